This is an optimization exercise on Yosys and OpenROAD, whose aim is a short achievable clock period and few clock cycles, not a production implementation. Function was checked by simulation only, so behaviour that the tests miss may differ from the original. Order is by start time. A run may have started before the one above it ended, and the first run may already hold edits. The series may have gaps, and a smaller design here may also do less where the tests do not look. Power is estimated from default activity; no workload was simulated.

## design/flow/config.mk

```make
export PLATFORM = sky130hd
export DESIGN_NAME = CPU
export DESIGN_NICKNAME = CPU
export VERILOG_FILES = /design/flow/design.v
export SDC_FILE = /design/flow/constraint.sdc
export NUM_CORES = 4
export LEC_CHECK = 0
export CAP_MARGIN = 20
export CORE_MARGIN = 2
export CORE_UTILIZATION = 40
export PLACE_DENSITY = 0.6
export SLEW_MARGIN = 20
```

## design/flow/constraint.sdc

```tcl
create_clock -name core_clock -period 6.0 [get_ports {in_clk}]
set_input_delay 1.2000 -clock core_clock [delete_from_list [all_inputs] [get_ports {in_clk}]]
set_output_delay 1.2000 -clock core_clock [all_outputs]
set_load 0.01 [all_outputs]
```

## design/flow/design.v

```verilog
module register_9bit (
    input wire [8:0] d,
    input wire clk,
    input wire en,  
    input wire re,  
    output reg [8:0] q
);
    always @(posedge clk) begin
        if (re)  
            q <= 9'b0;
        else if (en)  
            q <= d;
    end
endmodule
module register_1bit (
    input wire d,
    input wire clk,
    input wire re,  
    output reg q
);
    always @(posedge clk) begin
        if (re)  
            q <= 0;
        else     
            q <= d;
    end
endmodule
module counter_9bit (
    input wire clk,
    input wire re,          
    input wire en_write,    
    input wire incr_pc,     
    input wire [8:0] d,     
    output reg [8:0] q      
);
    always @(posedge clk) begin
        if (re)              
            q <= 9'b0;
        else if (en_write)   
            q <= d;
        else if (incr_pc)    
            q <= q + 1;
    end
endmodule
module mux_9to1 (
    input wire [8:0] in0, in1, in2, in3, in4, in5, in6, in7, in8, in9,
    input wire [3:0] sel,
    output reg [8:0] out
);
    always @(*) begin
        case (sel)
            4'd0: out = in0;
            4'd1: out = in1;
            4'd2: out = in2;
            4'd3: out = in3;
            4'd4: out = in4;
            4'd5: out = in5;
            4'd6: out = in6;
            4'd7: out = in7;
            4'd8: out = in8;
				4'd9: out = in9;
            default: out = 9'b0;
        endcase
    end
endmodule
module addsub_9bit (
    input wire [8:0] A,
    input wire [8:0] B,
    input wire sub_mode,  
    output wire [8:0] result
);
    assign result = sub_mode ? (A - B) : (A + B);
endmodule
module comparator (
    input  wire [8:0] A,        
    input  wire [8:0] B,        
    output wire       A_eq_B,   
    output wire       A_gt_B,   
    output wire       A_lt_B    
);
    assign A_eq_B = (A == B);
    assign A_gt_B = (A > B);
    assign A_lt_B = (A < B);
endmodule
module control_unit (
    input run,
    input clk,
    input reset,
    input [8:0] IR,
	 input [8:0] flag,	 
    output reg [3:0] mux_sel,
    output reg [15:0] en_reg,  
    output reg incr_pc,
    output reg addsub_sel,  
    output reg W,
	 output reg [2:0] step,
	 output [8:0] IR_process
);
    wire [2:0] opcode = IR[8:6];
    wire [2:0] Rx = IR[5:3];
    wire [2:0] Ry = IR[2:0];
	 assign IR_process = IR;
    reg [2:0] next_step;
    always @(posedge clk) begin   
        if (reset)
            step <= 0;
        else if(run)
            step <= next_step;
    end
    always @(*) begin
        next_step = step + 1;
        mux_sel = 4'b0000;
        en_reg  = 15'b0;
        incr_pc = 0;
        addsub_sel = 0;
        W = 0;
        if (step == 3'd0)
            en_reg[12] = 1;  
        case (opcode)
            3'b000: begin
                case (step)
                    3'd1: begin
                        mux_sel = {1'b0, Ry};   
                        en_reg[Rx] = 1;         
                    end
                    3'd2: begin
                        incr_pc = 1;           		 
                    end
                    3'd3: begin
                        mux_sel = {1'b0, 3'b111}; 	 
                        en_reg[11] = 1;           
                    end
                    3'd4: begin
                        next_step = 0;          
                    end
                endcase
            end
            3'b001: begin 
                case (step)
                    3'd1: begin
                        incr_pc = 1;            
                    end
                    3'd2: begin
                        mux_sel = {1'b0, 3'b111};  
                        en_reg[11] = 1;           
                    end
                    3'd3: begin
                        mux_sel = 9;          			 
                        en_reg[{1'b0,Rx}] = 1;         
                    end
                    3'd4: begin
                        incr_pc = 1;            
                    end
                    3'd5: begin
                        mux_sel = {1'b0, 3'b111};  
                        en_reg[11] = 1;           
                    end
                    3'd6: begin
                        next_step = 0;          
                    end
                endcase
            end
            3'b010: begin
                case (step)
                    3'd1: begin
                        mux_sel = {1'b0, Rx};   
                        en_reg[10] = 1;         
                    end
                    3'd2: begin
                        mux_sel = {1'b0, Ry};   
                        en_reg[8] = 1;          
                    end
                    3'd3: begin
                        mux_sel = 8;           	 
                        en_reg[Rx] = 1;  			 
                    end
                    3'd4: begin
                        incr_pc = 1;            
                    end
                    3'd5: begin
                        mux_sel = {1'b0, 3'b111};  
                        en_reg[11] = 1;           
                    end
                    3'd6: begin
                        next_step = 0;          
                    end
                endcase
            end
            3'b011: begin
                case (step)
                    3'd1: begin
                        mux_sel = {1'b0, Rx};   
                        en_reg[10] = 1;         
                    end
                    3'd2: begin
                        addsub_sel = 1;         
                        mux_sel = {1'b0, Ry};   
                        en_reg[8] = 1;          
                    end
                    3'd3: begin
                        mux_sel = 8;            
                        en_reg[Rx] = 1;         
                    end
                    3'd4: begin
                        incr_pc = 1;            
                    end
                    3'd5: begin
                        mux_sel = {1'b0, 3'b111};  
                        en_reg[11] = 1;           
                    end
                    3'd6: begin
                        next_step = 0;          
                    end
                endcase
            end
            3'b100: begin
                case (step)
                    3'd1: begin
                        mux_sel = {1'b0, Ry};   
                        en_reg[11] = 1;         
                    end
                    3'd2: begin
								mux_sel = 9;  			   
                        en_reg[Rx] = 1;         
                    end
						  3'd3: begin
                        incr_pc = 1;            
                    end
                    3'd4: begin
                        mux_sel = {1'b0, 3'b111};  
                        en_reg[11] = 1;           
                    end
                    3'd5: begin
                        next_step = 0;          
                    end
                endcase
            end
            3'b101: begin
                case (step)
                    3'd1: begin
                        mux_sel = {1'b0, Ry};   
                        en_reg[11] = 1;         
                    end
                    3'd2: begin
								mux_sel = {1'b0, Rx};   
                        en_reg[13] = 1;         
                    end
                    3'd3: begin
                        en_reg[14] = 1;         
                    end
						  3'd4: begin
                        incr_pc = 1;            
                    end
                    3'd5: begin
                        mux_sel = {1'b0, 3'b111};  
                        en_reg[11] = 1;           
                    end
                    3'd6: begin
                        next_step = 0;          
                    end
                endcase
            end
            3'b110: begin
                case (step)
						  3'd1: begin
                        en_reg[15] = 1;         
                    end
						  3'd2: begin
                        next_step = flag[0]? 4: next_step;  
                    end
                    3'd3: begin
                        mux_sel = {1'b0, Ry};   
                        en_reg[Rx] = 1;         
                    end
                    3'd4: begin
                        incr_pc = 1;           		 
                    end
                    3'd5: begin
                        mux_sel = {1'b0, 3'b111}; 	 
                        en_reg[11] = 1;           
                    end
                    3'd6: begin
                        next_step = 0;          
                    end
                endcase
            end
            default: begin
                next_step = 0;  
            end
        endcase
        if (!run) begin
            en_reg  = 16'b0;
            incr_pc = 0;
        end
    end
endmodule
module CPU(
	input wire [8:0] in_Din,
	input wire in_clk,
	input wire in_re,
	input wire in_run,
	output wire [8:0]out_Addr,
	output wire [8:0]out_Dout,
	output wire out_W
);
	wire [2:0] step;
	wire [8:0] IR_process;
	wire [15:0]en_reg_wire;
	wire [8:0] mux_output_wire;
	wire [8:0] IR_output;
	register_9bit IR_reg(
								 .d(in_Din),
								 .clk(in_clk),
								 .en(en_reg_wire[12]),
								 .q(IR_output),
								 .re(in_re)
								);
	wire [8:0] R0_output;
	register_9bit R0_reg(
								 .d(mux_output_wire),
								 .clk(in_clk),
								 .en(en_reg_wire[0]),
								 .q(R0_output),
								 .re(in_re)
								);
	wire [8:0] R1_output;
	register_9bit R1_reg(
								 .d(mux_output_wire),
								 .clk(in_clk),
								 .en(en_reg_wire[1]),
								 .q(R1_output),
								 .re(in_re)
								);
	wire [8:0] R2_output;
	register_9bit R2_reg(
								 .d(mux_output_wire),
								 .clk(in_clk),
								 .en(en_reg_wire[2]),
								 .q(R2_output),
								 .re(in_re)
								);
	wire [8:0] R3_output;
	register_9bit R3_reg(
								 .d(mux_output_wire),
								 .clk(in_clk),
								 .en(en_reg_wire[3]),
								 .q(R3_output),
								 .re(in_re)
								);
	wire [8:0] R4_output;
	register_9bit R4_reg(
								 .d(mux_output_wire),
								 .clk(in_clk),
								 .en(en_reg_wire[4]),
								 .q(R4_output),
								 .re(in_re)
								);
	wire [8:0] R5_output;
	register_9bit R5_reg(
								 .d(mux_output_wire),
								 .clk(in_clk),
								 .en(en_reg_wire[5]),
								 .q(R5_output),
								 .re(in_re)
								);
	wire [8:0] R6_output;
	register_9bit R6_reg(
								 .d(mux_output_wire),
								 .clk(in_clk),
								 .en(en_reg_wire[6]),
								 .q(R6_output),
								 .re(in_re)
								);
	wire [8:0] R7_output;
	wire incr_pc;
	counter_9bit R7_reg(
								 .d(mux_output_wire),
								 .clk(in_clk),
								 .incr_pc(incr_pc),
								 .en_write(en_reg_wire[7]),
								 .q(R7_output),
								 .re(in_re)
								);
	register_1bit W_reg(
								 .d(en_reg_wire[14]),
								 .clk(in_clk),
								 .q(out_W),
								 .re(in_re)
								);
	register_9bit ADDR_reg(
								 .d(mux_output_wire),
								 .clk(in_clk),
								 .en(en_reg_wire[11]),
								 .q(out_Addr),
								 .re(in_re)
								);
	register_9bit Dout_reg(
								 .d(mux_output_wire),
								 .clk(in_clk),
								 .en(en_reg_wire[13]),
								 .q(out_Dout),
								 .re(in_re)
								);
	wire [8:0] G_output;
	wire [8:0] addsub_out;
	wire addsub_sel;
	register_9bit G_reg(
								 .d(addsub_out),
								 .clk(in_clk),
								 .en(en_reg_wire[8]),
								 .q(G_output),
								 .re(in_re)
								);
	wire A_eq_B;
	wire A_gt_B;
	wire A_lt_B;
	comparator comparator_unit(
								.A(G_output),      
								.B(9'h000),			 
								.A_eq_B(A_eq_B),   
								.A_gt_B(A_gt_B),   
								.A_lt_B(A_lt_B)    
							);
	wire[8:0] flag_reg_input = {6'b000000,A_lt_B,A_gt_B,A_eq_B}; 
	wire[8:0] flag_reg_output;
	register_9bit flag_reg(
								 .d(flag_reg_input),
								 .clk(in_clk),
								 .en(en_reg_wire[15]),
								 .q(flag_reg_output),
								 .re(in_re)
								);
	wire [8:0] A_output;
	register_9bit A_reg(
								 .d(mux_output_wire),
								 .clk(in_clk),
								 .en(en_reg_wire[10]),
								 .q(A_output),
								 .re(in_re)
								);
	addsub_9bit addsub_unit(
							.A(A_output),
							.B(mux_output_wire),
							.sub_mode(addsub_sel),  
							.result(addsub_out)
							);
	wire [3:0]mux_sel_wire;
	mux_9to1 Mux_unit(
							.in0(R0_output), 
							.in1(R1_output), 
							.in2(R2_output), 
							.in3(R3_output), 
							.in4(R4_output), 
							.in5(R5_output), 
							.in6(R6_output), 
							.in7(R7_output), 
							.in8(G_output),
							.in9(in_Din),
							.sel(mux_sel_wire),
							.out(mux_output_wire)
							);
	control_unit uut (
		.clk(in_clk),
		.reset(in_re),
		.run(in_run),
		.IR(IR_output),
		.flag(flag_reg_output),
		.mux_sel(mux_sel_wire),
		.en_reg(en_reg_wire),
		.incr_pc(incr_pc),
		.addsub_sel(addsub_sel),
		.step(step),
		.IR_process(IR_process)
	);
endmodule
```

## design/flow/run.sh

```bash
#!/bin/bash
# synth_recipe.tcl (not shown) runs the flow's synth.tcl, then flattens the netlist and writes it again
# the make line also repeats each setting of config.mk as NAME=value (left out here)
make -C /OpenROAD-flow-scripts/flow DESIGN_CONFIG=/design/flow/config.mk WORK_HOME=/design/flow/orfs CLKGATE_MAP_FILE= SYNTH_SCRIPT=/design/flow/synth_recipe.tcl finish
```

==> results of run 1 <==
[worst paths after layout]
check              start          to  slack (ps)
max reg2reg  uut.step[0]  G_reg.q[8]         420
max          uut.step[0]  G_reg.q[8]         420
min reg2reg   G_reg.q[1]  G_reg.q[1]         500
min           G_reg.q[1]  G_reg.q[1]         500
[worst max-delay path, stage by stage (launching register included)]
cell and delay (ps):
dfxtp_1 430, inv_1 110, ha_2 300, mux2_2 310
a221o_1 350, a211o_1 360, nor2_1 290, buf_4 220
mux2i_1 260, o21ai_0 110, o2bb2ai_1 130, a21oi_1 170
buf_4 240, and3_1 230, nor2_1 70, xor2_1 160
ha_1 340, a21o_1 190, a21o_1 170, a21oi_1 210
o21ai_0 150, xor2_1 170, xnor2_1 150, xnor2_1 120
a211oi_1 210
[area by class of cell]
cell class	count	area share, %
clock buffer	18	5.52
timing repair buffer	75	7.99
tap	220	3.46
clock inverter	14	2.33
multi-input combinational	601	49.3
inverter	15	0.707
sequential	122	30.7
[sequential cells by signal, summed over array words and instances, names as in the netlist]
name,flops
Dout_reg.q,9
R5_reg.q,9
R1_reg.q,9
flag_reg.q,1
R3_reg.q,9
uut.step,3
R0_reg.q,9
A_reg.q,9
IR_reg.q,9
R2_reg.q,9
R6_reg.q,9
ADDR_reg.q,9
G_reg.q,9
R7_reg.q,9
W_reg.q,1
R4_reg.q,9
[cell families (layout without fill, tap and decap cells)]
family	count (synthesis)	after routing	synth area share, %
flops	122	122	36.8
xor+xnor	23	23	3.03
compound gates	235	235	26.1
simple gates	288	288	19.7
fa+ha+maj	20	20	3.88
buf+inv	81	122	5.14
mux	35	35	5.35
[routing by layer]
| layer | share of wire, % | GRT usage (%) |
|---|---|---|
| met3 | 6.1 | 5.10 |
| met4 | 2.6 | 9.56 |
| met5 | 0 | 0 |
| met1 | 46 | 34.1 |
| met2 | 46 | 38.8 |
[through the flow]
step           setup slack [ps]  instances  total power, mW
2_1_floorplan               469        804             1.25
3_3_place_gp                397       1033             1.41
3_5_place_dp                291       1033             1.42
4_1_cts                     254       1065             2.51
5_1_grt                    38.5       1065             2.61
6_report                    422       1065             2.50
[power breakdown]
part	switching, mW	total (mW)	internal, mW
Combinational	0.332	0.557	0.226
Clock	0.414	1.09	0.675
Sequential	0.0266	0.855	0.829
[timing repair]
item	4_1_cts	5_1_grt
setup endpoints to repair	0	2
hold buffers	0	0
resized for setup	0	5
[Yosys cell counts, types with 11 or more instances]
master / instances
nand2_1: 57
ha_1: 19
a211oi_1: 94
a21oi_1: 35
nor2_1: 142
mux2i_1: 31
inv_1: 15
nor3_1: 14
nand3_1: 16
xnor2_1: 12
clkbuf_1: 49
xor2_1: 11
o21ai_0: 18
dfxtp_1: 122
==> impl_metrics.env, run 1 <==
export IMPL_outcome="complete, no violations"
export IMPL_cap_violations=0
export IMPL_hold_ws_ps=498
export IMPL_pin_count=31
export IMPL_cts_root_buf="clkbuf_16"
export IMPL_grt_ovfl_total=0
export IMPL_finClkSkew_ps=7.08
export IMPL_place_area_mm2=0.00732
export IMPL_timing_final_crit_share_pct=93.0
export IMPL_multiInputGateArea_mm2=0.00393
export IMPL_worst_hold_path_num_cells=2
export IMPL_gp_congestion=0.929
export IMPL_hold_violations=0
export IMPL_yosys_warnings=5
export IMPL_dieHeight_um=133
export IMPL_cts_tree="yes"
export IMPL_ys_ff_latch=122
export IMPL_diodes=0
export IMPL_fin_crit_ps=5580
export IMPL_drt_pass1_iterations=5
export IMPL_avgViaCountPerCell=5.85
export IMPL_grt_max_degree=101
export IMPL_arrival_ps=5910
export IMPL_final_max_slew_viol_count=0
export IMPL_numCtsBuffers=17
export IMPL_register_area_mm2=0.00244
export IMPL_dieArea_mm2=0.0177
export IMPL_antenna_found_initial=0
export IMPL_synthFlopType="dfxtp_1"
export IMPL_grtUsageTotal_pct=25.0
export IMPL_ant_nets=0
export IMPL_fmax_ghz=0.179
export IMPL_area_delta_synth_final_pct=19.8
export IMPL_finalSetupViolCount=0
export IMPL_synth_top_cells_by_area="dfxtp_1 37%, a211oi_1 11%, nor2_1 8.0%"
export IMPL_rsz0062_at_grt="no"
export IMPL_die_w_um=133
export IMPL_port_buffers=30
export IMPL_worstSetupEndpointType="flop"
export IMPL_ff2ff_path_depth=24
export IMPL_critPathKind="reg -> reg"
export IMPL_drc_errors=0
export IMPL_cp_max_fo=14
export IMPL_synth_top_cell_by_area="dfxtp_1"
export IMPL_setup_tns_ps=0
export IMPL_path_clk_slew_ps=60
export IMPL_start_kind="flop"
export IMPL_async_flop_share_pct=0
export IMPL_rows=47
export IMPL_core_mm2=0.0164
export IMPL_dr_total_vias=6230
export IMPL_grt_pass1_wl_um=33900
export IMPL_post_cts_buffers=0
export IMPL_clock_latency_ps=420
export IMPL_synthesis_area_mm2=0.00664
export IMPL_initialDrtViolationCount=430
export IMPL_finalWirelength_um=21700
export IMPL_wl_per_cell_um=20.4
export IMPL_required_ps=6330
export IMPL_fill_cells=1609
export IMPL_drive_gt1_share_pct=13.1
export IMPL_nNetsFinal=864
export IMPL_htreeDepth=4
export IMPL_dp_hpwl_um=15100
export IMPL_synth_seq_area_share_pct=36.8
export IMPL_clock_path_buffers=2
export IMPL_start_util_pct=40.5
export IMPL_worstMarginPinSlew_ps=1100
export IMPL_syn_area_per_cell_um2=8.26
export IMPL_cts_sinks=122
export IMPL_stdcell_area_mm2=0.00796
export IMPL_layout_commonest_cell="nor2_1"
export IMPL_fin_util_pct=48.5
export IMPL_hp_class="reg -> reg"
export IMPL_synth_edff_count=0
export IMPL_slew_headroom_pct=26.6
export IMPL_grt_pass1_vias=5875
export IMPL_p_leak_nw=2.79
export IMPL_peakVddDrop_uv=210
export IMPL_cellPowerDensity_mw_per_mm2=314
export IMPL_yosysTopAreaCellShare_pct=36.8
export IMPL_layout_common_cells="142 x nor2_1, 122 x dfxtp_1, 93 x a211oi_1"
export IMPL_yosysUniqueCellTypes=72
export IMPL_netlist_instances=804
Testbench counts, summed over its fixed seeds: cycles 77,361.
==> run 2, diff against run 1 <==
==> design/flow/design.v (replaced) <==
module CPU(
	input wire [8:0] in_Din,
	input wire in_clk,
	input wire in_re,
	input wire in_run,
	output wire [8:0] out_Addr,
	output wire [8:0] out_Dout,
	output wire out_W
);
	localparam PH_NORM = 2'd0, PH_LD = 2'd1, PH_ST = 2'd2, PH_JG = 2'd3;
	reg [8:0] FA;         
	reg [8:0] IR;         
	reg       IRV;        
	reg [8:0] EPC;        
	reg [1:0] ph;         
	reg [2:0] LRX;        
	reg [8:0] R0, R1, R2, R3, R4, R5, R6, G;
	reg [8:0] DO;
	reg       W;
	assign out_Addr = FA;
	assign out_Dout = DO;
	assign out_W    = W;
	wire [2:0] op = IR[8:6];
	wire [2:0] rx = IR[5:3];
	wire [2:0] ry = IR[2:0];
	function [8:0] rd;
		input [2:0] i;
		begin
			case (i)
				3'd0: rd = R0;
				3'd1: rd = R1;
				3'd2: rd = R2;
				3'd3: rd = R3;
				3'd4: rd = R4;
				3'd5: rd = R5;
				3'd6: rd = R6;
				default: rd = EPC;
			endcase
		end
	endfunction
	wire [8:0] vx = rd(rx);
	wire [8:0] vy = rd(ry);
	wire [8:0] sum = (op[0]) ? (vx - vy) : (vx + vy);
	wire       gnz = |G;
	wire ex      = (ph == PH_NORM) && IRV;
	wire i_mv    = ex && op == 3'b000;
	wire i_mvi   = ex && op == 3'b001;
	wire i_as    = ex && (op == 3'b010 || op == 3'b011);
	wire i_ld    = ex && op == 3'b100;
	wire i_st    = ex && op == 3'b101;
	wire i_mvnz  = ex && op == 3'b110 && gnz;
	wire i_halt  = ex && op == 3'b111;
	reg        wen;
	reg  [2:0] wsel;
	reg  [8:0] wval;
	always @(*) begin
		wen = 1'b0; wsel = rx; wval = vy;
		if (ph == PH_LD) begin
			wen = 1'b1; wsel = LRX; wval = in_Din;
		end else if (i_mv || i_mvnz) begin
			wen = 1'b1; wval = vy;
		end else if (i_mvi) begin
			wen = 1'b1; wval = in_Din;
		end else if (i_as) begin
			wen = 1'b1; wval = sum;
		end
	end
	wire jump = wen && wsel == 3'd7;
	always @(posedge in_clk) begin
		if (in_re) begin
			FA <= 9'd0; IR <= 9'd0; IRV <= 1'b0; EPC <= 9'd0; ph <= PH_NORM; LRX <= 3'd0;
			R0 <= 9'd0; R1 <= 9'd0; R2 <= 9'd0; R3 <= 9'd0; R4 <= 9'd0; R5 <= 9'd0; R6 <= 9'd0;
			G <= 9'd0; DO <= 9'd0; W <= 1'b0;
		end else begin
			W <= 1'b0;
			if (ph == PH_ST) begin
				ph <= PH_NORM;
				FA <= EPC + 9'd1;
			end else if (in_run) begin
				if (wen && wsel != 3'd7) begin
					case (wsel)
						3'd0: R0 <= wval;
						3'd1: R1 <= wval;
						3'd2: R2 <= wval;
						3'd3: R3 <= wval;
						3'd4: R4 <= wval;
						3'd5: R5 <= wval;
						default: R6 <= wval;
					endcase
				end
				if (i_as) G <= sum;
				case (ph)
					PH_LD: begin
						ph <= PH_NORM;
						if (LRX == 3'd7) begin
							FA <= in_Din + 9'd1; IRV <= 1'b0;
						end else
							FA <= EPC + 9'd1;
					end
					PH_JG: begin
						ph <= PH_NORM;
						FA <= G + 9'd1;
					end
					default: begin
						if (i_halt) begin
						end else if (i_ld || i_st) begin
							FA <= vy;
							IR <= in_Din; EPC <= FA; IRV <= 1'b1;
							LRX <= rx;
							if (i_st) begin
								ph <= PH_ST; W <= 1'b1; DO <= vx;
							end else
								ph <= PH_LD;
						end else if (jump) begin
							IRV <= 1'b0;
							if (i_as) ph <= PH_JG;
							else FA <= wval + 9'd1;
						end else if (i_mvi) begin
							IRV <= 1'b0;
							FA <= FA + 9'd1;
						end else begin
							IR <= in_Din; EPC <= FA; IRV <= 1'b1;
							FA <= FA + 9'd1;
						end
					end
				endcase
			end
		end
	end
endmodule
==> impl_metrics.env, run 2 <==
export IMPL_outcome="complete, no violations"
export IMPL_grt_ovfl_total=0
export IMPL_clock_latency_ps=430
export IMPL_nNetsFinal=957
export IMPL_yosys_warnings=1
export IMPL_yosysTopAreaCellShare_pct=30.4
export IMPL_peakVddDrop_uv=196
export IMPL_cts_tree="yes"
export IMPL_finalWirelength_um=24300
export IMPL_grt_busiest_layer="met2"
export IMPL_use_met2_pct=40.2
export IMPL_path_clk_slew_ps=60
export IMPL_required_ps=6330
export IMPL_gr_usage_met3_pct=5.60
export IMPL_clock_path_buffers=2
export IMPL_wl_per_cell_um=20.7
export IMPL_numCtsBuffers=17
export IMPL_post_cts_buffers=0
export IMPL_ant_nets=0
export IMPL_grt_max_degree=62
export IMPL_stdcell_area_mm2=0.00859
export IMPL_start_util_pct=40.6
export IMPL_synthesis_area_mm2=0.00756
export IMPL_reg2reg_to="FA[8]"
export IMPL_avgViaCountPerCell=5.93
export IMPL_ys_ff_latch=115
export IMPL_netlist_instances=919
export IMPL_worstMarginPinSlew_ps=869
export IMPL_yosysMostFrequentCell="nor2_1"
export IMPL_ff2ff_path_depth=19
export IMPL_synthFlopType="dfxtp_1"
export IMPL_grt_pass1_vias=6783
export IMPL_dp_hpwl_um=17600
export IMPL_cellPowerDensity_mw_per_mm2=276
export IMPL_grtUsageTotal_pct=25.1
export IMPL_drt_pass1_iterations=5
export IMPL_place_area_mm2=0.00801
export IMPL_hold_ws_ps=484
export IMPL_crit_chain="inv_1 > a21oi_1 > a211oi_1 > or2_2 > ha_1 > o21a_1 > a21o_1 > xnor2_1 > ha_1 > inv_1 > a2111oi_0 > a211oi_1 > or2_1 > a31oi_4 > a21oi_1 > or4b_4 > xor2_1 > a311o_1 > o32ai_1"
export IMPL_dr_total_vias=6954
export IMPL_hp_class="reg -> reg"
export IMPL_setup_tns_ps=0
export IMPL_layout_common_cells="160 x nor2_1, 114 x dfxtp_1, 88 x mux2i_1"
export IMPL_hold_start="R2[7]"
export IMPL_start_kind="flop"
export IMPL_drive_gt1_share_pct=10.4
export IMPL_diodes=0
export IMPL_antenna_found_initial=0
export IMPL_finClkSkew_ps=9.27
export IMPL_p_total_mw=2.37
export IMPL_synth_top_cell_by_area="dfxtp_1"
export IMPL_cts_sinks=115
export IMPL_cts_root_buf="clkbuf_16"
export IMPL_critPathKind="reg -> reg"
export IMPL_dieArea_mm2=0.0200
export IMPL_layout_commonest_cell="nor2_1"
export IMPL_holdBufCountCts=0
export IMPL_timing_final_crit_share_pct=88.2
export IMPL_final_max_slew_viol_count=0
export IMPL_synth_top_cells_by_area="dfxtp_1 30%, mux2i_1 12%, nor2_1 8.0%"
export IMPL_area_delta_synth_final_pct=13.5
export IMPL_worstSetupEndpointType="flop"
export IMPL_dieHeight_um=142
export IMPL_initialDrtViolationCount=600
export IMPL_rows=50
export IMPL_die_w_um=142
export IMPL_core_mm2=0.0186
export IMPL_hold_violations=0
export IMPL_fin_crit_ps=5290
export IMPL_fin_util_pct=46.1
export IMPL_slew_headroom_pct=42.0
export IMPL_slowest_delay_ps=650
export IMPL_finalSetupViolCount=0
export IMPL_slowest_stage="dfxtp_1"
export IMPL_synth_common_cells="161 x nor2_1, 115 x dfxtp_1, 88 x mux2i_1"
export IMPL_drc_errors=0
export IMPL_hold_path_endpoint="R2[7]"
export IMPL_synth_edff_count=0
export IMPL_fmax_ghz=0.189
export IMPL_pin_count=31
export IMPL_gp_congestion=0.971
export IMPL_rsz0062_at_grt="no"
export IMPL_grt_pass1_wl_um=38700
export IMPL_cp_max_fo=16
export IMPL_r2r_slack_ps=710
export IMPL_yosysUniqueCellTypes=85
export IMPL_async_flop_share_pct=0
export IMPL_port_buffers=30
export IMPL_worst_hold_path_num_cells=2
export IMPL_arrival_ps=5630
export IMPL_cap_violations=0
export IMPL_rr_startpoint="IR[0]"
export IMPL_grt_use_met1_pct=33.0
export IMPL_htreeDepth=4
export IMPL_synth_seq_area_share_pct=30.4
export IMPL_p_leak_nw=3.11
export IMPL_syn_area_per_cell_um2=8.23
## run 2: how the worst max path moves through the flow
stage                     start     to  slack (ps)
after detailed placement  IR[2]  FA[8]         670
final                     IR[0]  FA[8]         710
after floorplan           IR[4]  FA[8]        1150
after CTS                 IR[2]  FA[8]         640
after global routing      IR[0]  FA[8]         130
after global placement    IR[2]  FA[8]         800
## run 2: cell families after synthesis
| group | share of synthesized area [%] |
|---|---|
| compound gates | 20.2 |
| xor+xnor | 5.09 |
| fa+ha+maj | 3.24 |
| buf+inv | 4.95 |
| flops | 30.4 |
| mux | 15.2 |
| simple gates | 20.8 |
## run 2: critical path, delay by kind of cell (launching register included)
| kind | cells | cell delay, ps |
|---|---|---|
| AOI/OAI and AO/OA | 10 | 2190 |
| xor gates and xnor gates | 2 | 300 |
| adders and majority gates | 2 | 560 |
| buffers and inverters | 2 | 370 |
| DFF | 1 | 650 |
| and+or+nand+nor | 3 | 1140 |
## run 2: final cells by class
| class | instances | area [um^2] |
|---|---|---|
| Clock buffer | 22 | 474 |
| Clock inverter | 9 | 105 |
| Fill cell | 1872 | 10100 |
| Inverter | 22 | 82.6 |
| Multi-Input combinational cell | 721 | 4890 |
| Sequential cell | 115 | 2300 |
| Tap cell | 234 | 293 |
| Timing Repair Buffer | 49 | 440 |
## run 2: per-stage QoR
stage | setup WS, ps | cells
after floorplan | 1150 | 919
after global placement | 803 | 1141
after detailed placement | 670 | 1141
after CTS | 643 | 1172
after global routing | 128 | 1172
final | 708 | 1172
## run 2: power by group
| part | internal (mW) | leakage (nW) | switching, mW | total (mW) |
|---|---|---|---|---|
| logic | 0.210 | 1.89 | 0.330 | 0.540 |
| clock network | 0.639 | 0.286 | 0.374 | 1.01 |
| registers | 0.784 | 0.930 | 0.0369 | 0.821 |
## run 2: timing repair
item | CTS | global route
hold endpoints to repair | 0 | 0
resized for setup | 0 | 1
setup endpoints to repair | 0 | 1
## run 2: layer usage
layer | share of wire [%] | wire length, um | vias to the layer above
met5 | 0 | 0 | -
met4 | 3.1 | 756 | 0
met3 | 6.2 | 1510 | 49
met2 | 46 | 11200 | 269
met1 | 45 | 10800 | 3310
li1 | - | - | 3326
Testbench counts for the RTL of run 2, summed over its fixed seeds: cycles 19,464.
==> run 3, diff against run 2 <==
--- a/design/flow/config.mk
+++ b/design/flow/config.mk
@@ -5,8 +5,11 @@
 export SDC_FILE = /design/flow/constraint.sdc
 export NUM_CORES = 4
 export LEC_CHECK = 0
+export ABC_CLOCK_PERIOD_IN_PS = 1500
 export CAP_MARGIN = 20
 export CORE_MARGIN = 2
 export CORE_UTILIZATION = 40
 export PLACE_DENSITY = 0.6
+export SETUP_SLACK_MARGIN = 4.0
 export SLEW_MARGIN = 20
+export TNS_END_PERCENT = 100
==> impl_metrics.env, run 3 <==
export IMPL_p_leak_nw=4.15
export IMPL_holdBufCountCts=0
export IMPL_synth_edff_count=0
export IMPL_cp_max_fo=6
export IMPL_syn_area_per_cell_um2=8.23
export IMPL_use_met2_pct=43.5
export IMPL_fin_ws_ps=1380
export IMPL_pin_count=31
export IMPL_synth_top_cells_by_area="dfxtp_1 30%, mux2i_1 12%, nor2_1 8.0%"
export IMPL_initialDrtViolationCount=906
export IMPL_yosys_warnings=1
export IMPL_start_kind="flop"
export IMPL_cap_violations=0
export IMPL_grt_ovfl_total=0
export IMPL_synth_top_cell_by_area="dfxtp_1"
export IMPL_yosysMostFrequentCell="nor2_1"
export IMPL_cellPowerDensity_mw_per_mm2=264
export IMPL_internal_power_mw=1.92
export IMPL_dr_total_vias=8033
export IMPL_slew_headroom_pct=27.5
export IMPL_drive_gt1_share_pct=41.2
export IMPL_nNetsFinal=1081
export IMPL_clkPwrFrac_pct=32.6
export IMPL_finClkSkew_ps=11.9
export IMPL_drc_errors=0
export IMPL_timing_final_crit_share_pct=76.9
export IMPL_worstSetupEndpointType="flop"
export IMPL_hold_violations=0
export IMPL_setup_tns_ps=0
export IMPL_grtUsageTotal_pct=27.6
export IMPL_numCtsBuffers=17
export IMPL_crit_chain="buf_4 > nand3b_1 > o21ai_1 > a211oi_2 > or2_4 > ha_4 > o21a_1 > a21o_4 > xnor2_4 > ha_4 > or3b_1 > nand3_2 > a211oi_2 > or2_1 > a31oi_4 > a21oi_2 > or4b_4 > buf_4 > mux2_2 > a21oi_2 > o32ai_2"
export IMPL_netlist_instances=919
export IMPL_arrival_ps=4890
export IMPL_layout_commonest_cell="nor2_1"
export IMPL_wl_per_cell_um=23.1
export IMPL_dp_hpwl_um=18000
export IMPL_synth_seq_area_share_pct=30.4
export IMPL_swShare_pct=34.4
export IMPL_worstMarginPinSlew_ps=1080
export IMPL_gp_congestion=0.932
export IMPL_grt_use_met1_pct=35.7
export IMPL_cts_tree="yes"
export IMPL_outcome="complete, no violations"
export IMPL_layout_common_cells="140 x nor2_1, 87 x dfxtp_1, 83 x mux2i_1"
export IMPL_core_mm2=0.0186
export IMPL_power_switching_mw=1.01
export IMPL_required_ps=6280
export IMPL_grt_pass1_vias=7391
export IMPL_pwr_share_seq_pct=28.1
export IMPL_grt_pass1_wl_um=42400
export IMPL_fin_crit_ps=4620
export IMPL_fmax_ghz=0.217
export IMPL_die_w_um=142
export IMPL_avgViaCountPerCell=6.19
export IMPL_slowest_stage="or4b_4"
export IMPL_async_flop_share_pct=0
export IMPL_rows=50
export IMPL_htreeDepth=4
export IMPL_peakVddDrop_uv=197
export IMPL_dieHeight_um=142
export IMPL_antenna_found_initial=1
export IMPL_synthFlopType="dfxtp_1"
export IMPL_gr_usage_met3_pct=7.36
export IMPL_slowest_delay_ps=570
export IMPL_pwr_share_comb_pct=39.2
export IMPL_yosysUniqueCellTypes=85
export IMPL_synth_common_cells="161 x nor2_1, 115 x dfxtp_1, 88 x mux2i_1"
export IMPL_grt_busiest_layer="met2"
export IMPL_area_delta_synth_final_pct=46.4
export IMPL_finalSetupViolCount=0
export IMPL_grt_max_degree=89
export IMPL_hp_class="reg -> reg"
export IMPL_cts_root_buf="clkbuf_16"
export IMPL_ys_ff_latch=115
export IMPL_path_clk_slew_ps=60
export IMPL_clock_path_buffers=2
export IMPL_finalWirelength_um=30000
export IMPL_ant_nets=0
export IMPL_dieArea_mm2=0.0200
export IMPL_synthesis_area_mm2=0.00756
export IMPL_critPathKind="reg -> reg"
export IMPL_cts_sinks=115
export IMPL_rsz0062_at_grt="yes"
export IMPL_yosysTopAreaCellShare_pct=30.4
export IMPL_clock_latency_ps=430
export IMPL_port_buffers=30
export IMPL_final_max_slew_viol_count=0
export IMPL_drt_pass1_iterations=5
export IMPL_start_util_pct=40.6
export IMPL_dp_slack_ps=667
-- run 3: cell counts after synthesis --
Identical to the previous run, type by type.
-- run 3: per-stage QoR --
stage / instances / util, % / total power, mW / hold slack [ps] / cell area, um^2
global placement: 1134 / 44.5 / 1.43 / 465 / 8300
finish: 1297 / 59.4 / 2.92 / 501 / 11100
detailed placement: 1134 / 44.5 / 1.43 / 471 / 8300
floorplan: 919 / - / 1.30 / 447 / 8070
global route: 1296 / 59.4 / 3.01 / 525 / 11100
CTS: 1250 / 54.7 / 2.66 / 479 / 10200
-- run 3: power groups by stage --
| stage | Combinational (mW) | Sequential, mW | Clock, mW |
|---|---|---|---|
| 3_3_place_gp | 0.594 | 0.838 | 0 |
| 6_report | 1.15 | 0.822 | 0.954 |
| 4_1_cts | 0.879 | 0.818 | 0.961 |
| 5_1_grt | 1.19 | 0.825 | 1.00 |
| 2_1_floorplan | 0.484 | 0.818 | 0 |
| 3_5_place_dp | 0.596 | 0.839 | 0 |
-- run 3: critical path: cells and delay by family (launching register included) --
family                     cells  cell delay (ps)
and+or+nand+nor                6             1720
muxes                          1              270
AOI/OAI and AO/OA              9             1200
DFF                            1              370
adders and majority gates      2              430
buffers and inverters          2              310
xor gates and xnor gates       1              170
-- run 3: path summary, 6_finish.rpt --
check | end | startpoint | depth (start not counted) | slack [ps]
max reg2reg | FA[8] | IR[2] | 21 | 1380
min reg2reg | DO[8] | DO[8] | 2 | 500
min | DO[8] | DO[8] | 2 | 500
max | FA[8] | IR[2] | 21 | 1380
-- run 3: cell families (layout without fill, tap and decap cells) --
kind of cell / count (synthesis) / after routing / synth area share, %
compound gates: 213 / 213 / 20.2
xor+xnor: 44 / 44 / 5.09
fa+ha+maj: 19 / 19 / 3.24
buf+inv: 83 / 225 / 4.95
flops: 115 / 115 / 30.4
mux: 106 / 106 / 15.2
other cells: 0 / 1 / 0
simple gates: 339 / 340 / 20.8
-- run 3: area by class of cell --
type / instances / area [um^2]
sequential: 115 / 2370
fill: 1496 / 7570
multi-input combinational: 722 / 6020
clock inverter: 13 / 114
antenna: 1 / 2.50
inverter: 22 / 114
clock buffer: 18 / 429
tap: 234 / 293
timing repair buffer: 172 / 1730
-- run 3: timing repair --
item	in CTS	in global routing
setup endpoints to repair	133	133
pin swaps	51	50
setup buffers	82	45
cloned	3	1
resized for setup	256	115
-- run 3: per-layer routing --
metal / vias up / wire (um)
met3: 139 / 2750
met1: 3858 / 11900
met4: 0 / 1720
li1: 3589 / -
met5: - / 0
met2: 447 / 13600
==> run 4, diff against run 3 <==
==> design/flow/design.v (replaced) <==
module CPU(
	input wire [8:0] in_Din,
	input wire in_clk,
	input wire in_re,
	input wire in_run,
	output wire [8:0] out_Addr,
	output wire [8:0] out_Dout,
	output wire out_W
);
	localparam PH_NORM = 2'd0, PH_LD = 2'd1, PH_ST = 2'd2, PH_JG = 2'd3;
	reg [8:0] FA;         
	reg [8:0] IR;         
	reg       IRV;        
	reg [8:0] EPC1;       
	reg [1:0] ph;         
	reg [2:0] LRX;        
	reg [8:0] R0, R1, R2, R3, R4, R5, R6, G;
	reg [8:0] OX, OY;     
	reg       FX, FY;     
	reg [8:0] RES;        
	reg [8:0] DO;
	reg       W;
	reg d_mv, d_mvi, d_as, d_sub, d_ld, d_st, d_mvnz, d_halt;
	assign out_Addr = FA;
	assign out_Dout = DO;
	assign out_W    = W;
	wire [8:0] FA1 = FA + 9'd1;
	wire [2:0] rx = IR[5:3];
	wire [2:0] dop = in_Din[8:6];
	wire [2:0] dx  = in_Din[5:3];
	wire [2:0] dy  = in_Din[2:0];
	function [8:0] rd;
		input [2:0] i;
		begin
			case (i)
				3'd0: rd = R0;
				3'd1: rd = R1;
				3'd2: rd = R2;
				3'd3: rd = R3;
				3'd4: rd = R4;
				3'd5: rd = R5;
				3'd6: rd = R6;
				default: rd = FA;
			endcase
		end
	endfunction
	function [8:0] rdp;
		input [2:0] i;
		begin
			case (i)
				3'd0: rdp = R0 + 9'd1;
				3'd1: rdp = R1 + 9'd1;
				3'd2: rdp = R2 + 9'd1;
				3'd3: rdp = R3 + 9'd1;
				3'd4: rdp = R4 + 9'd1;
				3'd5: rdp = R5 + 9'd1;
				3'd6: rdp = R6 + 9'd1;
				default: rdp = FA1;
			endcase
		end
	endfunction
	wire [8:0] vx  = FX ? RES : OX;
	wire [8:0] vy  = FY ? RES : OY;
	wire [8:0] sum = d_sub ? (vx - vy) : (vx + vy);
	wire       gnz = |G;
	wire ex   = (ph == PH_NORM) && IRV;
	wire e_wr = ex && (d_mv || d_mvi || d_as || (d_mvnz && gnz));    
	wire e_j  = e_wr && rx == 3'd7;                                 
	wire e_redirect = ex && (d_ld || d_st || d_mvi || d_halt || e_j);
	wire [8:0] e_val = d_mvi ? in_Din : d_as ? sum : vy;
	wire       w_en  = (ph == PH_LD) ? (LRX != 3'd7) : (e_wr && rx != 3'd7);
	wire [2:0] w_sel = (ph == PH_LD) ? LRX : rx;
	wire [8:0] w_val = (ph == PH_LD) ? in_Din : e_val;
	wire f_j = dx == 3'd7 && (dop == 3'b000 || (dop == 3'b110 && gnz && !(ex && d_as)))
	           && !(e_wr && rx == dy);
	always @(posedge in_clk) begin
		if (in_re) begin
			FA <= 9'd0; IR <= 9'd0; IRV <= 1'b0; EPC1 <= 9'd0; ph <= PH_NORM; LRX <= 3'd0;
			R0 <= 9'd0; R1 <= 9'd0; R2 <= 9'd0; R3 <= 9'd0; R4 <= 9'd0; R5 <= 9'd0; R6 <= 9'd0;
			G <= 9'd0; DO <= 9'd0; W <= 1'b0;
			OX <= 9'd0; OY <= 9'd0; FX <= 1'b0; FY <= 1'b0; RES <= 9'd0;
			d_mv <= 1'b0; d_mvi <= 1'b0; d_as <= 1'b0; d_sub <= 1'b0;
			d_ld <= 1'b0; d_st <= 1'b0; d_mvnz <= 1'b0; d_halt <= 1'b0;
		end else begin
			W <= 1'b0;
			if (ph == PH_ST) begin
				ph <= PH_NORM;
				FA <= EPC1;
			end else if (in_run) begin
				if (w_en) begin
					case (w_sel)
						3'd0: R0 <= w_val;
						3'd1: R1 <= w_val;
						3'd2: R2 <= w_val;
						3'd3: R3 <= w_val;
						3'd4: R4 <= w_val;
						3'd5: R5 <= w_val;
						default: R6 <= w_val;
					endcase
					RES <= w_val;
				end
				if (ex && d_as) G <= sum;
				if (ph == PH_LD) begin
					ph <= PH_NORM;
					FX <= IR[5:3] == LRX;
					FY <= IR[2:0] == LRX;
					if (LRX == 3'd7) begin
						FA <= in_Din + 9'd1; IRV <= 1'b0;
					end else
						FA <= EPC1;
				end else if (ph == PH_JG) begin
					ph <= PH_NORM;
					FA <= G + 9'd1;
				end else if (e_redirect) begin
					if (d_halt) begin
					end else if (d_ld || d_st) begin
						FA <= vy;
						LRX <= rx;
						if (d_st) begin
							ph <= PH_ST; W <= 1'b1; DO <= vx;
						end else
							ph <= PH_LD;
						IR <= in_Din; EPC1 <= FA1; IRV <= 1'b1;
						OX <= rd(dx); OY <= rd(dy); FX <= 1'b0; FY <= 1'b0;
						d_mv <= dop == 3'b000; d_mvi <= dop == 3'b001;
						d_as <= dop[2:1] == 2'b01; d_sub <= dop == 3'b011;
						d_ld <= dop == 3'b100; d_st <= dop == 3'b101;
						d_mvnz <= dop == 3'b110; d_halt <= dop == 3'b111;
					end else if (e_j) begin
						IRV <= 1'b0;
						if (d_as) ph <= PH_JG;
						else FA <= e_val + 9'd1;
					end else begin
						IRV <= 1'b0;
						FA <= FA1;
					end
				end else if (f_j) begin
					IRV <= 1'b0;
					FA <= rdp(dy);
				end else begin
					IR <= in_Din; EPC1 <= FA1; IRV <= 1'b1;
					FA <= FA1;
					OX <= rd(dx); OY <= rd(dy);
					FX <= w_en && w_sel == dx;
					FY <= w_en && w_sel == dy;
					d_mv <= dop == 3'b000; d_mvi <= dop == 3'b001;
					d_as <= dop[2:1] == 2'b01; d_sub <= dop == 3'b011;
					d_ld <= dop == 3'b100; d_st <= dop == 3'b101;
					d_mvnz <= dop == 3'b110; d_halt <= dop == 3'b111;
				end
			end
		end
	end
endmodule
==> impl_metrics.env, run 4 <==
export IMPL_cts_sinks=149
export IMPL_async_flop_share_pct=0
export IMPL_drc_errors=0
export IMPL_cellPowerDensity_mw_per_mm2=214
export IMPL_stdcell_area_mm2=0.0140
export IMPL_synthFlopType="dfxtp_1"
export IMPL_grt_pass1_vias=9964
export IMPL_hold_violations=0
export IMPL_drt_pass1_iterations=6
export IMPL_synthesis_area_mm2=0.00967
export IMPL_layout_commonest_cell="nor2_1"
export IMPL_fill_cells=1965
export IMPL_final_max_slew_viol_count=0
export IMPL_area_delta_synth_final_pct=44.5
export IMPL_timing_final_crit_share_pct=59.1
export IMPL_dp_slack_ps=1160
export IMPL_p_leak_nw=5.04
export IMPL_die_w_um=159
export IMPL_place_area_mm2=0.0104
export IMPL_fin_crit_ps=3550
export IMPL_diodes=0
export IMPL_pin_count=31
export IMPL_yosysUniqueCellTypes=83
export IMPL_multiInputGateArea_mm2=0.00767
export IMPL_worstMarginPinSlew_ps=968
export IMPL_yosysTopAreaCellShare_pct=30.8
export IMPL_dpl_cell_count=1466
export IMPL_start_kind="flop"
export IMPL_yosysMostFrequentCell="nor2_1"
export IMPL_critPathKind="reg -> reg"
export IMPL_clock_latency_ps=450
export IMPL_dp_hpwl_um=25100
export IMPL_hp_class="reg -> reg"
export IMPL_arrival_ps=3900
export IMPL_dieHeight_um=159
export IMPL_r2r_slack_ps=2450
export IMPL_ys_ff_latch=149
export IMPL_finalWirelength_um=40400
export IMPL_avgViaCountPerCell=6.35
export IMPL_synth_top_cells_by_area="dfxtp_1 31%, nor2_1 6.5%, mux2i_1 5.1%"
export IMPL_outcome="complete, no violations"
export IMPL_layout_common_cells="146 x nor2_1, 122 x dfxtp_1, 103 x buf_4"
export IMPL_htreeDepth=4
export IMPL_slew_headroom_pct=35.2
export IMPL_syn_area_per_cell_um2=8.05
export IMPL_cap_violations=0
export IMPL_synth_top_cell_by_area="dfxtp_1"
export IMPL_grt_ovfl_total=0
export IMPL_dieArea_mm2=0.0254
export IMPL_numCtsBuffers=17
export IMPL_wl_per_cell_um=24.3
export IMPL_dr_total_vias=10600
export IMPL_initialDrtViolationCount=1458
export IMPL_cts_root_buf="clkbuf_16"
export IMPL_peakVddDrop_uv=126
export IMPL_nNetsFinal=1369
export IMPL_grt_max_degree=70
export IMPL_grtUsageTotal_pct=30.5
export IMPL_finClkSkew_ps=15.7
export IMPL_setup_tns_ps=0
export IMPL_finalSetupViolCount=0
export IMPL_p_total_mw=3.00
export IMPL_drive_gt1_share_pct=39.5
export IMPL_start_util_pct=41.0
export IMPL_rsz0062_at_grt="yes"
export IMPL_synth_seq_area_share_pct=30.8
export IMPL_required_ps=6360
export IMPL_gp_congestion=1.04
export IMPL_cp_max_fo=6
export IMPL_cts_tree="yes"
export IMPL_clock_path_buffers=2
export IMPL_yosys_warnings=1
export IMPL_fmax_ghz=0.282
export IMPL_core_mm2=0.0236
export IMPL_path_clk_slew_ps=70
export IMPL_fin_util_pct=59.2
export IMPL_synth_edff_count=0
export IMPL_grt_pass1_wl_um=60400
export IMPL_final_cells=1665
export IMPL_port_buffers=30
export IMPL_worstSetupEndpointType="flop"
export IMPL_synth_common_cells="167 x nor2_1, 149 x dfxtp_1, 107 x nand2_1"
export IMPL_register_area_mm2=0.00305
export IMPL_fin_ws_ps=2450
export IMPL_rows=56
export IMPL_ant_nets=0
export IMPL_antenna_found_initial=0
export IMPL_netlist_instances=1201
export IMPL_hold_ws_ps=468
[run 4: changes by cell type in the layout (fill, tap and decap cells not counted), moves of 9 or more]
| cell | change |
|---|---|
| a211oi_1 | +22 |
| a21oi_1 | +35 |
| a221oi_1 | +9 |
| and2_4 | +10 |
| buf_12 | +15 |
| buf_4 | +23 |
| dfxtp_1 | +35 |
| mux2_2 | +16 |
| mux2i_1 | -49 |
| nand2_1 | +44 |
| o22ai_1 | +10 |
| xnor2_1 | +18 |
[run 4: power breakdown]
group          switching [mW]  internal [mW]  total, mW
registers              0.0348           1.01       1.04
clock network           0.550          0.566       1.12
logic                   0.451          0.387      0.838
total                    1.04           1.96       3.00
[run 4: cell families (layout without fill, tap and decap cells)]
family	Yosys count	after routing	synth area share, %
adders and majority gates	24	24	3.18
and+or+nand+nor	432	437	21.2
xor gates and xnor gates	60	60	5.43
AOI/OAI and AO/OA	336	338	24.6
muxes	82	82	9.52
DFF	149	149	30.8
buffers and inverters	118	256	5.25
[run 4: path summary, 6_finish.rpt]
check,end,start,depth (start not counted)
max,FA[8],FY,14
min,d_mvnz,d_mvnz,2
max reg2reg,FA[8],FY,14
min reg2reg,d_mvnz,d_mvnz,2
[run 4: layout make-up]
cell class | count | area share (%)
clock buffers | 17 | 3.04
clock inverters | 15 | 1.31
inverters | 22 | 0.868
multi-input cells | 941 | 54.9
flip-flops and latches | 149 | 21.8
well taps | 319 | 2.86
repair buffers | 202 | 15.2
[run 4: repair_timing]
item / CTS / global route
pin swaps: 89 / 56
hold buffers: 0 / 0
setup buffers: 119 / 38
gates resized for setup: 369 / 98
endpoints found under the setup margin: 168 / 168
gates cloned: 10 / 0
[run 4: metal layers]
| layer | routed length, um | global-route usage (%) | vias to the layer above |
|---|---|---|---|
| met3 | 3550 | 6.04 | 149 |
| met1 | 16300 | 39.5 | 5136 |
| met5 | 0 | 0 | - |
| li1 | - | - | 4682 |
| met2 | 18400 | 49.2 | 614 |
| met4 | 2110 | 13.5 | 0 |
[run 4: worst max-delay path, cell delays in order, from the launching register on]
cell,delay [ps]
dfxtp_4,440
mux2i_4,360
ha_4,180
o21a_1,150
nor2_1,80
xnor2_2,210
ha_4,250
a21o_1,210
and2_4,150
o311a_1,300
or3_4,350
mux2i_4,210
nor2_2,110
and3_1,190
o32ai_2,270
Testbench counts for the RTL of run 4, summed over its fixed seeds: cycles 18,339.
==> run 5, diff against run 4 <==
--- a/design/flow/design.v
+++ b/design/flow/design.v
@@ -20,6 +20,13 @@
 	reg [8:0] RES;        
 	reg [8:0] DO;
 	reg       W;
+	localparam CN = 16, CB = 4;
+	reg          CV [0:CN-1];
+	reg  [8-CB:0] CT [0:CN-1];
+	reg  [8:0]   CD [0:CN-1];
+	reg        IMMV;      
+	reg  [8:0] IMM;
+	reg  [8:0] EPC;       
 	reg d_mv, d_mvi, d_as, d_sub, d_ld, d_st, d_mvnz, d_halt;
 	assign out_Addr = FA;
 	assign out_Dout = DO;
@@ -66,15 +73,35 @@
 	wire ex   = (ph == PH_NORM) && IRV;
 	wire e_wr = ex && (d_mv || d_mvi || d_as || (d_mvnz && gnz));    
 	wire e_j  = e_wr && rx == 3'd7;                                 
-	wire e_redirect = ex && (d_ld || d_st || d_mvi || d_halt || e_j);
-	wire [8:0] e_val = d_mvi ? in_Din : d_as ? sum : vy;
+	wire e_redirect = ex && (d_ld || d_st || (d_mvi && !IMMV) || d_halt || e_j);
+	wire c_wr = ex && d_mvi && !IMMV;    
+	wire [CB-1:0] l_idx = FA[CB-1:0];
+	wire       l_hit = CV[l_idx] && CT[l_idx] == FA[8:CB];
+	wire       f_mvic = dop == 3'b001 && l_hit;   
+	wire [8:0] imm_val = IMMV ? IMM : in_Din;
+	wire [8:0] e_val = d_mvi ? imm_val : d_as ? sum : vy;
 	wire       w_en  = (ph == PH_LD) ? (LRX != 3'd7) : (e_wr && rx != 3'd7);
 	wire [2:0] w_sel = (ph == PH_LD) ? LRX : rx;
 	wire [8:0] w_val = (ph == PH_LD) ? in_Din : e_val;
 	wire f_j = dx == 3'd7 && (dop == 3'b000 || (dop == 3'b110 && gnz && !(ex && d_as)))
 	           && !(e_wr && rx == dy);
+	integer k;
 	always @(posedge in_clk) begin
 		if (in_re) begin
+			for (k = 0; k < CN; k = k + 1) CV[k] <= 1'b0;
+		end else if (in_run && c_wr) begin
+			CV[EPC[CB-1:0]] <= 1'b1;
+		end
+	end
+	always @(posedge in_clk) begin
+		if (!in_re && in_run && c_wr) begin
+			CT[EPC[CB-1:0]] <= EPC[8:CB];
+			CD[EPC[CB-1:0]] <= in_Din;
+		end
+	end
+	always @(posedge in_clk) begin
+		if (in_re) begin
+			IMMV <= 1'b0; IMM <= 9'd0; EPC <= 9'd0;
 			FA <= 9'd0; IR <= 9'd0; IRV <= 1'b0; EPC1 <= 9'd0; ph <= PH_NORM; LRX <= 3'd0;
 			R0 <= 9'd0; R1 <= 9'd0; R2 <= 9'd0; R3 <= 9'd0; R4 <= 9'd0; R5 <= 9'd0; R6 <= 9'd0;
 			G <= 9'd0; DO <= 9'd0; W <= 1'b0;
@@ -85,7 +112,7 @@
 			W <= 1'b0;
 			if (ph == PH_ST) begin
 				ph <= PH_NORM;
-				FA <= EPC1;
+				FA <= IMMV ? EPC1 + 9'd1 : EPC1;
 			end else if (in_run) begin
 				if (w_en) begin
 					case (w_sel)
@@ -107,7 +134,7 @@
 					if (LRX == 3'd7) begin
 						FA <= in_Din + 9'd1; IRV <= 1'b0;
 					end else
-						FA <= EPC1;
+						FA <= IMMV ? EPC1 + 9'd1 : EPC1;
 				end else if (ph == PH_JG) begin
 					ph <= PH_NORM;
 					FA <= G + 9'd1;
@@ -120,7 +147,8 @@
 							ph <= PH_ST; W <= 1'b1; DO <= vx;
 						end else
 							ph <= PH_LD;
-						IR <= in_Din; EPC1 <= FA1; IRV <= 1'b1;
+						IR <= in_Din; EPC1 <= FA1; IRV <= 1'b1; EPC <= FA;
+						IMMV <= f_mvic; IMM <= CD[l_idx];
 						OX <= rd(dx); OY <= rd(dy); FX <= 1'b0; FY <= 1'b0;
 						d_mv <= dop == 3'b000; d_mvi <= dop == 3'b001;
 						d_as <= dop[2:1] == 2'b01; d_sub <= dop == 3'b011;
@@ -138,8 +166,9 @@
 					IRV <= 1'b0;
 					FA <= rdp(dy);
 				end else begin
-					IR <= in_Din; EPC1 <= FA1; IRV <= 1'b1;
-					FA <= FA1;
+					IR <= in_Din; EPC1 <= FA1; IRV <= 1'b1; EPC <= FA;
+					IMMV <= f_mvic; IMM <= CD[l_idx];
+					FA <= f_mvic ? FA + 9'd2 : FA1;
 					OX <= rd(dx); OY <= rd(dy);
 					FX <= w_en && w_sel == dx;
 					FY <= w_en && w_sel == dy;
==> impl_metrics.env, run 5 <==
export IMPL_outcome="complete, no violations"
export IMPL_ant_nets=0
export IMPL_dieArea_mm2=0.0523
export IMPL_finalSetupViolCount=0
export IMPL_required_ps=6500
export IMPL_finalWirelength_um=73200
export IMPL_drc_errors=0
export IMPL_yosys_warnings=1
export IMPL_hold_violations=0
export IMPL_hold_ws_ps=447
export IMPL_avgViaCountPerCell=6.01
export IMPL_diodes=0
export IMPL_synth_seq_area_share_pct=52.0
export IMPL_worstSetupEndpointType="flop"
export IMPL_syn_area_per_cell_um2=11.3
export IMPL_fin_ws_ps=2310
export IMPL_dp_hpwl_um=41700
export IMPL_drt_pass1_iterations=6
export IMPL_cts_sinks=412
export IMPL_async_flop_share_pct=0
export IMPL_start_util_pct=40.4
export IMPL_antenna_found_initial=0
export IMPL_yosysUniqueCellTypes=91
export IMPL_finClkSkew_ps=44.9
export IMPL_gp_congestion=0.980
export IMPL_worstMarginPinSlew_ps=757
export IMPL_cts_tree="yes"
export IMPL_final_max_slew_viol_count=0
export IMPL_stdcell_area_mm2=0.0284
export IMPL_numCtsBuffers=44
export IMPL_timing_final_crit_share_pct=61.5
export IMPL_cts_root_buf="clkbuf_16"
export IMPL_dr_total_vias=16600
export IMPL_synthFlopType="edfxtp_1"
export IMPL_synth_top_cell_by_area="edfxtp_1"
export IMPL_grtUsageTotal_pct=26.8
export IMPL_pin_count=31
export IMPL_dp_slack_ps=1040
export IMPL_largest_reg_flops=144
export IMPL_cap_violations=0
export IMPL_slew_headroom_pct=48.1
export IMPL_layout_common_cells="224 x edfxtp_1, 173 x buf_4, 163 x nor2_1"
export IMPL_wl_per_cell_um=26.4
export IMPL_start_kind="flop"
export IMPL_fmax_ghz=0.271
export IMPL_dieHeight_um=229
export IMPL_peakVddDrop_uv=282
export IMPL_yosysTopAreaCellShare_pct=33.3
export IMPL_setup_tns_ps=0
export IMPL_arrival_ps=4190
export IMPL_critPathKind="reg -> reg"
export IMPL_synthesis_area_mm2=0.0202
export IMPL_htreeDepth=2
export IMPL_cp_max_fo=4
export IMPL_netlist_instances=1793
export IMPL_synth_top_cells_by_area="edfxtp_1 33%, dfxtp_1 19%, mux4_2 7.8%"
export IMPL_cellPowerDensity_mw_per_mm2=266
export IMPL_holdBufCountCts=0
export IMPL_grt_ovfl_total=0
export IMPL_synth_common_cells="224 x edfxtp_1, 211 x nor2_1, 188 x dfxtp_1"
export IMPL_synth_edff_count=224
export IMPL_yosysMostFrequentCell="edfxtp_1"
export IMPL_p_total_mw=7.55
export IMPL_clock_path_buffers=3
export IMPL_fin_crit_ps=3690
export IMPL_grt_pass1_wl_um=105000
export IMPL_ys_ff_latch=412
export IMPL_die_w_um=229
export IMPL_core_mm2=0.0500
export IMPL_grt_pass1_vias=16200
export IMPL_p_leak_nw=9.96
export IMPL_place_area_mm2=0.0216
export IMPL_hp_class="reg -> reg"
export IMPL_area_delta_synth_final_pct=40.8
export IMPL_initialDrtViolationCount=1651
export IMPL_drive_gt1_share_pct=42.5
export IMPL_grt_max_degree=88
export IMPL_rows=82
export IMPL_nNetsFinal=2101
export IMPL_layout_commonest_cell="edfxtp_1"
export IMPL_path_clk_slew_ps=60
export IMPL_rsz0062_at_grt="yes"
export IMPL_port_buffers=30
export IMPL_clock_latency_ps=610
## run 5: worst max-delay path: stages (launching register included)
cell and delay (ps):
dfxtp_4 420, mux2i_4 370, ha_4 210, nor2_4 40, xor2_1 160, ha_2 320, buf_6 150, o21a_1 170
o31a_1 150, buf_4 170, mux2i_4 180, o41ai_4 390, xnor2_1 240, a21oi_1 140, o221a_2 290, a211oi_2 210
## run 5: cells by family after synthesis
kind of cell / Yosys count / share of synthesized area (%)
simple gates: 579 / 13.3
fa+ha+maj: 26 / 1.65
xor+xnor: 70 / 3.04
mux: 199 / 14.5
flops: 412 / 52.0
compound gates: 357 / 12.2
buf+inv: 150 / 3.34
## run 5: cell type report
| type | instances | area, um^2 |
|---|---|---|
| Clock buffer | 58 | 1220 |
| Clock inverter | 22 | 375 |
| Tap cell | 672 | 841 |
| Fill cell | 4036 | 21500 |
| Multi-Input combinational cell | 1235 | 11300 |
| Timing Repair Buffer | 348 | 4070 |
| Inverter | 22 | 101 |
| Sequential cell | 412 | 10600 |
## run 5: metal layers
| layer | up-vias | GRT usage [%] | wire length, um |
|---|---|---|---|
| met3 | 181 | 4.18 | 5150 |
| met5 | - | 0 | 0 |
| li1 | 7271 | - | - |
| met4 | 0 | 10.1 | 3220 |
| met1 | 8443 | 36.4 | 30400 |
| met2 | 745 | 43.3 | 34400 |
## run 5: path summary, 6_finish.rpt
check             startpoint  endpoint  slack [ps]  depth (start not counted)
setup / recovery          FY     FA[5]        2310                         15
hold / removal         CV[2]     CV[2]         450                          1
setup reg to reg          FY     FA[5]        2310                         15
hold reg to reg        CV[2]     CV[2]         450                          1
## run 5: stage by stage
stage	std cells	utilization [%]
final	2769	56.9
after global routing	2769	56.9
after floorplan	1793	-
after detailed placement	2396	43.2
after global placement	2396	43.2
after CTS	2704	54.1
## run 5: what timing repair did
| item | 4_1_cts | 5_1_grt |
|---|---|---|
| endpoints found under the setup margin | 431 | 428 |
| setup buffers | 209 | 59 |
| gates cloned | 19 | 6 |
| gates resized for setup | 493 | 174 |
| pin swaps | 104 | 85 |
## run 5: power by group
part           switching (mW)  leakage (nW)  total, mW  internal (mW)
Sequential             0.0671          3.60       3.07           3.00
Combinational           0.774          5.58       1.45          0.680
Clock                    1.19         0.786       3.03           1.83
Testbench counts for the RTL of run 5, summed over its fixed seeds: cycles 16,833.
==> run 6, diff against run 5 <==
==> design/flow/design.v (replaced) <==
module CPU(
	input wire [8:0] in_Din,
	input wire in_clk,
	input wire in_re,
	input wire in_run,
	output wire [8:0] out_Addr,
	output wire [8:0] out_Dout,
	output wire out_W
);
	localparam CN = 16, CB = 4;
	reg [8:0] FA;                   
	reg       IRV;                  
	reg       pld, pst, pjr;        
	reg [8:0] R0, R1, R2, R3, R4, R5, R6, G;
	reg [6:0] WEN;                  
	reg [8:0] RES;
	reg       W;
	reg [8:0] DO;
	reg [2:0] rx;
	reg       d_x7, d_mv, d_mvi, d_add, d_sub, d_ld, d_st, d_mvnz, d_halt;
	reg [2:0] iy;                   
	reg [8:0] OX, OY;
	reg       FX, FY;
	reg [8:0] EPC;                  
	reg [8:0] AFT;                  
	reg       IMMV;                 
	reg [8:0] IMM;
	reg [2:0] LRX;                  
	reg          CV [0:CN-1];
	reg [8-CB:0] CT [0:CN-1];
	reg [8:0]    CD [0:CN-1];
	assign out_Addr = FA;
	assign out_Dout = DO;
	assign out_W    = W;
	wire [8:0] FA1 = FA + 9'd1;
	wire [8:0] FA2 = FA + 9'd2;
	wire norm = !(pld || pst || pjr);
	wire ex   = norm && IRV;
	wire [8:0] vx  = FX ? RES : OX;
	wire [8:0] vy  = FY ? RES : OY;
	wire [8:0] add = vx + vy;
	wire [8:0] dif = vx - vy;
	wire       gnz = |G;
	wire e_wr  = ex && (d_mv || d_mvi || d_add || d_sub || (d_mvnz && gnz));  
	wire e_wen = e_wr && !d_x7;
	wire e_j   = e_wr && d_x7;
	wire e_ldst  = ex && (d_ld || d_st);
	wire e_halt  = ex && d_halt;
	wire e_mviu  = ex && d_mvi && !IMMV;     
	wire e_mvic  = ex && d_mvi && IMMV;
	wire [8:0] e_val =
		({9{ex && d_add}} & add) |
		({9{ex && d_sub}} & dif) |
		({9{ex && (d_mv || d_mvnz)}} & vy) |
		({9{e_mvic}} & IMM) |
		({9{e_mviu || pld}} & in_Din);
	wire [2:0] dop = in_Din[8:6];
	wire [2:0] dx  = in_Din[5:3];
	wire [2:0] dy  = in_Din[2:0];
	wire [8:0] C0 = WEN[0] ? RES : R0;
	wire [8:0] C1 = WEN[1] ? RES : R1;
	wire [8:0] C2 = WEN[2] ? RES : R2;
	wire [8:0] C3 = WEN[3] ? RES : R3;
	wire [8:0] C4 = WEN[4] ? RES : R4;
	wire [8:0] C5 = WEN[5] ? RES : R5;
	wire [8:0] C6 = WEN[6] ? RES : R6;
	function [8:0] sel8;
		input [2:0] i;
		input [8:0] a0, a1, a2, a3, a4, a5, a6, a7;
		begin
			case (i)
				3'd0: sel8 = a0;
				3'd1: sel8 = a1;
				3'd2: sel8 = a2;
				3'd3: sel8 = a3;
				3'd4: sel8 = a4;
				3'd5: sel8 = a5;
				3'd6: sel8 = a6;
				default: sel8 = a7;
			endcase
		end
	endfunction
	wire [8:0] OXn = sel8(dx, C0, C1, C2, C3, C4, C5, C6, FA);
	wire [8:0] OYn = sel8(dy, C0, C1, C2, C3, C4, C5, C6, FA);
	wire [8:0] RESP1 = RES + 9'd1;
	wire [8:0] IMMP1 = IMM + 9'd1;
	wire [8:0] P0 = (e_mvic && rx == 3'd0) ? IMMP1 : WEN[0] ? RESP1 : R0 + 9'd1;
	wire [8:0] P1 = (e_mvic && rx == 3'd1) ? IMMP1 : WEN[1] ? RESP1 : R1 + 9'd1;
	wire [8:0] P2 = (e_mvic && rx == 3'd2) ? IMMP1 : WEN[2] ? RESP1 : R2 + 9'd1;
	wire [8:0] P3 = (e_mvic && rx == 3'd3) ? IMMP1 : WEN[3] ? RESP1 : R3 + 9'd1;
	wire [8:0] P4 = (e_mvic && rx == 3'd4) ? IMMP1 : WEN[4] ? RESP1 : R4 + 9'd1;
	wire [8:0] P5 = (e_mvic && rx == 3'd5) ? IMMP1 : WEN[5] ? RESP1 : R5 + 9'd1;
	wire [8:0] P6 = (e_mvic && rx == 3'd6) ? IMMP1 : WEN[6] ? RESP1 : R6 + 9'd1;
	wire [8:0] TJ = sel8(dy, P0, P1, P2, P3, P4, P5, P6, FA1);
	wire hz   = e_wen && !e_mvic && rx == dy;    
	wire f_j  = dx == 3'd7 && !hz &&
	            (dop == 3'b000 || (dop == 3'b110 && gnz && !(ex && (d_add || d_sub))));
	wire [CB-1:0] l_idx = FA[CB-1:0];
	wire          l_hit = CV[l_idx] && CT[l_idx] == FA[8:CB];
	wire f_mvic = dop == 3'b001 && l_hit;
	wire [8:0] FAS = f_mvic ? FA2 : FA1;      
	integer k;
	always @(posedge in_clk) begin
		if (in_re) begin
			for (k = 0; k < CN; k = k + 1) CV[k] <= 1'b0;
		end else if (in_run && !pst && e_mviu) begin
			CV[EPC[CB-1:0]] <= 1'b1;
		end
	end
	always @(posedge in_clk) begin
		if (!in_re && in_run && !pst && e_mviu) begin
			CT[EPC[CB-1:0]] <= EPC[8:CB];
			CD[EPC[CB-1:0]] <= in_Din;
		end
	end
	always @(posedge in_clk) begin
		if (in_re) begin
			R0 <= 9'd0; R1 <= 9'd0; R2 <= 9'd0; R3 <= 9'd0;
			R4 <= 9'd0; R5 <= 9'd0; R6 <= 9'd0;
		end else begin
			if (WEN[0]) R0 <= RES;
			if (WEN[1]) R1 <= RES;
			if (WEN[2]) R2 <= RES;
			if (WEN[3]) R3 <= RES;
			if (WEN[4]) R4 <= RES;
			if (WEN[5]) R5 <= RES;
			if (WEN[6]) R6 <= RES;
		end
	end
	always @(posedge in_clk) begin
		if (in_run && !pst) RES <= e_val;
	end
	always @(posedge in_clk) begin
		if (in_re) begin
			G <= 9'd0;
		end else if (in_run && ex && (d_add || d_sub)) begin
			G <= d_sub ? dif : add;
		end
	end
	always @(posedge in_clk) begin
		if (in_re || !in_run || pst) WEN <= 7'd0;
		else if (pld) WEN <= (7'd1 << LRX) & 7'h7f;
		else if (e_wen) WEN <= (7'd1 << rx) & 7'h7f;
		else WEN <= 7'd0;
	end
	task take;
		begin
			rx <= dx; iy <= dy; d_x7 <= dx == 3'd7;
			d_mv <= dop == 3'b000; d_mvi <= dop == 3'b001;
			d_add <= dop == 3'b010; d_sub <= dop == 3'b011;
			d_ld <= dop == 3'b100; d_st <= dop == 3'b101;
			d_mvnz <= dop == 3'b110; d_halt <= dop == 3'b111;
			OX <= OXn; OY <= OYn;
			EPC <= FA; AFT <= FAS;
			IMMV <= f_mvic; IMM <= CD[l_idx];
			IRV <= 1'b1;
		end
	endtask
	always @(posedge in_clk) begin
		if (in_re) begin
			FA <= 9'd0; IRV <= 1'b0; pld <= 1'b0; pst <= 1'b0; pjr <= 1'b0; W <= 1'b0;
		end else begin
			W <= 1'b0;
			if (pst) begin
				pst <= 1'b0;
				FA <= AFT;
			end else if (in_run) begin
				if (pld) begin
					pld <= 1'b0;
					if (LRX == 3'd7) begin
						pjr <= 1'b1; IRV <= 1'b0;
					end else begin
						FA <= AFT;
						FX <= rx == LRX;
						FY <= iy == LRX;
					end
				end else if (pjr) begin
					pjr <= 1'b0;
					FA <= RESP1;
				end else if (e_halt) begin
				end else if (e_ldst) begin
					FA <= vy; LRX <= rx;
					pld <= d_ld; pst <= d_st; W <= d_st; DO <= vx;
					take;
					FX <= 1'b0; FY <= 1'b0;
				end else if (e_j) begin
					IRV <= 1'b0;
					if (d_mv || d_mvnz) FA <= vy + 9'd1;
					else if (IMMV && d_mvi) FA <= IMMP1;
					else pjr <= 1'b1;          
				end else if (e_mviu) begin
					IRV <= 1'b0;
					FA <= FA1;
				end else if (f_j) begin
					IRV <= 1'b0;
					FA <= TJ;
				end else begin
					take;
					FX <= e_wen && rx == dx;
					FY <= e_wen && rx == dy;
					FA <= FAS;
				end
			end
		end
	end
endmodule
==> impl_metrics.env, run 6 <==
export IMPL_outcome="complete, no violations"
export IMPL_use_met2_pct=46.8
export IMPL_cts_root_buf="clkbuf_16"
export IMPL_fin_crit_ps=3130
export IMPL_place_area_mm2=0.0239
export IMPL_ys_ff_latch=420
export IMPL_grt_pass1_wl_um=128000
export IMPL_rsz0062_at_grt="yes"
export IMPL_arrival_ps=3580
export IMPL_dieHeight_um=240
export IMPL_hold_violations=0
export IMPL_finalWirelength_um=91200
export IMPL_largest_reg_flops=144
export IMPL_dr_total_vias=19300
export IMPL_async_flop_share_pct=0
export IMPL_numCtsBuffers=46
export IMPL_synthesis_area_mm2=0.0223
export IMPL_nNetsFinal=2264
export IMPL_area_delta_synth_final_pct=35.3
export IMPL_timing_final_crit_share_pct=52.1
export IMPL_clock_latency_ps=620
export IMPL_yosysMostFrequentCell="edfxtp_1"
export IMPL_hp_class="reg -> reg"
export IMPL_synth_edff_count=308
export IMPL_hold_start="CV[13]"
export IMPL_worstMarginPinSlew_ps=992
export IMPL_final_cells=3007
export IMPL_finClkSkew_ps=21.4
export IMPL_stdcell_area_mm2=0.0302
export IMPL_cellPowerDensity_mw_per_mm2=266
export IMPL_slew_headroom_pct=33.9
export IMPL_port_buffers=30
export IMPL_dp_slack_ps=1700
export IMPL_yosysUniqueCellTypes=81
export IMPL_cap_violations=0
export IMPL_ant_nets=0
export IMPL_fmax_ghz=0.320
export IMPL_worst_hold_path_num_cells=2
export IMPL_gr_usage_met3_pct=6.34
export IMPL_synthFlopType="edfxtp_1"
export IMPL_fin_ws_ps=2870
export IMPL_r2r_slack_ps=2870
export IMPL_holdBufCountCts=0
export IMPL_cts_tree="yes"
export IMPL_synth_common_cells="308 x edfxtp_1, 235 x nor2_1, 134 x mux2i_1"
export IMPL_antenna_found_initial=1
export IMPL_cts_sinks=420
export IMPL_start_kind="flop"
export IMPL_worstSetupEndpointType="flop"
export IMPL_grt_max_degree=75
export IMPL_dieArea_mm2=0.0577
export IMPL_setup_tns_ps=0
export IMPL_dpl_cell_count=2675
export IMPL_grtUsageTotal_pct=30.8
export IMPL_drc_errors=0
export IMPL_cp_max_fo=6
export IMPL_yosysTopAreaCellShare_pct=41.4
export IMPL_synth_top_cell_by_area="edfxtp_1"
export IMPL_synth_top_cells_by_area="edfxtp_1 41%, dfxtp_1 10%, mux4_2 6.5%"
export IMPL_drt_pass1_iterations=9
export IMPL_grt_pass1_vias=18200
export IMPL_wl_per_cell_um=30.3
export IMPL_core_mm2=0.0552
export IMPL_fin_util_pct=54.8
export IMPL_required_ps=6460
export IMPL_initialDrtViolationCount=2463
export IMPL_path_clk_slew_ps=60
export IMPL_peakVddDrop_uv=253
export IMPL_drive_gt1_share_pct=33.9
export IMPL_layout_common_cells="308 x edfxtp_1, 198 x nor2_1, 149 x buf_4"
export IMPL_hold_path_endpoint="CV[13]"
export IMPL_grt_ovfl_total=0
export IMPL_synth_seq_area_share_pct=51.4
export IMPL_gp_congestion=1.05
export IMPL_die_w_um=240
export IMPL_netlist_instances=1992
export IMPL_p_total_mw=8.03
export IMPL_critPathKind="reg -> reg"
export IMPL_p_leak_nw=10.4
export IMPL_avgViaCountPerCell=6.40
export IMPL_layout_commonest_cell="edfxtp_1"
export IMPL_clock_path_buffers=3
export IMPL_reg2reg_to="FA[8]"
export IMPL_syn_area_per_cell_um2=11.2
export IMPL_htreeDepth=2
export IMPL_hold_ws_ps=476
export IMPL_dp_hpwl_um=56000
export IMPL_yosys_warnings=1
export IMPL_pin_count=31
export IMPL_start_util_pct=40.5
export IMPL_grt_use_met1_pct=40.6
export IMPL_final_max_slew_viol_count=0
export IMPL_finalSetupViolCount=0
export IMPL_grt_busiest_layer="met2"
export IMPL_rr_startpoint="pjr"
export IMPL_rows=86
export IMPL_ff2ff_path_depth=11
-- run 6: cell count changes in the layout (fill, tap and decap cells not counted), sizes merged, moves of 39 or more --
cell	previous run	this run
o21ai	46	87
nand2	187	102
mux2i	95	134
dfxtp	188	112
o22ai	4	52
edfxtp	224	308
-- run 6: cells by family (layout without fill, tap and decap cells) --
| family | Yosys count | count (layout) | share of synthesized area, % |
|---|---|---|---|
| adder cells (fa/ha/maj) | 30 | 30 | 1.75 |
| AND/OR/NAND/NOR | 602 | 602 | 12.8 |
| other | 0 | 2 | 0 |
| XOR/XNOR | 106 | 106 | 4.16 |
| AO/OA/AOI/OAI | 406 | 406 | 12.2 |
| buffers and inverters | 204 | 469 | 3.60 |
| multiplexers | 224 | 224 | 14.1 |
| flip-flops | 420 | 420 | 51.4 |
-- run 6: cell type report --
cell class                      count  area [um^2]
Fill cell                        4538        25000
Multi-Input combinational cell   1368        11900
Sequential cell                   420        11600
Timing Repair Buffer              326         4100
Clock buffer                       60         1280
Tap cell                          748          936
Clock inverter                     23          250
Inverter                           60          244
Antenna cell                        2         5.00
-- run 6: worst max-delay path, stage by stage (launching register included) --
cell and delay, ps:
dfxtp_4 350, buf_12 120, or4b_4 590, a311oi_4 370, buf_4 200, nor2_2 50, nor2_1 470, nor3_1 170
and2_4 210, a31o_4 210, a31oi_1 130, a31oi_1 90
-- run 6: power by group --
part / internal [mW] / total (mW) / switching (mW)
clock: 1.67 / 2.91 / 1.23
sequential: 3.20 / 3.30 / 0.0916
combinational: 0.799 / 1.83 / 1.03
total: 5.68 / 8.03 / 2.36
-- run 6: how the worst max path moves through the flow --
stage,start,to,slack [ps],depth (start not counted)
floorplan,in_Din[1],AFT[0],2340,9
global placement,in_Din[7],AFT[4],1720,10
detailed placement,in_Din[7],OX[2],1700,10
CTS,FY,G[8],2830,15
global route,flop,FA[7],2850,11
finish,pjr,FA[8],2870,11
-- run 6: metal layers --
metal  routed length [um]  up-vias
li1                     -     8008
met1                34600     9567
met2                40200     1298
met3                 9730      382
met4                 6620        0
met5                    0        -
-- run 6: what timing repair did --
item	4_1_cts	5_1_grt
pin swaps	101	73
endpoints found under the setup margin	463	413
resized for setup	415	158
buffers inserted	164	59
cloned	15	9
Testbench counts for the RTL of run 6, summed over its fixed seeds: cycles 16,059.
==> run 7, diff against run 6 <==
==> design/flow/design.v (replaced) <==
module register_1bit (
    input  wire [2:0] sel,
    input  wire [8:0] a0, a1, a2, a3, a4, a5, a6, a7,
    output reg  [8:0] y
);
    always @(*) begin
        case (sel)
            3'd0: y = a0;
            3'd1: y = a1;
            3'd2: y = a2;
            3'd3: y = a3;
            3'd4: y = a4;
            3'd5: y = a5;
            3'd6: y = a6;
            default: y = a7;
        endcase
    end
endmodule
module mux_9to1 (
    input  wire       s,
    input  wire [8:0] a,
    input  wire [8:0] b,
    output wire [8:0] y
);
    assign y = s ? a : b;
endmodule
module addsub_9bit (
    input  wire [8:0] a,
    input  wire [8:0] b,
    input  wire       ci,
    output wire [8:0] s
);
    wire [8:0] p, g, c;
    ks_xor9 u_p (.a(a), .b(b), .y(p));
    ks_and9 u_g (.a(a), .b(b), .y(g));
    ks_tree u_c (.p(p), .g(g), .ci(ci), .c(c));
    ks_xor9 u_s (.a(p), .b(c), .y(s));
endmodule
module ks_xor9 (input wire [8:0] a, input wire [8:0] b, output wire [8:0] y);
    assign y = a ^ b;
endmodule
module ks_and9 (input wire [8:0] a, input wire [8:0] b, output wire [8:0] y);
    assign y = a & b;
endmodule
module ks_tree (
    input  wire [8:0] p,
    input  wire [8:0] g,
    input  wire       ci,
    output wire [8:0] c
);
    wire [9:0] p0 = {p, 1'b0};
    wire [9:0] g0 = {g, ci};
    wire [9:0] g1, p1, g2, p2, g4, p4, g8;
    genvar i;
    generate for (i = 0; i < 10; i = i + 1) begin : t
        if (i >= 1) begin
            assign g1[i] = g0[i] | (p0[i] & g0[i-1]);
            assign p1[i] = p0[i] & p0[i-1];
        end else begin
            assign g1[i] = g0[i]; assign p1[i] = p0[i];
        end
        if (i >= 2) begin
            assign g2[i] = g1[i] | (p1[i] & g1[i-2]);
            assign p2[i] = p1[i] & p1[i-2];
        end else begin
            assign g2[i] = g1[i]; assign p2[i] = p1[i];
        end
        if (i >= 4) begin
            assign g4[i] = g2[i] | (p2[i] & g2[i-4]);
            assign p4[i] = p2[i] & p2[i-4];
        end else begin
            assign g4[i] = g2[i]; assign p4[i] = p2[i];
        end
        if (i >= 8)
            assign g8[i] = g4[i] | (p4[i] & g4[i-8]);
        else
            assign g8[i] = g4[i];
    end endgenerate
    assign c = g8[8:0];
endmodule
module comparator (
    input  wire       s,
    input  wire [8:0] late,
    input  wire [8:0] other,
    output wire [8:0] y
);
    assign y = ({9{s}} & late) | other;
endmodule
module CPU(
	input wire [8:0] in_Din,
	input wire in_clk,
	input wire in_re,
	input wire in_run,
	output wire [8:0] out_Addr,
	output wire [8:0] out_Dout,
	output wire out_W
);
	localparam CN = 16, CB = 4;
	reg [8:0] FA;                   
	reg       IRV;                  
	reg       pld, pst, pjr;        
	reg       exr;                  
	reg [8:0] R0, R1, R2, R3, R4, R5, R6, G;
	reg [6:0] WEN;                  
	reg [8:0] RES, RESN;            
	reg       W;
	reg [8:0] DO;
	reg [2:0] rx, iy;
	reg       d_x7, d_mv, d_mvi, d_sub, d_as, d_ld, d_st, d_ldst, d_mvnz, d_halt;
	reg       d_mviu, d_mvic;       
	reg       d_wr, d_redu;         
	reg [8:0] OX, OY;               
	reg       FX;                   
	reg       FYr, FYs, FYo;        
	reg [8:0] EPC;                  
	reg [8:0] AFT;                  
	reg [8:0] IMM;
	reg [2:0] LRX;                  
	reg          CV [0:CN-1];
	reg [8-CB:0] CT [0:CN-1];
	reg [8:0]    CD [0:CN-1];
	assign out_Addr = FA;
	assign out_Dout = DO;
	assign out_W    = W;
	wire [8:0] FA1 = FA + 9'd1;
	wire [8:0] FA2 = FA + 9'd2;
	wire [8:0] vx  = FX ? RES : OX;
	wire [8:0] vy  = ({9{FYr}} & RES) | ({9{FYs}} & RESN) | ({9{FYo}} & OY);
	wire [8:0] sum;
	addsub_9bit u_alu (.a(vx), .b(vy), .ci(d_sub), .s(sum));
	reg        GNZ;
	wire       gnz = GNZ;
	wire [8:0] zc = {vx[7:0] | vy[7:0], d_sub};
	wire       s_nz = ((vx ^ vy) != zc);
	wire e_wr    = exr && (d_wr || (d_mvnz && gnz));    
	wire e_wen   = e_wr && !d_x7;
	wire e_j     = e_wr && d_x7;
	wire e_ldst  = exr && d_ldst;
	wire e_halt  = exr && d_halt;
	wire e_mviu  = exr && d_mviu;
	wire e_mvic  = exr && d_mvic;
	wire e_as    = exr && d_as;
	wire use_e   = !exr ? (pld || pst || pjr) : (d_redu || (d_x7 && d_mvnz && gnz));
	wire [8:0] e_oth =
		({9{exr && (d_mv || d_mvnz)}} & vy) |
		({9{e_mvic}} & IMM) |
		({9{e_mviu || pld}} & in_Din);
	wire       r_hold = !in_run || pst;
	wire [8:0] res_d;
	comparator u_res (.s(e_as && !r_hold), .late(sum), .other(r_hold ? RES : e_oth), .y(res_d));
	wire       g_en = in_run && e_as;
	wire [8:0] g_d;
	comparator u_g (.s(g_en && !in_re), .late(sum), .other((in_re || g_en) ? 9'd0 : G), .y(g_d));
	wire [2:0] dop = in_Din[8:6];
	wire [2:0] dx  = in_Din[5:3];
	wire [2:0] dy  = in_Din[2:0];
	wire [8:0] C0 = WEN[0] ? RES : R0;
	wire [8:0] C1 = WEN[1] ? RES : R1;
	wire [8:0] C2 = WEN[2] ? RES : R2;
	wire [8:0] C3 = WEN[3] ? RES : R3;
	wire [8:0] C4 = WEN[4] ? RES : R4;
	wire [8:0] C5 = WEN[5] ? RES : R5;
	wire [8:0] C6 = WEN[6] ? RES : R6;
	wire [8:0] OXn, OYn;
	register_1bit u_ox (.sel(dx), .a0(C0), .a1(C1), .a2(C2), .a3(C3), .a4(C4), .a5(C5), .a6(C6), .a7(FA), .y(OXn));
	register_1bit u_oy (.sel(dy), .a0(C0), .a1(C1), .a2(C2), .a3(C3), .a4(C4), .a5(C5), .a6(C6), .a7(FA), .y(OYn));
	wire [8:0] RESP1 = RES + 9'd1;
	wire [8:0] IMMP1 = IMM + 9'd1;
	wire [8:0] P0 = (e_mvic && rx == 3'd0) ? IMMP1 : WEN[0] ? RESP1 : R0 + 9'd1;
	wire [8:0] P1 = (e_mvic && rx == 3'd1) ? IMMP1 : WEN[1] ? RESP1 : R1 + 9'd1;
	wire [8:0] P2 = (e_mvic && rx == 3'd2) ? IMMP1 : WEN[2] ? RESP1 : R2 + 9'd1;
	wire [8:0] P3 = (e_mvic && rx == 3'd3) ? IMMP1 : WEN[3] ? RESP1 : R3 + 9'd1;
	wire [8:0] P4 = (e_mvic && rx == 3'd4) ? IMMP1 : WEN[4] ? RESP1 : R4 + 9'd1;
	wire [8:0] P5 = (e_mvic && rx == 3'd5) ? IMMP1 : WEN[5] ? RESP1 : R5 + 9'd1;
	wire [8:0] P6 = (e_mvic && rx == 3'd6) ? IMMP1 : WEN[6] ? RESP1 : R6 + 9'd1;
	wire       g_ok = gnz && !e_as;
	wire [7:0] y_ok;
	genvar gy;
	generate for (gy = 0; gy < 8; gy = gy + 1) begin : yok
		assign y_ok[gy] = !(e_wen && !e_mvic && rx == gy);
	end endgenerate
	wire [8:0] Q0 = y_ok[0] ? P0 : FA1;
	wire [8:0] Q1 = y_ok[1] ? P1 : FA1;
	wire [8:0] Q2 = y_ok[2] ? P2 : FA1;
	wire [8:0] Q3 = y_ok[3] ? P3 : FA1;
	wire [8:0] Q4 = y_ok[4] ? P4 : FA1;
	wire [8:0] Q5 = y_ok[5] ? P5 : FA1;
	wire [8:0] Q6 = y_ok[6] ? P6 : FA1;
	wire [8:0] QJ;
	register_1bit u_qj (.sel(dy), .a0(Q0), .a1(Q1), .a2(Q2), .a3(Q3), .a4(Q4), .a5(Q5), .a6(Q6), .a7(FA1), .y(QJ));
	wire       j_mv = dx == 3'd7 && dop == 3'b000;
	wire       j_nz = dx == 3'd7 && dop == 3'b110 && g_ok;
	wire f_j  = (j_mv || j_nz) && y_ok[dy];
	wire [CB-1:0] l_idx = FA[CB-1:0];
	reg  [CN-1:0] l_line;
	integer li;
	always @(*) begin
		for (li = 0; li < CN; li = li + 1)
			l_line[li] = CV[li] && CT[li] == FA[8:CB] && l_idx == li;
	end
	wire          l_hit = |l_line;
	wire f_mvic = dop == 3'b001 && l_hit;
	wire [8:0] FAS, FAF;
	mux_9to1 u_fas (.s(f_mvic), .a(FA2), .b(FA1), .y(FAS));
	mux_9to1 u_faf (.s(j_mv || j_nz), .a(QJ), .b(FAS), .y(FAF));
	reg n_irv, n_pld, n_pst, n_pjr, n_w, tk, tk_hold, ld_fwd;
	always @(*) begin
		n_irv = IRV; n_pld = pld; n_pst = pst; n_pjr = pjr; n_w = 1'b0;
		tk = 1'b0; tk_hold = 1'b0; ld_fwd = 1'b0;
		if (in_re) begin
			n_irv = 1'b0; n_pld = 1'b0; n_pst = 1'b0; n_pjr = 1'b0;
		end else if (pst) begin
			n_pst = 1'b0;
		end else if (in_run) begin
			if (pld) begin
				n_pld = 1'b0;
				if (LRX == 3'd7) begin
					n_pjr = 1'b1; n_irv = 1'b0;
				end else
					ld_fwd = 1'b1;
			end else if (pjr) begin
				n_pjr = 1'b0;
			end else if (e_halt) begin
			end else if (e_ldst) begin
				n_pld = d_ld; n_pst = d_st; n_w = d_st;
				tk = 1'b1; tk_hold = 1'b1; n_irv = 1'b1;
			end else if (e_j) begin
				n_irv = 1'b0;
				if (d_as || d_mviu) n_pjr = 1'b1;
			end else if (e_mviu) begin
				n_irv = 1'b0;
			end else begin
				tk = 1'b1; n_irv = !f_j;
			end
		end
	end
	always @(posedge in_clk) begin
		IRV <= n_irv; pld <= n_pld; pst <= n_pst; pjr <= n_pjr; W <= n_w;
		exr <= n_irv && !n_pld && !n_pst && !n_pjr;
	end
	wire e_jv = e_j && (d_mv || d_mvnz);
	wire e_ji = e_j && d_mvic;
	wire [8:0] EADDR =
		({9{pst || pld}} & AFT) |
		({9{pjr}} & RESP1) |
		({9{e_ldst}} & vy) |
		({9{e_jv}} & (vy + 9'd1)) |
		({9{e_ji}} & IMMP1) |
		({9{e_mviu || e_halt}} & FA1);
	wire       fa_e = use_e || in_re || !(in_run || pst);
	wire [8:0] fa_ea = in_re ? 9'd0 : !(in_run || pst) ? FA : EADDR;
	wire [8:0] fa_d;
	mux_9to1 u_fa (.s(fa_e), .a(fa_ea), .b(FAF), .y(fa_d));
	always @(posedge in_clk) FA <= fa_d;
	reg          FV;
	reg [8:0]    FP, FD;
	always @(posedge in_clk) begin
		FV <= !in_re && in_run && !pst && e_mviu;
		FP <= EPC;
		FD <= in_Din;
	end
	integer k;
	always @(posedge in_clk) begin
		if (in_re) begin
			for (k = 0; k < CN; k = k + 1) CV[k] <= 1'b0;
		end else if (FV) begin
			CV[FP[CB-1:0]] <= 1'b1;
		end
	end
	always @(posedge in_clk) begin
		if (FV) begin
			CT[FP[CB-1:0]] <= FP[8:CB];
			CD[FP[CB-1:0]] <= FD;
		end
	end
	always @(posedge in_clk) begin
		if (in_re) begin
			R0 <= 9'd0; R1 <= 9'd0; R2 <= 9'd0; R3 <= 9'd0;
			R4 <= 9'd0; R5 <= 9'd0; R6 <= 9'd0;
		end else begin
			if (WEN[0]) R0 <= RES;
			if (WEN[1]) R1 <= RES;
			if (WEN[2]) R2 <= RES;
			if (WEN[3]) R3 <= RES;
			if (WEN[4]) R4 <= RES;
			if (WEN[5]) R5 <= RES;
			if (WEN[6]) R6 <= RES;
		end
	end
	always @(posedge in_clk) begin
		if (in_re) GNZ <= 1'b0;
		else if (g_en) GNZ <= s_nz;
	end
	always @(posedge in_clk) begin
		RES <= res_d;
		RESN <= ~res_d;
		G <= g_d;
	end
	always @(posedge in_clk) begin
		if (in_re || !in_run || pst) WEN <= 7'd0;
		else if (pld) WEN <= (7'd1 << LRX) & 7'h7f;
		else if (e_wen) WEN <= (7'd1 << rx) & 7'h7f;
		else WEN <= 7'd0;
	end
	always @(posedge in_clk) begin
		if (tk) begin
			rx <= dx; iy <= dy; d_x7 <= dx == 3'd7;
			d_mv <= dop == 3'b000; d_mvi <= dop == 3'b001;
			d_sub <= dop == 3'b011; d_as <= dop[2:1] == 2'b01;
			d_ld <= dop == 3'b100; d_st <= dop == 3'b101; d_ldst <= dop[2:1] == 2'b10;
			d_mvnz <= dop == 3'b110; d_halt <= dop == 3'b111;
			d_mviu <= dop == 3'b001 && !f_mvic;
			d_mvic <= dop == 3'b001 && f_mvic;
			d_wr <= dop == 3'b000 || dop == 3'b001 || dop[2:1] == 2'b01;
			d_redu <= dop == 3'b111 || dop[2:1] == 2'b10 || (dop == 3'b001 && !f_mvic) ||
			          (dx == 3'd7 && (dop == 3'b000 || dop == 3'b001 || dop[2:1] == 2'b01));
			OX <= OXn; OY <= OYn ^ {9{dop == 3'b011}};
			EPC <= FA; AFT <= FAS;
			IMM <= CD[l_idx];
		end
		if (tk && tk_hold) begin
			FX <= 1'b0; FYr <= 1'b0; FYs <= 1'b0; FYo <= 1'b1;
		end else if (tk) begin
			FX <= e_wen && rx == dx;
			FYr <= e_wen && rx == dy && dop != 3'b011;
			FYs <= e_wen && rx == dy && dop == 3'b011;
			FYo <= !(e_wen && rx == dy);
		end else if (ld_fwd) begin
			FX <= rx == LRX;
			FYr <= iy == LRX && !d_sub;
			FYs <= iy == LRX && d_sub;
			FYo <= iy != LRX;
		end
		if (!in_re && in_run && !pst && e_ldst) begin
			LRX <= rx; DO <= vx;
		end
	end
endmodule
--- a/design/flow/config.mk
+++ b/design/flow/config.mk
@@ -12,4 +12,5 @@
 export PLACE_DENSITY = 0.6
 export SETUP_SLACK_MARGIN = 4.0
 export SLEW_MARGIN = 20
+export SYNTH_HIERARCHICAL = 1
 export TNS_END_PERCENT = 100
==> impl_metrics.env, run 7 <==
export IMPL_fmax_ghz=0.326
export IMPL_netlist_instances=2078
export IMPL_avgViaCountPerCell=6.18
export IMPL_dp_slack_ps=1790
export IMPL_die_w_um=246
export IMPL_critPathKind="reg -> reg"
export IMPL_cts_tree="yes"
export IMPL_initialDrtViolationCount=2343
export IMPL_p_leak_nw=11.4
export IMPL_grtUsageTotal_pct=28.7
export IMPL_clock_latency_ps=620
export IMPL_pin_count=31
export IMPL_hp_class="reg -> reg"
export IMPL_start_kind="flop"
export IMPL_largest_reg_flops=144
export IMPL_area_delta_synth_final_pct=34.2
export IMPL_start_util_pct=40.6
export IMPL_stdcell_area_mm2=0.0316
export IMPL_p_total_mw=8.66
export IMPL_peakVddDrop_uv=190
export IMPL_dr_total_vias=19500
export IMPL_grt_pass1_wl_um=126000
export IMPL_hold_ws_ps=339
export IMPL_htreeDepth=2
export IMPL_cts_root_buf="clkbuf_16"
export IMPL_slowest_delay_ps=510
export IMPL_crit_buf_inv=3
export IMPL_slew_headroom_pct=33.8
export IMPL_clock_path_buffers=3
export IMPL_dieArea_mm2=0.0607
export IMPL_finalWirelength_um=90600
export IMPL_cellPowerDensity_mw_per_mm2=274
export IMPL_worstSetupEndpointType="flop"
export IMPL_gp_congestion=0.979
export IMPL_grt_ovfl_total=0
export IMPL_yosys_warnings=8
export IMPL_place_area_mm2=0.0248
export IMPL_grt_use_met1_pct=38.4
export IMPL_setup_tns_ps=0
export IMPL_crit_family="compound AO/OA/AOI/OAI gates"
export IMPL_rsz0062_at_grt="yes"
export IMPL_layout_common_cells="300 x edfxtp_1, 220 x buf_4, 138 x nor2_1"
export IMPL_final_cells=3162
export IMPL_syn_area_per_cell_um2=11.3
export IMPL_grt_busiest_layer="met2"
export IMPL_gr_usage_met3_pct=6.74
export IMPL_path_clk_slew_ps=60
export IMPL_finalSetupViolCount=0
export IMPL_dpl_cell_count=2789
export IMPL_crit_chain="buf_4 > nand3b_1 > buf_4 > nor2_4 > buf_6 > a21oi_1 > a22oi_1 > a21oi_1 > o22a_1 > mux2_4 > mux2_4"
export IMPL_numCtsBuffers=49
export IMPL_nNetsFinal=2392
export IMPL_cts_sinks=442
export IMPL_antenna_found_initial=2
export IMPL_finClkSkew_ps=35.9
export IMPL_timing_final_crit_share_pct=51.2
export IMPL_grt_pass1_vias=18300
export IMPL_grt_max_degree=64
export IMPL_wl_per_cell_um=28.7
export IMPL_arrival_ps=3540
export IMPL_outcome="complete, no violations"
export IMPL_use_met2_pct=44.8
export IMPL_drt_pass1_iterations=6
export IMPL_ant_nets=0
export IMPL_drive_gt1_share_pct=38.0
export IMPL_core_mm2=0.0579
export IMPL_required_ps=6470
export IMPL_synthesis_area_mm2=0.0235
export IMPL_dp_hpwl_um=56300
export IMPL_hold_violations=0
export IMPL_final_max_slew_viol_count=0
export IMPL_fin_ws_ps=2930
export IMPL_slowest_stage="edfxtp_1"
export IMPL_fin_util_pct=54.5
export IMPL_dieHeight_um=246
export IMPL_port_buffers=30
export IMPL_cp_max_fo=8
export IMPL_worstMarginPinSlew_ps=991
export IMPL_drc_errors=0
export IMPL_rows=88
export IMPL_layout_commonest_cell="edfxtp_1"
export IMPL_fin_crit_ps=3070
export IMPL_cap_violations=0
-- run 7: what timing repair did --
action                                  4_1_cts  5_1_grt
hold endpoints to repair                      0        0
setup buffers                               136      117
pin swaps                                    49       93
cloned                                       18       11
endpoints found under the setup margin      223      203
resized for setup                           426      219
hold buffers                                  0        0
-- run 7: power by group --
part	switching [mW]	internal, mW	total, mW
Clock	1.28	1.94	3.22
Sequential	0.116	3.34	3.45
Combinational	1.09	0.888	1.98
Total	2.49	6.16	8.66
-- run 7: path summary, 6_finish.rpt --
path | startpoint | end | slack (ps) | cells after the start
min reg2reg | EPC[5] | FP[5] | 340 | 0
max reg2reg | rx[2] | FA[2] | 2930 | 11
min | EPC[5] | FP[5] | 340 | 0
max | rx[2] | FA[2] | 2930 | 11
-- run 7: per-layer routing --
| layer | part of all wire [%] | wire length, um | up-vias |
|---|---|---|---|
| li1 | - | - | 8358 |
| met1 | 40 | 36500 | 9790 |
| met2 | 44 | 40300 | 1127 |
| met3 | 10 | 9090 | 261 |
| met4 | 5.3 | 4810 | 2 |
| met5 | 0.014 | 13 | - |
-- run 7: area by class of cell --
| type | count | area, um^2 |
|---|---|---|
| clock buffers | 72 | 1450 |
| diodes | 1 | 2.50 |
| inverters | 50 | 204 |
| multi-input cells | 1447 | 12700 |
| well taps | 765 | 957 |
| clock inverters | 18 | 290 |
| fillers | 4845 | 26400 |
| repair buffers | 367 | 4060 |
| flip-flops and latches | 442 | 11900 |
Testbench counts for the RTL of run 7, summed over its fixed seeds: cycles 16,059.
==> run 8, diff against run 7 <==
--- a/design/flow/design.v
+++ b/design/flow/design.v
@@ -16,6 +16,13 @@
         endcase
     end
 endmodule
+module counter_9bit (
+    input  wire       sa, sb, sc, sd,
+    input  wire [8:0] a, b, c, d,
+    output wire [8:0] y
+);
+    assign y = ({9{sa}} & a) | ({9{sb}} & b) | ({9{sc}} & c) | ({9{sd}} & d);
+endmodule
 module mux_9to1 (
     input  wire       s,
     input  wire [8:0] a,
@@ -200,9 +207,9 @@
 	end
 	wire          l_hit = |l_line;
 	wire f_mvic = dop == 3'b001 && l_hit;
-	wire [8:0] FAS, FAF;
+	wire [8:0] FAS;
 	mux_9to1 u_fas (.s(f_mvic), .a(FA2), .b(FA1), .y(FAS));
-	mux_9to1 u_faf (.s(j_mv || j_nz), .a(QJ), .b(FAS), .y(FAF));
+	wire f_jq = j_mv || j_nz;    
 	reg n_irv, n_pld, n_pst, n_pjr, n_w, tk, tk_hold, ld_fwd;
 	always @(*) begin
 		n_irv = IRV; n_pld = pld; n_pst = pst; n_pjr = pjr; n_w = 1'b0;
@@ -250,7 +257,9 @@
 	wire       fa_e = use_e || in_re || !(in_run || pst);
 	wire [8:0] fa_ea = in_re ? 9'd0 : !(in_run || pst) ? FA : EADDR;
 	wire [8:0] fa_d;
-	mux_9to1 u_fa (.s(fa_e), .a(fa_ea), .b(FAF), .y(fa_d));
+	counter_9bit u_fa (.sa(fa_e), .sb(!fa_e && f_jq), .sc(!fa_e && !f_jq && f_mvic),
+	                   .sd(!fa_e && !f_jq && !f_mvic),
+	                   .a(fa_ea), .b(QJ), .c(FA2), .d(FA1), .y(fa_d));
 	always @(posedge in_clk) FA <= fa_d;
 	reg          FV;
 	reg [8:0]    FP, FD;
==> impl_metrics.env, run 8 <==
export IMPL_nNetsFinal=2398
export IMPL_yosys_warnings=8
export IMPL_grt_pass1_wl_um=125000
export IMPL_crit_family="compound AO/OA/AOI/OAI gates"
export IMPL_clock_latency_ps=600
export IMPL_cap_violations=0
export IMPL_rsz0062_at_grt="yes"
export IMPL_drive_gt1_share_pct=34.0
export IMPL_worst_hold_path_num_cells=0
export IMPL_crit_chain="buf_6 > or3b_4 > or2_4 > buf_12 > a211oi_4 > a21oi_2 > a221oi_2 > a21oi_2 > o22a_2 > a22oi_2 > nand2_1"
export IMPL_fmax_ghz=0.363
export IMPL_diodes=0
export IMPL_layout_commonest_cell="edfxtp_1"
export IMPL_synthesis_area_mm2=0.0235
export IMPL_cts_root_buf="clkbuf_16"
export IMPL_setup_tns_ps=0
export IMPL_netlist_instances=2130
export IMPL_register_area_mm2=0.0119
export IMPL_finalSetupViolCount=0
export IMPL_largest_reg_flops=144
export IMPL_crit_buf_inv=2
export IMPL_dieArea_mm2=0.0607
export IMPL_start_kind="flop"
export IMPL_ff2ff_path_depth=11
export IMPL_worstMarginPinSlew_ps=979
export IMPL_pin_count=31
export IMPL_peakVddDrop_uv=198
export IMPL_antenna_found_initial=1
export IMPL_cp_max_fo=7
export IMPL_cpMostUsedCell="a21oi_2"
export IMPL_initialDrtViolationCount=2316
export IMPL_fin_ws_ps=3240
export IMPL_met3_length_um=6900
export IMPL_worstSetupEndpointType="flop"
export IMPL_wl_per_cell_um=26.9
export IMPL_finalWirelength_um=85200
export IMPL_core_mm2=0.0579
export IMPL_arrival_ps=3240
export IMPL_clock_path_buffers=3
export IMPL_rows=88
export IMPL_finClkSkew_ps=16.0
export IMPL_top_layer="met4"
export IMPL_numCtsBuffers=47
export IMPL_r2r_slack_ps=3240
export IMPL_layout_common_cells="300 x edfxtp_1, 192 x nor2_1, 185 x buf_4"
export IMPL_final_max_slew_viol_count=0
export IMPL_cellPowerDensity_mw_per_mm2=279
export IMPL_path_depth=11
export IMPL_slew_headroom_pct=34.7
export IMPL_cts_tree="yes"
export IMPL_ant_nets=0
export IMPL_cts_sinks=442
export IMPL_grt_pass1_vias=18800
export IMPL_fin_crit_ps=2760
export IMPL_grt_ovfl_total=0
export IMPL_p_leak_nw=11.0
export IMPL_wl_met2_um=38800
export IMPL_outcome="complete, no violations"
export IMPL_p_total_mw=8.63
export IMPL_grtUsageTotal_pct=27.8
export IMPL_wl_met1_um=35900
export IMPL_htreeDepth=2
export IMPL_dp_hpwl_um=53200
export IMPL_hold_violations=0
export IMPL_dieHeight_um=246
export IMPL_drc_errors=0
export IMPL_area_delta_synth_final_pct=31.6
export IMPL_grt_max_degree=67
export IMPL_start_util_pct=40.6
export IMPL_drt_pass1_iterations=6
export IMPL_slowest_delay_ps=460
export IMPL_timing_final_crit_share_pct=45.9
export IMPL_hp_class="reg -> reg"
export IMPL_die_w_um=246
export IMPL_slowest_stage="or3b_4"
export IMPL_fill_cells=4894
export IMPL_holdBufCountCts=0
export IMPL_avgViaCountPerCell=6.09
export IMPL_multiInputGateArea_mm2=0.0125
export IMPL_port_buffers=30
export IMPL_path_clk_slew_ps=60
export IMPL_dp_slack_ps=1610
export IMPL_fin_util_pct=53.4
export IMPL_required_ps=6480
export IMPL_dr_total_vias=19300
export IMPL_gp_congestion=0.961
export IMPL_syn_area_per_cell_um2=11.0
export IMPL_critPathKind="reg -> reg"
==> run 8: cell count changes in the layout (fill, tap and decap cells not counted), moves of 14 or more <==
cell     change
nor3_1      +22
mux2i_1     +14
buf_4       -35
xnor2_1     +16
nor2_1      +54
a21oi_1     +15
nand2_1     +15
==> run 8: what timing repair did <==
item | CTS | global route
resized for setup | 443 | 108
buffers inserted | 169 | 46
pin swaps | 74 | 63
cloned | 27 | 1
endpoints found under the setup margin | 202 | 186
==> run 8: routing by layer <==
layer | global-route usage [%] | vias to the layer above
met5 | 0 | -
met4 | 10.7 | 0
met3 | 4.96 | 204
met2 | 43.6 | 1003
met1 | 38.3 | 9716
li1 | - | 8379
==> run 8: path summary, 6_finish.rpt <==
| check | start | to |
|---|---|---|
| max reg2reg | rx[1] | FA[4] |
| min | EPC[6] | FP[6] |
| max | rx[1] | FA[4] |
| min reg2reg | EPC[6] | FP[6] |
==> run 8: final cells by class <==
type	count	share of cell area (%)
Timing Repair Buffer	322	11.6
Clock inverter	27	1.02
Inverter	52	0.716
Multi-Input combinational cell	1494	40.5
Timing Repair inverter	4	0.0971
Clock buffer	61	4.40
Tap cell	765	3.09
Sequential cell	442	38.5
==> run 8: metrics by stage <==
step	cells	area (um^2)	hold WS, ps
global route	3167	30900	350
floorplan	2130	24300	323
global placement	2836	24900	326
detailed placement	2836	24900	327
CTS	3120	30000	342
finish	3167	30900	339
==> run 8: worst reg2reg max path, cell delays in order, from the launching register on <==
cell,delay [ps]
edfxtp_1,430
buf_6,150
or3b_4,460
or2_4,310
buf_12,150
a211oi_4,220
a21oi_2,60
a221oi_2,320
a21oi_2,90
o22a_2,250
a22oi_2,130
nand2_1,80
==> run 8: power breakdown <==
part,switching (mW),internal (mW),total (mW)
Clock,1.29,1.84,3.13
Combinational,1.12,0.918,2.04
Sequential,0.113,3.34,3.46
Testbench counts for the RTL of run 8, summed over its fixed seeds: cycles 16,059.
==> run 9, diff against run 8 <==
--- a/design/flow/design.v
+++ b/design/flow/design.v
@@ -23,6 +23,13 @@
 );
     assign y = ({9{sa}} & a) | ({9{sb}} & b) | ({9{sc}} & c) | ({9{sd}} & d);
 endmodule
+module sel5h (
+    input  wire       sa, sb, sc, sd, se,
+    input  wire [8:0] a, b, c, d, e,
+    output wire [8:0] y
+);
+    assign y = ({9{sa}} & a) | ({9{sb}} & b) | ({9{sc}} & c) | ({9{sd}} & d) | ({9{se}} & e);
+endmodule
 module mux_9to1 (
     input  wire       s,
     input  wire [8:0] a,
@@ -93,6 +100,19 @@
 );
     assign y = ({9{s}} & late) | other;
 endmodule
+module control_unit (
+    input  wire [8:0]  a,
+    input  wire [15:0] cv,     
+    input  wire [79:0] ct,     
+    output wire        hit
+);
+    wire [15:0] m;
+    genvar i;
+    generate for (i = 0; i < 16; i = i + 1) begin : l
+        assign m[i] = cv[i] && ct[5*i +: 5] == a[8:4] && a[3:0] == i;
+    end endgenerate
+    assign hit = |m;
+endmodule
 module CPU(
 	input wire [8:0] in_Din,
 	input wire in_clk,
@@ -120,7 +140,7 @@
 	reg       FX;                   
 	reg       FYr, FYs, FYo;        
 	reg [8:0] EPC;                  
-	reg [8:0] AFT;                  
+	wire [8:0] AFT = d_mvic ? EPC + 9'd2 : EPC + 9'd1;    
 	reg [8:0] IMM;
 	reg [2:0] LRX;                  
 	reg          CV [0:CN-1];
@@ -131,8 +151,10 @@
 	assign out_W    = W;
 	wire [8:0] FA1 = FA + 9'd1;
 	wire [8:0] FA2 = FA + 9'd2;
-	wire [8:0] vx  = FX ? RES : OX;
-	wire [8:0] vy  = ({9{FYr}} & RES) | ({9{FYs}} & RESN) | ({9{FYo}} & OY);
+	wire [8:0] vx, vy, vyr;
+	mux_9to1 u_vx  (.s(FX), .a(RES), .b(OX), .y(vx));
+	mux_9to1 u_vyr (.s(FYs), .a(RESN), .b(RES), .y(vyr));
+	mux_9to1 u_vy  (.s(FYo), .a(OY), .b(vyr), .y(vy));
 	wire [8:0] sum;
 	addsub_9bit u_alu (.a(vx), .b(vy), .ci(d_sub), .s(sum));
 	reg        GNZ;
@@ -199,13 +221,15 @@
 	wire       j_nz = dx == 3'd7 && dop == 3'b110 && g_ok;
 	wire f_j  = (j_mv || j_nz) && y_ok[dy];
 	wire [CB-1:0] l_idx = FA[CB-1:0];
-	reg  [CN-1:0] l_line;
-	integer li;
-	always @(*) begin
-		for (li = 0; li < CN; li = li + 1)
-			l_line[li] = CV[li] && CT[li] == FA[8:CB] && l_idx == li;
-	end
-	wire          l_hit = |l_line;
+	wire [CN-1:0]   cvv;
+	wire [5*CN-1:0] ctv;
+	genvar gl;
+	generate for (gl = 0; gl < CN; gl = gl + 1) begin : lk
+		assign cvv[gl] = CV[gl];
+		assign ctv[5*gl +: 5] = CT[gl];
+	end endgenerate
+	wire          l_hit;
+	control_unit u_hit (.a(FA), .cv(cvv), .ct(ctv), .hit(l_hit));
 	wire f_mvic = dop == 3'b001 && l_hit;
 	wire [8:0] FAS;
 	mux_9to1 u_fas (.s(f_mvic), .a(FA2), .b(FA1), .y(FAS));
@@ -245,21 +269,18 @@
 		IRV <= n_irv; pld <= n_pld; pst <= n_pst; pjr <= n_pjr; W <= n_w;
 		exr <= n_irv && !n_pld && !n_pst && !n_pjr;
 	end
-	wire e_jv = e_j && (d_mv || d_mvnz);
-	wire e_ji = e_j && d_mvic;
-	wire [8:0] EADDR =
-		({9{pst || pld}} & AFT) |
-		({9{pjr}} & RESP1) |
-		({9{e_ldst}} & vy) |
-		({9{e_jv}} & (vy + 9'd1)) |
-		({9{e_ji}} & IMMP1) |
-		({9{e_mviu || e_halt}} & FA1);
-	wire       fa_e = use_e || in_re || !(in_run || pst);
-	wire [8:0] fa_ea = in_re ? 9'd0 : !(in_run || pst) ? FA : EADDR;
+	wire [8:0] EA = pjr ? RESP1 : AFT;
+	wire [8:0] EB, EADDR;
+	counter_9bit u_eb (.sa(d_ldst), .sb(d_x7 && (d_mv || d_mvnz)), .sc(d_x7 && d_mvic),
+	                   .sd(!d_ldst && !(d_x7 && (d_mv || d_mvnz || d_mvic))),
+	                   .a(vy), .b(vy + 9'd1), .c(IMMP1), .d(FA1), .y(EB));
+	mux_9to1 u_ea (.s(exr), .a(EB), .b(EA), .y(EADDR));
+	wire       go   = !in_re && (in_run || pst);
 	wire [8:0] fa_d;
-	counter_9bit u_fa (.sa(fa_e), .sb(!fa_e && f_jq), .sc(!fa_e && !f_jq && f_mvic),
-	                   .sd(!fa_e && !f_jq && !f_mvic),
-	                   .a(fa_ea), .b(QJ), .c(FA2), .d(FA1), .y(fa_d));
+	sel5h u_fa (.sa(!in_re && !(in_run || pst)), .sb(go && use_e),
+	            .sc(go && !use_e && f_jq), .sd(go && !use_e && !f_jq && f_mvic),
+	            .se(go && !use_e && !f_jq && !f_mvic),
+	            .a(FA), .b(EADDR), .c(QJ), .d(FA2), .e(FA1), .y(fa_d));
 	always @(posedge in_clk) FA <= fa_d;
 	reg          FV;
 	reg [8:0]    FP, FD;
@@ -324,7 +345,7 @@
 			d_redu <= dop == 3'b111 || dop[2:1] == 2'b10 || (dop == 3'b001 && !f_mvic) ||
 			          (dx == 3'd7 && (dop == 3'b000 || dop == 3'b001 || dop[2:1] == 2'b01));
 			OX <= OXn; OY <= OYn ^ {9{dop == 3'b011}};
-			EPC <= FA; AFT <= FAS;
+			EPC <= FA;
 			IMM <= CD[l_idx];
 		end
 		if (tk && tk_hold) begin
==> impl_metrics.env, run 9 <==
export IMPL_outcome="complete, no violations"
export IMPL_drt_pass1_iterations=6
export IMPL_dp_slack_ps=2160
export IMPL_wl_per_cell_um=27.2
export IMPL_die_w_um=247
export IMPL_avgViaCountPerCell=6.07
export IMPL_cap_violations=0
export IMPL_dr_total_vias=19100
export IMPL_crit_family="compound AO/OA/AOI/OAI gates"
export IMPL_peakVddDrop_uv=238
export IMPL_layout_commonest_cell="edfxtp_1"
export IMPL_crit_end="FA[7]"
export IMPL_fin_ws_ps=3310
export IMPL_rows=89
export IMPL_cp_max_fo=6
export IMPL_start_util_pct=40.3
export IMPL_clock_latency_ps=600
export IMPL_pin_count=31
export IMPL_dpl_cell_count=2819
export IMPL_drc_errors=0
export IMPL_required_ps=6470
export IMPL_finClkSkew_ps=20.3
export IMPL_cts_tree="yes"
export IMPL_fill_cells=5021
export IMPL_port_buffers=30
export IMPL_final_max_slew_viol_count=0
export IMPL_crit_buf_inv=0
export IMPL_hold_violations=0
export IMPL_place_area_mm2=0.0248
export IMPL_fin_util_pct=52.4
export IMPL_antenna_found_initial=2
export IMPL_fmax_ghz=0.371
export IMPL_diodes=0
export IMPL_grt_pass1_wl_um=124000
export IMPL_critPathKind="reg -> reg"
export IMPL_rsz0062_at_grt="yes"
export IMPL_crit_chain="nand3_1 > o21a_1 > nor3_1 > a211oi_1 > a2bb2oi_1 > a22o_1 > a21oi_2 > a21oi_2 > a22oi_2 > nand2_1"
export IMPL_yosys_warnings=8
export IMPL_grt_max_degree=82
export IMPL_ff2ff_path_depth=10
export IMPL_worstMarginPinSlew_ps=921
export IMPL_nNetsFinal=2370
export IMPL_multiInputGateArea_mm2=0.0128
export IMPL_initialDrtViolationCount=2073
export IMPL_dp_hpwl_um=53100
export IMPL_hold_ws_ps=403
export IMPL_path_depth=10
export IMPL_final_cells=3145
export IMPL_cpMostUsedCell="a21oi_2"
export IMPL_htreeDepth=2
export IMPL_r2r_slack_ps=3310
export IMPL_slew_headroom_pct=38.2
export IMPL_slowest_stage="nor3_1"
export IMPL_worstSetupEndpointType="flop"
export IMPL_start_kind="flop"
export IMPL_clock_path_buffers=3
export IMPL_p_leak_nw=11.0
export IMPL_synthesis_area_mm2=0.0237
export IMPL_cts_root_buf="clkbuf_16"
export IMPL_finalSetupViolCount=0
export IMPL_cellPowerDensity_mw_per_mm2=273
export IMPL_p_total_mw=8.41
export IMPL_hp_class="reg -> reg"
export IMPL_numCtsBuffers=48
export IMPL_finalWirelength_um=85400
export IMPL_ant_nets=0
export IMPL_gp_congestion=0.981
export IMPL_dieHeight_um=247
export IMPL_startpoint="R2[2]"
export IMPL_fin_crit_ps=2690
export IMPL_netlist_instances=2097
export IMPL_rr_startpoint="R2[2]"
export IMPL_path_clk_slew_ps=60
export IMPL_grtUsageTotal_pct=27.4
export IMPL_slowest_delay_ps=510
export IMPL_layout_common_cells="291 x edfxtp_1, 174 x buf_4, 154 x nor2_1"
export IMPL_drive_gt1_share_pct=36.4
export IMPL_cts_sinks=432
export IMPL_grt_ovfl_total=0
export IMPL_reg2reg_to="FA[7]"
export IMPL_grt_pass1_vias=18500
export IMPL_largest_reg_flops=144
export IMPL_dieArea_mm2=0.0612
export IMPL_timing_final_crit_share_pct=44.9
export IMPL_core_mm2=0.0588
export IMPL_area_delta_synth_final_pct=30.1
export IMPL_stdcell_area_mm2=0.0308
export IMPL_register_area_mm2=0.0116
export IMPL_syn_area_per_cell_um2=11.3
export IMPL_setup_tns_ps=0
export IMPL_arrival_ps=3160
run 9: cell type report:
type | count | share of cell area [%]
clock buffer | 70 | 4.40
clock inverter | 16 | 0.479
inverter | 47 | 0.581
multi-input combinational | 1485 | 41.6
sequential | 432 | 37.8
tap | 773 | 3.14
timing repair buffer | 322 | 12.0
run 9: worst min path at each step:
stage	from	to	slack, ps	cells past startpoint
3_5_place_dp	EPC[8]	FP[8]	390	0
2_1_floorplan	EPC[8]	FP[8]	370	0
4_1_cts	EPC[8]	FP[8]	400	0
3_3_place_gp	EPC[8]	FP[8]	400	0
6_report	EPC[8]	FP[8]	400	0
5_1_grt	EPC[6]	FP[6]	420	0
run 9: per-layer routing:
metal	GRT usage [%]	share of wire, %	vias to the layer above
li1	-	-	8338
met4	14.9	6.0	0
met3	4.35	7.7	272
met2	43.3	46	973
met1	35.9	40	9506
met5	0	0	-
run 9: repair_timing:
| item | in CTS | in global routing |
|---|---|---|
| resized for setup | 482 | 139 |
| pin swaps | 94 | 78 |
| cloned | 12 | 4 |
| endpoints found under the setup margin | 182 | 163 |
| hold buffers | 0 | 0 |
| setup buffers | 176 | 48 |
run 9: where the power goes:
part	total, mW	switching [mW]	internal (mW)
sequential	3.38	0.111	3.27
clock	2.85	1.23	1.62
combinational	2.19	1.17	1.02
total	8.41	2.51	5.90
Testbench counts for the RTL of run 9, summed over its fixed seeds: cycles 16,059.
==> run 10, diff against run 9 <==
--- a/design/flow/design.v
+++ b/design/flow/design.v
@@ -125,8 +125,9 @@
 	localparam CN = 16, CB = 4;
 	reg [8:0] FA;                   
 	reg       IRV;                  
-	reg       pld, pst, pjr;        
+	reg       pld, pst, pjr, pj2;   
 	reg       exr;                  
+	reg [8:0] JT;                   
 	reg [8:0] R0, R1, R2, R3, R4, R5, R6, G;
 	reg [6:0] WEN;                  
 	reg [8:0] RES, RESN;            
@@ -140,13 +141,16 @@
 	reg       FX;                   
 	reg       FYr, FYs, FYo;        
 	reg [8:0] EPC;                  
-	wire [8:0] AFT = d_mvic ? EPC + 9'd2 : EPC + 9'd1;    
+	reg  [8:0] EPC1, EPC2;          
+	wire [8:0] AFT = d_mvic ? EPC2 : EPC1;    
+	reg        s_vy, s_vp, s_im, s_f1;        
 	reg [8:0] IMM;
 	reg [2:0] LRX;                  
 	reg          CV [0:CN-1];
 	reg [8-CB:0] CT [0:CN-1];
 	reg [8:0]    CD [0:CN-1];
-	assign out_Addr = FA;
+	reg [8:0] FAO;
+	assign out_Addr = FAO;
 	assign out_Dout = DO;
 	assign out_W    = W;
 	wire [8:0] FA1 = FA + 9'd1;
@@ -169,7 +173,7 @@
 	wire e_mviu  = exr && d_mviu;
 	wire e_mvic  = exr && d_mvic;
 	wire e_as    = exr && d_as;
-	wire use_e   = !exr ? (pld || pst || pjr) : (d_redu || (d_x7 && d_mvnz && gnz));
+	wire use_e   = !exr ? (pld || pst || pjr || pj2) : (d_redu || (d_x7 && d_mvnz && gnz));
 	wire [8:0] e_oth =
 		({9{exr && (d_mv || d_mvnz)}} & vy) |
 		({9{e_mvic}} & IMM) |
@@ -194,29 +198,28 @@
 	register_1bit u_ox (.sel(dx), .a0(C0), .a1(C1), .a2(C2), .a3(C3), .a4(C4), .a5(C5), .a6(C6), .a7(FA), .y(OXn));
 	register_1bit u_oy (.sel(dy), .a0(C0), .a1(C1), .a2(C2), .a3(C3), .a4(C4), .a5(C5), .a6(C6), .a7(FA), .y(OYn));
 	wire [8:0] RESP1 = RES + 9'd1;
-	wire [8:0] IMMP1 = IMM + 9'd1;
-	wire [8:0] P0 = (e_mvic && rx == 3'd0) ? IMMP1 : WEN[0] ? RESP1 : R0 + 9'd1;
-	wire [8:0] P1 = (e_mvic && rx == 3'd1) ? IMMP1 : WEN[1] ? RESP1 : R1 + 9'd1;
-	wire [8:0] P2 = (e_mvic && rx == 3'd2) ? IMMP1 : WEN[2] ? RESP1 : R2 + 9'd1;
-	wire [8:0] P3 = (e_mvic && rx == 3'd3) ? IMMP1 : WEN[3] ? RESP1 : R3 + 9'd1;
-	wire [8:0] P4 = (e_mvic && rx == 3'd4) ? IMMP1 : WEN[4] ? RESP1 : R4 + 9'd1;
-	wire [8:0] P5 = (e_mvic && rx == 3'd5) ? IMMP1 : WEN[5] ? RESP1 : R5 + 9'd1;
-	wire [8:0] P6 = (e_mvic && rx == 3'd6) ? IMMP1 : WEN[6] ? RESP1 : R6 + 9'd1;
+	reg  [8:0] RESP1R;
+	reg        RP1V;
+	reg  [8:0] IMMP1;                        
+	reg  [8:0] RP0, RP1, RP2, RP3, RP4, RP5, RP6;    
+	reg  [6:0] rxo;                          
+	reg        d_wrn7, d_nzn7;               
+	wire       e_wen7 = exr && (d_wrn7 || (d_nzn7 && gnz));
+	reg  [6:0] fwr, hzr, nzr;
+	wire [6:0] fw = fwr;
+	wire [6:0] hz = hzr | (nzr & {7{gnz}}) | (WEN & {7{!RP1V}} & ~fw);
+	wire [8:0] Q0, Q1, Q2, Q3, Q4, Q5, Q6;
+	counter_9bit u_q0 (.sa(1'b0), .sb(fw[0]), .sc(!fw[0] && WEN[0]), .sd(!fw[0] && !WEN[0]), .a(9'd0), .b(IMMP1), .c(RESP1R), .d(RP0), .y(Q0));
+	counter_9bit u_q1 (.sa(1'b0), .sb(fw[1]), .sc(!fw[1] && WEN[1]), .sd(!fw[1] && !WEN[1]), .a(9'd0), .b(IMMP1), .c(RESP1R), .d(RP1), .y(Q1));
+	counter_9bit u_q2 (.sa(1'b0), .sb(fw[2]), .sc(!fw[2] && WEN[2]), .sd(!fw[2] && !WEN[2]), .a(9'd0), .b(IMMP1), .c(RESP1R), .d(RP2), .y(Q2));
+	counter_9bit u_q3 (.sa(1'b0), .sb(fw[3]), .sc(!fw[3] && WEN[3]), .sd(!fw[3] && !WEN[3]), .a(9'd0), .b(IMMP1), .c(RESP1R), .d(RP3), .y(Q3));
+	counter_9bit u_q4 (.sa(1'b0), .sb(fw[4]), .sc(!fw[4] && WEN[4]), .sd(!fw[4] && !WEN[4]), .a(9'd0), .b(IMMP1), .c(RESP1R), .d(RP4), .y(Q4));
+	counter_9bit u_q5 (.sa(1'b0), .sb(fw[5]), .sc(!fw[5] && WEN[5]), .sd(!fw[5] && !WEN[5]), .a(9'd0), .b(IMMP1), .c(RESP1R), .d(RP5), .y(Q5));
+	counter_9bit u_q6 (.sa(1'b0), .sb(fw[6]), .sc(!fw[6] && WEN[6]), .sd(!fw[6] && !WEN[6]), .a(9'd0), .b(IMMP1), .c(RESP1R), .d(RP6), .y(Q6));
+	wire [7:0] y_ok = {1'b0, ~hz};
 	wire       g_ok = gnz && !e_as;
-	wire [7:0] y_ok;
-	genvar gy;
-	generate for (gy = 0; gy < 8; gy = gy + 1) begin : yok
-		assign y_ok[gy] = !(e_wen && !e_mvic && rx == gy);
-	end endgenerate
-	wire [8:0] Q0 = y_ok[0] ? P0 : FA1;
-	wire [8:0] Q1 = y_ok[1] ? P1 : FA1;
-	wire [8:0] Q2 = y_ok[2] ? P2 : FA1;
-	wire [8:0] Q3 = y_ok[3] ? P3 : FA1;
-	wire [8:0] Q4 = y_ok[4] ? P4 : FA1;
-	wire [8:0] Q5 = y_ok[5] ? P5 : FA1;
-	wire [8:0] Q6 = y_ok[6] ? P6 : FA1;
 	wire [8:0] QJ;
-	register_1bit u_qj (.sel(dy), .a0(Q0), .a1(Q1), .a2(Q2), .a3(Q3), .a4(Q4), .a5(Q5), .a6(Q6), .a7(FA1), .y(QJ));
+	register_1bit u_qj (.sel(dy), .a0(Q0), .a1(Q1), .a2(Q2), .a3(Q3), .a4(Q4), .a5(Q5), .a6(Q6), .a7(Q6), .y(QJ));
 	wire       j_mv = dx == 3'd7 && dop == 3'b000;
 	wire       j_nz = dx == 3'd7 && dop == 3'b110 && g_ok;
 	wire f_j  = (j_mv || j_nz) && y_ok[dy];
@@ -233,13 +236,13 @@
 	wire f_mvic = dop == 3'b001 && l_hit;
 	wire [8:0] FAS;
 	mux_9to1 u_fas (.s(f_mvic), .a(FA2), .b(FA1), .y(FAS));
-	wire f_jq = j_mv || j_nz;    
-	reg n_irv, n_pld, n_pst, n_pjr, n_w, tk, tk_hold, ld_fwd;
+	wire f_jq = f_j;    
+	reg n_irv, n_pld, n_pst, n_pjr, n_pj2, n_w, tk, tk_hold, ld_fwd;
 	always @(*) begin
-		n_irv = IRV; n_pld = pld; n_pst = pst; n_pjr = pjr; n_w = 1'b0;
+		n_irv = IRV; n_pld = pld; n_pst = pst; n_pjr = pjr; n_pj2 = pj2; n_w = 1'b0;
 		tk = 1'b0; tk_hold = 1'b0; ld_fwd = 1'b0;
 		if (in_re) begin
-			n_irv = 1'b0; n_pld = 1'b0; n_pst = 1'b0; n_pjr = 1'b0;
+			n_irv = 1'b0; n_pld = 1'b0; n_pst = 1'b0; n_pjr = 1'b0; n_pj2 = 1'b0;
 		end else if (pst) begin
 			n_pst = 1'b0;
 		end else if (in_run) begin
@@ -250,7 +253,9 @@
 				end else
 					ld_fwd = 1'b1;
 			end else if (pjr) begin
-				n_pjr = 1'b0;
+				n_pjr = 1'b0; n_pj2 = 1'b1;
+			end else if (pj2) begin
+				n_pj2 = 1'b0;
 			end else if (e_halt) begin
 			end else if (e_ldst) begin
 				n_pld = d_ld; n_pst = d_st; n_w = d_st;
@@ -265,14 +270,22 @@
 			end
 		end
 	end
+	wire       n_exr  = n_irv && !n_pld && !n_pst && !n_pjr && !n_pj2;
+	wire       n_mvic = tk ? (dop == 3'b001 && f_mvic) : d_mvic;
+	wire [6:0] n_rxo  = tk ? ((7'd1 << dx) & 7'h7f) : rxo;
+	wire       n_wrn7 = tk ? (dx != 3'd7 && (dop == 3'b000 || dop == 3'b001 || dop[2:1] == 2'b01)) : d_wrn7;
+	wire       n_nzn7 = tk ? (dx != 3'd7 && dop == 3'b110) : d_nzn7;
 	always @(posedge in_clk) begin
-		IRV <= n_irv; pld <= n_pld; pst <= n_pst; pjr <= n_pjr; W <= n_w;
-		exr <= n_irv && !n_pld && !n_pst && !n_pjr;
+		IRV <= n_irv; pld <= n_pld; pst <= n_pst; pjr <= n_pjr; pj2 <= n_pj2; W <= n_w;
+		exr <= n_exr;
+		fwr <= {7{n_exr && n_mvic}} & n_rxo;
+		hzr <= {7{n_exr && n_wrn7 && !n_mvic}} & n_rxo;
+		nzr <= {7{n_exr && n_nzn7}} & n_rxo;
+		if (pjr) JT <= RES + 9'd1;
 	end
-	wire [8:0] EA = pjr ? RESP1 : AFT;
+	wire [8:0] EA = pj2 ? JT : AFT;
 	wire [8:0] EB, EADDR;
-	counter_9bit u_eb (.sa(d_ldst), .sb(d_x7 && (d_mv || d_mvnz)), .sc(d_x7 && d_mvic),
-	                   .sd(!d_ldst && !(d_x7 && (d_mv || d_mvnz || d_mvic))),
+	counter_9bit u_eb (.sa(s_vy), .sb(s_vp), .sc(s_im), .sd(s_f1),
 	                   .a(vy), .b(vy + 9'd1), .c(IMMP1), .d(FA1), .y(EB));
 	mux_9to1 u_ea (.s(exr), .a(EB), .b(EA), .y(EADDR));
 	wire       go   = !in_re && (in_run || pst);
@@ -281,7 +294,15 @@
 	            .sc(go && !use_e && f_jq), .sd(go && !use_e && !f_jq && f_mvic),
 	            .se(go && !use_e && !f_jq && !f_mvic),
 	            .a(FA), .b(EADDR), .c(QJ), .d(FA2), .e(FA1), .y(fa_d));
-	always @(posedge in_clk) FA <= fa_d;
+	wire [8:0] fa_do;
+	sel5h u_fao (.sa(!in_re && !(in_run || pst)), .sb(go && use_e),
+	             .sc(go && !use_e && f_jq), .sd(go && !use_e && !f_jq && f_mvic),
+	             .se(go && !use_e && !f_jq && !f_mvic),
+	             .a(FA), .b(EADDR), .c(QJ), .d(FA2), .e(FA1), .y(fa_do));
+	always @(posedge in_clk) begin
+		FA <= fa_d;
+		FAO <= fa_do;
+	end
 	reg          FV;
 	reg [8:0]    FP, FD;
 	always @(posedge in_clk) begin
@@ -307,20 +328,32 @@
 		if (in_re) begin
 			R0 <= 9'd0; R1 <= 9'd0; R2 <= 9'd0; R3 <= 9'd0;
 			R4 <= 9'd0; R5 <= 9'd0; R6 <= 9'd0;
+			RP0 <= 9'd1; RP1 <= 9'd1; RP2 <= 9'd1; RP3 <= 9'd1;
+			RP4 <= 9'd1; RP5 <= 9'd1; RP6 <= 9'd1;
 		end else begin
-			if (WEN[0]) R0 <= RES;
-			if (WEN[1]) R1 <= RES;
-			if (WEN[2]) R2 <= RES;
-			if (WEN[3]) R3 <= RES;
-			if (WEN[4]) R4 <= RES;
-			if (WEN[5]) R5 <= RES;
-			if (WEN[6]) R6 <= RES;
+			if (WEN[0]) begin R0 <= RES; RP0 <= RESP1; end
+			if (WEN[1]) begin R1 <= RES; RP1 <= RESP1; end
+			if (WEN[2]) begin R2 <= RES; RP2 <= RESP1; end
+			if (WEN[3]) begin R3 <= RES; RP3 <= RESP1; end
+			if (WEN[4]) begin R4 <= RES; RP4 <= RESP1; end
+			if (WEN[5]) begin R5 <= RES; RP5 <= RESP1; end
+			if (WEN[6]) begin R6 <= RES; RP6 <= RESP1; end
 		end
 	end
 	always @(posedge in_clk) begin
 		if (in_re) GNZ <= 1'b0;
 		else if (g_en) GNZ <= s_nz;
 	end
+	wire [8:0] valp1 =
+		({9{exr && (d_mv || d_mvnz)}} & (vy + 9'd1)) |
+		({9{e_mvic}} & IMMP1) |
+		({9{e_mviu || pld}} & (in_Din + 9'd1));
+	always @(posedge in_clk) begin
+		if (!r_hold) begin
+			RESP1R <= valp1;
+			RP1V <= !e_as;
+		end
+	end
 	always @(posedge in_clk) begin
 		RES <= res_d;
 		RESN <= ~res_d;
@@ -345,8 +378,16 @@
 			d_redu <= dop == 3'b111 || dop[2:1] == 2'b10 || (dop == 3'b001 && !f_mvic) ||
 			          (dx == 3'd7 && (dop == 3'b000 || dop == 3'b001 || dop[2:1] == 2'b01));
 			OX <= OXn; OY <= OYn ^ {9{dop == 3'b011}};
-			EPC <= FA;
-			IMM <= CD[l_idx];
+			EPC <= FA; EPC1 <= FA1; EPC2 <= FA2;
+			s_vy <= dop[2:1] == 2'b10;
+			s_vp <= dx == 3'd7 && (dop == 3'b000 || dop == 3'b110);
+			s_im <= dx == 3'd7 && dop == 3'b001 && f_mvic;
+			s_f1 <= !(dop[2:1] == 2'b10) && !(dx == 3'd7 && (dop == 3'b000 || dop == 3'b110)) &&
+			        !(dx == 3'd7 && dop == 3'b001 && f_mvic);
+			IMM <= CD[l_idx]; IMMP1 <= CD[l_idx] + 9'd1;
+			rxo <= (7'd1 << dx) & 7'h7f;
+			d_wrn7 <= dx != 3'd7 && (dop == 3'b000 || dop == 3'b001 || dop[2:1] == 2'b01);
+			d_nzn7 <= dx != 3'd7 && dop == 3'b110;
 		end
 		if (tk && tk_hold) begin
 			FX <= 1'b0; FYr <= 1'b0; FYs <= 1'b0; FYo <= 1'b1;
==> impl_metrics.env, run 10 <==
export IMPL_outcome="complete, no violations"
export IMPL_clock_latency_ps=640
export IMPL_pin_count=31
export IMPL_grt_pass1_wl_um=135000
export IMPL_finClkSkew_ps=50.6
export IMPL_pwr_share_seq_pct=43.6
export IMPL_crit_buf_inv=2
export IMPL_clock_path_buffers=3
export IMPL_nNetsFinal=2627
export IMPL_p_total_mw=10.4
export IMPL_grt_busiest_layer="met2"
export IMPL_port_buffers=30
export IMPL_netlist_instances=2373
export IMPL_area_delta_synth_final_pct=27.5
export IMPL_finalWirelength_um=93100
export IMPL_gr_usage_met3_pct=4.17
export IMPL_core_mm2=0.0688
export IMPL_pwr_share_comb_pct=16.3
export IMPL_holdBufCountCts=0
export IMPL_required_ps=6560
export IMPL_gp_congestion=0.890
export IMPL_critPathKind="reg -> reg"
export IMPL_grt_ovfl_total=0
export IMPL_internal_power_mw=7.55
export IMPL_final_max_slew_viol_count=0
export IMPL_dp_hpwl_um=56300
export IMPL_synthesis_area_mm2=0.0279
export IMPL_p_leak_nw=12.7
export IMPL_fin_crit_ps=2690
export IMPL_power_switching_mw=2.85
export IMPL_peakVddDrop_uv=245
export IMPL_drive_gt1_share_pct=31.6
export IMPL_setup_tns_ps=0
export IMPL_cellPowerDensity_mw_per_mm2=292
export IMPL_cap_violations=0
export IMPL_wl_per_cell_um=25.9
export IMPL_die_w_um=268
export IMPL_swShare_pct=27.4
export IMPL_antenna_found_initial=1
export IMPL_layout_common_cells="338 x edfxtp_1, 205 x dfxtp_1, 151 x a22oi_1"
export IMPL_fmax_ghz=0.372
export IMPL_use_met2_pct=41.1
export IMPL_cts_root_buf="clkbuf_16"
export IMPL_clkPwrFrac_pct=40.1
export IMPL_dieArea_mm2=0.0720
export IMPL_numCtsBuffers=66
export IMPL_timing_final_crit_share_pct=44.9
export IMPL_grt_max_degree=68
export IMPL_start_kind="flop"
export IMPL_yosys_warnings=8
export IMPL_worstMarginPinSlew_ps=940
export IMPL_start_util_pct=40.6
export IMPL_crit_family="simple AND/OR/NAND/NOR gates"
export IMPL_layout_commonest_cell="edfxtp_1"
export IMPL_cts_tree="yes"
export IMPL_hold_ws_ps=339
export IMPL_ant_nets=0
export IMPL_drc_errors=0
export IMPL_dieHeight_um=268
export IMPL_grtUsageTotal_pct=25.4
export IMPL_worstSetupEndpointType="flop"
export IMPL_path_clk_slew_ps=60
export IMPL_finalSetupViolCount=0
export IMPL_grt_pass1_vias=20600
export IMPL_cp_max_fo=7
export IMPL_syn_area_per_cell_um2=11.8
export IMPL_arrival_ps=3250
export IMPL_slowest_stage="dfxtp_4"
export IMPL_rsz0062_at_grt="yes"
export IMPL_slowest_delay_ps=460
export IMPL_slew_headroom_pct=37.1
export IMPL_hold_violations=0
export IMPL_avgViaCountPerCell=5.86
export IMPL_drt_pass1_iterations=10
export IMPL_hp_class="reg -> reg"
export IMPL_largest_reg_flops=144
export IMPL_grt_use_met1_pct=33.1
export IMPL_cts_sinks=583
export IMPL_initialDrtViolationCount=2054
export IMPL_dr_total_vias=21000
export IMPL_fin_util_pct=51.8
export IMPL_htreeDepth=3
export IMPL_rows=96
export IMPL_crit_chain="buf_12 > xnor2_1 > nand4_1 > nor4_2 > nor4_2 > nand4_1 > buf_4 > and3b_2 > mux2_4 > or3b_4 > nor3_2"
-- run 10: per-stage QoR --
| stage | std cells | worst slack, ps | instance area (um^2) |
|---|---|---|---|
| 2_1_floorplan | 2442 | 2620 | 28900 |
| 3_3_place_gp | 3270 | 1600 | 29200 |
| 3_5_place_dp | 3270 | 1650 | 29200 |
| 4_1_cts | 3535 | 3390 | 34500 |
| 5_1_grt | 3586 | 3250 | 35600 |
| 6_report | 3589 | 3310 | 35600 |
-- run 10: path summary, 6_finish.rpt --
check	from	end	slack, ps	cells after the start
worst max-delay path	FA[4]	hzr[2]	3310	11
worst max register to register	FA[4]	hzr[2]	3310	11
worst min register to register	EPC[4]	FP[4]	340	0
worst min-delay path	EPC[4]	FP[4]	340	0
-- run 10: layer usage --
| metal | part of all wire, % | vias up |
|---|---|---|
| li1 | - | 9300 |
| met1 | 41 | 10500 |
| met2 | 47 | 948 |
| met3 | 6.7 | 249 |
| met4 | 5.1 | 0 |
| met5 | 0 | - |
-- run 10: repair_timing --
action                     4_1_cts  5_1_grt
resized for setup              463      132
buffers inserted               120       45
cloned                          23        6
setup endpoints to repair      396      301
pin swaps                       65       77
-- run 10: power by group through the flow --
stage / clock [mW] / combinational (mW) / sequential [mW]
global placement: 0 / 1.10 / 4.64
detailed placement: 0 / 1.11 / 4.64
global route: 4.38 / 1.78 / 4.54
finish: 4.17 / 1.70 / 4.53
CTS: 4.23 / 1.49 / 4.53
floorplan: 0 / 0.894 / 4.50
-- run 10: area by class of cell --
cell class,count,area (um^2)
fillers,5802,33200
flip-flops and latches,583,15200
multi-input cells,1619,13300
repair buffers,263,3390
clock buffers,89,1830
well taps,931,1160
clock inverters,33,453
inverters,64,259
repair inverters,4,27.5
diodes,3,7.51
-- run 10: worst reg2reg max path, delay by kind of cell, from the launching register on --
family / cells / cell delay (ps)
XOR/XNOR: 1 / 80
buffers and inverters: 2 / 350
flip-flops: 1 / 460
multiplexers: 1 / 300
AND/OR/NAND/NOR: 7 / 1450
Testbench counts for the RTL of run 10, summed over its fixed seeds: cycles 16,059.
==> run 11, diff against run 10 <==
--- a/design/flow/design.v
+++ b/design/flow/design.v
@@ -209,17 +209,17 @@
 	wire [6:0] fw = fwr;
 	wire [6:0] hz = hzr | (nzr & {7{gnz}}) | (WEN & {7{!RP1V}} & ~fw);
 	wire [8:0] Q0, Q1, Q2, Q3, Q4, Q5, Q6;
-	counter_9bit u_q0 (.sa(1'b0), .sb(fw[0]), .sc(!fw[0] && WEN[0]), .sd(!fw[0] && !WEN[0]), .a(9'd0), .b(IMMP1), .c(RESP1R), .d(RP0), .y(Q0));
-	counter_9bit u_q1 (.sa(1'b0), .sb(fw[1]), .sc(!fw[1] && WEN[1]), .sd(!fw[1] && !WEN[1]), .a(9'd0), .b(IMMP1), .c(RESP1R), .d(RP1), .y(Q1));
-	counter_9bit u_q2 (.sa(1'b0), .sb(fw[2]), .sc(!fw[2] && WEN[2]), .sd(!fw[2] && !WEN[2]), .a(9'd0), .b(IMMP1), .c(RESP1R), .d(RP2), .y(Q2));
-	counter_9bit u_q3 (.sa(1'b0), .sb(fw[3]), .sc(!fw[3] && WEN[3]), .sd(!fw[3] && !WEN[3]), .a(9'd0), .b(IMMP1), .c(RESP1R), .d(RP3), .y(Q3));
-	counter_9bit u_q4 (.sa(1'b0), .sb(fw[4]), .sc(!fw[4] && WEN[4]), .sd(!fw[4] && !WEN[4]), .a(9'd0), .b(IMMP1), .c(RESP1R), .d(RP4), .y(Q4));
-	counter_9bit u_q5 (.sa(1'b0), .sb(fw[5]), .sc(!fw[5] && WEN[5]), .sd(!fw[5] && !WEN[5]), .a(9'd0), .b(IMMP1), .c(RESP1R), .d(RP5), .y(Q5));
-	counter_9bit u_q6 (.sa(1'b0), .sb(fw[6]), .sc(!fw[6] && WEN[6]), .sd(!fw[6] && !WEN[6]), .a(9'd0), .b(IMMP1), .c(RESP1R), .d(RP6), .y(Q6));
-	wire [7:0] y_ok = {1'b0, ~hz};
+	counter_9bit u_q0 (.sa(hz[0]), .sb(fw[0]), .sc(!hz[0] && !fw[0] && WEN[0]), .sd(!hz[0] && !fw[0] && !WEN[0]), .a(FA1), .b(IMMP1), .c(RESP1R), .d(RP0), .y(Q0));
+	counter_9bit u_q1 (.sa(hz[1]), .sb(fw[1]), .sc(!hz[1] && !fw[1] && WEN[1]), .sd(!hz[1] && !fw[1] && !WEN[1]), .a(FA1), .b(IMMP1), .c(RESP1R), .d(RP1), .y(Q1));
+	counter_9bit u_q2 (.sa(hz[2]), .sb(fw[2]), .sc(!hz[2] && !fw[2] && WEN[2]), .sd(!hz[2] && !fw[2] && !WEN[2]), .a(FA1), .b(IMMP1), .c(RESP1R), .d(RP2), .y(Q2));
+	counter_9bit u_q3 (.sa(hz[3]), .sb(fw[3]), .sc(!hz[3] && !fw[3] && WEN[3]), .sd(!hz[3] && !fw[3] && !WEN[3]), .a(FA1), .b(IMMP1), .c(RESP1R), .d(RP3), .y(Q3));
+	counter_9bit u_q4 (.sa(hz[4]), .sb(fw[4]), .sc(!hz[4] && !fw[4] && WEN[4]), .sd(!hz[4] && !fw[4] && !WEN[4]), .a(FA1), .b(IMMP1), .c(RESP1R), .d(RP4), .y(Q4));
+	counter_9bit u_q5 (.sa(hz[5]), .sb(fw[5]), .sc(!hz[5] && !fw[5] && WEN[5]), .sd(!hz[5] && !fw[5] && !WEN[5]), .a(FA1), .b(IMMP1), .c(RESP1R), .d(RP5), .y(Q5));
+	counter_9bit u_q6 (.sa(hz[6]), .sb(fw[6]), .sc(!hz[6] && !fw[6] && WEN[6]), .sd(!hz[6] && !fw[6] && !WEN[6]), .a(FA1), .b(IMMP1), .c(RESP1R), .d(RP6), .y(Q6));
+	wire [7:0] y_ok = {1'b1, ~hz};
 	wire       g_ok = gnz && !e_as;
 	wire [8:0] QJ;
-	register_1bit u_qj (.sel(dy), .a0(Q0), .a1(Q1), .a2(Q2), .a3(Q3), .a4(Q4), .a5(Q5), .a6(Q6), .a7(Q6), .y(QJ));
+	register_1bit u_qj (.sel(dy), .a0(Q0), .a1(Q1), .a2(Q2), .a3(Q3), .a4(Q4), .a5(Q5), .a6(Q6), .a7(FA1), .y(QJ));
 	wire       j_mv = dx == 3'd7 && dop == 3'b000;
 	wire       j_nz = dx == 3'd7 && dop == 3'b110 && g_ok;
 	wire f_j  = (j_mv || j_nz) && y_ok[dy];
@@ -236,7 +236,7 @@
 	wire f_mvic = dop == 3'b001 && l_hit;
 	wire [8:0] FAS;
 	mux_9to1 u_fas (.s(f_mvic), .a(FA2), .b(FA1), .y(FAS));
-	wire f_jq = f_j;    
+	wire f_jq = j_mv || j_nz;    
 	reg n_irv, n_pld, n_pst, n_pjr, n_pj2, n_w, tk, tk_hold, ld_fwd;
 	always @(*) begin
 		n_irv = IRV; n_pld = pld; n_pst = pst; n_pjr = pjr; n_pj2 = pj2; n_w = 1'b0;
==> impl_metrics.env, run 11 <==
export IMPL_outcome="complete, no violations"
export IMPL_cpMostUsedCell="mux2_4"
export IMPL_holdBufCountCts=0
export IMPL_critPathKind="reg -> reg"
export IMPL_slew_headroom_pct=29.2
export IMPL_hold_violations=0
export IMPL_rows=97
export IMPL_final_max_slew_viol_count=0
export IMPL_antenna_found_initial=4
export IMPL_dieHeight_um=270
export IMPL_cap_violations=0
export IMPL_arrival_ps=3270
export IMPL_register_area_mm2=0.0152
export IMPL_numCtsBuffers=61
export IMPL_cts_root_buf="clkbuf_16"
export IMPL_initialDrtViolationCount=2778
export IMPL_slowest_delay_ps=360
export IMPL_start_util_pct=40.4
export IMPL_finalWirelength_um=103000
export IMPL_p_leak_nw=13.2
export IMPL_fmax_ghz=0.364
export IMPL_cp_max_fo=5
export IMPL_htreeDepth=2
export IMPL_clock_latency_ps=650
export IMPL_rsz0062_at_grt="yes"
export IMPL_setup_tns_ps=0
export IMPL_fill_cells=5821
export IMPL_avgViaCountPerCell=6.10
export IMPL_area_delta_synth_final_pct=31.3
export IMPL_dp_hpwl_um=59000
export IMPL_synthesis_area_mm2=0.0282
export IMPL_netlist_instances=2391
export IMPL_layout_commonest_cell="edfxtp_1"
export IMPL_crit_chain="buf_12 > mux2_4 > mux2_4 > and3_4 > and3_4 > xnor2_4 > a22oi_2 > nand2_1 > mux2_4 > a22oi_2 > nand2_1"
export IMPL_pin_count=31
export IMPL_ant_nets=0
export IMPL_p_total_mw=10.5
export IMPL_grt_pass1_wl_um=145000
export IMPL_core_mm2=0.0699
export IMPL_fin_crit_ps=2750
export IMPL_path_clk_slew_ps=60
export IMPL_layout_common_cells="338 x edfxtp_1, 200 x dfxtp_1, 157 x buf_4"
export IMPL_finalSetupViolCount=0
export IMPL_die_w_um=270
export IMPL_gp_congestion=0.969
export IMPL_ff2ff_path_depth=11
export IMPL_port_buffers=30
export IMPL_worstMarginPinSlew_ps=1060
export IMPL_hp_class="reg -> reg"
export IMPL_clock_path_buffers=3
export IMPL_wl_per_cell_um=28.5
export IMPL_drive_gt1_share_pct=37.4
export IMPL_cellPowerDensity_mw_per_mm2=284
export IMPL_required_ps=6520
export IMPL_worst_hold_path_num_cells=0
export IMPL_multiInputGateArea_mm2=0.0140
export IMPL_syn_area_per_cell_um2=11.8
export IMPL_drt_pass1_iterations=6
export IMPL_finClkSkew_ps=24.9
export IMPL_cts_tree="yes"
export IMPL_grtUsageTotal_pct=26.8
export IMPL_peakVddDrop_uv=259
export IMPL_grt_pass1_vias=21400
export IMPL_nNetsFinal=2639
export IMPL_dieArea_mm2=0.0727
export IMPL_start_kind="flop"
export IMPL_yosys_warnings=8
export IMPL_timing_final_crit_share_pct=45.8
export IMPL_slowest_stage="dfxtp_4"
export IMPL_grt_max_degree=58
export IMPL_largest_reg_flops=144
export IMPL_drc_errors=0
export IMPL_worstSetupEndpointType="flop"
export IMPL_grt_ovfl_total=0
export IMPL_dr_total_vias=22000
export IMPL_cts_sinks=583
run 11: timing repair:
action | CTS | global route
pin swaps | 99 | 117
gates cloned | 38 | 17
buffers inserted | 126 | 61
endpoints found under the setup margin | 407 | 267
resized for setup | 503 | 203
run 11: metrics by stage:
| step | setup slack (ps) | cell area [um^2] | instances | util, % | hold slack (ps) |
|---|---|---|---|---|---|
| after global routing | 3240 | 37100 | 3606 | 53.0 | 347 |
| after floorplan | 3340 | 29000 | 2391 | - | 323 |
| after global placement | 1920 | 29500 | 3248 | 42.2 | 324 |
| after CTS | 3320 | 35200 | 3528 | 50.3 | 342 |
| final | 3250 | 37100 | 3608 | 53.0 | 338 |
| after detailed placement | 1810 | 29500 | 3248 | 42.3 | 327 |
run 11: final timing paths:
path | start | to | slack, ps
setup reg to reg | FYs | FA[6] | 3250
setup / recovery | FYs | FA[6] | 3250
hold / removal | EPC[3] | FP[3] | 340
hold reg to reg | EPC[3] | FP[3] | 340
run 11: critical path: cells and delay by family (launching register included):
kind                      cells  cell delay (ps)
muxes                         3              890
and+or+nand+nor               4              620
AOI/OAI and AO/OA             2              480
DFF                           1              360
buffers and inverters         1              130
xor gates and xnor gates      1              130
run 11: area by class of cell:
cell class                 count  share of cell area, %
sequential                   583                   40.9
inverter                      63                  0.672
clock buffer                  96                   4.97
tap                          940                   3.17
multi-input combinational   1574                   37.7
clock inverter                20                  0.604
antenna                        2                 0.0135
timing repair buffer         330                   11.9
run 11: power breakdown:
part | switching, mW | internal, mW | leakage, nW
Clock | 1.66 | 2.21 | 1.00
Sequential | 0.216 | 4.37 | 5.10
Combinational | 1.13 | 0.947 | 7.11
run 11: layer usage:
layer	up-vias	global-route usage (%)	routed length, um
li1	9466	-	-
met1	11100	35.0	41200
met2	1130	42.7	47000
met3	340	4.98	8760
met4	4	13.8	5860
met5	-	0	20
Testbench counts for the RTL of run 11, summed over its fixed seeds: cycles 16,059.
==> run 12, diff against run 11 <==
--- a/design/flow/design.v
+++ b/design/flow/design.v
@@ -143,7 +143,7 @@
 	reg [8:0] EPC;                  
 	reg  [8:0] EPC1, EPC2;          
 	wire [8:0] AFT = d_mvic ? EPC2 : EPC1;    
-	reg        s_vy, s_vp, s_im, s_f1;        
+	reg        s_vy, s_im, s_f1;              
 	reg [8:0] IMM;
 	reg [2:0] LRX;                  
 	reg          CV [0:CN-1];
@@ -209,17 +209,17 @@
 	wire [6:0] fw = fwr;
 	wire [6:0] hz = hzr | (nzr & {7{gnz}}) | (WEN & {7{!RP1V}} & ~fw);
 	wire [8:0] Q0, Q1, Q2, Q3, Q4, Q5, Q6;
-	counter_9bit u_q0 (.sa(hz[0]), .sb(fw[0]), .sc(!hz[0] && !fw[0] && WEN[0]), .sd(!hz[0] && !fw[0] && !WEN[0]), .a(FA1), .b(IMMP1), .c(RESP1R), .d(RP0), .y(Q0));
-	counter_9bit u_q1 (.sa(hz[1]), .sb(fw[1]), .sc(!hz[1] && !fw[1] && WEN[1]), .sd(!hz[1] && !fw[1] && !WEN[1]), .a(FA1), .b(IMMP1), .c(RESP1R), .d(RP1), .y(Q1));
-	counter_9bit u_q2 (.sa(hz[2]), .sb(fw[2]), .sc(!hz[2] && !fw[2] && WEN[2]), .sd(!hz[2] && !fw[2] && !WEN[2]), .a(FA1), .b(IMMP1), .c(RESP1R), .d(RP2), .y(Q2));
-	counter_9bit u_q3 (.sa(hz[3]), .sb(fw[3]), .sc(!hz[3] && !fw[3] && WEN[3]), .sd(!hz[3] && !fw[3] && !WEN[3]), .a(FA1), .b(IMMP1), .c(RESP1R), .d(RP3), .y(Q3));
-	counter_9bit u_q4 (.sa(hz[4]), .sb(fw[4]), .sc(!hz[4] && !fw[4] && WEN[4]), .sd(!hz[4] && !fw[4] && !WEN[4]), .a(FA1), .b(IMMP1), .c(RESP1R), .d(RP4), .y(Q4));
-	counter_9bit u_q5 (.sa(hz[5]), .sb(fw[5]), .sc(!hz[5] && !fw[5] && WEN[5]), .sd(!hz[5] && !fw[5] && !WEN[5]), .a(FA1), .b(IMMP1), .c(RESP1R), .d(RP5), .y(Q5));
-	counter_9bit u_q6 (.sa(hz[6]), .sb(fw[6]), .sc(!hz[6] && !fw[6] && WEN[6]), .sd(!hz[6] && !fw[6] && !WEN[6]), .a(FA1), .b(IMMP1), .c(RESP1R), .d(RP6), .y(Q6));
-	wire [7:0] y_ok = {1'b1, ~hz};
+	counter_9bit u_q0 (.sa(1'b0), .sb(fw[0]), .sc(!fw[0] && WEN[0]), .sd(!fw[0] && !WEN[0]), .a(9'd0), .b(IMMP1), .c(RESP1R), .d(RP0), .y(Q0));
+	counter_9bit u_q1 (.sa(1'b0), .sb(fw[1]), .sc(!fw[1] && WEN[1]), .sd(!fw[1] && !WEN[1]), .a(9'd0), .b(IMMP1), .c(RESP1R), .d(RP1), .y(Q1));
+	counter_9bit u_q2 (.sa(1'b0), .sb(fw[2]), .sc(!fw[2] && WEN[2]), .sd(!fw[2] && !WEN[2]), .a(9'd0), .b(IMMP1), .c(RESP1R), .d(RP2), .y(Q2));
+	counter_9bit u_q3 (.sa(1'b0), .sb(fw[3]), .sc(!fw[3] && WEN[3]), .sd(!fw[3] && !WEN[3]), .a(9'd0), .b(IMMP1), .c(RESP1R), .d(RP3), .y(Q3));
+	counter_9bit u_q4 (.sa(1'b0), .sb(fw[4]), .sc(!fw[4] && WEN[4]), .sd(!fw[4] && !WEN[4]), .a(9'd0), .b(IMMP1), .c(RESP1R), .d(RP4), .y(Q4));
+	counter_9bit u_q5 (.sa(1'b0), .sb(fw[5]), .sc(!fw[5] && WEN[5]), .sd(!fw[5] && !WEN[5]), .a(9'd0), .b(IMMP1), .c(RESP1R), .d(RP5), .y(Q5));
+	counter_9bit u_q6 (.sa(1'b0), .sb(fw[6]), .sc(!fw[6] && WEN[6]), .sd(!fw[6] && !WEN[6]), .a(9'd0), .b(IMMP1), .c(RESP1R), .d(RP6), .y(Q6));
+	wire [7:0] y_ok = {1'b0, ~hz};
 	wire       g_ok = gnz && !e_as;
 	wire [8:0] QJ;
-	register_1bit u_qj (.sel(dy), .a0(Q0), .a1(Q1), .a2(Q2), .a3(Q3), .a4(Q4), .a5(Q5), .a6(Q6), .a7(FA1), .y(QJ));
+	register_1bit u_qj (.sel(dy), .a0(Q0), .a1(Q1), .a2(Q2), .a3(Q3), .a4(Q4), .a5(Q5), .a6(Q6), .a7(Q6), .y(QJ));
 	wire       j_mv = dx == 3'd7 && dop == 3'b000;
 	wire       j_nz = dx == 3'd7 && dop == 3'b110 && g_ok;
 	wire f_j  = (j_mv || j_nz) && y_ok[dy];
@@ -236,7 +236,7 @@
 	wire f_mvic = dop == 3'b001 && l_hit;
 	wire [8:0] FAS;
 	mux_9to1 u_fas (.s(f_mvic), .a(FA2), .b(FA1), .y(FAS));
-	wire f_jq = j_mv || j_nz;    
+	wire f_jq = f_j;    
 	reg n_irv, n_pld, n_pst, n_pjr, n_pj2, n_w, tk, tk_hold, ld_fwd;
 	always @(*) begin
 		n_irv = IRV; n_pld = pld; n_pst = pst; n_pjr = pjr; n_pj2 = pj2; n_w = 1'b0;
@@ -262,7 +262,7 @@
 				tk = 1'b1; tk_hold = 1'b1; n_irv = 1'b1;
 			end else if (e_j) begin
 				n_irv = 1'b0;
-				if (d_as || d_mviu) n_pjr = 1'b1;
+				if (!d_mvic) n_pjr = 1'b1;
 			end else if (e_mviu) begin
 				n_irv = 1'b0;
 			end else begin
@@ -285,8 +285,10 @@
 	end
 	wire [8:0] EA = pj2 ? JT : AFT;
 	wire [8:0] EB, EADDR;
-	counter_9bit u_eb (.sa(s_vy), .sb(s_vp), .sc(s_im), .sd(s_f1),
-	                   .a(vy), .b(vy + 9'd1), .c(IMMP1), .d(FA1), .y(EB));
+	wire [8:0] va;
+	mux_9to1 u_va (.s(FYo), .a(OY), .b(RES), .y(va));
+	counter_9bit u_eb (.sa(s_vy), .sb(1'b0), .sc(s_im), .sd(s_f1),
+	                   .a(va), .b(9'd0), .c(IMMP1), .d(FA1), .y(EB));
 	mux_9to1 u_ea (.s(exr), .a(EB), .b(EA), .y(EADDR));
 	wire       go   = !in_re && (in_run || pst);
 	wire [8:0] fa_d;
@@ -380,10 +382,8 @@
 			OX <= OXn; OY <= OYn ^ {9{dop == 3'b011}};
 			EPC <= FA; EPC1 <= FA1; EPC2 <= FA2;
 			s_vy <= dop[2:1] == 2'b10;
-			s_vp <= dx == 3'd7 && (dop == 3'b000 || dop == 3'b110);
 			s_im <= dx == 3'd7 && dop == 3'b001 && f_mvic;
-			s_f1 <= !(dop[2:1] == 2'b10) && !(dx == 3'd7 && (dop == 3'b000 || dop == 3'b110)) &&
-			        !(dx == 3'd7 && dop == 3'b001 && f_mvic);
+			s_f1 <= !(dop[2:1] == 2'b10) && !(dx == 3'd7 && dop == 3'b001 && f_mvic);
 			IMM <= CD[l_idx]; IMMP1 <= CD[l_idx] + 9'd1;
 			rxo <= (7'd1 << dx) & 7'h7f;
 			d_wrn7 <= dx != 3'd7 && (dop == 3'b000 || dop == 3'b001 || dop[2:1] == 2'b01);
==> impl_metrics.env, run 12 <==
export IMPL_grt_pass1_vias=20400
export IMPL_use_met2_pct=40.1
export IMPL_numCtsBuffers=61
export IMPL_p_leak_nw=12.8
export IMPL_arrival_ps=3300
export IMPL_core_mm2=0.0698
export IMPL_dp_hpwl_um=56200
export IMPL_cp_max_fo=5
export IMPL_finClkSkew_ps=67.3
export IMPL_slew_headroom_pct=39.4
export IMPL_power_switching_mw=2.81
export IMPL_fill_cells=5911
export IMPL_outcome="complete, no violations"
export IMPL_slowest_delay_ps=410
export IMPL_area_delta_synth_final_pct=27.0
export IMPL_holdBufCountCts=0
export IMPL_drt_pass1_iterations=10
export IMPL_syn_area_per_cell_um2=11.7
export IMPL_fmax_ghz=0.369
export IMPL_finalSetupViolCount=0
export IMPL_netlist_instances=2391
export IMPL_dr_total_vias=21300
export IMPL_start_kind="flop"
export IMPL_ant_nets=0
export IMPL_finalWirelength_um=94400
export IMPL_crit_buf_inv=5
export IMPL_final_max_slew_viol_count=0
export IMPL_cts_sinks=582
export IMPL_cts_root_buf="clkbuf_16"
export IMPL_wl_per_cell_um=26.1
export IMPL_htreeDepth=2
export IMPL_nNetsFinal=2650
export IMPL_fin_crit_ps=2710
export IMPL_grt_busiest_layer="met2"
export IMPL_layout_common_cells="337 x edfxtp_1, 209 x dfxtp_1, 171 x a22oi_1"
export IMPL_antenna_found_initial=5
export IMPL_cts_tree="yes"
export IMPL_drive_gt1_share_pct=30.3
export IMPL_worstMarginPinSlew_ps=909
export IMPL_layout_commonest_cell="edfxtp_1"
export IMPL_yosys_warnings=8
export IMPL_grtUsageTotal_pct=25.2
export IMPL_clock_path_buffers=3
export IMPL_critPathKind="reg -> reg"
export IMPL_dieArea_mm2=0.0724
export IMPL_rows=97
export IMPL_crit_chain="buf_12 > buf_16 > xnor2_2 > nand4_1 > o22ai_1 > nor2_1 > nand4_1 > buf_6 > buf_6 > and3b_2 > nor3_4 > clkbuf_16 > a222oi_1 > nand2_1"
export IMPL_port_buffers=30
export IMPL_internal_power_mw=7.44
export IMPL_setup_tns_ps=0
export IMPL_dieHeight_um=269
export IMPL_clkPwrFrac_pct=39.1
export IMPL_start_util_pct=40.3
export IMPL_cap_violations=0
export IMPL_required_ps=6590
export IMPL_avgViaCountPerCell=5.88
export IMPL_pwr_share_comb_pct=16.7
export IMPL_initialDrtViolationCount=2285
export IMPL_swShare_pct=27.4
export IMPL_rsz0062_at_grt="yes"
export IMPL_grt_ovfl_total=0
export IMPL_hp_class="reg -> reg"
export IMPL_grt_use_met1_pct=32.9
export IMPL_slowest_stage="dfxtp_4"
export IMPL_hold_violations=0
export IMPL_cellPowerDensity_mw_per_mm2=287
export IMPL_hold_ws_ps=342
export IMPL_pin_count=31
export IMPL_largest_reg_flops=144
export IMPL_timing_final_crit_share_pct=45.2
export IMPL_synthesis_area_mm2=0.0281
export IMPL_worstSetupEndpointType="flop"
export IMPL_clock_latency_ps=670
export IMPL_drc_errors=0
export IMPL_grt_max_degree=81
export IMPL_peakVddDrop_uv=216
export IMPL_crit_family="simple AND/OR/NAND/NOR gates"
export IMPL_path_clk_slew_ps=60
export IMPL_grt_pass1_wl_um=135000
export IMPL_gr_usage_met3_pct=4.31
export IMPL_pwr_share_seq_pct=44.3
export IMPL_gp_congestion=0.978
export IMPL_die_w_um=269
==> run 12: final timing paths <==
check | depth (start not counted) | slack [ps] | end | from
worst max-delay path | 14 | 3290 | FAO[8] | FA[4]
worst min-delay path | 0 | 340 | FP[4] | EPC[4]
worst max register to register | 14 | 3290 | FAO[8] | FA[4]
worst min register to register | 0 | 340 | FP[4] | EPC[4]
==> run 12: power groups by stage <==
| stage | Combinational [mW] | Sequential [mW] | Clock (mW) |
|---|---|---|---|
| CTS | 1.51 | 4.53 | 4.05 |
| finish | 1.71 | 4.54 | 4.00 |
| global route | 1.78 | 4.54 | 4.20 |
| detailed placement | 1.17 | 4.62 | 0 |
| floorplan | 0.905 | 4.50 | 0 |
| global placement | 1.16 | 4.62 | 0 |
==> run 12: metrics by stage <==
stage / total power, mW / utilization (%) / std cells / instance area, um^2 / worst slack (ps)
floorplan: 5.40 / - / 2470 / 29000 / 3160
global placement: 5.77 / 42.1 / 3310 / 29400 / 2040
detailed placement: 5.79 / 42.1 / 3310 / 29400 / 1880
CTS: 10.1 / 49.1 / 3544 / 34200 / 3370
global route: 10.5 / 51.1 / 3619 / 35700 / 3250
finish: 10.2 / 51.1 / 3620 / 35700 / 3290
==> run 12: layout make-up <==
class                      count  area [um^2]  area share, %
antenna                        3         7.51         0.0210
clock buffer                  69         1600           4.48
clock inverter                47          538           1.51
inverter                      65          259          0.726
multi-input combinational   1643        13400           37.4
sequential                   582        15100           42.4
tap                          940         1180           3.30
timing repair buffer         271         3630           10.2
==> run 12: what timing repair did <==
item                       4_1_cts  5_1_grt
resized for setup              445      141
buffers inserted                93       56
pin swaps                       85       92
gates cloned                    25       17
setup endpoints to repair      400      218
==> run 12: routing by layer <==
| metal | vias up | share of wire, % |
|---|---|---|
| met5 | - | 0.014 |
| met4 | 2 | 6.2 |
| met3 | 322 | 7.3 |
| met2 | 1000 | 46 |
| met1 | 10700 | 41 |
| li1 | 9312 | - |
Testbench counts for the RTL of run 12, summed over its fixed seeds: cycles 16,059.
==> run 13, diff against run 12 <==
--- a/design/flow/design.v
+++ b/design/flow/design.v
@@ -130,7 +130,8 @@
 	reg [8:0] JT;                   
 	reg [8:0] R0, R1, R2, R3, R4, R5, R6, G;
 	reg [6:0] WEN;                  
-	reg [8:0] RES, RESN;            
+	reg [8:0] RES;
+	reg [8:0] RXS;                  
 	reg       W;
 	reg [8:0] DO;
 	reg [2:0] rx, iy;
@@ -139,7 +140,7 @@
 	reg       d_wr, d_redu;         
 	reg [8:0] OX, OY;               
 	reg       FX;                   
-	reg       FYr, FYs, FYo;        
+	reg       FYo;                  
 	reg [8:0] EPC;                  
 	reg  [8:0] EPC1, EPC2;          
 	wire [8:0] AFT = d_mvic ? EPC2 : EPC1;    
@@ -155,10 +156,9 @@
 	assign out_W    = W;
 	wire [8:0] FA1 = FA + 9'd1;
 	wire [8:0] FA2 = FA + 9'd2;
-	wire [8:0] vx, vy, vyr;
+	wire [8:0] vx, vy;
 	mux_9to1 u_vx  (.s(FX), .a(RES), .b(OX), .y(vx));
-	mux_9to1 u_vyr (.s(FYs), .a(RESN), .b(RES), .y(vyr));
-	mux_9to1 u_vy  (.s(FYo), .a(OY), .b(vyr), .y(vy));
+	mux_9to1 u_vy  (.s(FYo), .a(OY), .b(RXS), .y(vy));
 	wire [8:0] sum;
 	addsub_9bit u_alu (.a(vx), .b(vy), .ci(d_sub), .s(sum));
 	reg        GNZ;
@@ -358,7 +358,7 @@
 	end
 	always @(posedge in_clk) begin
 		RES <= res_d;
-		RESN <= ~res_d;
+		RXS <= res_d ^ {9{tk ? dop == 3'b011 : d_sub}};
 		G <= g_d;
 	end
 	always @(posedge in_clk) begin
@@ -390,16 +390,12 @@
 			d_nzn7 <= dx != 3'd7 && dop == 3'b110;
 		end
 		if (tk && tk_hold) begin
-			FX <= 1'b0; FYr <= 1'b0; FYs <= 1'b0; FYo <= 1'b1;
+			FX <= 1'b0; FYo <= 1'b1;
 		end else if (tk) begin
 			FX <= e_wen && rx == dx;
-			FYr <= e_wen && rx == dy && dop != 3'b011;
-			FYs <= e_wen && rx == dy && dop == 3'b011;
 			FYo <= !(e_wen && rx == dy);
 		end else if (ld_fwd) begin
 			FX <= rx == LRX;
-			FYr <= iy == LRX && !d_sub;
-			FYs <= iy == LRX && d_sub;
 			FYo <= iy != LRX;
 		end
 		if (!in_re && in_run && !pst && e_ldst) begin
==> impl_metrics.env, run 13 <==
export IMPL_required_ps=6490
export IMPL_netlist_instances=2370
export IMPL_grtUsageTotal_pct=25.9
export IMPL_setup_tns_ps=0
export IMPL_holdBufCountCts=0
export IMPL_critPathKind="in -> reg"
export IMPL_antenna_found_initial=1
export IMPL_timing_final_crit_share_pct=43.8
export IMPL_drc_errors=0
export IMPL_hold_ws_ps=339
export IMPL_fin_ws_ps=3370
export IMPL_cts_root_buf="clkbuf_16"
export IMPL_drive_gt1_share_pct=32.9
export IMPL_dr_total_vias=21500
export IMPL_yosys_warnings=8
export IMPL_hp_class="reg -> reg"
export IMPL_cellPowerDensity_mw_per_mm2=290
export IMPL_grt_ovfl_total=0
export IMPL_grt_pass1_vias=20700
export IMPL_finalSetupViolCount=0
export IMPL_largest_reg_flops=144
export IMPL_hold_violations=0
export IMPL_htreeDepth=3
export IMPL_dpl_cell_count=3280
export IMPL_dp_hpwl_um=55700
export IMPL_port_buffers=30
export IMPL_wl_per_cell_um=26.2
export IMPL_peakVddDrop_uv=174
export IMPL_rsz0062_at_grt="yes"
export IMPL_stdcell_area_mm2=0.0364
export IMPL_synthesis_area_mm2=0.0280
export IMPL_cts_sinks=581
export IMPL_grt_pass1_wl_um=138000
export IMPL_cp_max_fo=10
export IMPL_fin_crit_ps=2630
export IMPL_avgViaCountPerCell=5.88
export IMPL_r2r_slack_ps=3380
export IMPL_syn_area_per_cell_um2=11.8
export IMPL_clock_latency_ps=610
export IMPL_p_leak_nw=13.2
export IMPL_slew_headroom_pct=27.1
export IMPL_finClkSkew_ps=29.5
export IMPL_layout_common_cells="336 x edfxtp_1, 202 x dfxtp_1, 170 x a22oi_1"
export IMPL_cap_violations=0
export IMPL_start_util_pct=40.6
export IMPL_pin_count=31
export IMPL_dieArea_mm2=0.0721
export IMPL_crit_end="FA[3]"
export IMPL_initialDrtViolationCount=2372
export IMPL_ant_nets=0
export IMPL_startpoint="in_Din[0]"
export IMPL_drt_pass1_iterations=9
export IMPL_final_cells=3656
export IMPL_rows=96
export IMPL_p_total_mw=10.6
export IMPL_clock_path_buffers=3
export IMPL_reg2reg_to="FA[3]"
export IMPL_numCtsBuffers=66
export IMPL_fin_util_pct=52.9
export IMPL_worstMarginPinSlew_ps=1090
export IMPL_rr_startpoint="FA[7]"
export IMPL_dieHeight_um=269
export IMPL_gp_congestion=0.901
export IMPL_ff2ff_path_depth=14
export IMPL_grt_max_degree=85
export IMPL_outcome="complete, no violations"
export IMPL_path_clk_slew_ps=60
export IMPL_dp_slack_ps=1780
export IMPL_arrival_ps=3120
export IMPL_fmax_ghz=0.380
export IMPL_core_mm2=0.0689
export IMPL_layout_commonest_cell="edfxtp_1"
export IMPL_area_delta_synth_final_pct=30.2
export IMPL_worstSetupEndpointType="flop"
export IMPL_die_w_um=269
export IMPL_nNetsFinal=2700
export IMPL_cts_tree="yes"
export IMPL_final_max_slew_viol_count=0
export IMPL_finalWirelength_um=95900
export IMPL_place_area_mm2=0.0293
export IMPL_start_kind="primary input"
[run 13: cell count changes in the layout (fill, tap and decap cells not counted), sizes merged, moves of 5 or more]
cell    delta
xor2       +7
nand3     +10
bufinv     -5
nand4      -6
nor2       -6
a22oi      -7
clkbuf    +14
clkinv    -11
buf       +68
mux2      -16
[run 13: area by class of cell]
cell class | instances | area [um^2]
Timing Repair Buffer | 334 | 4350
Clock buffer | 86 | 1820
Multi-Input combinational cell | 1629 | 13400
Antenna cell | 1 | 2.50
Fill cell | 5716 | 32500
Sequential cell | 581 | 15100
Tap cell | 931 | 1160
Inverter | 61 | 253
Timing Repair inverter | 1 | 8.76
Clock inverter | 32 | 280
[run 13: worst min path at each step]
stage                      start    end  slack, ps  cells after the start
after floorplan           EPC[1]  FP[1]        320                      0
after global placement    EPC[4]  FP[4]        320                      0
after detailed placement  EPC[7]  FP[7]        330                      0
after CTS                 EPC[4]  FP[4]        340                      0
after global routing      EPC[4]  FP[4]        340                      0
final                     EPC[3]  FP[3]        340                      0
[run 13: metal layers]
layer,up-vias,wire length (um),GRT usage (%)
met5,-,0,0
met4,0,5260,13.1
li1,9375,-,-
met2,1131,43600,40.4
met3,269,8120,4.73
met1,10700,38900,34.7
[run 13: report_power, final]
part           internal (mW)  switching (mW)
Sequential              4.36           0.193
Combinational          0.972            1.07
Clock                   2.32            1.66
[run 13: what timing repair did]
action | in CTS | in global routing
pin swaps | 94 | 75
buffers inserted | 147 | 70
gates resized for setup | 456 | 136
cloned | 28 | 12
setup endpoints to repair | 413 | 292
[run 13: critical path: stages]
cell and delay [ps]:
buf_16 120, a211o_1 220, a211o_1 230, a311o_1 400, nor2_4 150, buf_6 120
buf_6 100, nor3_4 50, buf_6 160, a222oi_1 250, nand2_1 100
Testbench counts for the RTL of run 13, summed over its fixed seeds: cycles 16,059.
==> run 14, diff against run 13 <==
--- a/design/flow/design.v
+++ b/design/flow/design.v
@@ -207,7 +207,7 @@
 	wire       e_wen7 = exr && (d_wrn7 || (d_nzn7 && gnz));
 	reg  [6:0] fwr, hzr, nzr;
 	wire [6:0] fw = fwr;
-	wire [6:0] hz = hzr | (nzr & {7{gnz}}) | (WEN & {7{!RP1V}} & ~fw);
+	wire [6:0] hz = (hzr & ~fw) | (nzr & {7{gnz}}) | (WEN & {7{!RP1V}} & ~fw);
 	wire [8:0] Q0, Q1, Q2, Q3, Q4, Q5, Q6;
 	counter_9bit u_q0 (.sa(1'b0), .sb(fw[0]), .sc(!fw[0] && WEN[0]), .sd(!fw[0] && !WEN[0]), .a(9'd0), .b(IMMP1), .c(RESP1R), .d(RP0), .y(Q0));
 	counter_9bit u_q1 (.sa(1'b0), .sb(fw[1]), .sc(!fw[1] && WEN[1]), .sd(!fw[1] && !WEN[1]), .a(9'd0), .b(IMMP1), .c(RESP1R), .d(RP1), .y(Q1));
@@ -279,7 +279,7 @@
 		IRV <= n_irv; pld <= n_pld; pst <= n_pst; pjr <= n_pjr; pj2 <= n_pj2; W <= n_w;
 		exr <= n_exr;
 		fwr <= {7{n_exr && n_mvic}} & n_rxo;
-		hzr <= {7{n_exr && n_wrn7 && !n_mvic}} & n_rxo;
+		hzr <= {7{n_exr && n_wrn7}} & n_rxo;
 		nzr <= {7{n_exr && n_nzn7}} & n_rxo;
 		if (pjr) JT <= RES + 9'd1;
 	end
@@ -291,16 +291,16 @@
 	                   .a(va), .b(9'd0), .c(IMMP1), .d(FA1), .y(EB));
 	mux_9to1 u_ea (.s(exr), .a(EB), .b(EA), .y(EADDR));
 	wire       go   = !in_re && (in_run || pst);
-	wire [8:0] fa_d;
-	sel5h u_fa (.sa(!in_re && !(in_run || pst)), .sb(go && use_e),
-	            .sc(go && !use_e && f_jq), .sd(go && !use_e && !f_jq && f_mvic),
-	            .se(go && !use_e && !f_jq && !f_mvic),
-	            .a(FA), .b(EADDR), .c(QJ), .d(FA2), .e(FA1), .y(fa_d));
-	wire [8:0] fa_do;
-	sel5h u_fao (.sa(!in_re && !(in_run || pst)), .sb(go && use_e),
-	             .sc(go && !use_e && f_jq), .sd(go && !use_e && !f_jq && f_mvic),
-	             .se(go && !use_e && !f_jq && !f_mvic),
-	             .a(FA), .b(EADDR), .c(QJ), .d(FA2), .e(FA1), .y(fa_do));
+	wire       m_im = go && !use_e && dop == 3'b001;
+	wire [8:0] fa_r, fa_ro, fa_d, fa_do;
+	counter_9bit u_far (.sa(!in_re && !(in_run || pst)), .sb(go && use_e),
+	                    .sc(go && !use_e && f_jq), .sd(go && !use_e && !f_jq),
+	                    .a(FA), .b(EADDR), .c(QJ), .d(FA1), .y(fa_r));
+	mux_9to1 u_fa (.s(m_im && l_hit), .a(FA2), .b(fa_r), .y(fa_d));
+	counter_9bit u_faro (.sa(!in_re && !(in_run || pst)), .sb(go && use_e),
+	                     .sc(go && !use_e && f_jq), .sd(go && !use_e && !f_jq),
+	                     .a(FA), .b(EADDR), .c(QJ), .d(FA1), .y(fa_ro));
+	mux_9to1 u_fao (.s(m_im && l_hit), .a(FA2), .b(fa_ro), .y(fa_do));
 	always @(posedge in_clk) begin
 		FA <= fa_d;
 		FAO <= fa_do;
==> impl_metrics.env, run 14 <==
export IMPL_crit_buf_inv=4
export IMPL_numCtsBuffers=67
export IMPL_drive_gt1_share_pct=34.8
export IMPL_core_mm2=0.0699
export IMPL_peakVddDrop_uv=213
export IMPL_cts_tree="yes"
export IMPL_slowest_delay_ps=440
export IMPL_hp_class="reg -> reg"
export IMPL_crit_chain="buf_8 > or3b_4 > or4_4 > a31oi_4 > buf_12 > buf_6 > buf_6 > a21o_4 > nand4_4 > nor4_4"
export IMPL_avgViaCountPerCell=5.90
export IMPL_start_kind="primary input"
export IMPL_largest_reg_flops=144
export IMPL_gp_congestion=0.930
export IMPL_critPathKind="in -> reg"
export IMPL_required_ps=6540
export IMPL_dieArea_mm2=0.0726
export IMPL_final_max_slew_viol_count=0
export IMPL_worstSetupEndpointType="flop"
export IMPL_cts_root_buf="clkbuf_16"
export IMPL_cts_sinks=581
export IMPL_antenna_found_initial=1
export IMPL_grt_max_degree=80
export IMPL_rsz0062_at_grt="yes"
export IMPL_diodes=0
export IMPL_hold_ws_ps=342
export IMPL_finalSetupViolCount=0
export IMPL_drt_pass1_iterations=6
export IMPL_port_buffers=30
export IMPL_finalWirelength_um=98200
export IMPL_cp_max_fo=6
export IMPL_grt_pass1_wl_um=143000
export IMPL_yosys_warnings=8
export IMPL_ant_nets=0
export IMPL_dp_hpwl_um=56800
export IMPL_clock_path_buffers=3
export IMPL_syn_area_per_cell_um2=11.8
export IMPL_dieHeight_um=269
export IMPL_fmax_ghz=0.358
export IMPL_final_cells=3664
export IMPL_finClkSkew_ps=42.8
export IMPL_p_leak_nw=13.3
export IMPL_timing_final_crit_share_pct=46.6
export IMPL_fill_cells=5853
export IMPL_r2r_slack_ps=3260
export IMPL_initialDrtViolationCount=2547
export IMPL_slowest_stage="or4_4"
export IMPL_layout_commonest_cell="edfxtp_1"
export IMPL_grtUsageTotal_pct=26.4
export IMPL_fin_util_pct=52.5
export IMPL_nNetsFinal=2695
export IMPL_cpMostUsedCell="buf_6"
export IMPL_setup_tns_ps=0
export IMPL_wl_per_cell_um=26.8
export IMPL_rows=97
export IMPL_drc_errors=0
export IMPL_clock_latency_ps=650
export IMPL_cellPowerDensity_mw_per_mm2=292
export IMPL_grt_pass1_vias=21500
export IMPL_layout_common_cells="336 x edfxtp_1, 203 x dfxtp_1, 170 x a22oi_1"
export IMPL_start_util_pct=40.3
export IMPL_holdBufCountCts=0
export IMPL_synthesis_area_mm2=0.0282
export IMPL_htreeDepth=3
export IMPL_dpl_cell_count=3321
export IMPL_arrival_ps=3330
export IMPL_netlist_instances=2399
export IMPL_cap_violations=0
export IMPL_dr_total_vias=21600
export IMPL_hold_violations=0
export IMPL_area_delta_synth_final_pct=30.2
export IMPL_crit_family="simple AND/OR/NAND/NOR gates"
export IMPL_grt_ovfl_total=0
export IMPL_pin_count=31
export IMPL_fin_crit_ps=2800
export IMPL_outcome="complete, no violations"
export IMPL_worstMarginPinSlew_ps=896
export IMPL_slew_headroom_pct=40.2
export IMPL_path_clk_slew_ps=60
export IMPL_die_w_um=269
run 14: changes by cell type in the layout (fill, tap and decap cells not counted), moves of 12 or more:
cell | before | now
mux2_4 | 39 | 64
nor2b_1 | 78 | 12
a221oi_2 | 19 | 32
xnor2_1 | 114 | 102
a222oi_1 | 23 | 4
and2_1 | 14 | 74
a22oi_2 | 21 | 45
buf_4 | 155 | 132
run 14: layout make-up:
class / instances / area [um^2] / share of cell area [%]
sequential: 581 / 15100 / 41.1
multi-input combinational: 1658 / 13900 / 37.9
tap: 940 / 1180 / 3.20
timing repair buffer: 298 / 3960 / 10.8
clock inverter: 32 / 375 / 1.02
clock buffer: 92 / 1920 / 5.24
timing repair inverter: 1 / 6.26 / 0.0170
inverter: 62 / 245 / 0.668
run 14: per-layer routing:
| layer | up-vias | routed length (um) | track usage (%) |
|---|---|---|---|
| li1 | 9440 | - | - |
| met1 | 10800 | 40000 | 34.8 |
| met2 | 1136 | 45500 | 42.0 |
| met3 | 267 | 7700 | 4.47 |
| met4 | 2 | 4990 | 13.5 |
| met5 | - | 29 | 0 |
run 14: repair_timing:
| item | 4_1_cts | 5_1_grt |
|---|---|---|
| setup buffers | 131 | 46 |
| pin swaps | 91 | 63 |
| setup endpoints to repair | 312 | 267 |
| gates cloned | 41 | 1 |
| gates resized for setup | 531 | 104 |
run 14: power by group:
part / leakage (nW) / internal [mW] / switching (mW)
sequential: 5.08 / 4.36 / 0.219
clock: 1.13 / 2.46 / 1.78
combinational: 7.10 / 0.890 / 1.01
run 14: worst paths after layout:
| kind | start | to | cells past startpoint |
|---|---|---|---|
| worst min-delay path | EPC[4] | FP[4] | 0 |
| worst max-delay path | in_run | hzr[5] | 10 |
| worst max register to register | pld | hzr[5] | 9 |
| worst min register to register | EPC[4] | FP[4] | 0 |
run 14: per-stage QoR:
step / power (mW) / cell area [um^2] / setup slack, ps
3_5_place_dp: 5.87 / 29600 / 1530
3_3_place_gp: 5.85 / 29600 / 1600
5_1_grt: 11.0 / 36700 / 3200
6_report: 10.7 / 36700 / 3200
4_1_cts: 10.6 / 35800 / 3320
2_1_floorplan: 5.47 / 29300 / 2700
Testbench counts for the RTL of run 14, summed over its fixed seeds: cycles 16,059.
==> run 15, diff against run 14 <==
--- a/design/flow/design.v
+++ b/design/flow/design.v
@@ -1,3 +1,12 @@
+module register_9bit #(parameter W = 9) (
+    input  wire         re,
+    input  wire         h,
+    input  wire [W-1:0] q,
+    input  wire [W-1:0] g,
+    output wire [W-1:0] y
+);
+    assign y = {W{!re}} & (h ? q : g);
+endmodule
 module register_1bit (
     input  wire [2:0] sel,
     input  wire [8:0] a0, a1, a2, a3, a4, a5, a6, a7,
@@ -237,50 +246,52 @@
 	wire [8:0] FAS;
 	mux_9to1 u_fas (.s(f_mvic), .a(FA2), .b(FA1), .y(FAS));
 	wire f_jq = f_j;    
-	reg n_irv, n_pld, n_pst, n_pjr, n_pj2, n_w, tk, tk_hold, ld_fwd;
+	reg n_irv, n_pld, n_pst, n_pjr, n_pj2, n_w, tk_g, tk_hold, ld_fwd_g;
 	always @(*) begin
 		n_irv = IRV; n_pld = pld; n_pst = pst; n_pjr = pjr; n_pj2 = pj2; n_w = 1'b0;
-		tk = 1'b0; tk_hold = 1'b0; ld_fwd = 1'b0;
-		if (in_re) begin
-			n_irv = 1'b0; n_pld = 1'b0; n_pst = 1'b0; n_pjr = 1'b0; n_pj2 = 1'b0;
-		end else if (pst) begin
+		tk_g = 1'b0; tk_hold = 1'b0; ld_fwd_g = 1'b0;
+		if (pst) begin
 			n_pst = 1'b0;
-		end else if (in_run) begin
-			if (pld) begin
-				n_pld = 1'b0;
-				if (LRX == 3'd7) begin
-					n_pjr = 1'b1; n_irv = 1'b0;
-				end else
-					ld_fwd = 1'b1;
-			end else if (pjr) begin
-				n_pjr = 1'b0; n_pj2 = 1'b1;
-			end else if (pj2) begin
-				n_pj2 = 1'b0;
-			end else if (e_halt) begin
-			end else if (e_ldst) begin
-				n_pld = d_ld; n_pst = d_st; n_w = d_st;
-				tk = 1'b1; tk_hold = 1'b1; n_irv = 1'b1;
-			end else if (e_j) begin
-				n_irv = 1'b0;
-				if (!d_mvic) n_pjr = 1'b1;
-			end else if (e_mviu) begin
-				n_irv = 1'b0;
-			end else begin
-				tk = 1'b1; n_irv = !f_j;
-			end
+		end else if (pld) begin
+			n_pld = 1'b0;
+			if (LRX == 3'd7) begin
+				n_pjr = 1'b1; n_irv = 1'b0;
+			end else
+				ld_fwd_g = 1'b1;
+		end else if (pjr) begin
+			n_pjr = 1'b0; n_pj2 = 1'b1;
+		end else if (pj2) begin
+			n_pj2 = 1'b0;
+		end else if (e_halt) begin
+		end else if (e_ldst) begin
+			n_pld = d_ld; n_pst = d_st; n_w = d_st;
+			tk_g = 1'b1; tk_hold = 1'b1; n_irv = 1'b1;
+		end else if (e_j) begin
+			n_irv = 1'b0;
+			if (!d_mvic) n_pjr = 1'b1;
+		end else if (e_mviu) begin
+			n_irv = 1'b0;
+		end else begin
+			tk_g = 1'b1; n_irv = !f_j;
 		end
 	end
+	wire c_hold = !in_run && !pst;
+	wire tk     = !in_re && !c_hold && tk_g;
+	wire ld_fwd = !in_re && !c_hold && ld_fwd_g;
 	wire       n_exr  = n_irv && !n_pld && !n_pst && !n_pjr && !n_pj2;
-	wire       n_mvic = tk ? (dop == 3'b001 && f_mvic) : d_mvic;
-	wire [6:0] n_rxo  = tk ? ((7'd1 << dx) & 7'h7f) : rxo;
-	wire       n_wrn7 = tk ? (dx != 3'd7 && (dop == 3'b000 || dop == 3'b001 || dop[2:1] == 2'b01)) : d_wrn7;
-	wire       n_nzn7 = tk ? (dx != 3'd7 && dop == 3'b110) : d_nzn7;
+	wire       n_mvic = tk_g ? (dop == 3'b001 && f_mvic) : d_mvic;
+	wire [6:0] n_rxo  = tk_g ? ((7'd1 << dx) & 7'h7f) : rxo;
+	wire       n_wrn7 = tk_g ? (dx != 3'd7 && (dop == 3'b000 || dop == 3'b001 || dop[2:1] == 2'b01)) : d_wrn7;
+	wire       n_nzn7 = tk_g ? (dx != 3'd7 && dop == 3'b110) : d_nzn7;
+	wire [26:0] c_q = {IRV, pld, pst, pjr, pj2, exr, fwr, hzr, nzr};
+	wire [26:0] c_g = {n_irv, n_pld, n_pst, n_pjr, n_pj2, n_exr,
+	                   {7{n_exr && n_mvic}} & n_rxo, {7{n_exr && n_wrn7}} & n_rxo,
+	                   {7{n_exr && n_nzn7}} & n_rxo};
+	wire [26:0] c_d;
+	register_9bit #(.W(27)) u_ctl (.re(in_re), .h(c_hold), .q(c_q), .g(c_g), .y(c_d));
 	always @(posedge in_clk) begin
-		IRV <= n_irv; pld <= n_pld; pst <= n_pst; pjr <= n_pjr; pj2 <= n_pj2; W <= n_w;
-		exr <= n_exr;
-		fwr <= {7{n_exr && n_mvic}} & n_rxo;
-		hzr <= {7{n_exr && n_wrn7}} & n_rxo;
-		nzr <= {7{n_exr && n_nzn7}} & n_rxo;
+		{IRV, pld, pst, pjr, pj2, exr, fwr, hzr, nzr} <= c_d;
+		W <= !in_re && in_run && n_w;
 		if (pjr) JT <= RES + 9'd1;
 	end
 	wire [8:0] EA = pj2 ? JT : AFT;
==> impl_metrics.env, run 15 <==
export IMPL_outcome="complete, no violations"
export IMPL_wl_per_cell_um=26.2
export IMPL_netlist_instances=2437
export IMPL_ant_nets=0
export IMPL_path_clk_slew_ps=70
export IMPL_dieArea_mm2=0.0741
export IMPL_antenna_found_initial=0
export IMPL_dpl_cell_count=3364
export IMPL_clkPwrFrac_pct=36.4
export IMPL_setup_tns_ps=0
export IMPL_worstSetupEndpointType="flop"
export IMPL_finClkSkew_ps=56.8
export IMPL_hold_ws_ps=344
export IMPL_dp_slack_ps=1580
export IMPL_start_kind="flop"
export IMPL_final_max_slew_viol_count=0
export IMPL_port_buffers=30
export IMPL_dieHeight_um=272
export IMPL_grt_max_degree=106
export IMPL_synthesis_area_mm2=0.0288
export IMPL_power_switching_mw=3.21
export IMPL_area_delta_synth_final_pct=28.7
export IMPL_grt_pass1_wl_um=138000
export IMPL_core_mm2=0.0714
export IMPL_diodes=0
export IMPL_arrival_ps=3160
export IMPL_drc_errors=0
export IMPL_numCtsBuffers=61
export IMPL_cellPowerDensity_mw_per_mm2=303
export IMPL_finalWirelength_um=97400
export IMPL_pwr_share_seq_pct=41.3
export IMPL_pwr_share_comb_pct=22.2
export IMPL_reg2reg_to="fwr[3]"
export IMPL_htreeDepth=2
export IMPL_rows=98
export IMPL_avgViaCountPerCell=5.87
export IMPL_layout_common_cells="346 x edfxtp_1, 190 x dfxtp_1, 180 x nor2_1"
export IMPL_hold_violations=0
export IMPL_nNetsFinal=2736
export IMPL_dp_hpwl_um=56800
export IMPL_startpoint="FA[4]"
export IMPL_fmax_ghz=0.378
export IMPL_slew_headroom_pct=28.7
export IMPL_grt_pass1_vias=20900
export IMPL_clock_latency_ps=680
export IMPL_cp_max_fo=14
export IMPL_swShare_pct=28.6
export IMPL_dr_total_vias=21800
export IMPL_timing_final_crit_share_pct=44.1
export IMPL_die_w_um=272
export IMPL_cts_root_buf="clkbuf_16"
export IMPL_hp_class="reg -> reg"
export IMPL_critPathKind="reg -> reg"
export IMPL_ff2ff_path_depth=15
export IMPL_pin_count=31
export IMPL_cts_tree="yes"
export IMPL_rr_startpoint="FA[4]"
export IMPL_internal_power_mw=8.01
export IMPL_syn_area_per_cell_um2=11.8
export IMPL_fin_ws_ps=3350
export IMPL_required_ps=6520
export IMPL_peakVddDrop_uv=307
export IMPL_grtUsageTotal_pct=25.0
export IMPL_drt_pass1_iterations=7
export IMPL_yosys_warnings=8
export IMPL_crit_end="fwr[3]"
export IMPL_clock_path_buffers=3
export IMPL_initialDrtViolationCount=2335
export IMPL_fin_crit_ps=2650
export IMPL_start_util_pct=40.3
export IMPL_drive_gt1_share_pct=33.5
export IMPL_p_leak_nw=13.5
export IMPL_r2r_slack_ps=3350
export IMPL_rsz0062_at_grt="yes"
export IMPL_cap_violations=0
export IMPL_gp_congestion=0.926
export IMPL_worstMarginPinSlew_ps=1070
export IMPL_largest_reg_flops=144
export IMPL_layout_commonest_cell="edfxtp_1"
export IMPL_grt_ovfl_total=0
export IMPL_final_cells=3713
export IMPL_cts_sinks=582
export IMPL_finalSetupViolCount=0
## run 15: cell type report
cell class | instances | area (um^2)
sequential | 582 | 15200
inverter | 55 | 244
clock buffer | 82 | 1690
timing repair buffer | 318 | 4090
clock inverter | 34 | 504
multi-input combinational | 1692 | 14100
fill | 5907 | 34300
tap | 950 | 1190
## run 15: critical path: stages (launching register included)
cell      delay (ps)
dfxtp_4          360
buf_12           140
buf_16           170
xnor2_1          140
nand4_1          110
nor2_1            60
nor4_1           300
nand4_1          160
buf_6            170
nand3b_1         220
inv_2             80
a22oi_2          130
or2_4            230
nor2_2            50
mux2i_1          150
nor2_1            50
## run 15: how the worst min path moves through the flow
stage | cells past startpoint | slack [ps] | startpoint | endpoint
after floorplan | 0 | 320 | EPC[1] | FP[1]
after global placement | 0 | 330 | EPC[4] | FP[4]
after detailed placement | 0 | 330 | EPC[8] | FP[8]
after CTS | 0 | 340 | EPC[6] | FP[6]
after global routing | 0 | 350 | EPC[6] | FP[6]
final | 0 | 340 | EPC[6] | FP[6]
## run 15: timing repair
action                     CTS  global route
hold buffers                 0             0
buffers inserted           146            51
setup endpoints to repair  394           263
cloned                      27             9
pin swaps                   52            53
resized for setup          477           141
## run 15: power groups by stage
stage	Sequential, mW	Clock [mW]	Combinational (mW)
after floorplan	4.58	0	1.16
after global placement	4.77	0	1.44
after detailed placement	4.78	0	1.46
after CTS	4.64	4.12	2.12
after global routing	4.64	4.28	2.59
final	4.64	4.09	2.50
## run 15: metal layers
layer  vias up  part of all wire [%]  global-route usage (%)
met3       272                   7.3                    3.72
met2      1053                    46                    40.0
li1       9524                     -                       -
met5         -                     0                       0
met1     10900                    42                    34.0
met4         0                   4.9                    10.3
## run 15: per-stage QoR
step | total power [mW] | area, um^2 | utilization (%)
finish | 11.2 | 37000 | 51.9
global route | 11.5 | 37000 | 51.9
CTS | 10.9 | 35800 | 50.2
detailed placement | 6.23 | 30200 | 42.3
global placement | 6.21 | 30100 | 42.2
floorplan | 5.74 | 29800 | -
Testbench counts for the RTL of run 15, summed over its fixed seeds: cycles 16,059.
==> run 16, diff against run 15 <==
--- a/design/flow/design.v
+++ b/design/flow/design.v
@@ -215,7 +215,7 @@
 	reg        d_wrn7, d_nzn7;               
 	wire       e_wen7 = exr && (d_wrn7 || (d_nzn7 && gnz));
 	reg  [6:0] fwr, hzr, nzr;
-	wire [6:0] fw = fwr;
+	wire [6:0] fw = fwr & {7{d_mvic}};
 	wire [6:0] hz = (hzr & ~fw) | (nzr & {7{gnz}}) | (WEN & {7{!RP1V}} & ~fw);
 	wire [8:0] Q0, Q1, Q2, Q3, Q4, Q5, Q6;
 	counter_9bit u_q0 (.sa(1'b0), .sb(fw[0]), .sc(!fw[0] && WEN[0]), .sd(!fw[0] && !WEN[0]), .a(9'd0), .b(IMMP1), .c(RESP1R), .d(RP0), .y(Q0));
@@ -279,13 +279,13 @@
 	wire tk     = !in_re && !c_hold && tk_g;
 	wire ld_fwd = !in_re && !c_hold && ld_fwd_g;
 	wire       n_exr  = n_irv && !n_pld && !n_pst && !n_pjr && !n_pj2;
-	wire       n_mvic = tk_g ? (dop == 3'b001 && f_mvic) : d_mvic;
+	wire       n_mvi  = tk_g ? (dop == 3'b001) : d_mvi;
 	wire [6:0] n_rxo  = tk_g ? ((7'd1 << dx) & 7'h7f) : rxo;
 	wire       n_wrn7 = tk_g ? (dx != 3'd7 && (dop == 3'b000 || dop == 3'b001 || dop[2:1] == 2'b01)) : d_wrn7;
 	wire       n_nzn7 = tk_g ? (dx != 3'd7 && dop == 3'b110) : d_nzn7;
 	wire [26:0] c_q = {IRV, pld, pst, pjr, pj2, exr, fwr, hzr, nzr};
 	wire [26:0] c_g = {n_irv, n_pld, n_pst, n_pjr, n_pj2, n_exr,
-	                   {7{n_exr && n_mvic}} & n_rxo, {7{n_exr && n_wrn7}} & n_rxo,
+	                   {7{n_exr && n_mvi}} & n_rxo, {7{n_exr && n_wrn7}} & n_rxo,
 	                   {7{n_exr && n_nzn7}} & n_rxo};
 	wire [26:0] c_d;
 	register_9bit #(.W(27)) u_ctl (.re(in_re), .h(c_hold), .q(c_q), .g(c_g), .y(c_d));
==> impl_metrics.env, run 16 <==
export IMPL_cts_root_buf="clkbuf_16"
export IMPL_drc_errors=0
export IMPL_numCtsBuffers=67
export IMPL_final_max_slew_viol_count=0
export IMPL_swShare_pct=29.0
export IMPL_pwr_share_comb_pct=21.0
export IMPL_dp_hpwl_um=56800
export IMPL_ant_nets=0
export IMPL_finalSetupViolCount=0
export IMPL_syn_area_per_cell_um2=11.8
export IMPL_final_cells=3749
export IMPL_largest_reg_flops=144
export IMPL_grt_pass1_wl_um=140000
export IMPL_start_util_pct=40.5
export IMPL_grt_max_degree=75
export IMPL_timing_final_crit_share_pct=43.9
export IMPL_synthesis_area_mm2=0.0290
export IMPL_initialDrtViolationCount=2573
export IMPL_p_leak_nw=13.5
export IMPL_crit_chain="buf_12 > buf_12 > a21boi_4 > a22oi_2 > o221ai_2 > o31a_1 > nand3_4 > and2_4 > a22oi_2 > nand2_1 > mux2_4"
export IMPL_clock_latency_ps=630
export IMPL_required_ps=6500
export IMPL_area_delta_synth_final_pct=27.5
export IMPL_slowest_delay_ps=280
export IMPL_drive_gt1_share_pct=33.4
export IMPL_pin_count=31
export IMPL_pwr_share_seq_pct=42.3
export IMPL_cts_sinks=583
export IMPL_core_mm2=0.0716
export IMPL_nNetsFinal=2769
export IMPL_power_switching_mw=3.18
export IMPL_arrival_ps=3140
export IMPL_setup_tns_ps=0
export IMPL_dpl_cell_count=3392
export IMPL_rows=98
export IMPL_start_kind="primary input"
export IMPL_layout_commonest_cell="edfxtp_1"
export IMPL_htreeDepth=3
export IMPL_dieHeight_um=273
export IMPL_hp_class="reg -> reg"
export IMPL_grt_pass1_vias=21100
export IMPL_port_buffers=30
export IMPL_peakVddDrop_uv=203
export IMPL_clock_path_buffers=3
export IMPL_internal_power_mw=7.79
export IMPL_grtUsageTotal_pct=25.2
export IMPL_slowest_stage="o31a_1"
export IMPL_slew_headroom_pct=37.3
export IMPL_cp_max_fo=6
export IMPL_fmax_ghz=0.379
export IMPL_critPathKind="in -> reg"
export IMPL_dr_total_vias=22100
export IMPL_path_clk_slew_ps=60
export IMPL_finClkSkew_ps=25.7
export IMPL_rsz0062_at_grt="yes"
export IMPL_finalWirelength_um=99100
export IMPL_yosys_warnings=8
export IMPL_fin_crit_ps=2640
export IMPL_drt_pass1_iterations=8
export IMPL_worstSetupEndpointType="flop"
export IMPL_hold_violations=0
export IMPL_wl_per_cell_um=26.4
export IMPL_avgViaCountPerCell=5.90
export IMPL_gp_congestion=0.932
export IMPL_antenna_found_initial=5
export IMPL_grt_ovfl_total=0
export IMPL_die_w_um=273
export IMPL_dieArea_mm2=0.0747
export IMPL_clkPwrFrac_pct=36.7
export IMPL_outcome="complete, no violations"
export IMPL_crit_buf_inv=2
export IMPL_crit_family="compound AO/OA/AOI/OAI gates"
export IMPL_cellPowerDensity_mw_per_mm2=296
export IMPL_layout_common_cells="347 x edfxtp_1, 201 x dfxtp_1, 191 x nor2_1"
export IMPL_cts_tree="yes"
export IMPL_cap_violations=0
export IMPL_netlist_instances=2466
export IMPL_worstMarginPinSlew_ps=940
-- run 16: worst paths after layout --
check,endpoint,startpoint,slack [ps],cells past startpoint
max,FAO[0],in_Din[0],3360,11
min,FP[8],EPC[8],340,0
max reg2reg,FA[8],d_mvic,3400,13
min reg2reg,FP[8],EPC[8],340,0
-- run 16: area by class of cell --
class                   count  area, um^2
diodes                      3        7.51
flip-flops and latches    583       15200
inverters                  63         297
repair buffers            306        3940
clock inverters            28         270
clock buffers              94        1870
fillers                  6067       34600
repair inverters            3        22.5
well taps                 950        1190
multi-input cells        1719       14200
-- run 16: worst reg2reg max path, cell delays in order (launching register included) --
cell and delay (ps):
edfxtp_1 440, buf_12 180, nand2_4 110, inv_6 60, buf_4 120, a22oi_1 150, nand2_1 80, or2_1 220
a22o_1 210, a31oi_2 210, a32oi_2 200, a22oi_2 190, nand2_1 60, mux2_4 260
-- run 16: metrics by stage --
| step | util [%] | cell area, um^2 | total power [mW] | worst slack (ps) | hold WS (ps) |
|---|---|---|---|---|---|
| floorplan | - | 30000 | 5.81 | 2720 | 323 |
| global placement | 42.3 | 30300 | 6.25 | 1770 | 325 |
| detailed placement | 42.3 | 30300 | 6.28 | 1710 | 327 |
| CTS | 49.2 | 35300 | 10.7 | 3420 | 335 |
| global route | 51.7 | 37000 | 11.3 | 3330 | 347 |
| finish | 51.7 | 37000 | 11.0 | 3360 | 336 |
-- run 16: power by group through the flow --
| stage | clock network (mW) | registers, mW | logic [mW] |
|---|---|---|---|
| 4_1_cts | 4.07 | 4.64 | 2.01 |
| 3_5_place_dp | 0 | 4.73 | 1.55 |
| 3_3_place_gp | 0 | 4.72 | 1.53 |
| 5_1_grt | 4.23 | 4.65 | 2.41 |
| 6_report | 4.02 | 4.64 | 2.30 |
| 2_1_floorplan | 0 | 4.57 | 1.25 |
-- run 16: routing by layer --
metal,global-route usage (%),vias to the layer above,share of wire [%]
li1,-,9639,-
met1,33.1,11000,40
met2,40.1,1129,46
met3,4.11,289,8.1
met4,13.2,0,5.8
met5,0,-,0
-- run 16: what timing repair did --
item / 4_1_cts / 5_1_grt
setup endpoints to repair: 350 / 276
hold buffers: 0 / 0
resized for setup: 438 / 200
pin swaps: 47 / 103
cloned: 38 / 14
buffers inserted: 99 / 81
Testbench counts for the RTL of run 16, summed over its fixed seeds: cycles 16,059.
==> run 17, diff against run 16 <==
--- a/design/flow/design.v
+++ b/design/flow/design.v
@@ -101,6 +101,9 @@
     end endgenerate
     assign c = g8[8:0];
 endmodule
+module ks_inc9 (input wire [8:0] a, output wire [8:0] y);
+    assign y = a + 9'd1;
+endmodule
 module comparator (
     input  wire       s,
     input  wire [8:0] late,
@@ -210,6 +213,11 @@
 	reg  [8:0] RESP1R;
 	reg        RP1V;
 	reg  [8:0] IMMP1;                        
+	wire [8:0] CDP [0:CN-1];
+	genvar gc;
+	generate for (gc = 0; gc < CN; gc = gc + 1) begin : cdp
+		ks_inc9 u_inc (.a(CD[gc]), .y(CDP[gc]));
+	end endgenerate
 	reg  [8:0] RP0, RP1, RP2, RP3, RP4, RP5, RP6;    
 	reg  [6:0] rxo;                          
 	reg        d_wrn7, d_nzn7;               
@@ -395,7 +403,7 @@
 			s_vy <= dop[2:1] == 2'b10;
 			s_im <= dx == 3'd7 && dop == 3'b001 && f_mvic;
 			s_f1 <= !(dop[2:1] == 2'b10) && !(dx == 3'd7 && dop == 3'b001 && f_mvic);
-			IMM <= CD[l_idx]; IMMP1 <= CD[l_idx] + 9'd1;
+			IMM <= CD[l_idx]; IMMP1 <= CDP[l_idx];
 			rxo <= (7'd1 << dx) & 7'h7f;
 			d_wrn7 <= dx != 3'd7 && (dop == 3'b000 || dop == 3'b001 || dop[2:1] == 2'b01);
 			d_nzn7 <= dx != 3'd7 && dop == 3'b110;
==> impl_metrics.env, run 17 <==
export IMPL_pin_count=31
export IMPL_layout_commonest_cell="edfxtp_1"
export IMPL_start_kind="primary input"
export IMPL_wl_per_cell_um=27.5
export IMPL_r2r_slack_ps=3360
export IMPL_setup_tns_ps=0
export IMPL_largest_reg_flops=144
export IMPL_drive_gt1_share_pct=34.9
export IMPL_htreeDepth=3
export IMPL_area_delta_synth_final_pct=30.7
export IMPL_grt_ovfl_total=0
export IMPL_clock_latency_ps=630
export IMPL_required_ps=6500
export IMPL_finalSetupViolCount=0
export IMPL_dp_slack_ps=1580
export IMPL_nNetsFinal=3266
export IMPL_rows=103
export IMPL_start_util_pct=40.4
export IMPL_ff2ff_path_depth=13
export IMPL_fin_util_pct=52.8
export IMPL_grt_max_degree=101
export IMPL_cellPowerDensity_mw_per_mm2=273
export IMPL_port_buffers=30
export IMPL_critPathKind="in -> reg"
export IMPL_antenna_found_initial=1
export IMPL_p_leak_nw=15.4
export IMPL_holdBufCountCts=0
export IMPL_hp_class="reg -> reg"
export IMPL_rsz0062_at_grt="yes"
export IMPL_reg2reg_to="FA[8]"
export IMPL_peakVddDrop_uv=292
export IMPL_drc_errors=0
export IMPL_numCtsBuffers=68
export IMPL_rr_startpoint="d_mvic"
export IMPL_hold_violations=0
export IMPL_grtUsageTotal_pct=27.8
export IMPL_dieArea_mm2=0.0821
export IMPL_outcome="complete, no violations"
export IMPL_synthesis_area_mm2=0.0319
export IMPL_cp_max_fo=16
export IMPL_drt_pass1_iterations=6
export IMPL_netlist_instances=2867
export IMPL_cts_root_buf="clkbuf_16"
export IMPL_gp_congestion=0.934
export IMPL_timing_final_crit_share_pct=44.6
export IMPL_arrival_ps=3170
export IMPL_slew_headroom_pct=26.5
export IMPL_final_max_slew_viol_count=0
export IMPL_worstMarginPinSlew_ps=1100
export IMPL_finClkSkew_ps=23.6
export IMPL_die_w_um=286
export IMPL_grt_pass1_wl_um=169000
export IMPL_dp_hpwl_um=70900
export IMPL_startpoint="in_Din[6]"
export IMPL_fin_crit_ps=2680
export IMPL_layout_common_cells="347 x edfxtp_1, 233 x nor2_1, 226 x buf_4"
export IMPL_fin_ws_ps=3320
export IMPL_dr_total_vias=26100
export IMPL_core_mm2=0.0790
export IMPL_fmax_ghz=0.374
export IMPL_syn_area_per_cell_um2=11.1
export IMPL_yosys_warnings=8
export IMPL_dieHeight_um=286
export IMPL_path_clk_slew_ps=60
export IMPL_crit_end="FA[8]"
export IMPL_cts_tree="yes"
export IMPL_cap_violations=0
export IMPL_worstSetupEndpointType="flop"
export IMPL_clock_path_buffers=3
export IMPL_grt_pass1_vias=25100
export IMPL_cts_sinks=583
export IMPL_ant_nets=0
export IMPL_finalWirelength_um=119000
export IMPL_avgViaCountPerCell=6.03
export IMPL_initialDrtViolationCount=3240
[run 17: what timing repair did]
| action | 4_1_cts | 5_1_grt |
|---|---|---|
| buffers inserted | 174 | 103 |
| setup endpoints to repair | 378 | 244 |
| pin swaps | 100 | 90 |
| cloned | 34 | 14 |
| gates resized for setup | 505 | 167 |
| endpoints found under the hold margin | 0 | 0 |
[run 17: stage by stage]
step / power (mW) / cell area [um^2] / hold WS (ps) / cells
6_report: 11.4 / 41700 / 340 / 4329
5_1_grt: 11.7 / 41700 / 349 / 4328
4_1_cts: 11.1 / 39800 / 342 / 4211
3_5_place_dp: 6.28 / 33400 / 328 / 3877
3_3_place_gp: 6.27 / 33400 / 324 / 3877
2_1_floorplan: 5.77 / 33000 / 323 / 2946
[run 17: how the worst min path moves through the flow]
stage / end / slack [ps] / start / cells after the start
global placement: FP[8] / 320 / EPC[8] / 0
floorplan: FP[1] / 320 / EPC[1] / 0
global route: FP[3] / 350 / EPC[3] / 0
detailed placement: FP[7] / 330 / EPC[7] / 0
CTS: FP[4] / 340 / EPC[4] / 0
finish: FP[4] / 340 / EPC[4] / 0
[run 17: area by class of cell]
type                       instances  area, um^2
clock inverter                    34         388
antenna                            1        2.50
timing repair buffer             404        5010
sequential                       583       15200
tap                             1050        1310
inverter                          76         313
clock buffer                      92        1950
timing repair inverter             3        22.5
multi-input combinational       2086       17500
fill                            6646       37300
[run 17: power breakdown]
| part | total [mW] | switching [mW] | internal, mW | leakage, nW |
|---|---|---|---|---|
| Combinational | 2.35 | 1.28 | 1.08 | 9.12 |
| Clock | 4.36 | 1.77 | 2.59 | 1.13 |
| Sequential | 4.67 | 0.256 | 4.41 | 5.11 |
| Total | 11.4 | 3.30 | 8.08 | 15.4 |
[run 17: worst max-delay path, cell delays in order]
cell and delay (ps):
buf_4 190, and3b_2 280, and3_1 220, o21ai_2 220, a41oi_4 90, and4b_4 270
buf_12 160, a22oi_2 180, nand2_1 80, mux2_4 260
[run 17: metal layers]
metal | up-vias | wire (um) | GRT usage, % | part of all wire, %
met5 | - | 0 | 0 | 0
met4 | 0 | 6590 | 12.0 | 5.5
met3 | 357 | 10300 | 4.88 | 8.6
met2 | 1477 | 55400 | 45.5 | 47
met1 | 12900 | 46800 | 36.0 | 39
li1 | 11300 | - | - | -
Testbench counts for the RTL of run 17, summed over its fixed seeds: cycles 16,059.
==> run 18, diff against run 17 <==
--- a/design/flow/design.v
+++ b/design/flow/design.v
@@ -101,9 +101,6 @@
     end endgenerate
     assign c = g8[8:0];
 endmodule
-module ks_inc9 (input wire [8:0] a, output wire [8:0] y);
-    assign y = a + 9'd1;
-endmodule
 module comparator (
     input  wire       s,
     input  wire [8:0] late,
@@ -213,11 +210,6 @@
 	reg  [8:0] RESP1R;
 	reg        RP1V;
 	reg  [8:0] IMMP1;                        
-	wire [8:0] CDP [0:CN-1];
-	genvar gc;
-	generate for (gc = 0; gc < CN; gc = gc + 1) begin : cdp
-		ks_inc9 u_inc (.a(CD[gc]), .y(CDP[gc]));
-	end endgenerate
 	reg  [8:0] RP0, RP1, RP2, RP3, RP4, RP5, RP6;    
 	reg  [6:0] rxo;                          
 	reg        d_wrn7, d_nzn7;               
@@ -403,7 +395,7 @@
 			s_vy <= dop[2:1] == 2'b10;
 			s_im <= dx == 3'd7 && dop == 3'b001 && f_mvic;
 			s_f1 <= !(dop[2:1] == 2'b10) && !(dx == 3'd7 && dop == 3'b001 && f_mvic);
-			IMM <= CD[l_idx]; IMMP1 <= CDP[l_idx];
+			IMM <= CD[l_idx]; IMMP1 <= CD[l_idx] + 9'd1;
 			rxo <= (7'd1 << dx) & 7'h7f;
 			d_wrn7 <= dx != 3'd7 && (dop == 3'b000 || dop == 3'b001 || dop[2:1] == 2'b01);
 			d_nzn7 <= dx != 3'd7 && dop == 3'b110;
--- a/design/flow/config.mk
+++ b/design/flow/config.mk
@@ -9,6 +9,7 @@
 export CAP_MARGIN = 20
 export CORE_MARGIN = 2
 export CORE_UTILIZATION = 40
+export GPL_ROUTABILITY_DRIVEN = 0
 export PLACE_DENSITY = 0.6
 export SETUP_SLACK_MARGIN = 4.0
 export SLEW_MARGIN = 20
==> impl_metrics.env, run 18 <==
export IMPL_outcome="complete, no violations"
export IMPL_ant_nets=0
export IMPL_port_buffers=30
export IMPL_hold_start="EPC[6]"
export IMPL_synthesis_area_mm2=0.0290
export IMPL_cellPowerDensity_mw_per_mm2=294
export IMPL_cap_violations=0
export IMPL_finalSetupViolCount=0
export IMPL_start_util_pct=40.5
export IMPL_grt_use_met1_pct=33.2
export IMPL_dieArea_mm2=0.0747
export IMPL_cp_max_fo=6
export IMPL_hp_class="reg -> reg"
export IMPL_use_met2_pct=39.3
export IMPL_rsz0062_at_grt="yes"
export IMPL_drc_errors=0
export IMPL_crit_chain="buf_6 > nor2b_4 > nand2_1 > nor4_2 > nor4_2 > nand4_1 > buf_6 > and2_4 > and2_4 > clkbuf_16 > mux2_4"
export IMPL_finalWirelength_um=98300
export IMPL_pin_count=31
export IMPL_rr_startpoint="FA[0]"
export IMPL_cts_sinks=583
export IMPL_r2r_slack_ps=3370
export IMPL_fin_crit_ps=2630
export IMPL_dieHeight_um=273
export IMPL_layout_commonest_cell="edfxtp_1"
export IMPL_clock_path_buffers=3
export IMPL_peakVddDrop_uv=257
export IMPL_path_clk_slew_ps=60
export IMPL_hold_violations=0
export IMPL_core_mm2=0.0716
export IMPL_final_max_slew_viol_count=0
export IMPL_grt_max_degree=70
export IMPL_area_delta_synth_final_pct=28.2
export IMPL_htreeDepth=3
export IMPL_worstMarginPinSlew_ps=882
export IMPL_grt_busiest_layer="met2"
export IMPL_die_w_um=273
export IMPL_arrival_ps=3150
export IMPL_finClkSkew_ps=39.7
export IMPL_worstSetupEndpointType="flop"
export IMPL_final_cells=3750
export IMPL_place_area_mm2=0.0303
export IMPL_slew_headroom_pct=41.2
export IMPL_register_area_mm2=0.0152
export IMPL_hold_ws_ps=336
export IMPL_start_kind="flop"
export IMPL_cts_tree="yes"
export IMPL_critPathKind="reg -> reg"
export IMPL_grt_ovfl_total=0
export IMPL_p_leak_nw=13.6
export IMPL_yosys_warnings=8
export IMPL_avgViaCountPerCell=5.91
export IMPL_setup_tns_ps=0
export IMPL_nNetsFinal=2768
export IMPL_slowest_delay_ps=480
export IMPL_wl_per_cell_um=26.2
export IMPL_layout_common_cells="347 x edfxtp_1, 202 x dfxtp_1, 178 x nor2_1"
export IMPL_dp_hpwl_um=55900
export IMPL_syn_area_per_cell_um2=11.8
export IMPL_initialDrtViolationCount=2427
export IMPL_numCtsBuffers=67
export IMPL_crit_buf_inv=3
export IMPL_rows=98
export IMPL_dr_total_vias=22100
export IMPL_multiInputGateArea_mm2=0.0142
export IMPL_drive_gt1_share_pct=33.8
export IMPL_dpl_cell_count=3389
export IMPL_fill_cells=5983
export IMPL_cts_root_buf="clkbuf_16"
export IMPL_required_ps=6510
export IMPL_largest_reg_flops=144
export IMPL_slowest_stage="dfxtp_4"
export IMPL_timing_final_crit_share_pct=43.9
export IMPL_grt_pass1_wl_um=140000
export IMPL_grt_pass1_vias=21300
export IMPL_stdcell_area_mm2=0.0372
export IMPL_crit_family="simple AND/OR/NAND/NOR gates"
export IMPL_gr_usage_met3_pct=4.60
export IMPL_netlist_instances=2466
export IMPL_startpoint="FA[0]"
export IMPL_grtUsageTotal_pct=25.2
export IMPL_clock_latency_ps=640
export IMPL_antenna_found_initial=4
export IMPL_drt_pass1_iterations=7
export IMPL_fmax_ghz=0.380
[run 18: area by class of cell]
class,count,area share [%]
diodes,3,0.0202
clock buffers,93,4.90
clock inverters,31,0.844
inverters,63,0.797
multi-input cells,1714,38.3
flip-flops and latches,583,41.0
well taps,950,3.19
repair buffers,311,11.0
repair inverters,2,0.0404
[run 18: repair_timing]
action                                  CTS  global route
cloned                                   35            13
gates resized for setup                 481           164
endpoints found under the setup margin  330           247
setup buffers                           130            56
pin swaps                                88            90
hold buffers                              0             0
[run 18: worst paths after layout]
| path | depth (start not counted) | end |
|---|---|---|
| setup / recovery | 11 | FA[2] |
| hold / removal | 0 | FP[6] |
| setup reg to reg | 11 | FA[2] |
| hold reg to reg | 0 | FP[6] |
[run 18: report_power, final]
part           switching (mW)  internal, mW
sequential              0.249          4.40
clock                    1.75          2.22
combinational            1.23          1.09
total                    3.23          7.71
[run 18: metal layers]
metal / share of wire [%] / routed length (um) / up-vias
met2: 45 / 44300 / 1196
met1: 41 / 39900 / 11000
met4: 5.7 / 5590 / 4
met3: 8.7 / 8530 / 296
li1: - / - / 9647
met5: 0.026 / 26 / -
[run 18: stage by stage]
stage	total power, mW	setup WS, ps	util, %
floorplan	5.81	2720	-
global placement	6.24	1730	42.3
detailed placement	6.27	1600	42.3
CTS	10.7	3480	49.9
global route	11.2	3340	51.9
finish	10.9	3370	52.0
Testbench counts for the RTL of run 18, summed over its fixed seeds: cycles 16,059.
==> run 19, diff against run 18 <==
--- a/design/flow/design.v
+++ b/design/flow/design.v
@@ -113,14 +113,17 @@
     input  wire [8:0]  a,
     input  wire [15:0] cv,     
     input  wire [79:0] ct,     
-    output wire        hit
+    input  wire        en,
+    output wire        hit,
+    output wire        hite
 );
     wire [15:0] m;
     genvar i;
     generate for (i = 0; i < 16; i = i + 1) begin : l
         assign m[i] = cv[i] && ct[5*i +: 5] == a[8:4] && a[3:0] == i;
     end endgenerate
-    assign hit = |m;
+    assign hit  = |m;
+    assign hite = en && (|m);
 endmodule
 module CPU(
 	input wire [8:0] in_Din,
@@ -241,7 +244,9 @@
 		assign ctv[5*gl +: 5] = CT[gl];
 	end endgenerate
 	wire          l_hit;
-	control_unit u_hit (.a(FA), .cv(cvv), .ct(ctv), .hit(l_hit));
+	wire          l_hite;      
+	wire          m_im = !in_re && (in_run || pst) && !use_e && dop == 3'b001;
+	control_unit u_hit (.a(FA), .cv(cvv), .ct(ctv), .en(m_im), .hit(l_hit), .hite(l_hite));
 	wire f_mvic = dop == 3'b001 && l_hit;
 	wire [8:0] FAS;
 	mux_9to1 u_fas (.s(f_mvic), .a(FA2), .b(FA1), .y(FAS));
@@ -302,16 +307,15 @@
 	                   .a(va), .b(9'd0), .c(IMMP1), .d(FA1), .y(EB));
 	mux_9to1 u_ea (.s(exr), .a(EB), .b(EA), .y(EADDR));
 	wire       go   = !in_re && (in_run || pst);
-	wire       m_im = go && !use_e && dop == 3'b001;
 	wire [8:0] fa_r, fa_ro, fa_d, fa_do;
 	counter_9bit u_far (.sa(!in_re && !(in_run || pst)), .sb(go && use_e),
 	                    .sc(go && !use_e && f_jq), .sd(go && !use_e && !f_jq),
 	                    .a(FA), .b(EADDR), .c(QJ), .d(FA1), .y(fa_r));
-	mux_9to1 u_fa (.s(m_im && l_hit), .a(FA2), .b(fa_r), .y(fa_d));
+	mux_9to1 u_fa (.s(l_hite), .a(FA2), .b(fa_r), .y(fa_d));
 	counter_9bit u_faro (.sa(!in_re && !(in_run || pst)), .sb(go && use_e),
 	                     .sc(go && !use_e && f_jq), .sd(go && !use_e && !f_jq),
 	                     .a(FA), .b(EADDR), .c(QJ), .d(FA1), .y(fa_ro));
-	mux_9to1 u_fao (.s(m_im && l_hit), .a(FA2), .b(fa_ro), .y(fa_do));
+	mux_9to1 u_fao (.s(l_hite), .a(FA2), .b(fa_ro), .y(fa_do));
 	always @(posedge in_clk) begin
 		FA <= fa_d;
 		FAO <= fa_do;
==> impl_metrics.env, run 19 <==
export IMPL_outcome="complete, no violations"
export IMPL_final_max_slew_viol_count=0
export IMPL_htreeDepth=3
export IMPL_initialDrtViolationCount=2799
export IMPL_cts_root_buf="clkbuf_16"
export IMPL_r2r_slack_ps=3350
export IMPL_fin_crit_ps=2670
export IMPL_dp_hpwl_um=56200
export IMPL_dr_total_vias=21900
export IMPL_register_area_mm2=0.0152
export IMPL_rows=98
export IMPL_layout_commonest_cell="edfxtp_1"
export IMPL_slowest_delay_ps=290
export IMPL_finalWirelength_um=95100
export IMPL_clock_path_buffers=3
export IMPL_grtUsageTotal_pct=24.4
export IMPL_finClkSkew_ps=27.6
export IMPL_setup_tns_ps=0
export IMPL_slew_headroom_pct=40.7
export IMPL_pin_count=31
export IMPL_drive_gt1_share_pct=33.1
export IMPL_avgViaCountPerCell=5.91
export IMPL_reg2reg_to="FA[7]"
export IMPL_syn_area_per_cell_um2=11.7
export IMPL_cp_max_fo=7
export IMPL_drc_errors=0
export IMPL_critPathKind="in -> reg"
export IMPL_drt_pass1_iterations=8
export IMPL_crit_chain="buf_16 > clkinvlp_4 > a221oi_2 > o21ai_1 > a32oi_2 > nand4_1 > buf_4 > nor2b_4 > buf_12 > a22oi_2 > nand2_1 > mux2_4"
export IMPL_hold_start="EPC[3]"
export IMPL_dieArea_mm2=0.0743
export IMPL_required_ps=6510
export IMPL_ant_nets=0
export IMPL_numCtsBuffers=68
export IMPL_port_buffers=30
export IMPL_holdBufCountCts=0
export IMPL_die_w_um=273
export IMPL_fmax_ghz=0.375
export IMPL_worst_hold_path_num_cells=0
export IMPL_dieHeight_um=273
export IMPL_worstMarginPinSlew_ps=889
export IMPL_grt_max_degree=93
export IMPL_cts_tree="yes"
export IMPL_path_clk_slew_ps=60
export IMPL_netlist_instances=2465
export IMPL_finalSetupViolCount=0
export IMPL_ff2ff_path_depth=13
export IMPL_slowest_stage="a32oi_2"
export IMPL_fin_ws_ps=3330
export IMPL_core_mm2=0.0715
export IMPL_startpoint="in_Din[0]"
export IMPL_cellPowerDensity_mw_per_mm2=290
export IMPL_clock_latency_ps=640
export IMPL_area_delta_synth_final_pct=26.6
export IMPL_start_kind="primary input"
export IMPL_multiInputGateArea_mm2=0.0143
export IMPL_cap_violations=0
export IMPL_cts_sinks=583
export IMPL_p_leak_nw=13.2
export IMPL_timing_final_crit_share_pct=44.4
export IMPL_arrival_ps=3170
export IMPL_fill_cells=6039
export IMPL_start_util_pct=40.4
export IMPL_hp_class="reg -> reg"
export IMPL_worstSetupEndpointType="flop"
export IMPL_peakVddDrop_uv=223
export IMPL_rr_startpoint="d_mvic"
export IMPL_yosys_warnings=8
export IMPL_hold_path_endpoint="FP[3]"
export IMPL_synthesis_area_mm2=0.0288
export IMPL_grt_pass1_wl_um=136000
export IMPL_grt_ovfl_total=0
export IMPL_largest_reg_flops=144
export IMPL_dp_slack_ps=1920
export IMPL_nNetsFinal=2727
export IMPL_layout_common_cells="347 x edfxtp_1, 203 x dfxtp_1, 192 x nor2_1"
export IMPL_hold_violations=0
export IMPL_rsz0062_at_grt="yes"
export IMPL_diodes=0
export IMPL_antenna_found_initial=0
export IMPL_grt_pass1_vias=20700
export IMPL_wl_per_cell_um=25.6
run 19: stage by stage:
step           hold slack, ps  instance area, um^2  std cells  utilization, %  power [mW]
6_report                  340                36500       3707            51.1        10.6
5_1_grt                   346                36500       3707            51.1        10.9
4_1_cts                   339                35000       3649            48.9        10.4
2_1_floorplan             323                29700       2544               -        5.47
3_5_place_dp              328                30000       3392            42.0        5.87
3_3_place_gp              327                30000       3392            42.0        5.85
run 19: worst max-delay path by stage:
stage          endpoint  slack (ps)  depth (start not counted)
2_1_floorplan    FAO[1]        3190                         10
3_3_place_gp     FAO[0]        1620                         10
3_5_place_dp     FAO[2]        1920                         10
4_1_cts           FA[7]        3430                         11
5_1_grt          FAO[0]        3310                         12
6_report          FA[7]        3330                         12
run 19: critical path, delay by kind of cell:
kind / cells / cell delay, ps
simple gates: 3 / 410
compound gates: 4 / 730
buf+inv: 4 / 570
mux: 1 / 270
run 19: power by group:
part,switching (mW),internal [mW],leakage (nW)
logic,0.951,0.783,6.98
registers,0.233,4.39,5.11
clock network,1.78,2.43,1.12
run 19: repair_timing:
item,CTS,global route
pin swaps,65,115
gates resized for setup,450,193
hold endpoints to repair,0,0
buffers inserted,116,49
endpoints found under the setup margin,370,270
gates cloned,15,9
run 19: area by class of cell:
class	count	area share, %
flip-flops and latches	583	41.8
multi-input cells	1720	39.1
repair buffers	268	8.83
clock buffers	85	5.03
well taps	950	3.26
clock inverters	41	1.29
inverters	59	0.747
repair inverters	1	0.0206
run 19: per-layer routing:
layer	GRT usage [%]	vias to the layer above	share of wire, %
li1	-	9544	-
met1	33.0	11000	41
met2	38.8	1147	46
met3	3.81	254	8.3
met4	10.8	0	4.9
met5	0	-	0
Testbench counts for the RTL of run 19, summed over its fixed seeds: cycles 16,059.
==> run 20, diff against run 19 <==
--- a/design/flow/design.v
+++ b/design/flow/design.v
@@ -113,17 +113,14 @@
     input  wire [8:0]  a,
     input  wire [15:0] cv,     
     input  wire [79:0] ct,     
-    input  wire        en,
-    output wire        hit,
-    output wire        hite
+    output wire        hit
 );
     wire [15:0] m;
     genvar i;
     generate for (i = 0; i < 16; i = i + 1) begin : l
         assign m[i] = cv[i] && ct[5*i +: 5] == a[8:4] && a[3:0] == i;
     end endgenerate
-    assign hit  = |m;
-    assign hite = en && (|m);
+    assign hit = |m;
 endmodule
 module CPU(
 	input wire [8:0] in_Din,
@@ -162,8 +159,7 @@
 	reg          CV [0:CN-1];
 	reg [8-CB:0] CT [0:CN-1];
 	reg [8:0]    CD [0:CN-1];
-	reg [8:0] FAO;
-	assign out_Addr = FAO;
+	assign out_Addr = FA;
 	assign out_Dout = DO;
 	assign out_W    = W;
 	wire [8:0] FA1 = FA + 9'd1;
@@ -244,9 +240,7 @@
 		assign ctv[5*gl +: 5] = CT[gl];
 	end endgenerate
 	wire          l_hit;
-	wire          l_hite;      
-	wire          m_im = !in_re && (in_run || pst) && !use_e && dop == 3'b001;
-	control_unit u_hit (.a(FA), .cv(cvv), .ct(ctv), .en(m_im), .hit(l_hit), .hite(l_hite));
+	control_unit u_hit (.a(FA), .cv(cvv), .ct(ctv), .hit(l_hit));
 	wire f_mvic = dop == 3'b001 && l_hit;
 	wire [8:0] FAS;
 	mux_9to1 u_fas (.s(f_mvic), .a(FA2), .b(FA1), .y(FAS));
@@ -307,18 +301,14 @@
 	                   .a(va), .b(9'd0), .c(IMMP1), .d(FA1), .y(EB));
 	mux_9to1 u_ea (.s(exr), .a(EB), .b(EA), .y(EADDR));
 	wire       go   = !in_re && (in_run || pst);
-	wire [8:0] fa_r, fa_ro, fa_d, fa_do;
+	wire       m_im = go && !use_e && dop == 3'b001;
+	wire [8:0] fa_r, fa_d;
 	counter_9bit u_far (.sa(!in_re && !(in_run || pst)), .sb(go && use_e),
 	                    .sc(go && !use_e && f_jq), .sd(go && !use_e && !f_jq),
 	                    .a(FA), .b(EADDR), .c(QJ), .d(FA1), .y(fa_r));
-	mux_9to1 u_fa (.s(l_hite), .a(FA2), .b(fa_r), .y(fa_d));
-	counter_9bit u_faro (.sa(!in_re && !(in_run || pst)), .sb(go && use_e),
-	                     .sc(go && !use_e && f_jq), .sd(go && !use_e && !f_jq),
-	                     .a(FA), .b(EADDR), .c(QJ), .d(FA1), .y(fa_ro));
-	mux_9to1 u_fao (.s(l_hite), .a(FA2), .b(fa_ro), .y(fa_do));
+	mux_9to1 u_fa (.s(m_im && l_hit), .a(FA2), .b(fa_r), .y(fa_d));
 	always @(posedge in_clk) begin
 		FA <= fa_d;
-		FAO <= fa_do;
 	end
 	reg          FV;
 	reg [8:0]    FP, FD;
==> impl_metrics.env, run 20 <==
export IMPL_grtUsageTotal_pct=23.9
export IMPL_setup_tns_ps=0
export IMPL_fin_crit_ps=2560
export IMPL_cp_max_fo=2
export IMPL_ant_nets=0
export IMPL_dieHeight_um=270
export IMPL_hold_violations=0
export IMPL_pwr_share_seq_pct=42.6
export IMPL_antenna_found_initial=0
export IMPL_grt_ovfl_total=0
export IMPL_die_w_um=270
export IMPL_cellPowerDensity_mw_per_mm2=295
export IMPL_peakVddDrop_uv=190
export IMPL_dieArea_mm2=0.0728
export IMPL_largest_reg_flops=144
export IMPL_finalSetupViolCount=0
export IMPL_grt_pass1_wl_um=132000
export IMPL_crit_chain="buf_8 > buf_6 > buf_6"
export IMPL_core_mm2=0.0700
export IMPL_rows=97
export IMPL_power_switching_mw=3.04
export IMPL_slowest_delay_ps=380
export IMPL_finClkSkew_ps=31.6
export IMPL_synthesis_area_mm2=0.0283
export IMPL_pin_count=31
export IMPL_drc_errors=0
export IMPL_slowest_stage="dfxtp_4"
export IMPL_internal_power_mw=7.70
export IMPL_clkPwrFrac_pct=37.8
export IMPL_cap_violations=0
export IMPL_diodes=0
export IMPL_grt_max_degree=91
export IMPL_layout_common_cells="347 x edfxtp_1, 200 x dfxtp_1, 182 x nor2_1"
export IMPL_cts_tree="yes"
export IMPL_avgViaCountPerCell=5.83
export IMPL_timing_final_crit_share_pct=42.7
export IMPL_cts_root_buf="clkbuf_16"
export IMPL_cpMostUsedCell="buf_6"
export IMPL_holdBufCountCts=0
export IMPL_wl_per_cell_um=24.8
export IMPL_port_buffers=30
export IMPL_area_delta_synth_final_pct=28.6
export IMPL_p_total_mw=10.7
export IMPL_grt_pass1_vias=20800
export IMPL_worstSetupEndpointType="primary output"
export IMPL_yosys_warnings=8
export IMPL_layout_commonest_cell="edfxtp_1"
export IMPL_nNetsFinal=2708
export IMPL_dr_total_vias=21400
export IMPL_hp_class="reg -> reg"
export IMPL_pwr_share_comb_pct=19.7
export IMPL_slew_headroom_pct=29.5
export IMPL_drt_pass1_iterations=8
export IMPL_dp_hpwl_um=53900
export IMPL_netlist_instances=2411
export IMPL_start_kind="flop"
export IMPL_cts_sinks=574
export IMPL_arrival_ps=1360
export IMPL_start_util_pct=40.4
export IMPL_required_ps=4800
export IMPL_htreeDepth=3
export IMPL_rsz0062_at_grt="yes"
export IMPL_syn_area_per_cell_um2=11.7
export IMPL_final_max_slew_viol_count=0
export IMPL_outcome="complete, no violations"
export IMPL_p_leak_nw=13.1
export IMPL_critPathKind="reg -> out"
export IMPL_initialDrtViolationCount=2170
export IMPL_numCtsBuffers=66
export IMPL_finalWirelength_um=91200
export IMPL_path_clk_slew_ps=60
export IMPL_fmax_ghz=0.390
export IMPL_clock_latency_ps=640
export IMPL_worstMarginPinSlew_ps=1050
export IMPL_clock_path_buffers=3
export IMPL_drive_gt1_share_pct=34.3
export IMPL_swShare_pct=28.3
==> run 20: power by group through the flow <==
stage | Clock, mW | Sequential, mW | Combinational (mW)
finish | 4.05 | 4.57 | 2.11
global route | 4.26 | 4.58 | 2.21
CTS | 4.10 | 4.56 | 1.82
detailed placement | 0 | 4.67 | 1.32
global placement | 0 | 4.67 | 1.30
floorplan | 0 | 4.49 | 1.12
==> run 20: area by class of cell <==
cell class	count	area, um^2
clock buffer	87	1830
tap	940	1180
timing repair buffer	303	3710
sequential	574	15000
fill	5847	33600
inverter	56	240
clock inverter	34	373
multi-input combinational	1681	14000
==> run 20: critical path, delay by kind of cell (launching register included) <==
| family | cells | cell delay, ps |
|---|---|---|
| flip-flops | 1 | 380 |
| buffers and inverters | 3 | 350 |
==> run 20: metrics by stage <==
stage	hold WS, ps	cells	instance area (um^2)	utilization [%]	setup slack (ps)
6_report	335	3675	36400	51.9	3440
5_1_grt	342	3675	36400	51.9	3410
4_1_cts	338	3613	34800	49.7	3420
3_5_place_dp	328	3324	29600	42.2	1960
3_3_place_gp	324	3324	29600	42.2	2040
2_1_floorplan	323	2490	29300	-	3160
==> run 20: path summary, 6_finish.rpt <==
| kind | from | to | slack [ps] | depth (start not counted) |
|---|---|---|---|---|
| min | EPC[6] | FP[6] | 340 | 0 |
| max reg2reg | d_mvic | FA[0] | 3470 | 12 |
| max | FA[4] | out_Addr[4] | 3440 | 3 |
| min reg2reg | EPC[6] | FP[6] | 340 | 0 |
==> run 20: metal layers <==
metal	share of wire [%]	vias up	track usage, %	wire length [um]
li1	-	9387	-	-
met4	5.6	0	11.7	5090
met1	40	10700	30.7	36800
met5	0	-	0	0
met3	6.8	296	3.56	6220
met2	47	1012	39.5	43200
==> run 20: repair_timing <==
item	4_1_cts	5_1_grt
endpoints found under the setup margin	357	264
endpoints found under the hold margin	0	0
pin swaps	85	97
gates resized for setup	468	186
cloned	22	11
buffers inserted	146	51
Testbench counts for the RTL of run 20, summed over its fixed seeds: cycles 16,059.
==> run 21, diff against run 20 <==
--- a/design/flow/design.v
+++ b/design/flow/design.v
@@ -159,6 +159,7 @@
 	reg          CV [0:CN-1];
 	reg [8-CB:0] CT [0:CN-1];
 	reg [8:0]    CD [0:CN-1];
+	reg [8:0]    CDP [0:CN-1];      
 	assign out_Addr = FA;
 	assign out_Dout = DO;
 	assign out_W    = W;
@@ -214,7 +215,7 @@
 	reg        d_wrn7, d_nzn7;               
 	wire       e_wen7 = exr && (d_wrn7 || (d_nzn7 && gnz));
 	reg  [6:0] fwr, hzr, nzr;
-	wire [6:0] fw = fwr & {7{d_mvic}};
+	wire [6:0] fw = fwr;
 	wire [6:0] hz = (hzr & ~fw) | (nzr & {7{gnz}}) | (WEN & {7{!RP1V}} & ~fw);
 	wire [8:0] Q0, Q1, Q2, Q3, Q4, Q5, Q6;
 	counter_9bit u_q0 (.sa(1'b0), .sb(fw[0]), .sc(!fw[0] && WEN[0]), .sd(!fw[0] && !WEN[0]), .a(9'd0), .b(IMMP1), .c(RESP1R), .d(RP0), .y(Q0));
@@ -329,6 +330,7 @@
 		if (FV) begin
 			CT[FP[CB-1:0]] <= FP[8:CB];
 			CD[FP[CB-1:0]] <= FD;
+			CDP[FP[CB-1:0]] <= FD + 9'd1;
 		end
 	end
 	always @(posedge in_clk) begin
@@ -389,7 +391,7 @@
 			s_vy <= dop[2:1] == 2'b10;
 			s_im <= dx == 3'd7 && dop == 3'b001 && f_mvic;
 			s_f1 <= !(dop[2:1] == 2'b10) && !(dx == 3'd7 && dop == 3'b001 && f_mvic);
-			IMM <= CD[l_idx]; IMMP1 <= CD[l_idx] + 9'd1;
+			IMM <= CD[l_idx]; IMMP1 <= CDP[l_idx];
 			rxo <= (7'd1 << dx) & 7'h7f;
 			d_wrn7 <= dx != 3'd7 && (dop == 3'b000 || dop == 3'b001 || dop[2:1] == 2'b01);
 			d_nzn7 <= dx != 3'd7 && dop == 3'b110;
==> impl_metrics.env, run 21 <==
export IMPL_drc_errors=0
export IMPL_slew_headroom_pct=35.0
export IMPL_wl_per_cell_um=28.1
export IMPL_drt_pass1_iterations=9
export IMPL_fin_crit_ps=2500
export IMPL_rows=106
export IMPL_fmax_ghz=0.400
export IMPL_setup_tns_ps=0
export IMPL_arrival_ps=1300
export IMPL_hold_path_endpoint="FP[8]"
export IMPL_cts_sinks=718
export IMPL_p_leak_nw=15.4
export IMPL_grt_pass1_wl_um=157000
export IMPL_fill_cells=6783
export IMPL_synthesis_area_mm2=0.0337
export IMPL_cts_tree="yes"
export IMPL_grt_ovfl_total=0
export IMPL_cp_max_fo=3
export IMPL_hold_start="EPC[8]"
export IMPL_clock_path_buffers=3
export IMPL_slowest_delay_ps=380
export IMPL_stdcell_area_mm2=0.0438
export IMPL_critPathKind="reg -> out"
export IMPL_grtUsageTotal_pct=24.7
export IMPL_ant_nets=0
export IMPL_dieHeight_um=294
export IMPL_layout_commonest_cell="edfxtp_1"
export IMPL_area_delta_synth_final_pct=29.9
export IMPL_r2r_slack_ps=3520
export IMPL_peakVddDrop_uv=242
export IMPL_pwr_share_comb_pct=21.9
export IMPL_timing_final_crit_share_pct=41.7
export IMPL_yosys_warnings=8
export IMPL_worst_hold_path_num_cells=0
export IMPL_ff2ff_path_depth=10
export IMPL_finalSetupViolCount=0
export IMPL_port_buffers=30
export IMPL_cts_root_buf="clkbuf_16"
export IMPL_slowest_stage="dfxtp_4"
export IMPL_grt_max_degree=90
export IMPL_grt_pass1_vias=23000
export IMPL_path_clk_slew_ps=60
export IMPL_cellPowerDensity_mw_per_mm2=308
export IMPL_dp_hpwl_um=59800
export IMPL_core_mm2=0.0836
export IMPL_finClkSkew_ps=49.8
export IMPL_swShare_pct=28.5
export IMPL_hold_violations=0
export IMPL_syn_area_per_cell_um2=13.1
export IMPL_final_max_slew_viol_count=0
export IMPL_pwr_share_seq_pct=42.4
export IMPL_outcome="complete, no violations"
export IMPL_drive_gt1_share_pct=35.9
export IMPL_numCtsBuffers=77
export IMPL_netlist_instances=2568
export IMPL_htreeDepth=3
export IMPL_crit_chain="buf_12 > buf_6"
export IMPL_antenna_found_initial=4
export IMPL_clkPwrFrac_pct=35.7
export IMPL_pin_count=31
export IMPL_place_area_mm2=0.0352
export IMPL_cap_violations=0
export IMPL_reg2reg_to="RESP1R[4]"
export IMPL_layout_common_cells="491 x edfxtp_1, 185 x dfxtp_1, 173 x nor2_1"
export IMPL_rr_startpoint="FYo"
export IMPL_start_kind="flop"
export IMPL_dr_total_vias=24600
export IMPL_required_ps=4800
export IMPL_hp_class="reg -> reg"
export IMPL_initialDrtViolationCount=3275
export IMPL_worstMarginPinSlew_ps=965
export IMPL_start_util_pct=40.4
export IMPL_finalWirelength_um=114000
export IMPL_worstSetupEndpointType="primary output"
export IMPL_die_w_um=294
export IMPL_avgViaCountPerCell=6.06
export IMPL_clock_latency_ps=660
export IMPL_dieArea_mm2=0.0867
export IMPL_internal_power_mw=9.64
export IMPL_nNetsFinal=2936
export IMPL_rsz0062_at_grt="yes"
export IMPL_power_switching_mw=3.85
==> run 21: area by class of cell <==
type / instances / area, um^2 / share of cell area [%]
Antenna cell: 1 / 2.50 / 0.00571
Timing Repair Buffer: 359 / 5020 / 11.5
Inverter: 53 / 218 / 0.497
Tap cell: 1080 / 1350 / 3.08
Multi-Input combinational cell: 1701 / 15300 / 34.8
Clock buffer: 104 / 2100 / 4.79
Clock inverter: 39 / 452 / 1.03
Sequential cell: 718 / 19400 / 44.3
==> run 21: critical path, delay by kind of cell, from the launching register on <==
family / cells / cell delay, ps
buffers and inverters: 2 / 260
DFF: 1 / 380
==> run 21: metal layers <==
layer	up-vias	track usage [%]	wire length, um
met5	-	0	0
met4	0	8.59	4810
met3	333	4.98	10300
met2	1424	40.2	53400
met1	12500	33.0	45500
li1	10300	-	-
==> run 21: worst max-delay path by stage <==
stage / from / end / slack [ps] / depth (start not counted)
floorplan: in_run / EPC1[0] / 2830 / 4
global placement: in_run / IMMP1[3] / 1870 / 7
detailed placement: in_Din[7] / FA[2] / 1810 / 8
CTS: in_Din[1] / FA[2] / 3480 / 9
global route: FA[3] / out_Addr[3] / 3470 / 2
finish: FA[3] / out_Addr[3] / 3500 / 2
==> run 21: through the flow <==
step	hold slack (ps)	setup WS (ps)	power [mW]	cells	utilization (%)
2_1_floorplan	323	2830	7.18	2647	-
3_3_place_gp	325	1870	7.71	3603	42.1
3_5_place_dp	328	1810	7.75	3603	42.1
4_1_cts	349	3480	13.1	3917	49.5
5_1_grt	354	3470	13.9	4054	52.4
6_report	347	3500	13.5	4055	52.4
==> run 21: what timing repair did <==
item                       in CTS  in global routing
setup endpoints to repair     782                557
cloned                         36                 25
pin swaps                      70                118
gates resized for setup       470                197
hold buffers                    0                  0
setup buffers                 135                111
==> run 21: power groups by stage <==
| stage | Clock (mW) | Sequential (mW) | Combinational, mW |
|---|---|---|---|
| after global placement | 0 | 5.89 | 1.82 |
| after floorplan | 0 | 5.67 | 1.50 |
| after CTS | 4.86 | 5.73 | 2.56 |
| after global routing | 5.07 | 5.74 | 3.06 |
| after detailed placement | 0 | 5.90 | 1.85 |
| final | 4.82 | 5.73 | 2.95 |
Testbench counts for the RTL of run 21, summed over its fixed seeds: cycles 16,059.
==> run 22, diff against run 21 <==
--- a/design/flow/design.v
+++ b/design/flow/design.v
@@ -159,7 +159,6 @@
 	reg          CV [0:CN-1];
 	reg [8-CB:0] CT [0:CN-1];
 	reg [8:0]    CD [0:CN-1];
-	reg [8:0]    CDP [0:CN-1];      
 	assign out_Addr = FA;
 	assign out_Dout = DO;
 	assign out_W    = W;
@@ -330,7 +329,6 @@
 		if (FV) begin
 			CT[FP[CB-1:0]] <= FP[8:CB];
 			CD[FP[CB-1:0]] <= FD;
-			CDP[FP[CB-1:0]] <= FD + 9'd1;
 		end
 	end
 	always @(posedge in_clk) begin
@@ -391,7 +389,7 @@
 			s_vy <= dop[2:1] == 2'b10;
 			s_im <= dx == 3'd7 && dop == 3'b001 && f_mvic;
 			s_f1 <= !(dop[2:1] == 2'b10) && !(dx == 3'd7 && dop == 3'b001 && f_mvic);
-			IMM <= CD[l_idx]; IMMP1 <= CDP[l_idx];
+			IMM <= CD[l_idx]; IMMP1 <= CD[l_idx] + 9'd1;
 			rxo <= (7'd1 << dx) & 7'h7f;
 			d_wrn7 <= dx != 3'd7 && (dop == 3'b000 || dop == 3'b001 || dop[2:1] == 2'b01);
 			d_nzn7 <= dx != 3'd7 && dop == 3'b110;
==> impl_metrics.env, run 22 <==
export IMPL_cts_sinks=574
export IMPL_place_area_mm2=0.0295
export IMPL_die_w_um=269
export IMPL_critPathKind="reg -> reg"
export IMPL_clkPwrFrac_pct=36.6
export IMPL_internal_power_mw=7.60
export IMPL_rr_startpoint="FA[5]"
export IMPL_slew_headroom_pct=43.6
export IMPL_yosys_warnings=8
export IMPL_fmax_ghz=0.396
export IMPL_slowest_delay_ps=340
export IMPL_crit_buf_inv=3
export IMPL_hold_violations=0
export IMPL_peakVddDrop_uv=256
export IMPL_rsz0062_at_grt="yes"
export IMPL_finClkSkew_ps=31.2
export IMPL_dpl_cell_count=3310
export IMPL_worstSetupEndpointType="flop"
export IMPL_worstMarginPinSlew_ps=844
export IMPL_worst_hold_path_num_cells=0
export IMPL_finalSetupViolCount=0
export IMPL_ff2ff_path_depth=11
export IMPL_final_max_slew_viol_count=0
export IMPL_nNetsFinal=2693
export IMPL_setup_tns_ps=0
export IMPL_reg2reg_to="FA[6]"
export IMPL_cts_tree="yes"
export IMPL_core_mm2=0.0699
export IMPL_start_util_pct=40.3
export IMPL_grt_max_degree=93
export IMPL_cellPowerDensity_mw_per_mm2=295
export IMPL_syn_area_per_cell_um2=11.8
export IMPL_pin_count=31
export IMPL_outcome="complete, no violations"
export IMPL_largest_reg_flops=144
export IMPL_dp_hpwl_um=56900
export IMPL_area_delta_synth_final_pct=29.0
export IMPL_hold_path_endpoint="FP[8]"
export IMPL_finalWirelength_um=97800
export IMPL_antenna_found_initial=4
export IMPL_dr_total_vias=21800
export IMPL_htreeDepth=3
export IMPL_cap_violations=0
export IMPL_multiInputGateArea_mm2=0.0139
export IMPL_layout_commonest_cell="edfxtp_1"
export IMPL_drt_pass1_iterations=6
export IMPL_avgViaCountPerCell=5.95
export IMPL_drc_errors=0
export IMPL_register_area_mm2=0.0151
export IMPL_grt_ovfl_total=0
export IMPL_numCtsBuffers=66
export IMPL_fin_util_pct=52.0
export IMPL_cp_max_fo=5
export IMPL_hold_start="EPC[8]"
export IMPL_synthesis_area_mm2=0.0282
export IMPL_layout_common_cells="347 x edfxtp_1, 190 x dfxtp_1, 175 x nor2_1"
export IMPL_required_ps=6500
export IMPL_wl_per_cell_um=26.7
export IMPL_rows=97
export IMPL_final_cells=3660
export IMPL_drive_gt1_share_pct=33.5
export IMPL_grt_pass1_wl_um=138000
export IMPL_swShare_pct=29.2
export IMPL_initialDrtViolationCount=2619
export IMPL_grt_pass1_vias=21000
export IMPL_dieHeight_um=269
export IMPL_start_kind="flop"
export IMPL_slowest_stage="nor4_2"
export IMPL_ant_nets=0
export IMPL_port_buffers=30
export IMPL_cts_root_buf="clkbuf_16"
export IMPL_pwr_share_comb_pct=21.0
export IMPL_crit_chain="buf_12 > buf_12 > xnor2_2 > nand4_1 > nor4_2 > nor4_1 > nand4_1 > buf_6 > and2_4 > and2_4 > mux2_4"
export IMPL_power_switching_mw=3.13
export IMPL_clock_path_buffers=3
export IMPL_clock_latency_ps=620
export IMPL_crit_family="simple AND/OR/NAND/NOR gates"
export IMPL_dieArea_mm2=0.0726
export IMPL_timing_final_crit_share_pct=42.1
export IMPL_stdcell_area_mm2=0.0364
export IMPL_hp_class="reg -> reg"
export IMPL_holdBufCountCts=0
export IMPL_diodes=0
export IMPL_pwr_share_seq_pct=42.4
export IMPL_arrival_ps=3030
export IMPL_fin_crit_ps=2530
export IMPL_netlist_instances=2396
export IMPL_grtUsageTotal_pct=25.2
export IMPL_fill_cells=5784
export IMPL_path_clk_slew_ps=60
export IMPL_r2r_slack_ps=3470
export IMPL_p_leak_nw=13.1
## run 22: worst max path at each step
stage	startpoint	end	slack, ps	cells past startpoint
floorplan	in_run	RXS[0]	840	5
finish	FA[5]	FA[6]	3470	11
global route	FA[5]	FA[6]	3440	11
CTS	DO[6]	out_Dout[6]	3530	1
detailed placement	in_Din[7]	FA[1]	1810	9
global placement	in_run	EPC2[1]	1900	5
## run 22: layout make-up
| class | count | share of cell area, % |
|---|---|---|
| Inverter | 58 | 0.698 |
| Tap cell | 940 | 3.23 |
| Clock buffer | 90 | 5.04 |
| Multi-Input combinational cell | 1660 | 38.1 |
| Timing Repair Buffer | 307 | 10.7 |
| Clock inverter | 31 | 0.753 |
| Sequential cell | 574 | 41.5 |
## run 22: power groups by stage
stage | Clock, mW | Sequential (mW) | Combinational, mW
3_3_place_gp | 0 | 4.67 | 1.35
6_report | 3.92 | 4.55 | 2.25
3_5_place_dp | 0 | 4.67 | 1.37
5_1_grt | 4.11 | 4.56 | 2.33
2_1_floorplan | 0 | 4.50 | 1.14
4_1_cts | 3.95 | 4.55 | 1.92
## run 22: routing by layer
layer  up-vias  track usage [%]  wire (um)
met5         -                0          0
li1       9347                -          -
met1     10900             33.1      38900
met4         0             12.0       5200
met2      1215             40.3      44800
met3       305             4.85       8900
## run 22: what timing repair did
| item | CTS | global route |
|---|---|---|
| setup buffers | 123 | 74 |
| resized for setup | 460 | 199 |
| pin swaps | 73 | 81 |
| cloned | 24 | 8 |
| setup endpoints to repair | 378 | 268 |
## run 22: metrics by stage
| stage | power (mW) | hold WS [ps] | setup slack [ps] |
|---|---|---|---|
| floorplan | 5.64 | 323 | 838 |
| global placement | 6.02 | 323 | 1900 |
| detailed placement | 6.04 | 327 | 1810 |
| CTS | 10.4 | 340 | 3530 |
| global route | 11.0 | 345 | 3440 |
| finish | 10.7 | 340 | 3470 |
Testbench counts for the RTL of run 22, summed over its fixed seeds: cycles 16,059.
==> run 23, diff against run 22 <==
--- a/design/flow/design.v
+++ b/design/flow/design.v
@@ -159,6 +159,7 @@
 	reg          CV [0:CN-1];
 	reg [8-CB:0] CT [0:CN-1];
 	reg [8:0]    CD [0:CN-1];
+	reg [8:0]    CDP [0:CN-1];      
 	assign out_Addr = FA;
 	assign out_Dout = DO;
 	assign out_W    = W;
@@ -329,6 +330,7 @@
 		if (FV) begin
 			CT[FP[CB-1:0]] <= FP[8:CB];
 			CD[FP[CB-1:0]] <= FD;
+			CDP[FP[CB-1:0]] <= FD + 9'd1;
 		end
 	end
 	always @(posedge in_clk) begin
@@ -389,7 +391,7 @@
 			s_vy <= dop[2:1] == 2'b10;
 			s_im <= dx == 3'd7 && dop == 3'b001 && f_mvic;
 			s_f1 <= !(dop[2:1] == 2'b10) && !(dx == 3'd7 && dop == 3'b001 && f_mvic);
-			IMM <= CD[l_idx]; IMMP1 <= CD[l_idx] + 9'd1;
+			IMM <= CD[l_idx]; IMMP1 <= CDP[l_idx];
 			rxo <= (7'd1 << dx) & 7'h7f;
 			d_wrn7 <= dx != 3'd7 && (dop == 3'b000 || dop == 3'b001 || dop[2:1] == 2'b01);
 			d_nzn7 <= dx != 3'd7 && dop == 3'b110;
--- a/design/flow/config.mk
+++ b/design/flow/config.mk
@@ -8,7 +8,7 @@
 export ABC_CLOCK_PERIOD_IN_PS = 1500
 export CAP_MARGIN = 20
 export CORE_MARGIN = 2
-export CORE_UTILIZATION = 40
+export CORE_UTILIZATION = 45
 export GPL_ROUTABILITY_DRIVEN = 0
 export PLACE_DENSITY = 0.6
 export SETUP_SLACK_MARGIN = 4.0
==> impl_metrics.env, run 23 <==
export IMPL_outcome="complete, no violations"
export IMPL_gr_usage_met3_pct=4.45
export IMPL_hold_start="EPC[7]"
export IMPL_clock_latency_ps=650
export IMPL_clock_path_buffers=3
export IMPL_cts_sinks=718
export IMPL_internal_power_mw=9.55
export IMPL_ff2ff_path_depth=10
export IMPL_power_switching_mw=3.82
export IMPL_hold_path_endpoint="FP[7]"
export IMPL_peakVddDrop_uv=262
export IMPL_required_ps=6510
export IMPL_layout_commonest_cell="edfxtp_1"
export IMPL_area_delta_synth_final_pct=26.0
export IMPL_synthesis_area_mm2=0.0337
export IMPL_rows=100
export IMPL_nNetsFinal=2884
export IMPL_worstSetupEndpointType="flop"
export IMPL_setup_tns_ps=0
export IMPL_avgViaCountPerCell=6.04
export IMPL_final_cells=3886
export IMPL_grt_pass1_vias=22900
export IMPL_finalWirelength_um=108000
export IMPL_timing_final_crit_share_pct=43.1
export IMPL_start_kind="primary input"
export IMPL_diodes=0
export IMPL_htreeDepth=3
export IMPL_grt_busiest_layer="met2"
export IMPL_cts_root_buf="clkbuf_16"
export IMPL_r2r_slack_ps=3440
export IMPL_grt_pass1_wl_um=155000
export IMPL_use_met2_pct=44.5
export IMPL_clkPwrFrac_pct=35.5
export IMPL_drive_gt1_share_pct=33.8
export IMPL_pwr_share_seq_pct=42.8
export IMPL_yosys_warnings=8
export IMPL_worst_hold_path_num_cells=0
export IMPL_fin_util_pct=57.2
export IMPL_reg2reg_to="FA[3]"
export IMPL_antenna_found_initial=1
export IMPL_drc_errors=0
export IMPL_hp_class="reg -> reg"
export IMPL_initialDrtViolationCount=2301
export IMPL_hold_violations=0
export IMPL_numCtsBuffers=78
export IMPL_finClkSkew_ps=41.4
export IMPL_finalSetupViolCount=0
export IMPL_slew_headroom_pct=26.1
export IMPL_fin_ws_ps=3410
export IMPL_drt_pass1_iterations=9
export IMPL_arrival_ps=3100
export IMPL_dr_total_vias=23500
export IMPL_grt_use_met1_pct=35.9
export IMPL_cap_violations=0
export IMPL_cp_max_fo=5
export IMPL_cts_tree="yes"
export IMPL_die_w_um=278
export IMPL_rr_startpoint="exr"
export IMPL_netlist_instances=2568
export IMPL_dp_slack_ps=1960
export IMPL_path_clk_slew_ps=60
export IMPL_ant_nets=0
export IMPL_critPathKind="in -> reg"
export IMPL_p_leak_nw=14.9
export IMPL_swShare_pct=28.6
export IMPL_dp_hpwl_um=59200
export IMPL_start_util_pct=45.4
export IMPL_dieArea_mm2=0.0772
export IMPL_grtUsageTotal_pct=27.2
export IMPL_port_buffers=30
export IMPL_grt_ovfl_total=0
export IMPL_layout_common_cells="491 x edfxtp_1, 183 x nor2_1, 182 x dfxtp_1"
export IMPL_wl_per_cell_um=27.7
export IMPL_fmax_ghz=0.387
export IMPL_dieHeight_um=278
export IMPL_pwr_share_comb_pct=21.7
export IMPL_final_max_slew_viol_count=0
export IMPL_cellPowerDensity_mw_per_mm2=315
export IMPL_syn_area_per_cell_um2=13.1
export IMPL_rsz0062_at_grt="yes"
export IMPL_worstMarginPinSlew_ps=1110
export IMPL_core_mm2=0.0743
export IMPL_grt_max_degree=72
export IMPL_fin_crit_ps=2590
export IMPL_pin_count=31
export IMPL_dpl_cell_count=3498
-- run 23: changes by cell type in the layout (fill, tap and decap cells not counted), sizes merged, moves of 5 or more --
cell	previous run	this run
and2	26	21
mux2i	65	56
mux4	37	90
inv	58	53
xor2	60	55
clkbuf	98	106
nand2	137	144
a21oi	100	89
xnor2	119	124
nor2	226	234
buf	289	295
edfxtp	347	491
-- run 23: final cells by class --
cell class	count	area, um^2
clock buffer	102	2080
multi-input combinational	1696	15000
sequential	718	19400
timing repair buffer	309	4170
timing repair inverter	2	15.0
fill	5876	31800
clock inverter	37	437
inverter	53	230
tap	969	1210
-- run 23: worst max path at each step --
stage	from	endpoint	slack, ps	cells after the start
floorplan	in_run	EPC1[0]	2830	4
global placement	in_Din[8]	FA[0]	2060	8
detailed placement	in_Din[8]	FA[0]	1960	8
CTS	FA[1]	out_Addr[1]	3510	2
global route	FA[6]	FA[1]	3420	13
finish	in_Din[5]	FA[3]	3410	10
-- run 23: layer usage --
metal / part of all wire (%) / wire, um / vias to the layer above
li1: - / - / 10200
met1: 40 / 42900 / 11900
met2: 48 / 51100 / 1073
met3: 7.4 / 7920 / 280
met4: 5.2 / 5570 / 2
met5: 0.018 / 19 / -
-- run 23: repair_timing --
item	CTS	global route
cloned	35	5
buffers inserted	158	51
hold buffers	0	0
gates resized for setup	476	138
endpoints found under the setup margin	748	483
pin swaps	81	79
-- run 23: critical path: stages --
cell      delay, ps
buf_4           120
nand3_4         140
inv_4            80
o211ai_1        150
a311o_1         440
buf_6           160
o21ba_4         230
a22oi_2         170
nand2_1         120
mux2_4          280
-- run 23: through the flow --
stage | hold slack [ps] | total power, mW | cell area, um^2
after floorplan | 323 | 7.18 | 34800
after global placement | 326 | 7.73 | 35000
after detailed placement | 328 | 7.77 | 35100
after CTS | 342 | 13.2 | 41400
after global routing | 352 | 13.8 | 42500
final | 339 | 13.4 | 42500
-- run 23: power by group through the flow --
stage	registers [mW]	logic, mW	clock network, mW
floorplan	5.67	1.50	0
global placement	5.91	1.82	0
global route	5.73	3.03	5.00
finish	5.72	2.91	4.75
CTS	5.72	2.65	4.80
detailed placement	5.92	1.85	0
Testbench counts for the RTL of run 23, summed over its fixed seeds: cycles 16,059.

[re-timing with driven ports]
Ports are ideal in the flow. The routed layouts listed here were re-timed in OpenROAD.
Step 1, drivers: a clkbuf_16 drives in_clk and a buf_2 each remaining input, both assumed.
Step 2, shift: input delay + t, output delay - t, t = (earliest + latest rising clock arrival at the registers) / 2. This alone moves slack from input paths to output paths.
Slacks: ideal / step 1 / step 2; pairs: ideal / step 1.
run	shift t [ns]	setup slack, ns	worst setup path after step 2	pins driven straight from the clock port
run 1	0.465	0.422 / 0.422 / 0.422	register to register	1
run 2	0.465	0.708 / 0.708 / 0.708	register to register	1
run 3	0.472	1.384 / 1.384 / 1.384	register to register	1
run 4	0.491	2.454 / 2.454 / 2.266	input to register	1
run 5	0.645	2.311 / 2.311 / 1.851	input to register	1
run 6	0.667	2.874 / 2.874 / 2.314	input to register	1
run 7	0.661	2.930 / 2.930 / 2.678	input to register	1
run 8	0.651	3.244 / 3.244 / 2.841	input to register	1
run 9	0.645	3.306 / 3.306 / 2.848	input to register	1
run 10	0.680	3.308 / 3.236 / 2.556	input to register	1
run 11	0.706	3.255 / 3.255 / 2.796	input to register	1
run 12	0.701	3.288 / 3.288 / 2.597	input to register	1
run 13	0.660	3.371 / 3.175 / 2.515	input to register	1
run 14	0.696	3.203 / 3.050 / 2.354	input to register	1
run 15	0.716	3.354 / 3.144 / 2.429	input to register	1
run 16	0.684	3.364 / 3.358 / 2.673	input to register	1
run 17	0.680	3.325 / 3.308 / 2.628	input to register	1
run 18	0.689	3.366 / 3.255 / 2.566	input to register	1
run 19	0.695	3.335 / 3.109 / 2.414	input to register	1
run 20	0.690	3.436 / 3.369 / 2.834	input to register	1
run 21	0.702	3.497 / 3.265 / 2.563	input to register	1
run 22	0.673	3.472 / 3.333 / 2.659	input to register	1
run 23	0.695	3.413 / 3.189 / 2.495	input to register	1
After both steps setup and hold are still met in every run listed. The setup slack of run 21, which loses most, moves by -0.232 ns with the drivers and by -0.934 ns with both steps.
